Background: an optimization exercise with open tools, aiming at small area, a short achievable clock period and few clock cycles per item. Do not read the settings as production practice. At most, simulation tests tie the RTL to the original design; equivalence was not proved. Runs are listed by start time; runs that overlapped did not see each other's results, and the first one shown may already differ from the original design. Not every run is shown, and edits may drop behaviour that the tests do not exercise. The RTL of runs 2 to 4 and 18 was laid out without a check of its function. Power and IR drop assume default switching activity.

===== config.mk =====
export PLATFORM = sky130hd
export DESIGN_NAME = pratica3
export DESIGN_NICKNAME = pratica3
export VERILOG_FILES = /design/flow/design.v
export SDC_FILE = /design/flow/constraint.sdc
export NUM_CORES = 4
export LEC_CHECK = 0
export CAP_MARGIN = 20
export CORE_MARGIN = 2
export CORE_UTILIZATION = 40
export SLEW_MARGIN = 20

===== constraint.sdc =====
create_clock -name core_clock -period 33.0 [get_ports {clock}]
set_input_delay 6.6000 -clock core_clock [delete_from_list [all_inputs] [get_ports {clock}]]
set_output_delay 6.6000 -clock core_clock [all_outputs]
set_load 0.01 [all_outputs]

===== design.v =====
module mux(R1, R2, R3, R4, R5, R6, R7, RegAddr, RegOut);
	input [15:0]R1, R2, R3, R4, R5, R6, R7;
	input [2:0]RegAddr;
	output reg [15:0]RegOut;
  always@(*)
  begin
    case(RegAddr)
      3'b001: RegOut = R1;
      3'b010: RegOut = R2;
      3'b011: RegOut = R3;
      3'b100: RegOut = R4;
      3'b101: RegOut = R5;
      3'b110: RegOut = R6;
      3'b111: RegOut = R7;
      default: RegOut = 16'd0;    
    endcase
  end
endmodule
module BancoRegistradores(clock, reset, data, address, write, R1, R2, R3, R4, R5, R6, R7);
	input clock, reset;
	input [15:0]data;
	input write;
	input [2:0]address;
	output reg[15:0]R1,R2,R3,R4,R5,R6,R7;
	always@(posedge clock)
	begin
		if(reset)
		begin
		  R1 <= 1; R2 <= 1; R3 <= 1; R4 <= 2; R5 <= 0; R6 <= 1; R7 <= 0;
		end
		else if(write==1'b1)
		begin
		  if(address == 3'b001)
			 R1 <= data;
		  if(address == 3'b010)
			 R2 <= data;
		  if(address == 3'b011)
			 R3 <= data;
		  if(address == 3'b100)
			 R4 <= data;
		  if(address == 3'b101)
			 R5 <= data;
		  if(address == 3'b110)
			 R6 <= data;
		  if(address == 3'b111)
			 R7 <= data;
		end
	end
endmodule
module FilaInstrucao(clock, reset, inValid, inInstr, inReady, outLiberado, instructionOut, disponibilidade);
  input clock, reset, inValid, disponibilidade;
  input [15:0] inInstr;
  output inReady;
  output reg outLiberado;
  output reg[15:0]instructionOut;
  assign inReady = ~outLiberado | disponibilidade;
	always @ (posedge clock)
	begin
	  if(reset)
	    outLiberado <= 1'b0;
	  else if(inReady)
	  begin
	    outLiberado <= inValid;
	    if(inValid)
	      instructionOut <= inInstr;
	  end
	end
endmodule
module UnidadeFuncional(clock, reset, iIn, opIn, Vj, Vk, instructionIn, instructionOut, done, out, disponivelUnidadeFuncional);
	input clock, reset, iIn;
	input [3:0] opIn;
	input [15:0] Vj, Vk;
	input [2:0] instructionIn;
	output done;
	output reg [15:0] out;
	output reg [2:0] instructionOut;
	output disponivelUnidadeFuncional;
	reg busy, Latencia;
	reg [15:0] result;
	always @(*)
	begin
		case(opIn)
			4'b0000: result = Vj + Vk;
			4'b0001: result = Vj - Vk;
			4'b0100: result = Vj * Vk;
			4'b0101: result = (Vk == 16'd0) ? 16'hFFFF : Vj / Vk;
			default: result = 16'd0;
		endcase
	end
	assign disponivelUnidadeFuncional = ~busy;
	assign done = busy & ~Latencia;
	always @(posedge clock)
	begin
		if(reset)
			busy <= 1'b0;
		else if(iIn && !busy)
		begin
			busy <= 1'b1;
			Latencia <= (opIn == 4'b0100 || opIn == 4'b0101);
			instructionOut <= instructionIn;
			out <= result;
		end
		else if(busy)
		begin
			if(Latencia)
				Latencia <= 1'b0;
			else
				busy <= 1'b0;
		end
	end
endmodule
module estacaoReserva(instruction, Clock, reset, enableInstr, R1, R2, R3, R4, R5, R6, R7,
                      disponivel, write, address, data, busyAny);
   input[15:0] R1, R2, R3, R4, R5, R6, R7;
   input Clock, reset, enableInstr;
   input [15:0] instruction;
   output disponivel;
   output write;
   output [2:0] address;
   output [15:0] data;
   output busyAny;
   reg [7:1] Busy;
   reg [7:1] Disp;
   reg [3:0] OP [7:1];
   reg [2:0] Dst [7:1];
   reg [15:0] Vj [7:1];
   reg [15:0] Vk [7:1];
   reg [2:0] Qj [7:1];
   reg [2:0] Qk [7:1];
   reg [2:0] regList [7:1];
   wire [15:0] regY, regX;
   wire [2:0] ry = instruction[9:7];
   wire [2:0] rx = instruction[6:4];
   wire [2:0] rz = instruction[12:10];
   wire [3:0] opc = instruction[3:0];
   wire isArith = (opc == 4'b0000 || opc == 4'b0001 || opc == 4'b0100 || opc == 4'b0101) && (rz != 3'b000);
   wire cdbValid;
   wire [2:0] cdbTag;
   wire [15:0] cdbVal;
   wire disponivelUF;
   assign disponivel = ~&Busy;
   assign busyAny = |Busy;
   wire issue = enableInstr & disponivel;
   wire alloc = issue & isArith;
   reg [2:0] freeTag;
   integer j;
   always @(*)
   begin
      freeTag = 3'd0;
      for(j=7; j>=1; j=j-1)
         if(!Busy[j]) freeTag = j;
   end
   mux SelecRy(R1, R2, R3, R4, R5, R6, R7, ry, regY);
   mux SelecRx(R1, R2, R3, R4, R5, R6, R7, rx, regX);
   wire [2:0] tagY = (ry == 3'b000) ? 3'd0 : regList[ry];
   wire [2:0] tagX = (rx == 3'b000) ? 3'd0 : regList[rx];
   wire fwdY = cdbValid && tagY != 3'd0 && tagY == cdbTag;
   wire fwdX = cdbValid && tagX != 3'd0 && tagX == cdbTag;
   wire [2:0] newQj = fwdY ? 3'd0 : tagY;
   wire [2:0] newQk = fwdX ? 3'd0 : tagX;
   wire [15:0] newVj = fwdY ? cdbVal : regY;
   wire [15:0] newVk = fwdX ? cdbVal : regX;
   reg [2:0] selTag;
   integer i;
   always @(*)
   begin
      selTag = 3'd0;
      for(i=1; i<=7; i=i+1)
         if(Busy[i] && !Disp[i] && Qj[i] == 3'd0 && Qk[i] == 3'd0) selTag = i;
   end
   wire dispatch = disponivelUF && selTag != 3'd0;
   wire [3:0] selOp = (selTag == 3'd0) ? 4'd0 : OP[selTag];
   wire [15:0] selVj = (selTag == 3'd0) ? 16'd0 : Vj[selTag];
   wire [15:0] selVk = (selTag == 3'd0) ? 16'd0 : Vk[selTag];
   UnidadeFuncional UnFuncional(Clock, reset, dispatch, selOp, selVj, selVk, selTag,
                                cdbTag, cdbValid, cdbVal, disponivelUF);
   wire [2:0] wbDst = (cdbTag == 3'd0) ? 3'd0 : Dst[cdbTag];
   assign address = wbDst;
   assign data = cdbVal;
   assign write = cdbValid && wbDst != 3'd0 && regList[wbDst] == cdbTag;
   integer k;
   always @(posedge Clock)
   begin
      if(reset)
      begin
         Busy <= 7'd0;
         Disp <= 7'd0;
         for(k=1; k<=7; k=k+1)
            regList[k] <= 3'd0;
      end
      else
      begin
         for(k=1; k<=7; k=k+1)
         begin
            if(alloc && rz == k)
               regList[k] <= freeTag;
            else if(cdbValid && regList[k] == cdbTag)
               regList[k] <= 3'd0;
            if(alloc && freeTag == k)
            begin
               Busy[k] <= 1'b1;
               Disp[k] <= 1'b0;
               OP[k] <= opc;
               Dst[k] <= rz;
               Qj[k] <= newQj;
               Qk[k] <= newQk;
               Vj[k] <= newVj;
               Vk[k] <= newVk;
            end
            else if(Busy[k])
            begin
               if(cdbValid && cdbTag == k)
                  Busy[k] <= 1'b0;
               if(dispatch && selTag == k)
                  Disp[k] <= 1'b1;
               if(cdbValid && Qj[k] != 3'd0 && Qj[k] == cdbTag)
               begin
                  Qj[k] <= 3'd0;
                  Vj[k] <= cdbVal;
               end
               if(cdbValid && Qk[k] != 3'd0 && Qk[k] == cdbTag)
               begin
                  Qk[k] <= 3'd0;
                  Vk[k] <= cdbVal;
               end
            end
         end
      end
   end
endmodule
module CDB(clock, reset, instr_valid, instr, instr_ready, idle,
           R1, R2, R3, R4, R5, R6, R7);
  input clock, reset, instr_valid;
  input [15:0] instr;
  output instr_ready, idle;
  output [15:0] R1, R2, R3, R4, R5, R6, R7;
  wire [15:0] instructionNext, CDBIn;
  wire instructionNextUsando, disponibilidade, busyAny;
  wire [2:0] address;
  wire wEnable;
  FilaInstrucao fila(clock, reset, instr_valid, instr, instr_ready,
                     instructionNextUsando, instructionNext, disponibilidade);
  estacaoReserva controleFuncional(instructionNext, clock, reset, instructionNextUsando,
                                   R1, R2, R3, R4, R5, R6, R7,
                                   disponibilidade, wEnable, address, CDBIn, busyAny);
  BancoRegistradores bancoRegistradores(clock, reset, CDBIn, address, wEnable,
                                        R1, R2, R3, R4, R5, R6, R7);
  assign idle = ~instructionNextUsando & ~busyAny;
endmodule
module pratica3(clock, reset, instr_valid, instr, instr_ready, idle,
                R1, R2, R3, R4, R5, R6, R7);
	input clock, reset;
	input instr_valid;
	input [15:0] instr;
	output instr_ready, idle;
	output [15:0] R1, R2, R3, R4, R5, R6, R7;
	CDB cdb(clock, reset, instr_valid, instr, instr_ready, idle,
	        R1, R2, R3, R4, R5, R6, R7);
endmodule

===== run.sh =====
#!/bin/bash
# synth_recipe.tcl (not shown) runs the flow's synth.tcl, then flattens the netlist and writes it again
# the make line also repeats each setting of config.mk as NAME=value (left out here)
make -C /OpenROAD-flow-scripts/flow DESIGN_CONFIG=/design/flow/config.mk WORK_HOME=/design/flow/orfs CLKGATE_MAP_FILE= SYNTH_SCRIPT=/design/flow/synth_recipe.tcl finish

==> metrics.cfg, run 1 <==
[cts]
clkTransAtPathRegs_ps=60
postCtsHoldBufs=0
cts_buffers=50
cts_tree=built
clock_latency_ps=610
clock-sinks=497
cts_max_path_buffers=3
htree_levels=2
cts-root-buf=clkbuf_16

[setup_path]
worstPathMaxFanout=8
worst_path_largest_cell_delay_ps=640
path_buf_inv=12
start_kind=flip-flop
cp-end-kind=flip-flop
cpMostUsedCell=o21a_1
cp_top_family=compound AO/OA/AOI/OAI gates
arrival_ps=31670
crit_slowest_cell=or4_4
required_ps=33330
crit_type=reg -> reg

[synthesis]
synth_area_um2=36440
syn-num-nets=4376
ys_ff_latch=497
yosys_warnings=54
synth_edf_count=348
synth_compound_area_frac=0.1626
synth_xor_area_frac=0.04141
synth_fa_ha_area_frac=0.1149
synth_top_area_cell=edfxtp_1
seq_area_frac_synth=0.3686
syn_inst=4071
yosysTopAreaCellShare=0.2868
synthFlopType=edfxtp_1
synthArstFlopShare=0
syn_area_per_cell_um2=8.951
yosys.area_share.simple=0.1921
synth.area.top_cells=edfxtp_1, dfxtp_1, nor2_1
synthMuxAreaShare=0.07636
synth_cell_type_count=103
synth_top_family_by_area=simple AND/OR/NAND/NOR gates

[floorplan]
core_area_um2=90150
ios=133
die_w_um=305.8
rows=110
initial_core_util=0.4042
die_area_um2=93530
die_height_um=305.8

[global_route]
grt_pass1_vias=32400
overflow=0
antenna_found_initial=2
grt_max_degree=98
grt_pass1_wl_mm=199.7
track_usage=0.2760

[placed_design]
place_ws_ps=-205.4
place_congestion=0.9664
placed_cell_area_um2=41930
io_buffers=129
hpwl_mm=95.26

[timing]
slew_viol_final=0
final-setup-viol-count=0
skew_ps=21.93
hold_viol=0
fmax_ghz=0.03191
whs_ps=509.4
worst_pin_slew_ps=1185
max_slew_margin=0.2032
fin_crit_ps=31340
finalCritPeriodShare=0.9497
setup_ws_ps=1659

[cells_and_area]
finish.instance_area_um2=44460
diodes=0
post-route-util=0.4931
final_cell_mix=nor2_1, buf_4, nand2_1, edfxtp_1, ha_1
nNetsFinal=4822
final_common_cell=nor2_1
areaGrowthSynthToFinish_pct=22.00
drive_gt1_frac=0.1843

[routing]
antenna_left=0
drtIter0Drc=3068
first_pass_iters=7
routed-via-count=33420
vias_per_cell=5.828
wl_mm=131.8
routedWlPerCell_um=22.98
drc_errors=0

[outcome]
status=finished clean

[hold_path]
hp-class=reg -> reg

[job]
drv_cap=0

## worst paths after layout
check | startpoint | endpoint | slack, ps | cells after the start
max | cdb.controleFuncional.Qk[5][0] | cdb.controleFuncional.UnFuncional.out[0] | 1660 | 162
min | cdb.controleFuncional.Disp[2] | cdb.controleFuncional.Disp[2] | 510 | 2
max reg2reg | cdb.controleFuncional.Qk[5][0] | cdb.controleFuncional.UnFuncional.out[0] | 1660 | 162
min reg2reg | cdb.controleFuncional.Disp[2] | cdb.controleFuncional.Disp[2] | 510 | 2
## routing by layer
metal	track usage	routed length [um]	vias to the layer above
met4	0.1046	5559	2
met5	0	13	-
met1	0.3655	54310	16192
li1	-	-	15480
met2	0.4586	61630	1450
met3	0.03760	10270	296
## through the flow
step	std cells	TNS [ps]
2_1_floorplan	4071	0
3_3_place_gp	5598	0
3_5_place_dp	5598	-205.4
4_1_cts	5696	0
5_1_grt	5734	-181.8
6_report	5734	0
## cells in the mapped netlist, types with 10 or more instances
master	n
mux2_2	62
edfxtp_1	348
fa_1	81
nor2_1	743
dfxtp_1	149
inv_1	177
and2_1	32
a221oi_1	32
nor2b_1	43
o211ai_1	31
mux2i_1	143
a21o_1	32
a41oi_1	10
o21ai_0	194
a211oi_1	13
o31ai_1	32
mux4_2	29
xor2_1	47
o21a_1	55
nand4_1	34
nand2_1	403
a21oi_1	193
buf_1	35
clkbuf_1	194
a21boi_0	12
ha_1	205
and3_1	14
a22oi_1	50
a221o_1	32
a211o_1	11
or2_2	15
xnor2_1	120
nor3_1	98
o22ai_1	18
a31oi_1	43
nand2b_1	31
nand3_1	81
or3_1	18
nor3b_1	21
nor4_1	14
## tightest hold or removal path: stages (launching register included)
cell and delay, ps:
dfxtp_1 340, a32oi_1 60, nor2_1 70
## repair_timing
item / 4_1_cts / 5_1_grt
setup endpoints to repair: 1 / 2
setup buffers: 5 / 38
pin swaps: 3 / 73
hold endpoints to repair: 0 / 0
gates resized for setup: 5 / 121
## cell families after synthesis
| group | Yosys count |
|---|---|
| AOI/OAI and AO/OA | 874 |
| and+or+nand+nor | 1590 |
| buffers and inverters | 421 |
| adders and majority gates | 286 |
| muxes | 234 |
| xor gates and xnor gates | 169 |
| DFF | 497 |
## flip-flops by register name, indices dropped and copies added, names as in the netlist, 21 cells and up
register / count
cdb.controleFuncional.Vj: 112
cdb.controleFuncional.Vk: 112
cdb.controleFuncional.Dst: 21
cdb.controleFuncional.regList: 21
cdb.controleFuncional.Qk: 21
cdb.controleFuncional.Qj: 21
cdb.controleFuncional.OP: 28
## layout make-up
cell class,count,area [um2]
fill,8569,45690
multi-input combinational,3153,22110
sequential,497,13430
timing repair buffer,634,5099
tap,1176,1471
clock buffer,69,1394
inverter,181,684.4
clock inverter,24,264.0
Testbench counts, summed over its fixed seeds: cycles 28,783, items 12,000.
Power of run 1 is not shown: default switching activity piles up to over one toggle a cycle in this logic, so the estimate is an artifact.
==> inputs of run 2 (changes only) <==
==> design.v (replaced) <==
module mux(R1, R2, R3, R4, R5, R6, R7, RegAddr, RegOut);
	input [15:0]R1, R2, R3, R4, R5, R6, R7;
	input [2:0]RegAddr;
	output reg [15:0]RegOut;
  always@(*)
  begin
    case(RegAddr)
      3'b001: RegOut = R1;
      3'b010: RegOut = R2;
      3'b011: RegOut = R3;
      3'b100: RegOut = R4;
      3'b101: RegOut = R5;
      3'b110: RegOut = R6;
      3'b111: RegOut = R7;
      default: RegOut = 16'd0;    
    endcase
  end
endmodule
module BancoRegistradores(clock, reset, data, address, write, R1, R2, R3, R4, R5, R6, R7);
	input clock, reset;
	input [15:0]data;
	input write;
	input [2:0]address;
	output reg[15:0]R1,R2,R3,R4,R5,R6,R7;
	always@(posedge clock)
	begin
		if(reset)
		begin
		  R1 <= 1; R2 <= 1; R3 <= 1; R4 <= 2; R5 <= 0; R6 <= 1; R7 <= 0;
		end
		else if(write==1'b1)
		begin
		  if(address == 3'b001)
			 R1 <= data;
		  if(address == 3'b010)
			 R2 <= data;
		  if(address == 3'b011)
			 R3 <= data;
		  if(address == 3'b100)
			 R4 <= data;
		  if(address == 3'b101)
			 R5 <= data;
		  if(address == 3'b110)
			 R6 <= data;
		  if(address == 3'b111)
			 R7 <= data;
		end
	end
endmodule
module FilaInstrucao(clock, reset, inValid, inInstr, inReady, valid, instrOut, done);
  input clock, reset, inValid, done;
  input [15:0] inInstr;
  output inReady;
  output reg valid;
  output reg [12:0] instrOut;
  assign inReady = ~valid | done;
  always @(posedge clock)
  begin
    if(reset)
      valid <= 1'b0;
    else if(inReady)
      valid <= inValid;
    if(inReady)
      instrOut <= inInstr[12:0];
  end
endmodule
module UnidadeFuncional(clock, reset, valid, op, rz, Y, X, done, we, result);
	input clock, reset, valid;
	input [3:0] op;
	input [2:0] rz;
	input [15:0] Y, X;
	output done, we;
	output reg [15:0] result;
	wire isAdd = (op == 4'b0000);
	wire isSub = (op == 4'b0001);
	wire isMul = (op == 4'b0100);
	wire isDiv = (op == 4'b0101);
	reg [1:0] cnt;
	reg [15:0] rem;
	reg [11:0] quo;
	wire last = (cnt == 2'd3);
	assign done = ~isDiv | last;
	assign we = valid & (rz != 3'd0) & (isAdd | isSub | isMul | (isDiv & last));
	wire [16:0] sumW = {Y, 1'b1} + {X ^ {16{isSub}}, isSub};
	wire [15:0] prod = Y * X;
	reg [3:0] ybits;
	always @(*)
	begin
		case(cnt)
			2'd0: ybits = Y[15:12];
			2'd1: ybits = Y[11:8];
			2'd2: ybits = Y[7:4];
			default: ybits = Y[3:0];
		endcase
	end
	reg [15:0] r;
	reg [16:0] t, d;
	reg [3:0] qb;
	integer b;
	always @(*)
	begin
		r = (cnt == 2'd0) ? 16'd0 : rem;
		for(b=3; b>=0; b=b-1)
		begin
			t = {r, ybits[b]};
			d = t - {1'b0, X};
			qb[b] = ~d[16];
			r = d[16] ? t[15:0] : d[15:0];
		end
	end
	always @(*)
	begin
		if(isMul)
			result = prod;
		else if(isDiv)
			result = {quo, qb};
		else
			result = sumW[16:1];
	end
	always @(posedge clock)
	begin
		if(reset)
			cnt <= 2'd0;
		else if(valid & isDiv)
			cnt <= cnt + 2'd1;
		rem <= r;
		quo <= {quo[7:0], qb};
	end
endmodule
module pratica3(clock, reset, instr_valid, instr, instr_ready, idle,
                R1, R2, R3, R4, R5, R6, R7);
	input clock, reset;
	input instr_valid;
	input [15:0] instr;
	output instr_ready, idle;
	output [15:0] R1, R2, R3, R4, R5, R6, R7;
	wire        v;
	wire [12:0] ir;
	wire        done;
	wire        we;
	wire [15:0] result;
	wire [15:0] regY, regX;
	FilaInstrucao fila(clock, reset, instr_valid, instr, instr_ready, v, ir, done);
	mux SelecRy(R1, R2, R3, R4, R5, R6, R7, ir[9:7], regY);
	mux SelecRx(R1, R2, R3, R4, R5, R6, R7, ir[6:4], regX);
	UnidadeFuncional uf(clock, reset, v, ir[3:0], ir[12:10], regY, regX, done, we, result);
	BancoRegistradores banco(clock, reset, result, ir[12:10], we,
	                         R1, R2, R3, R4, R5, R6, R7);
	assign idle = ~v;
endmodule
==> metrics.cfg, run 2 <==
[timing]
fin_tns_setup_ps=0
hold_viol=0
final-setup-viol-count=0
slew_viol_final=0
worst_pin_slew_ps=979.0
skew_ps=16.23
rsz0062_at_grt=false
fmax_ghz=0.06299
whs_ps=351.1
finalCritPeriodShare=0.4811
max_slew_margin=0.3473
fin_crit_ps=15880

[routing]
wl_mm=53.87
first_pass_iters=5
drtIter0Drc=1066
drc_errors=0
vias_per_cell=5.756
antenna_left=0
routed-via-count=14804
routedWlPerCell_um=20.95

[setup_path]
cpMostUsedCell=ha_1
crit_type=reg -> reg
worst_path_largest_cell_delay_ps=680
worstPathMaxFanout=35
start_kind=flip-flop
required_ps=33340
arrival_ps=16210
crit_slowest_cell=o41ai_1
cp-end-kind=flip-flop

[global_route]
antenna_found_initial=1
track_usage=0.2617
grt_max_degree=89
grt_pass1_vias=14387
overflow=0
grt_pass1_wl_mm=83.95

[outcome]
status=finished clean

[cells_and_area]
drive_gt1_frac=0.08842
final_common_cell=nor2_1
finish.instance_area_um2=18500
diodes=0
areaGrowthSynthToFinish_pct=15.85
nNetsFinal=2270
fillers=3846
final_cell_mix=nor2_1, nand2_1, inv_1, dfxtp_1, ha_1
post-route-util=0.4677

[floorplan]
rows=73
die_area_um2=41530
core_area_um2=39550
die_height_um=203.8
ios=133
initial_core_util=0.4037
die_w_um=203.8

[cts]
clock_latency_ps=440
postCtsHoldBufs=0
cts_buffers=17
clkTransAtPathRegs_ps=70
cts_tree=built
ctsResizeCount=0
post_cts_buffers=0
cts_max_path_buffers=2
htree_levels=4
clock-sinks=156
cts-root-buf=clkbuf_16

[synthesis]
syn-num-nets=2173
synth_cell_type_count=86
yosys_warnings=4
synth_edf_count=13
synth_top_cells_by_count=nor2_1, nand2_1, inv_1, dfxtp_1, ha_1
synth.area.top_cells=dfxtp_1, fa_1, ha_1
synth_top_area_cell=dfxtp_1
ys_ff_latch=156
synth_most_common_cell=nor2_1
yosysTopAreaCellShare=0.1793
synth_area_um2=15970
seq_area_frac_synth=0.2038
synthFlopType=dfxtp_1
syn_area_per_cell_um2=8.242
synthArstFlopShare=0
syn_inst=1937

[placed_design]
io_buffers=129
placed_cell_area_um2=17860
hpwl_mm=39.92
place_congestion=0.9015

[hold_path]
hp-class=reg -> reg

[job]
drv_cap=0

[power]
powerDensity_nw_per_um2=84.55
vdd_drop_max_uv=163.8
p_leak_nw=7.611

==> run 2: worst max-delay path, delay by kind of cell (launching register included) <==
kind / cells / cell delay, ps
simple gates: 14 / 3360
xor+xnor: 2 / 300
fa+ha+maj: 5 / 1760
mux: 4 / 1650
buf+inv: 7 / 2270
compound gates: 21 / 6040
flops: 1 / 330
==> run 2: final cells by class <==
cell class / count / area [um2] / area share
clock inverter: 13 / 167.7 / 0.009065
tap: 525 / 656.9 / 0.03552
clock buffer: 19 / 464.2 / 0.02510
inverter: 168 / 630.6 / 0.03410
multi-input combinational: 1516 / 11690 / 0.6320
sequential: 156 / 3253 / 0.1759
timing repair buffer: 175 / 1634 / 0.08835
==> run 2: cell families after synthesis <==
group / Yosys count / synth area share
mux: 108 / 0.08997
flops: 156 / 0.2038
buf+inv: 265 / 0.06481
simple gates: 644 / 0.1808
fa+ha+maj: 217 / 0.2096
compound gates: 434 / 0.1864
xor+xnor: 113 / 0.06473
==> run 2: worst paths after layout <==
kind                          from           to  slack (ps)  cells past startpoint
setup reg to reg  fila.instrOut[9]  banco.R7[0]       17120                     53
hold reg to reg          uf.quo[6]   uf.quo[10]         350                      0
setup / recovery  fila.instrOut[9]  banco.R7[0]       17120                     53
hold / removal           uf.quo[6]   uf.quo[10]         350                      0
==> run 2: power breakdown <==
part	total [mW]	switching (mW)	internal, mW
logic	1.11	0.577	0.535
registers	0.233	0.00950	0.224
clock network	0.218	0.0963	0.122
==> run 2: metal layers <==
metal / GRT usage / wire length (um) / vias up
li1: - / - / 6954
met5: 0 / 0 / -
met3: 0.04650 / 4091 / 101
met2: 0.4185 / 24510 / 583
met1: 0.3538 / 23470 / 7166
met4: 0.09359 / 1800 / 0
==> run 2: through the flow <==
step / setup slack, ps / power (mW) / instances
4_1_cts: 17370 / 1.554 / 2572
6_report: 17120 / 1.564 / 2572
3_3_place_gp: 17660 / 1.304 / 2540
5_1_grt: 16170 / 1.678 / 2572
3_5_place_dp: 17470 / 1.328 / 2540
2_1_floorplan: 20430 / 1.136 / 1937
==> inputs of run 3 (changes only) <==
==> design.v (replaced) <==
module mux(R1, R2, R3, R4, R5, R6, R7, RegAddr, RegOut);
	input [15:0]R1, R2, R3, R4, R5, R6, R7;
	input [2:0]RegAddr;
	output reg [15:0]RegOut;
  always@(*)
  begin
    case(RegAddr)
      3'b001: RegOut = R1;
      3'b010: RegOut = R2;
      3'b011: RegOut = R3;
      3'b100: RegOut = R4;
      3'b101: RegOut = R5;
      3'b110: RegOut = R6;
      3'b111: RegOut = R7;
      default: RegOut = 16'd0;    
    endcase
  end
endmodule
module BancoRegistradores(clock, reset, data, address, write, R1, R2, R3, R4, R5, R6, R7);
	input clock, reset;
	input [15:0] data;
	input write;
	input [2:0] address;
	output reg [15:0] R1, R2, R3, R4, R5, R6, R7;
	always @(posedge clock)
	begin
		if(reset)
		begin
		  R1 <= 1; R2 <= 1; R3 <= 1; R4 <= 2; R5 <= 0; R6 <= 1; R7 <= 0;
		end
		else if(write)
		begin
		  if(address == 3'b001) R1 <= data;
		  if(address == 3'b010) R2 <= data;
		  if(address == 3'b011) R3 <= data;
		  if(address == 3'b100) R4 <= data;
		  if(address == 3'b101) R5 <= data;
		  if(address == 3'b110) R6 <= data;
		  if(address == 3'b111) R7 <= data;
		end
	end
endmodule
module FilaInstrucao(clock, reset, inValid, inInstr, inReady, idle,
                     valid, instrOut, stallNext, evNext);
  input clock, reset, inValid;
  input [15:0] inInstr;
  input stallNext;    
  input evNext;       
  output reg inReady;
  output reg idle;
  output reg valid;
  output reg [12:0] instrOut;
  wire validNext = ~inReady | inValid;
  always @(posedge clock)
  begin
    if(reset)
    begin
      valid <= 1'b0;
      inReady <= 1'b1;
      idle <= 1'b1;
    end
    else
    begin
      valid <= validNext;
      inReady <= ~validNext | ~stallNext;
      idle <= ~validNext & ~evNext;
    end
    if(inReady)
      instrOut <= inInstr[12:0];
  end
endmodule
module UnidadeFuncional(clock, reset, load, loadValid, loadOp, loadDst, Yin, Xin,
                        stall, stallNext, evNext, we, dst, result);
	input clock, reset;
	input load, loadValid;
	input [1:0] loadOp;
	input [2:0] loadDst;
	input [15:0] Yin, Xin;
	output stall, stallNext, evNext, we;
	output reg [2:0] dst;
	output reg [15:0] result;
	reg ev;
	reg [1:0] op;
	reg [1:0] cnt;
	reg [15:0] A, B, rem;
	reg [17:0] B3;
	wire isDiv = (op == 2'b11);
	wire last = (cnt == 2'd3);
	wire done = ev & (~isDiv | last);
	assign stall = ev & isDiv & ~last;
	assign we = done;
	assign evNext = load ? loadValid : (ev & ~done);
	assign stallNext = load ? (loadValid & (loadOp == 2'b11))
	                        : (ev & isDiv & ~cnt[1]);
	wire sub = op[0];
	wire [16:0] sumW = {A, 1'b1} + {B ^ {16{sub}}, sub};
	wire [15:0] prod = A * B;
	wire [3:0] a = A[15:12];
	wire ge0 = (B[15:1] == 15'd0) & ({1'b0, a[3]} >= B[0]);
	wire [0:0] r0 = ge0 ? (a[3] - B[0]) : a[3];
	wire ge1 = (B[15:2] == 14'd0) & ({r0, a[2]} >= B[1:0]);
	wire [1:0] r1 = ge1 ? ({r0, a[2]} - B[1:0]) : {r0, a[2]};
	wire ge2 = (B[15:3] == 13'd0) & ({r1, a[1]} >= B[2:0]);
	wire [2:0] r2 = ge2 ? ({r1, a[1]} - B[2:0]) : {r1, a[1]};
	wire ge3 = (B[15:4] == 12'd0) & ({r2, a[0]} >= B[3:0]);
	wire [3:0] r3 = ge3 ? ({r2, a[0]} - B[3:0]) : {r2, a[0]};
	wire [3:0] qNarrow = {ge0, ge1, ge2, ge3};
	function [17:0] r4step;      
		input [15:0] r;
		input [1:0] y;
		input [15:0] d;
		input [17:0] d3;
		reg [17:0] x;
		reg [18:0] s1, s2, s3;
		begin
			x = {r, y};
			s1 = {1'b0, x} - {3'b000, d};
			s2 = {1'b0, x} - {2'b00, d, 1'b0};
			s3 = {1'b0, x} - {1'b0, d3};
			if(~s3[18])      r4step = {2'd3, s3[15:0]};
			else if(~s2[18]) r4step = {2'd2, s2[15:0]};
			else if(~s1[18]) r4step = {2'd1, s1[15:0]};
			else             r4step = {2'd0, x[15:0]};
		end
	endfunction
	wire [17:0] st1 = r4step(rem, A[15:14], B, B3);
	wire [17:0] st2 = r4step(st1[15:0], A[13:12], B, B3);
	wire [3:0] qWide = {st1[17:16], st2[17:16]};
	wire first = (cnt == 2'd0);
	wire [3:0] qBits = first ? qNarrow : qWide;
	wire [15:0] remNext = first ? {12'd0, r3} : st2[15:0];
	wire [15:0] quotient = {A[11:0], qBits};
	always @(*)
	begin
		case(op)
			2'b10: result = prod;
			2'b11: result = quotient;
			default: result = sumW[16:1];
		endcase
	end
	always @(posedge clock)
	begin
		if(reset)
			ev <= 1'b0;
		else
			ev <= evNext;
		if(load)
		begin
			op <= loadOp;
			dst <= loadDst;
			B <= Xin;
			cnt <= 2'd0;
		end
		else
			cnt <= cnt + 2'd1;
		A <= load ? Yin : quotient;
		rem <= remNext;
		B3 <= {2'b00, B} + {1'b0, B, 1'b0};
	end
endmodule
module estacaoReserva(ir, irValid, stall, R1, R2, R3, R4, R5, R6, R7,
                      we, dst, result, adv, newValid, newOp, newY, newX);
   input [12:0] ir;
   input irValid, stall;
   input [15:0] R1, R2, R3, R4, R5, R6, R7;
   input we;
   input [2:0] dst;
   input [15:0] result;
   output adv, newValid;
   output [1:0] newOp;
   output [15:0] newY, newX;
   wire [2:0] rz = ir[12:10];
   wire [2:0] ry = ir[9:7];
   wire [2:0] rx = ir[6:4];
   wire [3:0] opc = ir[3:0];
   wire isArith = (opc == 4'b0000 || opc == 4'b0001 || opc == 4'b0100 || opc == 4'b0101);
   assign adv = irValid & ~stall;
   assign newValid = isArith & (rz != 3'd0);
   assign newOp = {opc[2], opc[0]};    
   wire [15:0] regY, regX;
   mux SelecRy(R1, R2, R3, R4, R5, R6, R7, ry, regY);
   mux SelecRx(R1, R2, R3, R4, R5, R6, R7, rx, regX);
   wire fwdY = we & (dst == ry);
   wire fwdX = we & (dst == rx);
   assign newY = fwdY ? result : regY;
   assign newX = fwdX ? result : regX;
endmodule
module CDB(clock, reset, instr_valid, instr, instr_ready, idle,
           R1, R2, R3, R4, R5, R6, R7);
  input clock, reset, instr_valid;
  input [15:0] instr;
  output instr_ready, idle;
  output [15:0] R1, R2, R3, R4, R5, R6, R7;
  wire        irValid;
  wire [12:0] ir;
  wire        stall, stallNext, evNext;
  wire        adv;           
  wire        newValid;      
  wire [1:0]  newOp;
  wire [15:0] newY, newX;
  wire        we;
  wire [2:0]  dst;
  wire [15:0] result;
  FilaInstrucao fila(clock, reset, instr_valid, instr, instr_ready, idle,
                     irValid, ir, stallNext, evNext);
  estacaoReserva operandos(ir, irValid, stall, R1, R2, R3, R4, R5, R6, R7,
                           we, dst, result, adv, newValid, newOp, newY, newX);
  UnidadeFuncional uf(clock, reset, adv, newValid, newOp, ir[12:10], newY, newX,
                      stall, stallNext, evNext, we, dst, result);
  BancoRegistradores banco(clock, reset, result, dst, we,
                           R1, R2, R3, R4, R5, R6, R7);
endmodule
module pratica3(clock, reset, instr_valid, instr, instr_ready, idle,
                R1, R2, R3, R4, R5, R6, R7);
	input clock, reset;
	input instr_valid;
	input [15:0] instr;
	output instr_ready, idle;
	output [15:0] R1, R2, R3, R4, R5, R6, R7;
	CDB cdb(clock, reset, instr_valid, instr, instr_ready, idle,
	        R1, R2, R3, R4, R5, R6, R7);
endmodule
==> metrics.cfg, run 3 <==
[floorplan]
die_w_um=228.4
die_height_um=228.4
ios=133
initial_core_util=0.4032
die_area_um2=52180
core_area_um2=49970
rows=82

[synthesis]
synth_top_area_cell=dfxtp_1
ys_ff_latch=202
synth_edf_count=34
synth_most_common_cell=ha_1
seq_area_frac_synth=0.2176
yosys.area_share.simple=0.1515
syn_inst=2403
synth_compound_area_frac=0.2218
synth.area.top_cells=dfxtp_1, ha_1, fa_1
synth_fa_ha_area_frac=0.2186
synthArstFlopShare=0
synth_area_um2=20150
synth_cell_type_count=80
synth_xor_area_frac=0.06130
syn_area_per_cell_um2=8.384
synthFlopType=dfxtp_1
syn-num-nets=2720
yosys_warnings=4
synthMuxAreaShare=0.06819
synth_top_family_by_area=compound AO/OA/AOI/OAI gates
yosysTopAreaCellShare=0.1669
synth_top_cells_by_count=ha_1, inv_1, nor2_1, nand2_1, a21oi_1

[hold_path]
hp-class=reg -> reg

[setup_path]
required_ps=26400
crit_type=reg -> out
r2r-start=cdb.uf.B[3]
cp_num_cells=1
arrival_ps=1930
crit_chain=clkdlybuf4s50_1
crit_path_end=instr_ready
crit_slowest_cell=dfxtp_1
crit_start=cdb.fila.inReady
reg2reg_slack_ps=25190
r2r-end=cdb.uf.rem[10]
path_buf_inv=1
worstPathMaxFanout=15
reg2regPathDepth=19
worst_path_largest_cell_delay_ps=710
cp_top_family=flip-flops
start_kind=flip-flop
cp-end-kind=output pin

[routing]
routedWlPerCell_um=20.78
drtIter0Drc=1573
first_pass_iters=6
antenna_left=0
vias_per_cell=5.819
drc_errors=0
routed-via-count=18399
wl_mm=65.71

[cts]
ctsResizeCount=0
cts_tree=built
clock-sinks=202
cts-root-buf=clkbuf_16
clkTransAtPathRegs_ps=60
cts_max_path_buffers=3
post_cts_buffers=0
postCtsHoldBufs=0
htree_levels=1
clock_latency_ps=560
cts_buffers=24

[timing]
final-setup-viol-count=0
max_slew_margin=0.2310
finalCritPeriodShare=0.2585
fin_crit_ps=8529
worst_pin_slew_ps=1151
skew_ps=14.03
hold_viol=0
slew_viol_final=0
fmax_ghz=0.1172
fin_tns_setup_ps=0
rsz0062_at_grt=false

[placed_design]
io_buffers=129
place_congestion=0.9579
hpwl_mm=48.17

[global_route]
grt_max_degree=79
track_usage=0.2466
antenna_found_initial=0
grt_pass1_wl_mm=103.4
grt_pass1_vias=18058
overflow=0

[cells_and_area]
areaGrowthSynthToFinish_pct=13.98
final_common_cell=ha_1
largest_register_ffs=18
final_cell_mix=ha_1, inv_1, nor2_1, nand2_1, a21oi_1
top_register=cdb.uf.B3
drive_gt1_frac=0.06225
nNetsFinal=2789
fillers=4905
diodes=0

[outcome]
status=finished clean

[job]
drv_cap=0

[run 3: cell types whose count changed after synthesis, sizes merged, moves of 33 or more]
cell / change
inv: +37
nor2: -49
and2: +48
ha: +75
clkbuf: +33
a21oi: +77
o21ai: +80
[run 3: cell type report]
class,instances,area (um2),share of cell area
clock buffers,34,688.2,0.02997
inverters,202,758.2,0.03302
flip-flops and latches,202,4384,0.1909
well taps,672,840.8,0.03662
repair buffers,165,1556,0.06778
multi-input cells,1877,14580,0.6349
clock inverters,10,156.4,0.006811
[run 3: routing by layer]
metal | part of all wire | vias up | global-route usage
met5 | 0 | - | 0
met4 | 0.023 | 0 | 0.06291
met2 | 0.45 | 649 | 0.3986
met3 | 0.073 | 99 | 0.04204
met1 | 0.45 | 8956 | 0.3410
li1 | - | 8695 | -
[run 3: worst register-to-register path, stage by stage, from the launching register on]
cell and delay (ps):
edfxtp_1 870, inv_1 430, ha_1 460, o21a_1 120, o31a_1 130, o41a_1 440, a21oi_1 250, o21a_1 590
a21oi_1 140, o21ai_0 560, ha_1 380, o21a_1 130, o21ai_0 350, a21oi_1 240, o2111a_1 320, o31a_1 280
a2111oi_4 630, and2_1 700, mux2_4 350, a221o_1 340
[run 3: logic make-up (layout without fill, tap and decap cells)]
| logic type | after synthesis | count (layout) |
|---|---|---|
| AO/OA/AOI/OAI | 681 | 681 |
| AND/OR/NAND/NOR | 648 | 648 |
| buffers and inverters | 324 | 411 |
| adder cells (fa/ha/maj) | 298 | 298 |
| flip-flops | 202 | 202 |
| XOR/XNOR | 141 | 141 |
| multiplexers | 109 | 109 |
[run 3: worst min path at each step]
stage / startpoint / end / slack (ps) / depth (start not counted)
after detailed placement: cdb.fila.instrOut[2] / cdb.uf.op[1] / 440 / 0
after global routing: cdb.fila.instrOut[2] / cdb.uf.op[1] / 470 / 0
final: cdb.fila.instrOut[2] / cdb.uf.op[1] / 450 / 0
after floorplan: cdb.uf.cnt[0] / cdb.uf.cnt[0] / 420 / 1
after CTS: cdb.fila.instrOut[2] / cdb.uf.op[1] / 450 / 0
after global placement: cdb.uf.cnt[0] / cdb.uf.cnt[0] / 430 / 1
[run 3: per-stage QoR]
stage,util,area [um2],worst slack (ps),hold slack [ps],instances
floorplan,-,20150,25540,417.3,2403
global placement,0.4426,22110,25060,428.9,3118
detailed placement,0.4426,22110,25030,438.2,3118
CTS,0.4595,22960,24410,452.4,3162
global route,0.4596,22960,24370,469.9,3162
finish,0.4596,22960,24470,448.5,3162
Power of run 3 is not shown: the default activity estimate is doubtful for this run.
==> inputs of run 4 (changes only) <==
==> design.v (replaced) <==
module mux(R1, R2, R3, R4, R5, R6, R7, RegAddr, RegOut);
	input [15:0]R1, R2, R3, R4, R5, R6, R7;
	input [2:0]RegAddr;
	output reg [15:0]RegOut;
  always@(*)
  begin
    case(RegAddr)
      3'b001: RegOut = R1;
      3'b010: RegOut = R2;
      3'b011: RegOut = R3;
      3'b100: RegOut = R4;
      3'b101: RegOut = R5;
      3'b110: RegOut = R6;
      3'b111: RegOut = R7;
      default: RegOut = 16'd0;    
    endcase
  end
endmodule
module BancoRegistradores(clock, reset, data, address, write, R1, R2, R3, R4, R5, R6, R7);
	input clock, reset;
	input [15:0] data;
	input write;
	input [2:0] address;
	output reg [15:0] R1, R2, R3, R4, R5, R6, R7;
	wire [15:0] d0 = data & {16{~reset}};                   
	wire [15:0] d1 = {d0[15:1], data[0] | reset};           
	wire [15:0] d2 = {d0[15:2], data[1] | reset, d0[0]};    
	wire [7:0] sel = {7'd0, write} << address;
	always @(posedge clock)
	begin
		if(reset | sel[1]) R1 <= d1;
		if(reset | sel[2]) R2 <= d1;
		if(reset | sel[3]) R3 <= d1;
		if(reset | sel[4]) R4 <= d2;
		if(reset | sel[5]) R5 <= d0;
		if(reset | sel[6]) R6 <= d1;
		if(reset | sel[7]) R7 <= d0;
	end
endmodule
module FilaInstrucao(clock, reset, inValid, inInstr, inReady, idle,
                     valid, instrOut, stall, stallNext, evNext);
  input clock, reset, inValid;
  input [15:0] inInstr;
  input stall;        
  input stallNext;    
  input evNext;       
  output reg inReady;
  output reg idle;
  output reg valid;
  output reg [12:0] instrOut;
  wire take = ~valid | ~stall;
  wire validNext = ~take | inValid;
  always @(posedge clock)
  begin
    if(reset)
    begin
      valid <= 1'b0;
      inReady <= 1'b1;
      idle <= 1'b1;
    end
    else
    begin
      valid <= validNext;
      inReady <= ~validNext | ~stallNext;
      idle <= ~validNext & ~evNext;
    end
    if(take)
      instrOut <= inInstr[12:0];
  end
endmodule
module UnidadeFuncional(clock, reset, adv, loadValid, loadDiv, fwdAny, loadOp, loadDst,
                        Yin, Xin, trivial, prepA, prepRem, prepCnt,
                        stall, pend, stallNext, evNext, A, B, we, dst, result);
	input clock, reset;
	input adv, loadValid, loadDiv, fwdAny;
	input [1:0] loadOp;
	input [2:0] loadDst;
	input [15:0] Yin, Xin;
	input trivial;
	input [15:0] prepA, prepRem;
	input [3:0] prepCnt;
	output stall, pend, stallNext, evNext, we;
	output reg [15:0] A, B;
	output reg [2:0] dst;
	output reg [15:0] result;
	localparam ADD = 3'd0, SUB = 3'd1, MUL = 3'd2, MOV = 3'd3, ITER = 3'd4, PEND = 3'd5;
	reg ev;
	reg [2:0] op;
	reg [3:0] cnt;
	reg [15:0] rem;
	wire isIter = (op == ITER);
	assign pend = ev & (op == PEND);
	wire last = (cnt == 4'd1);
	wire done = ev & ~pend & (~isIter | last);
	assign stall = ev & (pend | (isIter & ~last));
	assign we = done;
	wire loadPrep = adv & loadDiv & ~fwdAny;    
	wire prep = loadPrep | pend;
	wire [2:0] divOp = trivial ? MOV : ITER;
	wire [2:0] loadOpE = loadDiv ? (fwdAny ? PEND : divOp) : {1'b0, loadOp};
	assign evNext = adv ? loadValid : (ev & ~done);
	assign stallNext = adv ? (loadValid & loadDiv & (fwdAny | ~trivial))
	                       : (pend ? ~trivial : (ev & isIter & (cnt > 4'd2)));
	wire sub = op[0];
	wire [16:0] sumW = {A, 1'b1} + {B ^ {16{sub}}, sub};
	wire [15:0] prod = A * B;
	wire [16:0] t1 = {rem, A[15]};
	wire [16:0] d1 = t1 - {1'b0, B};
	wire q1 = ~d1[16];
	wire [15:0] r1 = q1 ? d1[15:0] : t1[15:0];
	wire [16:0] t2 = {r1, A[14]};
	wire [16:0] d2 = t2 - {1'b0, B};
	wire q2 = ~d2[16];
	wire [15:0] r2 = q2 ? d2[15:0] : t2[15:0];
	wire [15:0] shifted = {A[13:0], q1, q2};
	always @(*)
	begin
		case(op)
			ADD, SUB: result = sumW[16:1];
			MUL: result = prod;
			MOV: result = A;
			default: result = shifted;
		endcase
	end
	always @(posedge clock)
	begin
		if(reset)
			ev <= 1'b0;
		else
			ev <= evNext;
		if(adv)
		begin
			op <= loadOpE;
			dst <= loadDst;
			B <= Xin;
		end
		else if(pend)
			op <= divOp;
		A <= prep ? prepA : (adv ? Yin : shifted);
		rem <= prep ? prepRem : r2;
		cnt <= prep ? prepCnt : cnt - 4'd1;
	end
endmodule
module estacaoReserva(ir, irValid, stall, pend, A, B, R1, R2, R3, R4, R5, R6, R7,
                      we, dst, result, adv, newValid, newDiv, fwdAny, newOp, newY, newX,
                      trivial, prepA, prepRem, prepCnt);
   input [12:0] ir;
   input irValid, stall, pend;
   input [15:0] A, B;
   input [15:0] R1, R2, R3, R4, R5, R6, R7;
   input we;
   input [2:0] dst;
   input [15:0] result;
   output adv, newValid, newDiv, fwdAny;
   output [1:0] newOp;
   output [15:0] newY, newX;
   output trivial;
   output reg [15:0] prepA, prepRem;
   output reg [3:0] prepCnt;
   wire [2:0] rz = ir[12:10];
   wire [2:0] ry = ir[9:7];
   wire [2:0] rx = ir[6:4];
   wire [3:0] opc = ir[3:0];
   wire isArith = (opc == 4'b0000 || opc == 4'b0001 || opc == 4'b0100 || opc == 4'b0101);
   assign adv = irValid & ~stall;
   assign newValid = isArith & (rz != 3'd0);
   assign newDiv = (opc == 4'b0101);
   assign newOp = {opc[2], opc[0]};    
   wire [15:0] regY, regX;
   mux SelecRy(R1, R2, R3, R4, R5, R6, R7, ry, regY);
   mux SelecRx(R1, R2, R3, R4, R5, R6, R7, rx, regX);
   wire fwdY = we & (dst == ry);
   wire fwdX = we & (dst == rx);
   assign fwdAny = fwdY | fwdX;
   assign newY = fwdY ? result : regY;
   assign newX = fwdX ? result : regX;
   wire [15:0] y = pend ? A : regY;
   wire [15:0] x = pend ? B : regX;
   wire xz = (x == 16'd0);
   wire x1 = (x == 16'd1);
   wire lt0 = (y < x);
   wire lt4 = (y[15:4] < x);
   wire lt8 = (y[15:8] < x);
   wire lt12 = (y[15:12] < x);
   assign trivial = xz | x1 | lt0;
   always @(*)
   begin
      if(trivial)
      begin
         prepA = xz ? 16'hFFFF : (x1 ? y : 16'd0);
         prepRem = 16'd0;
         prepCnt = 4'd0;
      end
      else if(lt4)
      begin
         prepA = {y[3:0], 12'd0};
         prepRem = {4'd0, y[15:4]};
         prepCnt = 4'd2;
      end
      else if(lt8)
      begin
         prepA = {y[7:0], 8'd0};
         prepRem = {8'd0, y[15:8]};
         prepCnt = 4'd4;
      end
      else if(lt12)
      begin
         prepA = {y[11:0], 4'd0};
         prepRem = {12'd0, y[15:12]};
         prepCnt = 4'd6;
      end
      else
      begin
         prepA = y;
         prepRem = 16'd0;
         prepCnt = 4'd8;
      end
   end
endmodule
module CDB(clock, reset, instr_valid, instr, instr_ready, idle,
           R1, R2, R3, R4, R5, R6, R7);
  input clock, reset, instr_valid;
  input [15:0] instr;
  output instr_ready, idle;
  output [15:0] R1, R2, R3, R4, R5, R6, R7;
  wire        irValid;
  wire [12:0] ir;
  wire        stall, pend, stallNext, evNext;
  wire        adv, newValid, newDiv, fwdAny;
  wire [1:0]  newOp;
  wire [15:0] newY, newX;
  wire        trivial;
  wire [15:0] prepA, prepRem;
  wire [3:0]  prepCnt;
  wire [15:0] A, B;
  wire        we;
  wire [2:0]  dst;
  wire [15:0] result;
  FilaInstrucao fila(clock, reset, instr_valid, instr, instr_ready, idle,
                     irValid, ir, stall, stallNext, evNext);
  estacaoReserva operandos(ir, irValid, stall, pend, A, B, R1, R2, R3, R4, R5, R6, R7,
                           we, dst, result, adv, newValid, newDiv, fwdAny, newOp, newY, newX,
                           trivial, prepA, prepRem, prepCnt);
  UnidadeFuncional uf(clock, reset, adv, newValid, newDiv, fwdAny, newOp, ir[12:10],
                      newY, newX, trivial, prepA, prepRem, prepCnt,
                      stall, pend, stallNext, evNext, A, B, we, dst, result);
  BancoRegistradores banco(clock, reset, result, dst, we,
                           R1, R2, R3, R4, R5, R6, R7);
endmodule
module pratica3(clock, reset, instr_valid, instr, instr_ready, idle,
                R1, R2, R3, R4, R5, R6, R7);
	input clock, reset;
	input instr_valid;
	input [15:0] instr;
	output instr_ready, idle;
	output [15:0] R1, R2, R3, R4, R5, R6, R7;
	CDB cdb(clock, reset, instr_valid, instr, instr_ready, idle,
	        R1, R2, R3, R4, R5, R6, R7);
endmodule
==> metrics.cfg, run 4 <==
[floorplan]
rows=76
die_height_um=213.3
die_w_um=213.3
initial_core_util=0.4060
core_area_um2=43170
ios=133
die_area_um2=45510

[setup_path]
start_kind=flip-flop
crit_type=reg -> out
r2r-start=cdb.uf.B[3]
path_buf_inv=1
worst_path_largest_cell_delay_ps=580
required_ps=26400
worstPathMaxFanout=3
crit_chain=clkdlybuf4s50_1
r2r-end=cdb.uf.A[12]
arrival_ps=1490
crit_slowest_cell=clkdlybuf4s50_1
cp-end-kind=output pin
reg2regPathDepth=19
cp_top_family=buffers and inverters
reg2reg_slack_ps=25650

[cells_and_area]
instances_no_fill=2530
nNetsFinal=2171
drive_gt1_frac=0.08278
finish.instance_area_um2=20030
final_cell_mix=inv_1, nand2_1, edfxtp_1, ha_1, nor2_1
areaGrowthSynthToFinish_pct=14.29
multi_input_area_um2=11240
final_common_cell=inv_1
seq_area_um2=5215
diodes=0
fillers=4134

[timing]
fin_crit_ps=8086
hold_viol=0
rsz0062_at_grt=false
final-setup-viol-count=0
max_slew_margin=0.2268
whs_ps=452.6
finalCritPeriodShare=0.2450
worst_pin_slew_ps=1150
fmax_ghz=0.1237
skew_ps=19.14
slew_viol_final=0
fin_tns_setup_ps=0

[hold_path]
min_to=cdb.uf.dst[2]
hold_path_depth=0
holdCritStartpoint=cdb.fila.instrOut[12]
hp-class=reg -> reg

[global_route]
grt_pass1_vias=14912
overflow=0
track_usage=0.2609
grt_max_degree=49
grt_pass1_wl_mm=89.43
antenna_found_initial=1

[synthesis]
synth.area.top_cells=edfxtp_1, ha_1, fa_1
ys_ff_latch=187
yosysTopAreaCellShare=0.2518
synthFlopType=edfxtp_1
synth_cell_type_count=88
synth_area_um2=17530
seq_area_frac_synth=0.2975
syn_area_per_cell_um2=9.522
yosys_warnings=5
syn_inst=1841
syn-num-nets=2080
synth_top_cells_by_count=inv_1, nand2_1, edfxtp_1, ha_1, nor2_1
synth_most_common_cell=inv_1
synth_edf_count=147
synth_top_area_cell=edfxtp_1
synthArstFlopShare=0

[placed_design]
placed_cell_area_um2=19450
place_congestion=0.9831
hpwl_mm=43.24
dp_cells=2498
io_buffers=129

[routing]
wl_met1_mm=24.78
vias_per_cell=5.891
wl_mm=58.13
drtIter0Drc=1307
first_pass_iters=5
wl_met2_mm=26.69
routed-via-count=14905
drc_errors=0
antenna_left=0
dr_wl_met3_mm=4.720
routedWlPerCell_um=22.98
top_layer_used=met4

[cts]
htree_levels=4
cts-root-buf=clkbuf_16
postCtsHoldBufs=0
cts_buffers=17
clock_latency_ps=470
post_cts_buffers=0
cts_tree=built
cts_max_path_buffers=2
ctsResizeCount=0
clkTransAtPathRegs_ps=80
clock-sinks=187

[outcome]
status=finished clean

[job]
drv_cap=0

run 4: cell types whose count changed after synthesis, moves of 25 or more:
cell	change
a221oi_1	+25
ha_1	-70
xnor2_1	-30
o21ai_0	-44
inv_1	-30
nor3_1	-35
nor2_1	-55
clkbuf_1	-31
a211oi_1	-53
dfxtp_1	-128
a21oi_1	-96
nand2_1	-25
edfxtp_1	+113
run 4: how the worst max path moves through the flow:
stage	startpoint	endpoint	slack, ps	depth (start not counted)
final	cdb.banco.R4[13]	R4[13]	24910	1
after global routing	cdb.banco.R1[1]	R1[1]	24880	1
after CTS	cdb.banco.R4[1]	R4[1]	24930	1
after detailed placement	reset	cdb.banco.R4[11]	24490	5
after global placement	reset	cdb.banco.R4[11]	24480	5
after floorplan	reset	cdb.banco.R2[0]	24950	4
run 4: per-layer routing:
layer	up-vias	track usage
li1	6789	-
met1	7360	0.3413
met2	630	0.4238
met3	126	0.05931
met4	0	0.09459
met5	-	0
run 4: cell families after synthesis:
logic type,Yosys count,synth area share
AND/OR/NAND/NOR,491,0.1342
AO/OA/AOI/OAI,433,0.1712
buffers and inverters,275,0.06253
adder cells (fa/ha/maj),220,0.1921
flip-flops,187,0.2975
multiplexers,139,0.09179
XOR/XNOR,96,0.05061
run 4: metrics by stage:
step | utilization | worst slack [ps]
after floorplan | - | 24950
after global placement | 0.4506 | 24480
after detailed placement | 0.4506 | 24490
after CTS | 0.4641 | 24930
after global routing | 0.4641 | 24880
final | 0.4641 | 24910
run 4: area by class of cell:
type	instances	area share
clock inverters	15	0.007682
repair buffers	170	0.07982
multi-input cells	1379	0.5613
well taps	585	0.03654
clock buffers	17	0.02123
inverters	177	0.03316
flip-flops and latches	187	0.2603
Power of run 4 is not shown: the default activity estimate is doubtful for this run.
==> inputs of run 5 (changes only) <==
--- a/design.v
+++ b/design.v
@@ -17,7 +17,7 @@
   end
 endmodule
 module BancoRegistradores(clock, reset, data, address, write, R1, R2, R3, R4, R5, R6, R7);
-	input clock, reset;
+	input clock, reset;    
 	input [15:0] data;
 	input write;
 	input [2:0] address;
@@ -56,7 +56,7 @@
     begin
       valid <= 1'b0;
       inReady <= 1'b1;
-      idle <= 1'b1;
+      idle <= 1'b0;       
     end
     else
     begin
@@ -103,7 +103,8 @@
 	                       : (pend ? ~trivial : (ev & isIter & (cnt > 4'd2)));
 	wire sub = op[0];
 	wire [16:0] sumW = {A, 1'b1} + {B ^ {16{sub}}, sub};
-	wire [15:0] prod = A * B;
+	wire [15:0] prod;
+	multiplicador mul(A, B, prod);
 	wire [16:0] t1 = {rem, A[15]};
 	wire [16:0] d1 = t1 - {1'b0, B};
 	wire q1 = ~d1[16];
@@ -140,6 +141,51 @@
 		rem <= prep ? prepRem : r2;
 		cnt <= prep ? prepCnt : cnt - 4'd1;
 	end
+endmodule
+module multiplicador(a, b, p);
+	input [15:0] a, b;
+	output [15:0] p;
+	wire [16:0] bx = {b, 1'b0};
+	reg [15:0] row [0:8];
+	reg [15:0] m;
+	reg neg;
+	reg [7:0] negs;
+	integer k;
+	always @(*)
+	begin
+		for(k = 0; k < 8; k = k + 1)
+		begin
+			case(bx[2*k +: 3])
+				3'b000, 3'b111: begin m = 16'd0; neg = 1'b0; end
+				3'b001, 3'b010: begin m = a; neg = 1'b0; end
+				3'b011:         begin m = {a[14:0], 1'b0}; neg = 1'b0; end
+				3'b100:         begin m = ~{a[14:0], 1'b0}; neg = 1'b1; end
+				default:        begin m = ~a; neg = 1'b1; end
+			endcase
+			row[k] = m << (2*k);
+			negs[k] = neg;
+		end
+		for(k = 1; k < 8; k = k + 1)
+			row[k][2*k-2] = negs[k-1];
+		row[8] = {1'b0, negs[7], 14'd0};
+	end
+	function [31:0] csa;    
+		input [15:0] x, y, z;
+		reg [15:0] s, c;
+		begin
+			s = x ^ y ^ z;
+			c = (x & y) | (x & z) | (y & z);
+			csa = {c[14:0], 1'b0, s};
+		end
+	endfunction
+	wire [31:0] l1a = csa(row[0], row[1], row[2]);
+	wire [31:0] l1b = csa(row[3], row[4], row[5]);
+	wire [31:0] l1c = csa(row[6], row[7], row[8]);
+	wire [31:0] l2a = csa(l1a[15:0], l1a[31:16], l1b[15:0]);
+	wire [31:0] l2b = csa(l1b[31:16], l1c[15:0], l1c[31:16]);
+	wire [31:0] l3 = csa(l2a[15:0], l2a[31:16], l2b[15:0]);
+	wire [31:0] l4 = csa(l3[15:0], l3[31:16], l2b[31:16]);
+	assign p = l4[15:0] + l4[31:16];
 endmodule
 module estacaoReserva(ir, irValid, stall, pend, A, B, R1, R2, R3, R4, R5, R6, R7,
                       we, dst, result, adv, newValid, newDiv, fwdAny, newOp, newY, newX,
@@ -179,9 +225,9 @@
    wire xz = (x == 16'd0);
    wire x1 = (x == 16'd1);
    wire lt0 = (y < x);
-   wire lt4 = (y[15:4] < x);
-   wire lt8 = (y[15:8] < x);
-   wire lt12 = (y[15:12] < x);
+   wire lt4 = (x[15:12] != 4'd0) | (y[15:4] < x[11:0]);
+   wire lt8 = (x[15:8] != 8'd0) | (y[15:8] < x[7:0]);
+   wire lt12 = (x[15:4] != 12'd0) | (y[15:12] < x[3:0]);
    assign trivial = xz | x1 | lt0;
    always @(*)
    begin
@@ -244,7 +290,10 @@
   UnidadeFuncional uf(clock, reset, adv, newValid, newDiv, fwdAny, newOp, ir[12:10],
                       newY, newX, trivial, prepA, prepRem, prepCnt,
                       stall, pend, stallNext, evNext, A, B, we, dst, result);
-  BancoRegistradores banco(clock, reset, result, dst, we,
+  reg resetRF;
+  always @(posedge clock)
+    resetRF <= reset;
+  BancoRegistradores banco(clock, resetRF, result, dst, we,
                            R1, R2, R3, R4, R5, R6, R7);
 endmodule
 module pratica3(clock, reset, instr_valid, instr, instr_ready, idle,
==> metrics.cfg, run 5 <==
[synthesis]
synth_top_area_cell=edfxtp_1
syn_inst=1850
yosysTopAreaCellShare=0.2557
syn_area_per_cell_um2=9.330
synth_top_cells_by_count=edfxtp_1, nor2_1, nand2_1, ha_1, a21oi_1
synth_cell_type_count=91
synth_edf_count=147
seq_area_frac_synth=0.3033
synth_area_um2=17260
ys_ff_latch=188
syn-num-nets=2032
synthArstFlopShare=0
synth_most_common_cell=edfxtp_1
yosys_warnings=8
synth.area.top_cells=edfxtp_1, ha_1, fa_1
synthFlopType=edfxtp_1

[global_route]
grt_pass1_vias=14774
antenna_found_initial=0
track_usage=0.2680
overflow=0
grt_pass1_wl_mm=91.67
grt_max_degree=47

[cells_and_area]
fillers=4102
finish.instance_area_um2=19640
drive_gt1_frac=0.09030
areaGrowthSynthToFinish_pct=13.79
final_cell_mix=edfxtp_1, nor2_1, clkdlybuf4s50_1, nand2_1, ha_1
multi_input_area_um2=11120
seq_area_um2=5235
final_common_cell=edfxtp_1
nNetsFinal=2096
diodes=0

[setup_path]
crit_slowest_cell=clkdlybuf4s50_1
worst_path_largest_cell_delay_ps=620
cp_num_cells=1
reg2regPathDepth=17
path_buf_inv=1
crit_chain=clkdlybuf4s50_1
r2r-end=cdb.banco.R2[15]
start_kind=flip-flop
required_ps=26400
r2r-start=cdb.uf.B[9]
crit_type=reg -> out
cp_top_family=buffers and inverters
arrival_ps=1500
worstPathMaxFanout=3
reg2reg_slack_ps=26070
crit_path_end=R1[0]
cp-end-kind=output pin
crit_start=cdb.banco.R1[0]

[job]
drv_cap=0

[timing]
max_slew_margin=0.2709
finalCritPeriodShare=0.2454
fmax_ghz=0.1235
hold_viol=0
fin_tns_setup_ps=0
worst_pin_slew_ps=1084
whs_ps=454.3
slew_viol_final=0
setup_ws_ps=24900
fin_crit_ps=8099
skew_ps=9.507
final-setup-viol-count=0
rsz0062_at_grt=false

[placed_design]
place_ws_ps=25380
io_buffers=129
placed_cell_area_um2=19040
hpwl_mm=44.67
place_congestion=0.9954

[hold_path]
hp-class=reg -> reg
hold_path_depth=0

[cts]
postCtsHoldBufs=0
cts_buffers=17
post_cts_buffers=0
cts_tree=built
htree_levels=4
ctsResizeCount=0
clock-sinks=188
cts-root-buf=clkbuf_16
clkTransAtPathRegs_ps=80
cts_max_path_buffers=2
clock_latency_ps=450

[floorplan]
core_area_um2=42790
die_w_um=211.7
die_area_um2=44830
ios=133
die_height_um=211.7
rows=76
initial_core_util=0.4034

[outcome]
status=finished clean

[routing]
drc_errors=0
first_pass_iters=6
drtIter0Drc=1474
routed-via-count=15497
vias_per_cell=6.266
antenna_left=0
routedWlPerCell_um=24.36
wl_mm=60.24

## run 5: cell count changes after synthesis, sizes merged, moves of 14 or more
cell	delta
and2	-68
buf	+28
fa	-40
a21oi	+35
nand2	-31
xor2	+35
a22oi	+14
a21o	+14
inv	-78
ha	-17
## run 5: worst min path at each step
| stage | startpoint | endpoint |
|---|---|---|
| global placement | cdb.fila.instrOut[11] | cdb.uf.dst[1] |
| floorplan | cdb.fila.instrOut[11] | cdb.uf.dst[1] |
| global route | cdb.fila.instrOut[11] | cdb.uf.dst[1] |
| finish | cdb.fila.instrOut[11] | cdb.uf.dst[1] |
| CTS | cdb.fila.instrOut[11] | cdb.uf.dst[1] |
| detailed placement | cdb.fila.instrOut[11] | cdb.uf.dst[1] |
## run 5: layer usage
metal,vias up,wire [um],track usage
met5,-,0,0
met4,0,1742,0.08694
met3,117,4781,0.04614
met2,753,27830,0.4364
met1,7572,25880,0.3616
li1,7055,-,-
## run 5: cell type report
type | instances | share of cell area
Multi-Input combinational cell | 1433 | 0.5662
Tap cell | 546 | 0.03478
Clock inverter | 14 | 0.007454
Sequential cell | 188 | 0.2665
Inverter | 96 | 0.01835
Clock buffer | 18 | 0.02185
Timing Repair Buffer | 178 | 0.08486
## run 5: stage by stage
| stage | util | std cells |
|---|---|---|
| 4_1_cts | 0.4585 | 2472 |
| 3_3_place_gp | 0.4450 | 2440 |
| 5_1_grt | 0.4590 | 2473 |
| 3_5_place_dp | 0.4450 | 2440 |
| 6_report | 0.4590 | 2473 |
| 2_1_floorplan | - | 1850 |
## run 5: logic make-up after synthesis
kind of cell,Yosys count,share of synthesized area
AND/OR/NAND/NOR,460,0.1280
adder cells (fa/ha/maj),163,0.1364
flip-flops,188,0.3033
buffers and inverters,229,0.05502
AO/OA/AOI/OAI,548,0.2237
XOR/XNOR,131,0.06807
multiplexers,131,0.08547
Testbench counts for the RTL of run 5, summed over its fixed seeds: cycles 13,239, items 12,000.
Power of run 5 is not shown: the default activity estimate is doubtful for this run.
==> inputs of run 6 (changes only) <==
==> flow/run.sh (new file) <==
#!/bin/bash
# The standard layout, except that the port buffers are sky130_fd_sc_hd__buf_2
# cells rather than the delay buffers buffer_ports picks by default.
set -euo pipefail
bash standard.sh BUFFER_PORTS_ARGS="-buffer_cell sky130_fd_sc_hd__buf_2" finish > standard.log 2>&1
==> standard.sh (new file) <==
#!/bin/bash
# synth_recipe.tcl (not shown) runs the flow's synth.tcl, then flattens the netlist and writes it again
# the make line also repeats each setting of config.mk as NAME=value (left out here)
make -C /OpenROAD-flow-scripts/flow DESIGN_CONFIG=/design/flow/config.mk WORK_HOME=/design/flow/orfs CLKGATE_MAP_FILE= SYNTH_SCRIPT=/design/flow/synth_recipe.tcl "${@:-finish}"
removed: run.sh
==> metrics.cfg, run 6 <==
[synthesis]
ys_ff_latch=188
synth_cell_type_count=91
synthArstFlopShare=0
syn-num-nets=2032
synth.area.top_cells=edfxtp_1, ha_1, fa_1
synth_area_um2=17260
syn_area_per_cell_um2=9.330
syn_inst=1850
synth_edf_count=147
synth_top_cells_by_count=edfxtp_1, nor2_1, nand2_1, ha_1, a21oi_1
synth_most_common_cell=edfxtp_1
yosys_warnings=8
seq_area_frac_synth=0.3033
synth_top_area_cell=edfxtp_1
synthFlopType=edfxtp_1
yosysTopAreaCellShare=0.2557

[cts]
clkTransAtPathRegs_ps=80
postCtsHoldBufs=0
cts_tree=built
cts-root-buf=clkbuf_16
htree_levels=4
cts_buffers=17
clock_latency_ps=470
ctsResizeCount=0
clock-sinks=188
cts_max_path_buffers=2
post_cts_buffers=0

[job]
drv_cap=0

[floorplan]
core_area_um2=42790
die_area_um2=44830
die_w_um=211.7
ios=133
rows=76
initial_core_util=0.4034
die_height_um=211.7

[cells_and_area]
final_common_cell=edfxtp_1
diodes=0
final_cell_mix=edfxtp_1, nor2_1, buf_2, nand2_1, ha_1
finish.instance_area_um2=18990
nNetsFinal=2092
areaGrowthSynthToFinish_pct=10.02
instances_no_fill=2469
drive_gt1_frac=0.1550

[placed_design]
placed_cell_area_um2=18370
dp_cells=2437
io_buffers=129
hpwl_mm=44.25
place_congestion=1.023

[timing]
slew_viol_final=0
max_slew_margin=0.1896
skew_ps=16.61
hold_viol=0
final-setup-viol-count=0
fin_tns_setup_ps=0
finalCritPeriodShare=0.2341
rsz0062_at_grt=false
fin_crit_ps=7726
whs_ps=463.1
fmax_ghz=0.1294
worst_pin_slew_ps=1203

[setup_path]
crit_type=reg -> out
cp-end-kind=output pin
crit_chain=buf_2
worstPathMaxFanout=3
cp_top_family=flip-flops
crit_slowest_cell=edfxtp_1
reg2reg_slack_ps=26100
reg2regPathDepth=17
start_kind=flip-flop
worst_path_largest_cell_delay_ps=470
r2r-end=cdb.banco.R1[14]
path_buf_inv=1
arrival_ps=1130
required_ps=26400
r2r-start=cdb.uf.B[2]

[routing]
drtIter0Drc=1300
routed-via-count=15375
routedWlPerCell_um=24.10
wl_mm=59.51
first_pass_iters=6
vias_per_cell=6.227
drc_errors=0
antenna_left=0

[hold_path]
hp-class=reg -> reg
hold_path_depth=0
holdCritStartpoint=cdb.fila.instrOut[11]
min_to=cdb.uf.dst[1]

[global_route]
grt_pass1_wl_mm=89.99
antenna_found_initial=0
track_usage=0.2643
overflow=0
grt_pass1_vias=14781
grt_max_degree=50

[outcome]
status=finished clean

==> run 6: metrics by stage <==
| step | setup WS, ps | utilization |
|---|---|---|
| after global placement | 25770 | 0.4293 |
| after CTS | 25260 | 0.4438 |
| after detailed placement | 25760 | 0.4293 |
| after floorplan | 25970 | - |
| final | 25270 | 0.4438 |
| after global routing | 25250 | 0.4438 |
==> run 6: worst max path at each step <==
stage / cells after the start / to / slack [ps] / start
3_3_place_gp: 1 / R1[0] / 25770 / cdb.banco.R1[0]
3_5_place_dp: 1 / R1[0] / 25760 / cdb.banco.R1[0]
5_1_grt: 1 / R1[0] / 25250 / cdb.banco.R1[0]
6_report: 1 / R1[0] / 25270 / cdb.banco.R1[0]
4_1_cts: 1 / R1[0] / 25260 / cdb.banco.R1[0]
2_1_floorplan: 0 / R1[4] / 25970 / cdb.banco.R1[4]
==> run 6: area by class of cell <==
type	count	area, um2
multi-input combinational	1433	11110
fill	4097	23800
clock inverter	15	195.2
clock buffer	17	425.4
inverter	96	360.3
timing repair buffer	174	983.4
sequential	188	5235
tap	546	683.2
==> run 6: logic make-up after synthesis <==
family	share of synthesized area
AO/OA/AOI/OAI	0.2237
XOR/XNOR	0.06807
adder cells (fa/ha/maj)	0.1364
buffers and inverters	0.05502
flip-flops	0.3033
multiplexers	0.08547
AND/OR/NAND/NOR	0.1280
==> run 6: metal layers <==
metal  vias up  part of all wire  global-route usage
met4         0             0.038              0.1105
met3       129             0.082             0.05459
met2       737              0.46              0.4318
met1      7464              0.42              0.3400
li1       7045                 -                   -
met5         -                 0                   0
Power of run 6 is not shown: the default activity estimate is doubtful for this run.
==> inputs of run 7 (changes only) <==
--- a/config.mk
+++ b/config.mk
@@ -8,4 +8,6 @@
 export CAP_MARGIN = 20
 export CORE_MARGIN = 2
 export CORE_UTILIZATION = 40
+export CTS_BUF_LIST = sky130_fd_sc_hd__clkbuf_8
+export CTS_CLUSTER_SIZE = 40
 export SLEW_MARGIN = 20
==> metrics.cfg, run 7 <==
[outcome]
status=finished clean

[synthesis]
yosysTopAreaCellShare=0.2557
syn_area_per_cell_um2=9.330
synth_most_common_cell=edfxtp_1
ys_ff_latch=188
synth.area.top_cells=edfxtp_1, ha_1, fa_1
synth_top_area_cell=edfxtp_1
synth_top_cells_by_count=edfxtp_1, nor2_1, nand2_1, ha_1, a21oi_1
yosys_warnings=8
synth_edf_count=147
synthFlopType=edfxtp_1
synth_area_um2=17260
seq_area_frac_synth=0.3033
synth_cell_type_count=91
syn-num-nets=2032
syn_inst=1850
synthArstFlopShare=0

[global_route]
grt_pass1_vias=14724
overflow=0
grt_max_degree=50
grt_pass1_wl_mm=89.94
antenna_found_initial=0
track_usage=0.2646

[cts]
postCtsHoldBufs=0
ctsResizeCount=0
cts_buffers=17
clock-sinks=188
clock_latency_ps=530
clkTransAtPathRegs_ps=110
cts-root-buf=clkbuf_8
cts_tree=built
post_cts_buffers=0
htree_levels=4
cts_max_path_buffers=2

[floorplan]
initial_core_util=0.4034
rows=76
die_area_um2=44830
die_w_um=211.7
die_height_um=211.7
ios=133
core_area_um2=42790

[setup_path]
required_ps=26400
crit_chain=buf_2
start_kind=flip-flop
cp-end-kind=output pin
path_buf_inv=1
arrival_ps=1200
worstPathMaxFanout=3
cp_top_family=flip-flops
worst_path_largest_cell_delay_ps=480
crit_slowest_cell=edfxtp_1
crit_type=reg -> out

[timing]
whs_ps=468.0
final-setup-viol-count=0
worst_pin_slew_ps=1177
fmax_ghz=0.1282
rsz0062_at_grt=false
fin_tns_setup_ps=0
max_slew_margin=0.2071
slew_viol_final=0
hold_viol=0
setup_ws_ps=25200
skew_ps=22.34
finalCritPeriodShare=0.2364
fin_crit_ps=7802

[routing]
wl_mm=59.51
routed-via-count=15297
drtIter0Drc=1388
antenna_left=0
first_pass_iters=5
routedWlPerCell_um=24.10
vias_per_cell=6.196
drc_errors=0

[placed_design]
place_ws_ps=25760
place_congestion=1.023
io_buffers=129
hpwl_mm=44.25

[cells_and_area]
drive_gt1_frac=0.1550
fillers=4129
final_cell_mix=edfxtp_1, nor2_1, buf_2, nand2_1, ha_1
areaGrowthSynthToFinish_pct=8.909
nNetsFinal=2092
final_common_cell=edfxtp_1
diodes=0

[hold_path]
hp-class=reg -> reg

[job]
drv_cap=0

run 7: cell count changes in the layout (fill, tap and decap cells not counted):
cell / before / now
clkbuf_16: 17 / 0
clkbuf_8: 0 / 17
run 7: logic make-up after synthesis:
family / synth area share
AOI/OAI and AO/OA: 0.2237
xor gates and xnor gates: 0.06807
adders and majority gates: 0.1364
buffers and inverters: 0.05502
DFF: 0.3033
muxes: 0.08547
and+or+nand+nor: 0.1280
run 7: per-stage QoR:
stage / cells / cell area [um2] / util
final: 2469 / 18800 / 0.4393
after global routing: 2469 / 18800 / 0.4393
after CTS: 2469 / 18800 / 0.4393
after detailed placement: 2437 / 18370 / 0.4293
after global placement: 2437 / 18370 / 0.4293
after floorplan: 1850 / 17260 / -
run 7: cell type report:
cell class	instances	area (um2)	share of cell area
sequential	188	5235	0.2785
clock inverter	15	195.2	0.01038
inverter	96	360.3	0.01917
tap	546	683.2	0.03634
timing repair buffer	174	983.4	0.05232
clock buffer	17	234.0	0.01245
multi-input combinational	1433	11110	0.5909
run 7: worst paths after layout:
path	depth (start not counted)	endpoint	from	slack [ps]
max	1	R1[0]	cdb.banco.R1[0]	25200
min	0	cdb.uf.dst[1]	cdb.fila.instrOut[11]	470
max reg2reg	17	cdb.banco.R4[15]	cdb.uf.B[9]	26110
min reg2reg	0	cdb.uf.dst[1]	cdb.fila.instrOut[11]	470
run 7: per-layer routing:
layer,wire [um],GRT usage,vias up
li1,-,-,7040
met3,5072,0.05667,125
met2,27320,0.4273,698
met5,0,0,-
met1,24740,0.3408,7434
met4,2380,0.1170,0
Power of run 7 is not shown: the default activity estimate is doubtful for this run.
==> inputs of run 8 (changes only) <==
==> flow/run.sh (replaced) <==
#!/bin/bash
# The standard layout with two changes:
#  - ABC maps the logic with delay-targeted area recovery (map -D, then
#    buffering and gate sizing to the same target) instead of the default
#    speed script, which sizes every path for minimum delay;
#  - the port buffers are sky130_fd_sc_hd__buf_2 cells rather than the delay
#    buffers buffer_ports picks by default.
# Synthesis is otherwise ORFS's (synth_recipe.tcl, unchanged), so the
# registers and their names are the standard synthesis's.
set -euo pipefail
work=$PWD
rm -rf "$work/scripts"
cp -r "$FLOW_HOME/scripts" "$work/scripts"
cp "$work/flow/abc_area.script" "$work/scripts/abc_area.script"
bash standard.sh SCRIPTS_DIR="$work/scripts" ABC_AREA=1 \
  BUFFER_PORTS_ARGS="-buffer_cell sky130_fd_sc_hd__buf_2" finish > standard.log 2>&1
==> flow/abc_area.script (new file) <==
strash
dch
map -D 5000 -B 0.9
topo
stime -c
buffer -c
upsize -c -D 5000
dnsize -c -D 5000
--- a/config.mk
+++ b/config.mk
@@ -8,6 +8,4 @@
 export CAP_MARGIN = 20
 export CORE_MARGIN = 2
 export CORE_UTILIZATION = 40
-export CTS_BUF_LIST = sky130_fd_sc_hd__clkbuf_8
-export CTS_CLUSTER_SIZE = 40
 export SLEW_MARGIN = 20
==> metrics.cfg, run 8 <==
[cts]
post_cts_buffers=0
ctsResizeCount=0
clock_latency_ps=470
cts_tree=built
cts_buffers=17
htree_levels=4
cts_max_path_buffers=2
cts-root-buf=clkbuf_16
clock-sinks=188
clkTransAtPathRegs_ps=80
postCtsHoldBufs=0

[global_route]
overflow=0
antenna_found_initial=0
grt_max_degree=55
grt_pass1_wl_mm=89.53
grt_pass1_vias=15067
track_usage=0.2885

[setup_path]
r2r-end=cdb.uf.A[0]
path_buf_inv=1
crit_slowest_cell=edfxtp_1
crit_type=reg -> out
cp_top_family=flip-flops
arrival_ps=1120
worst_path_largest_cell_delay_ps=470
reg2reg_slack_ps=25310
worstPathMaxFanout=3
reg2regPathDepth=42
crit_chain=buf_2
required_ps=26400
cp-end-kind=output pin
r2r-start=cdb.uf.B[1]
start_kind=flip-flop

[synthesis]
synth_top_family_by_area=compound AO/OA/AOI/OAI gates
synth_edf_count=147
synth_area_um2=15710
yosysTopAreaCellShare=0.2810
syn_area_per_cell_um2=7.906
yosys.area_share.simple=0.1407
seq_area_frac_synth=0.3333
synth_top_cells_by_count=nand2_1, inv_1, o21ai_0, a21oi_1, edfxtp_1
synth_fa_ha_area_frac=0.1499
synth_top_area_cell=edfxtp_1
synthArstFlopShare=0
synthMuxAreaShare=0
synthFlopType=edfxtp_1
yosys_warnings=8
syn_inst=1987
synth_compound_area_frac=0.2495
synth_most_common_cell=nand2_1
synth_xor_area_frac=0.03680
syn-num-nets=2169
synth_cell_type_count=40
ys_ff_latch=188
synth.area.top_cells=edfxtp_1, ha_1, nand2_1

[hold_path]
hold_path_depth=0
min_to=cdb.uf.dst[1]
hp-class=reg -> reg
holdCritStartpoint=cdb.fila.instrOut[11]

[timing]
skew_ps=19.61
slew_viol_final=0
fin_tns_setup_ps=0
rsz0062_at_grt=false
hold_viol=0
max_slew_margin=0.2512
fin_crit_ps=7718
whs_ps=450.7
final-setup-viol-count=0
setup_ws_ps=25280
fmax_ghz=0.1296
worst_pin_slew_ps=1123
finalCritPeriodShare=0.2339

[floorplan]
initial_core_util=0.4055
core_area_um2=38740
die_w_um=202.2
ios=133
die_height_um=202.2
die_area_um2=40870
rows=72

[cells_and_area]
areaGrowthSynthToFinish_pct=11.47
final_cell_mix=nand2_1, inv_1, o21ai_0, a21oi_1, edfxtp_1
diodes=0
final_common_cell=nand2_1
drive_gt1_frac=0.09134
fillers=3915
nNetsFinal=2261

[placed_design]
place_congestion=0.9734
place_ws_ps=25530
io_buffers=129
hpwl_mm=44.91

[routing]
first_pass_iters=6
drtIter0Drc=1629
antenna_left=0
wl_mm=59.35
vias_per_cell=5.982
drc_errors=0
routed-via-count=15608
routedWlPerCell_um=22.75

[outcome]
status=finished clean

[job]
drv_cap=0

-- run 8: changes by cell type in the layout (fill, tap and decap cells not counted), sizes merged, moves of 20 or more --
cell	change
nand2	+192
a21oi	+46
o21ai	+119
a21o	-21
nor2b	-27
buf	-20
mux2i	-78
o221ai	+44
inv	+196
xor2	-25
o22ai	+57
nand2b	-23
xnor2	-38
mux2	-45
-- run 8: layout make-up --
class / instances / area (um2) / area share
Tap cell: 518 / 648.1 / 0.03701
Clock inverter: 14 / 183.9 / 0.01050
Timing Repair Buffer: 154 / 833.3 / 0.04759
Multi-Input combinational cell: 1423 / 9077 / 0.5184
Sequential cell: 188 / 5235 / 0.2990
Inverter: 295 / 1107 / 0.06324
Clock buffer: 17 / 425.4 / 0.02429
-- run 8: kinds of logic (layout without fill, tap and decap cells) --
logic type,count (synthesis),after routing
AO/OA/AOI/OAI,643,643
AND/OR/NAND/NOR,551,551
buffers and inverters,376,480
flip-flops,188,188
adder cells (fa/ha/maj),163,163
XOR/XNOR,66,66
-- run 8: worst max path at each step --
stage | start | endpoint | slack, ps | depth (start not counted)
after global routing | cdb.uf.B[1] | cdb.uf.A[0] | 24770 | 42
after global placement | cdb.uf.B[1] | cdb.banco.R1[0] | 25510 | 38
final | cdb.banco.R1[10] | R1[10] | 25280 | 1
after detailed placement | cdb.uf.B[1] | cdb.banco.R1[0] | 25530 | 38
after floorplan | cdb.banco.R5[15] | R5[15] | 25980 | 0
after CTS | cdb.banco.R1[10] | R1[10] | 25290 | 1
-- run 8: routing by layer --
metal / track usage / wire [um] / up-vias
li1: - / - / 7177
met1: 0.3769 / 24540 / 7381
met2: 0.4512 / 26070 / 879
met3: 0.06014 / 5562 / 171
met4: 0.1502 / 3180 / 0
met5: 0 / 0 / -
-- run 8: stage by stage --
step	std cells	area [um2]	util
2_1_floorplan	1987	15710	-
3_3_place_gp	2578	16900	0.4363
3_5_place_dp	2578	16900	0.4363
4_1_cts	2609	17510	0.4520
5_1_grt	2609	17510	0.4520
6_report	2609	17510	0.4520
Power of run 8 is not shown: the default activity estimate is doubtful for this run.
==> inputs of run 9 (changes only) <==
==> flow/abc_area.script (replaced) <==
strash
dch
map -D 4500 -B 0.9
topo
stime -c
buffer -c
upsize -c -D 4500
dnsize -c -D 4500
==> metrics.cfg, run 9 <==
[timing]
skew_ps=23.31
worst_pin_slew_ps=1208
final-setup-viol-count=0
fmax_ghz=0.1295
finalCritPeriodShare=0.2339
rsz0062_at_grt=false
fin_crit_ps=7720
slew_viol_final=0
setup_ws_ps=25280
fin_tns_setup_ps=0
max_slew_margin=0.1737
hold_viol=0

[synthesis]
synth_xor_area_frac=0.03520
syn-num-nets=2232
synth_top_cells_by_count=nand2_1, inv_1, o21ai_0, a21oi_1, edfxtp_1
synth_compound_area_frac=0.2459
synth_top_area_cell=edfxtp_1
yosys_warnings=8
synth.area.top_cells=edfxtp_1, ha_1, nand2_1
ys_ff_latch=188
seq_area_frac_synth=0.3287
yosysTopAreaCellShare=0.2772
synth_cell_type_count=44
synth_top_family_by_area=compound AO/OA/AOI/OAI gates
yosys.area_share.simple=0.1509
synth_area_um2=15920
synth_fa_ha_area_frac=0.1479
syn_area_per_cell_um2=7.768
synthArstFlopShare=0
synth_most_common_cell=nand2_1
synthFlopType=edfxtp_1
syn_inst=2050
synthMuxAreaShare=0
synth_edf_count=147

[setup_path]
start_kind=flip-flop
crit_type=reg -> out
worst_path_largest_cell_delay_ps=470
worstPathMaxFanout=3
cp-end-kind=output pin
r2r-start=cdb.uf.B[7]
path_buf_inv=1
arrival_ps=1120
cp_top_family=flip-flops
crit_slowest_cell=edfxtp_1
crit_chain=buf_2
crit_start=cdb.banco.R3[10]
required_ps=26400

[routing]
drtIter0Drc=1773
wl_mm=59.23
drc_errors=0
vias_per_cell=5.910
routedWlPerCell_um=22.07
antenna_left=0
first_pass_iters=6
routed-via-count=15862

[floorplan]
core_area_um2=39550
die_height_um=203.5
rows=73
initial_core_util=0.4026
die_area_um2=41420
ios=133
die_w_um=203.5

[global_route]
overflow=0
grt_pass1_wl_mm=88.95
antenna_found_initial=0
grt_max_degree=54
track_usage=0.2835
grt_pass1_vias=15193

[hold_path]
hp-class=reg -> reg
holdCritStartpoint=cdb.fila.instrOut[11]

[cells_and_area]
final_common_cell=nand2_1
diodes=0
areaGrowthSynthToFinish_pct=11.42
nNetsFinal=2328
final_cell_mix=nand2_1, inv_1, o21ai_0, a21oi_1, edfxtp_1
drive_gt1_frac=0.09588

[cts]
postCtsHoldBufs=0
cts_buffers=17
clock-sinks=188
cts_tree=built
cts_max_path_buffers=2
cts-root-buf=clkbuf_16
htree_levels=4
post_cts_buffers=0
ctsResizeCount=0
clock_latency_ps=480
clkTransAtPathRegs_ps=70

[job]
drv_cap=0

[placed_design]
place_congestion=1.011
io_buffers=129
place_ws_ps=25580
hpwl_mm=44.70

[outcome]
status=finished clean

run 9: cell count changes after synthesis, moves of 5 or more:
cell / previous run / this run
a21oi_1: 157 / 169
a221oi_1: 30 / 23
nand2_1: 317 / 353
nor2_1: 146 / 140
o2111ai_1: 7 / 12
o21ai_0: 218 / 237
o221ai_1: 51 / 42
run 9: cells by family after synthesis:
group / count (synthesis)
compound gates: 653
simple gates: 594
buf+inv: 388
flops: 188
fa+ha+maj: 163
xor+xnor: 64
run 9: area by class of cell:
type / instances / area [um2]
inverters: 302 / 1134
clock buffers: 17 / 425.4
flip-flops and latches: 188 / 5235
multi-input cells: 1474 / 9251
fillers: 4004 / 21810
repair buffers: 163 / 898.4
well taps: 525 / 656.9
clock inverters: 15 / 142.6
run 9: layer usage:
metal,track usage,vias to the layer above,wire length (um)
met2,0.4533,891,26430
met4,0.1429,0,2799
met3,0.05849,142,5992
met1,0.3641,7443,24000
met5,0,-,0
li1,-,7386,-
run 9: path summary, 6_finish.rpt:
check                                  endpoint  slack (ps)  cells after the start
worst min register to register    cdb.uf.dst[1]         440                      0
worst max-delay path                     R3[10]       25280                      1
worst max register to register  cdb.banco.R1[0]       25400                     29
worst min-delay path              cdb.uf.dst[1]         440                      0
run 9: stage by stage:
stage / hold WS (ps) / instance area, um2 / std cells / utilization
finish: 444.4 / 17740 / 2684 / 0.4486
global route: 460.3 / 17740 / 2684 / 0.4486
CTS: 447.7 / 17740 / 2683 / 0.4484
detailed placement: 435.3 / 17170 / 2651 / 0.4341
global placement: 441.3 / 17170 / 2651 / 0.4341
floorplan: 426.5 / 15920 / 2050 / -
Power of run 9 is not shown: the default activity estimate is doubtful for this run.
==> inputs of run 10 (changes only) <==
==> flow/abc_area.script (replaced) <==
strash
dch
map -D 4000 -B 0.9
topo
stime -c
buffer -c
upsize -c -D 4000
dnsize -c -D 4000
==> metrics.cfg, run 10 <==
[routing]
top_layer_used=met4
routedWlPerCell_um=22.47
dr_wl_met3_mm=6.252
antenna_left=0
first_pass_iters=6
wl_mm=62.25
routed-via-count=16471
drc_errors=0
drtIter0Drc=2146
vias_per_cell=5.946
wl_met1_mm=25.47
wl_met2_mm=27.84

[timing]
fin_tns_setup_ps=0
skew_ps=18.67
final-setup-viol-count=0
rsz0062_at_grt=false
fin_crit_ps=7743
max_slew_margin=0.2996
fmax_ghz=0.1291
hold_viol=0
worst_pin_slew_ps=1043
slew_viol_final=0
finalCritPeriodShare=0.2346

[synthesis]
ys_ff_latch=188
syn_inst=2141
synth_edf_count=147
synth_cell_type_count=42
seq_area_frac_synth=0.3230
synthFlopType=edfxtp_1
synth_top_area_cell=edfxtp_1
synth_most_common_cell=nand2_1
yosys_warnings=8
syn-num-nets=2323
synthArstFlopShare=0
synth_area_um2=16210
synth.area.top_cells=edfxtp_1, nand2_1, ha_1
yosysTopAreaCellShare=0.2723
syn_area_per_cell_um2=7.570
synth_top_cells_by_count=nand2_1, inv_1, o21ai_0, a21oi_1

[setup_path]
cp_top_family=flip-flops
worstPathMaxFanout=3
cp-end-kind=output pin
crit_type=reg -> out
crit_chain=buf_2
start_kind=flip-flop
required_ps=26400
arrival_ps=1140
worst_path_largest_cell_delay_ps=470
crit_slowest_cell=edfxtp_1
path_buf_inv=1

[floorplan]
core_area_um2=39820
ios=133
initial_core_util=0.4070
rows=73
die_height_um=205.3
die_w_um=205.3
die_area_um2=42150

[global_route]
antenna_found_initial=0
grt_pass1_wl_mm=94.10
grt_max_degree=56
overflow=0
track_usage=0.2987
grt_pass1_vias=15658

[cts]
postCtsHoldBufs=0
clock_latency_ps=490
ctsResizeCount=0
cts-root-buf=clkbuf_16
clkTransAtPathRegs_ps=80
cts_max_path_buffers=2
clock-sinks=188
cts_tree=built
post_cts_buffers=0
htree_levels=4
cts_buffers=17

[hold_path]
hp-class=reg -> reg

[outcome]
status=finished clean

[placed_design]
place_congestion=0.9669
hpwl_mm=47.33
io_buffers=129

[cells_and_area]
final_common_cell=nand2_1
diodes=0
nNetsFinal=2414
areaGrowthSynthToFinish_pct=11.11
drive_gt1_frac=0.08775
final_cell_mix=nand2_1, inv_1, o21ai_0, a21oi_1

[job]
drv_cap=0

## run 10: changes by cell type in the layout (fill, tap and decap cells not counted), sizes merged, moves of 6 or more
cell and delta:
a31oi +7, buf -6, inv +13, nand2 +52, nand3 +26, nand4 -6, nor2 +7, o21ai +25
o21bai -6, o221ai -6
## run 10: per-layer routing
layer	track usage	vias up
met5	0	-
met4	0.1341	0
met3	0.06446	147
met2	0.4745	937
met1	0.3901	7761
li1	-	7626
## run 10: area by class of cell
class | instances | area, um2
timing repair buffer | 156 | 848.3
clock inverter | 14 | 163.9
fill | 4080 | 21810
tap | 525 | 656.9
multi-input combinational | 1553 | 9489
clock buffer | 18 | 429.2
sequential | 188 | 5235
inverter | 316 | 1186
## run 10: worst paths after layout
check	slack, ps	startpoint	cells after the start	endpoint
max	25260	cdb.banco.R5[3]	1	R5[3]
min	460	cdb.fila.instrOut[12]	0	cdb.uf.dst[2]
max reg2reg	25740	cdb.uf.B[3]	27	cdb.uf.A[12]
min reg2reg	460	cdb.fila.instrOut[12]	0	cdb.uf.dst[2]
## run 10: logic make-up (layout without fill, tap and decap cells)
| family | Yosys count | count (layout) | synth area share |
|---|---|---|---|
| simple gates | 670 | 670 | 0.1667 |
| flops | 188 | 188 | 0.3230 |
| fa+ha+maj | 163 | 163 | 0.1453 |
| buf+inv | 400 | 504 | 0.09271 |
| xor+xnor | 58 | 58 | 0.03134 |
| compound gates | 660 | 660 | 0.2397 |
| mux | 2 | 2 | 0.001235 |
## run 10: through the flow
step | instances | hold WS (ps) | util | worst slack, ps | instance area (um2)
after floorplan | 2141 | 420.7 | - | 25980 | 16210
after global placement | 2738 | 447.0 | 0.4373 | 25790 | 17410
after detailed placement | 2738 | 443.1 | 0.4373 | 25770 | 17410
after CTS | 2770 | 451.5 | 0.4522 | 25260 | 18010
after global routing | 2770 | 459.2 | 0.4522 | 25230 | 18010
final | 2770 | 456.0 | 0.4522 | 25260 | 18010
Power of run 10 is not shown: the default activity estimate is doubtful for this run.
==> inputs of run 11 (changes only) <==
--- a/design.v
+++ b/design.v
@@ -38,18 +38,24 @@
 	end
 endmodule
 module FilaInstrucao(clock, reset, inValid, inInstr, inReady, idle,
-                     valid, instrOut, stall, stallNext, evNext);
+                     valid, instrOut, stall, busyNext, weNext, dstNext, evNext);
   input clock, reset, inValid;
   input [15:0] inInstr;
-  input stall;        
-  input stallNext;    
-  input evNext;       
+  input stall;          
+  input busyNext;       
+  input weNext;         
+  input [2:0] dstNext;  
+  input evNext;         
   output reg inReady;
   output reg idle;
   output reg valid;
   output reg [12:0] instrOut;
   wire take = ~valid | ~stall;
   wire validNext = ~take | inValid;
+  wire [12:0] irNext = take ? inInstr[12:0] : instrOut;
+  wire hazNext = (irNext[3:0] == 4'b0101) & weNext &
+                 ((irNext[9:7] == dstNext) | (irNext[6:4] == dstNext));
+  wire stallNext = busyNext | hazNext;
   always @(posedge clock)
   begin
     if(reset)
@@ -68,39 +74,38 @@
       instrOut <= inInstr[12:0];
   end
 endmodule
-module UnidadeFuncional(clock, reset, adv, loadValid, loadDiv, fwdAny, loadOp, loadDst,
+module UnidadeFuncional(clock, reset, adv, loadValid, loadDiv, loadOp, loadDst,
                         Yin, Xin, trivial, prepA, prepRem, prepCnt,
-                        stall, pend, stallNext, evNext, A, B, we, dst, result);
+                        busy, busyNext, weNext, dstNext, evNext, we, dst, result);
 	input clock, reset;
-	input adv, loadValid, loadDiv, fwdAny;
+	input adv, loadValid, loadDiv;
 	input [1:0] loadOp;
 	input [2:0] loadDst;
 	input [15:0] Yin, Xin;
 	input trivial;
 	input [15:0] prepA, prepRem;
 	input [3:0] prepCnt;
-	output stall, pend, stallNext, evNext, we;
-	output reg [15:0] A, B;
+	output busy, busyNext, weNext, evNext, we;
+	output [2:0] dstNext;
 	output reg [2:0] dst;
 	output reg [15:0] result;
-	localparam ADD = 3'd0, SUB = 3'd1, MUL = 3'd2, MOV = 3'd3, ITER = 3'd4, PEND = 3'd5;
+	localparam ADD = 3'd0, SUB = 3'd1, MUL = 3'd2, MOV = 3'd3, ITER = 3'd4;
 	reg ev;
 	reg [2:0] op;
 	reg [3:0] cnt;
-	reg [15:0] rem;
+	reg [15:0] A, B, rem;
 	wire isIter = (op == ITER);
-	assign pend = ev & (op == PEND);
 	wire last = (cnt == 4'd1);
-	wire done = ev & ~pend & (~isIter | last);
-	assign stall = ev & (pend | (isIter & ~last));
+	wire done = ev & (~isIter | last);
+	assign busy = ev & isIter & ~last;
 	assign we = done;
-	wire loadPrep = adv & loadDiv & ~fwdAny;    
-	wire prep = loadPrep | pend;
-	wire [2:0] divOp = trivial ? MOV : ITER;
-	wire [2:0] loadOpE = loadDiv ? (fwdAny ? PEND : divOp) : {1'b0, loadOp};
+	wire prep = adv & loadDiv;
+	wire longDiv = loadDiv & ~trivial;
+	wire [2:0] loadOpE = loadDiv ? (trivial ? MOV : ITER) : {1'b0, loadOp};
 	assign evNext = adv ? loadValid : (ev & ~done);
-	assign stallNext = adv ? (loadValid & loadDiv & (fwdAny | ~trivial))
-	                       : (pend ? ~trivial : (ev & isIter & (cnt > 4'd2)));
+	assign busyNext = adv ? (loadValid & longDiv) : (ev & isIter & (cnt > 4'd2));
+	assign weNext = adv ? (loadValid & ~longDiv) : (ev & isIter & (cnt == 4'd2));
+	assign dstNext = adv ? loadDst : dst;
 	wire sub = op[0];
 	wire [16:0] sumW = {A, 1'b1} + {B ^ {16{sub}}, sub};
 	wire [15:0] prod;
@@ -135,8 +140,6 @@
 			dst <= loadDst;
 			B <= Xin;
 		end
-		else if(pend)
-			op <= divOp;
 		A <= prep ? prepA : (adv ? Yin : shifted);
 		rem <= prep ? prepRem : r2;
 		cnt <= prep ? prepCnt : cnt - 4'd1;
@@ -187,17 +190,16 @@
 	wire [31:0] l4 = csa(l3[15:0], l3[31:16], l2b[31:16]);
 	assign p = l4[15:0] + l4[31:16];
 endmodule
-module estacaoReserva(ir, irValid, stall, pend, A, B, R1, R2, R3, R4, R5, R6, R7,
-                      we, dst, result, adv, newValid, newDiv, fwdAny, newOp, newY, newX,
+module estacaoReserva(ir, irValid, busy, R1, R2, R3, R4, R5, R6, R7,
+                      we, dst, result, stall, adv, newValid, newDiv, newOp, newY, newX,
                       trivial, prepA, prepRem, prepCnt);
    input [12:0] ir;
-   input irValid, stall, pend;
-   input [15:0] A, B;
+   input irValid, busy;
    input [15:0] R1, R2, R3, R4, R5, R6, R7;
    input we;
    input [2:0] dst;
    input [15:0] result;
-   output adv, newValid, newDiv, fwdAny;
+   output stall, adv, newValid, newDiv;
    output [1:0] newOp;
    output [15:0] newY, newX;
    output trivial;
@@ -208,20 +210,20 @@
    wire [2:0] rx = ir[6:4];
    wire [3:0] opc = ir[3:0];
    wire isArith = (opc == 4'b0000 || opc == 4'b0001 || opc == 4'b0100 || opc == 4'b0101);
-   assign adv = irValid & ~stall;
-   assign newValid = isArith & (rz != 3'd0);
-   assign newDiv = (opc == 4'b0101);
-   assign newOp = {opc[2], opc[0]};    
    wire [15:0] regY, regX;
    mux SelecRy(R1, R2, R3, R4, R5, R6, R7, ry, regY);
    mux SelecRx(R1, R2, R3, R4, R5, R6, R7, rx, regX);
    wire fwdY = we & (dst == ry);
    wire fwdX = we & (dst == rx);
-   assign fwdAny = fwdY | fwdX;
    assign newY = fwdY ? result : regY;
    assign newX = fwdX ? result : regX;
-   wire [15:0] y = pend ? A : regY;
-   wire [15:0] x = pend ? B : regX;
+   assign newValid = isArith & (rz != 3'd0);
+   assign newDiv = (opc == 4'b0101);
+   assign newOp = {opc[2], opc[0]};    
+   assign stall = busy | (newDiv & (fwdY | fwdX));
+   assign adv = irValid & ~stall;
+   wire [15:0] y = regY;
+   wire [15:0] x = regX;
    wire xz = (x == 16'd0);
    wire x1 = (x == 16'd1);
    wire lt0 = (y < x);
@@ -271,25 +273,25 @@
   output [15:0] R1, R2, R3, R4, R5, R6, R7;
   wire        irValid;
   wire [12:0] ir;
-  wire        stall, pend, stallNext, evNext;
-  wire        adv, newValid, newDiv, fwdAny;
+  wire        busy, busyNext, weNext, evNext;
+  wire [2:0]  dstNext;
+  wire        stall, adv, newValid, newDiv;
   wire [1:0]  newOp;
   wire [15:0] newY, newX;
   wire        trivial;
   wire [15:0] prepA, prepRem;
   wire [3:0]  prepCnt;
-  wire [15:0] A, B;
   wire        we;
   wire [2:0]  dst;
   wire [15:0] result;
   FilaInstrucao fila(clock, reset, instr_valid, instr, instr_ready, idle,
-                     irValid, ir, stall, stallNext, evNext);
-  estacaoReserva operandos(ir, irValid, stall, pend, A, B, R1, R2, R3, R4, R5, R6, R7,
-                           we, dst, result, adv, newValid, newDiv, fwdAny, newOp, newY, newX,
+                     irValid, ir, stall, busyNext, weNext, dstNext, evNext);
+  estacaoReserva operandos(ir, irValid, busy, R1, R2, R3, R4, R5, R6, R7,
+                           we, dst, result, stall, adv, newValid, newDiv, newOp, newY, newX,
                            trivial, prepA, prepRem, prepCnt);
-  UnidadeFuncional uf(clock, reset, adv, newValid, newDiv, fwdAny, newOp, ir[12:10],
+  UnidadeFuncional uf(clock, reset, adv, newValid, newDiv, newOp, ir[12:10],
                       newY, newX, trivial, prepA, prepRem, prepCnt,
-                      stall, pend, stallNext, evNext, A, B, we, dst, result);
+                      busy, busyNext, weNext, dstNext, evNext, we, dst, result);
   reg resetRF;
   always @(posedge clock)
     resetRF <= reset;
==> flow/abc_area.script (replaced) <==
strash
dch
map -D 5000 -B 0.9
topo
stime -c
buffer -c
upsize -c -D 5000
dnsize -c -D 5000
==> metrics.cfg, run 11 <==
[synthesis]
synthArstFlopShare=0
synth_area_um2=15650
syn-num-nets=2179
yosysTopAreaCellShare=0.2571
synth_cell_type_count=43
synth_top_cells_by_count=inv_1, nand2_1, o21ai_0, nor2_1, a21oi_1
synthFlopType=edfxtp_1
ys_ff_latch=188
syn_inst=1997
synth_top_area_cell=edfxtp_1
synth_edf_count=134
syn_area_per_cell_um2=7.837
yosys_warnings=8
seq_area_frac_synth=0.3262
synth.area.top_cells=edfxtp_1, ha_1, inv_1
synth_most_common_cell=inv_1

[timing]
slew_viol_final=0
fmax_ghz=0.1301
fin_tns_setup_ps=0
hold_viol=0
max_slew_margin=0.1980
finalCritPeriodShare=0.2328
skew_ps=15.00
rsz0062_at_grt=false
fin_crit_ps=7684
worst_pin_slew_ps=1192
setup_ws_ps=25320
final-setup-viol-count=0

[setup_path]
cp-end-kind=output pin
r2r-start=cdb.uf.B[1]
crit_slowest_cell=edfxtp_1
crit_chain=buf_2
required_ps=26400
start_kind=flip-flop
reg2regPathDepth=33
arrival_ps=1080
reg2reg_slack_ps=25430
path_buf_inv=1
crit_type=reg -> out
worstPathMaxFanout=3
r2r-end=cdb.banco.R2[15]
cp_top_family=flip-flops
worst_path_largest_cell_delay_ps=450

[cts]
cts_max_path_buffers=2
post_cts_buffers=0
cts_buffers=17
cts_tree=built
clkTransAtPathRegs_ps=80
htree_levels=4
cts-root-buf=clkbuf_16
ctsResizeCount=0
postCtsHoldBufs=0
clock_latency_ps=450
clock-sinks=188

[global_route]
track_usage=0.2848
overflow=0
grt_pass1_vias=15184
grt_pass1_wl_mm=89.59
grt_max_degree=41
antenna_found_initial=0

[floorplan]
die_height_um=201.8
die_area_um2=40720
ios=133
die_w_um=201.8
rows=72
core_area_um2=38650
initial_core_util=0.4049

[cells_and_area]
diodes=0
areaGrowthSynthToFinish_pct=12.92
final_cell_mix=inv_1, nand2_1, o21ai_0, nor2_1, a21oi_1
nNetsFinal=2295
drive_gt1_frac=0.1058
final_common_cell=inv_1
post-route-util=0.4573

[routing]
vias_per_cell=5.893
antenna_left=0
drtIter0Drc=1669
routed-via-count=15581
first_pass_iters=6
routedWlPerCell_um=22.05
wl_mm=58.31
drc_errors=0

[placed_design]
hpwl_mm=43.58
place_ws_ps=25100
place_congestion=0.9769
io_buffers=129

[hold_path]
min_to=cdb.fila.instrOut[1]
hp-class=reg -> reg
hold_path_depth=2
holdCritStartpoint=cdb.fila.instrOut[1]

[outcome]
status=finished clean

[job]
drv_cap=0

[run 11: cell count changes after synthesis, sizes merged, moves of 10 or more]
cell / before / now
edfxtp: 147 / 134
a21oi: 165 / 145
o211ai: 14 / 24
nand2: 405 / 303
dfxtp: 41 / 54
o21ai: 262 / 202
nor4: 5 / 20
nand3: 76 / 51
clkbuf: 81 / 70
inv: 307 / 322
xnor2: 17 / 28
[run 11: through the flow]
| step | cells | hold slack, ps | cell area [um2] |
|---|---|---|---|
| 2_1_floorplan | 1997 | 439.9 | 15650 |
| 3_3_place_gp | 2612 | 462.9 | 17020 |
| 3_5_place_dp | 2612 | 468.7 | 17020 |
| 4_1_cts | 2644 | 484.0 | 17670 |
| 5_1_grt | 2644 | 512.4 | 17670 |
| 6_report | 2644 | 483.1 | 17670 |
[run 11: layout make-up]
type / instances / area, um2
Clock buffer: 17 / 425.4
Tap cell: 518 / 648.1
Multi-Input combinational cell: 1404 / 9056
Timing Repair Buffer: 174 / 983.4
Sequential cell: 188 / 5105
Clock inverter: 15 / 222.7
Fill cell: 3830 / 20980
Inverter: 328 / 1231
[run 11: worst max-delay path by stage]
stage	start	end	cells past startpoint
2_1_floorplan	instr[4]	cdb.fila.inReady	7
3_3_place_gp	instr[4]	cdb.fila.inReady	8
3_5_place_dp	instr[4]	cdb.fila.inReady	8
4_1_cts	cdb.banco.R1[1]	R1[1]	1
5_1_grt	cdb.uf.B[1]	cdb.banco.R5[15]	33
6_report	cdb.banco.R1[1]	R1[1]	1
[run 11: cell families (layout without fill, tap and decap cells)]
logic type / Yosys count / count (layout) / synth area share
AOI/OAI and AO/OA: 607 / 607 / 0.2382
and+or+nand+nor: 561 / 561 / 0.1469
buffers and inverters: 405 / 534 / 0.09714
DFF: 188 / 188 / 0.3262
adders and majority gates: 163 / 163 / 0.1505
xor gates and xnor gates: 69 / 69 / 0.03862
muxes: 4 / 4 / 0.002558
[run 11: routing by layer]
layer	global-route usage	share of wire
met5	0	0
met3	0.05031	0.087
met4	0.1074	0.038
met2	0.4729	0.46
met1	0.3704	0.41
Testbench counts for the RTL of run 11, summed over its fixed seeds: cycles 13,239, items 12,000.
Power of run 11 is not shown: the default activity estimate is doubtful for this run.
==> inputs of run 12 (changes only) <==
==> flow/run.sh (replaced) <==
#!/bin/bash
# The standard layout with three changes:
#  - ABC maps the logic with delay-targeted area recovery (map -D, then
#    buffering and gate sizing to the same target) instead of the default
#    speed script, which sizes every path for minimum delay;
#  - the port buffers are sky130_fd_sc_hd__buf_2 cells rather than the delay
#    buffers buffer_ports picks by default;
#  - the flow's own timing repair (after floorplan, CTS and global routing)
#    aims for 25.4 ns of setup slack, so it sizes the few long paths of the
#    area-mapped netlist up instead of leaving them as mapped.
# Synthesis is otherwise ORFS's (synth_recipe.tcl, unchanged), so the
# registers and their names are the standard synthesis's. The clock, the
# input and output delays and every other constraint are the standard flow's.
set -euo pipefail
work=$PWD
rm -rf "$work/scripts"
cp -r "$FLOW_HOME/scripts" "$work/scripts"
cp "$work/flow/abc_area.script" "$work/scripts/abc_area.script"
bash standard.sh SCRIPTS_DIR="$work/scripts" ABC_AREA=1 SETUP_SLACK_MARGIN=25.4 \
  BUFFER_PORTS_ARGS="-buffer_cell sky130_fd_sc_hd__buf_2" finish > standard.log 2>&1
==> metrics.cfg, run 12 <==
[routing]
drc_errors=0
wl_mm=59.35
routedWlPerCell_um=21.60
drtIter0Drc=1730
first_pass_iters=6
antenna_left=0
routed-via-count=16018
vias_per_cell=5.829

[timing]
final-setup-viol-count=0
setup_ws_ps=25300
skew_ps=12.90
fin_tns_setup_ps=0
hold_viol=0
rsz0062_at_grt=true
finalCritPeriodShare=0.2333
slew_viol_final=0
fmax_ghz=0.1299
worst_pin_slew_ps=1130
fin_crit_ps=7698
max_slew_margin=0.2399

[synthesis]
synth_cell_type_count=43
yosys_warnings=8
syn_area_per_cell_um2=7.837
synthFlopType=edfxtp_1
synth_fa_ha_area_frac=0.1505
synth.area.top_cells=edfxtp_1, ha_1, inv_1
yosysTopAreaCellShare=0.2571
syn_inst=1997
synth_top_cells_by_count=inv_1, nand2_1, o21ai_0, nor2_1, a21oi_1
seq_area_frac_synth=0.3262
synth_compound_area_frac=0.2382
synthArstFlopShare=0
yosys.area_share.simple=0.1469
synth_area_um2=15650
synth_most_common_cell=inv_1
synth_top_area_cell=edfxtp_1
synth_edf_count=134
syn-num-nets=2179
synth_xor_area_frac=0.03862
synth_top_family_by_area=compound AO/OA/AOI/OAI gates
ys_ff_latch=188
synthMuxAreaShare=0.002558

[cts]
clock_latency_ps=450
postCtsHoldBufs=0
htree_levels=4
cts-root-buf=clkbuf_16
clock-sinks=188
cts_max_path_buffers=2
cts_tree=built
clkTransAtPathRegs_ps=80
cts_buffers=17

[outcome]
status=finished clean

[setup_path]
arrival_ps=1100
start_kind=flip-flop
required_ps=26400
crit_slowest_cell=edfxtp_1
r2r-start=cdb.uf.B[4]
reg2regPathDepth=34
cp-end-kind=output pin
cp_top_family=flip-flops
reg2reg_slack_ps=25890
path_buf_inv=1
crit_chain=buf_2
worstPathMaxFanout=2
r2r-end=cdb.banco.R2[15]
worst_path_largest_cell_delay_ps=470
crit_type=reg -> out

[floorplan]
die_height_um=201.8
ios=133
core_area_um2=38650
die_area_um2=40720
initial_core_util=0.4049
die_w_um=201.8
rows=72

[cells_and_area]
diodes=0
fillers=3719
nNetsFinal=2399
final_common_cell=inv_1
instances_no_fill=2748
final_cell_mix=inv_1, nand2_1, o21ai_0, buf_4, a21oi_1
drive_gt1_frac=0.1502
areaGrowthSynthToFinish_pct=19.12

[placed_design]
place_ws_ps=25100
dp_cells=2612
io_buffers=129
place_congestion=0.9769
hpwl_mm=43.58

[hold_path]
hp-class=reg -> reg
min_to=cdb.fila.instrOut[1]
hold_path_depth=2
holdCritStartpoint=cdb.fila.instrOut[1]

[global_route]
grt_pass1_wl_mm=90.60
track_usage=0.2879
antenna_found_initial=0
overflow=0
grt_max_degree=41
grt_pass1_vias=15495

[job]
drv_cap=0

## run 12: cell types whose count changed in the layout (fill, tap and decap cells not counted)
| cell | previous run | this run |
|---|---|---|
| buf_2 | 129 | 102 |
| buf_4 | 45 | 149 |
| buf_6 | 0 | 27 |
| nor2_1 | 146 | 142 |
| nor2_2 | 0 | 4 |
| nor3_1 | 18 | 17 |
| nor3_2 | 1 | 2 |
| o31ai_1 | 1 | 0 |
| o31ai_2 | 0 | 1 |
## run 12: how the worst max path moves through the flow
stage,from,end,slack (ps),cells past startpoint
2_1_floorplan,instr[4],cdb.fila.inReady,25430,7
3_3_place_gp,instr[4],cdb.fila.inReady,25100,8
3_5_place_dp,instr[4],cdb.fila.inReady,25100,8
4_1_cts,cdb.banco.R3[1],R3[1],25320,1
5_1_grt,cdb.banco.R2[11],R2[11],25300,1
6_report,cdb.banco.R2[11],R2[11],25300,1
## run 12: layer usage
layer | vias up | wire length, um | share of wire | track usage
li1 | 7413 | - | - | -
met2 | 773 | 27540 | 0.46 | 0.4818
met4 | 0 | 2277 | 0.038 | 0.1077
met5 | - | 0 | 0 | 0
met1 | 7680 | 24480 | 0.41 | 0.3709
met3 | 152 | 5053 | 0.085 | 0.05208
## run 12: area by class of cell
type / instances / area [um2] / share of cell area
Timing Repair Buffer: 278 / 1933 / 0.1037
Inverter: 328 / 1231 / 0.06604
Clock buffer: 17 / 425.4 / 0.02282
Sequential cell: 188 / 5105 / 0.2738
Multi-Input combinational cell: 1404 / 9076 / 0.4869
Tap cell: 518 / 648.1 / 0.03477
Clock inverter: 15 / 222.7 / 0.01195
## run 12: timing repair
item	CTS	global route
endpoints found under the setup margin	107	150
cloned	0	0
setup buffers	71	33
gates resized for setup	6	41
## run 12: kinds of logic after synthesis
| logic type | after synthesis |
|---|---|
| AO/OA/AOI/OAI | 607 |
| flip-flops | 188 |
| adder cells (fa/ha/maj) | 163 |
| buffers and inverters | 405 |
| XOR/XNOR | 69 |
| multiplexers | 4 |
| AND/OR/NAND/NOR | 561 |
## run 12: metrics by stage
stage	utilization	area, um2	hold slack [ps]
after floorplan	-	15650	439.9
after global placement	0.4403	17020	462.9
after detailed placement	0.4405	17020	468.7
after CTS	0.4720	18240	484.0
after global routing	0.4824	18640	512.4
final	0.4824	18640	483.6
Power of run 12 is not shown: the default activity estimate is doubtful for this run.
==> inputs of run 13 (changes only) <==
==> flow/run.sh (replaced) <==
#!/bin/bash
# The standard layout with three changes:
#  - Yosys leaves adders to ABC instead of mapping them onto full- and
#    half-adder cells first (ADDER_MAP_FILE empty: no extract_fa), so ABC
#    can optimise through them;
#  - ABC maps for area and then buffers and sizes gates against a delay
#    target (flow/abc_area.script) instead of the default speed script,
#    which sizes every path for minimum delay;
#  - the port buffers are sky130_fd_sc_hd__buf_2 cells rather than the delay
#    buffers buffer_ports picks by default.
# Synthesis is otherwise ORFS's (synth_recipe.tcl, unchanged), so the
# registers and their names are the standard synthesis's. The clock, the
# input and output delays and every other constraint are the standard flow's.
set -euo pipefail
work=$PWD
rm -rf "$work/scripts"
cp -r "$FLOW_HOME/scripts" "$work/scripts"
cp "$work/flow/abc_area.script" "$work/scripts/abc_area.script"
bash standard.sh SCRIPTS_DIR="$work/scripts" ABC_AREA=1 ADDER_MAP_FILE= \
  BUFFER_PORTS_ARGS="-buffer_cell sky130_fd_sc_hd__buf_2" finish > standard.log 2>&1
==> flow/abc_area.script (replaced) <==
strash
dch
map -a
topo
stime -c
buffer -c
upsize -c -D 5500
dnsize -c -D 5500
==> metrics.cfg, run 13 <==
[synthesis]
syn_area_per_cell_um2=6.738
syn_inst=2297
yosys_warnings=8
seq_area_frac_synth=0.3298
synth_cell_type_count=40
yosysTopAreaCellShare=0.2600
synth_edf_count=134
synth_top_cells_by_count=nor2_1, inv_1, nand2_1, o21ai_0, a21oi_1
synth_most_common_cell=nor2_1
ys_ff_latch=188
synth_area_um2=15480
synthArstFlopShare=0
synthFlopType=edfxtp_1
synth.area.top_cells=edfxtp_1, nor2_1, inv_1
synth_top_area_cell=edfxtp_1
syn-num-nets=2316

[routing]
routedWlPerCell_um=19.87
vias_per_cell=5.741
drc_errors=0
routed-via-count=16770
drtIter0Drc=1538
first_pass_iters=6
antenna_left=0
wl_mm=58.03

[cts]
ctsResizeCount=0
cts_max_path_buffers=2
cts-root-buf=clkbuf_16
clock_latency_ps=480
htree_levels=4
postCtsHoldBufs=0
clock-sinks=188
post_cts_buffers=0
cts_tree=built
cts_buffers=17
clkTransAtPathRegs_ps=80

[cells_and_area]
diodes=0
final_cell_mix=nor2_1, inv_1, nand2_1, o21ai_0, a21oi_1
drive_gt1_frac=0.08906
nNetsFinal=2409
areaGrowthSynthToFinish_pct=12.07
final_common_cell=nor2_1

[floorplan]
die_area_um2=40280
die_w_um=200.7
rows=72
initial_core_util=0.4033
die_height_um=200.7
ios=133
core_area_um2=38380

[placed_design]
place_congestion=1.026
io_buffers=129
place_ws_ps=25260
hpwl_mm=44.58

[timing]
rsz0062_at_grt=false
final-setup-viol-count=0
finalCritPeriodShare=0.2399
skew_ps=28.12
fin_tns_setup_ps=0
slew_viol_final=0
whs_ps=473.9
setup_ws_ps=25080
worst_pin_slew_ps=1071
fin_crit_ps=7916
hold_viol=0
fmax_ghz=0.1263
max_slew_margin=0.2858

[setup_path]
cp-end-kind=flip-flop
path_buf_inv=7
reg2reg_slack_ps=25080
worstPathMaxFanout=13
crit_slowest_cell=edfxtp_1
required_ps=33150
crit_type=reg -> reg
arrival_ps=8060
cpMostUsedCell=nor2_1
start_kind=flip-flop
cp_top_family=simple AND/OR/NAND/NOR gates
worst_path_largest_cell_delay_ps=610

[global_route]
overflow=0
antenna_found_initial=0
grt_max_degree=40
grt_pass1_wl_mm=88.47
grt_pass1_vias=15782
track_usage=0.2824

[job]
drv_cap=0

[hold_path]
hp-class=reg -> reg

[outcome]
status=finished clean

-- run 13: changes by cell type in the layout (fill, tap and decap cells not counted), moves of 24 or more --
cell | previous run | this run
a21oi_1 | 145 | 199
a22oi_1 | 12 | 76
buf_2 | 102 | 129
buf_4 | 149 | 30
buf_6 | 27 | 0
fa_1 | 42 | 0
ha_1 | 121 | 0
nor2_1 | 142 | 418
o221ai_1 | 42 | 71
o22ai_1 | 85 | 42
xnor2_1 | 28 | 52
xor2_1 | 41 | 69
-- run 13: per-layer routing --
metal  up-vias  wire (um)  part of all wire  track usage
li1       8058          -                 -            -
met1      7739      23750              0.41       0.3529
met2       825      26830              0.46       0.4706
met3       148       4888             0.084      0.05211
met4         0       2561             0.044       0.1365
met5         -          0                 0            0
-- run 13: path summary, 6_finish.rpt --
kind                            cells after the start          endpoint           from
worst max-delay path                               34  cdb.banco.R7[15]    cdb.uf.B[1]
worst min-delay path                                1     cdb.uf.cnt[0]  cdb.uf.cnt[0]
worst max register to register                     34  cdb.banco.R7[15]    cdb.uf.B[1]
worst min register to register                      1     cdb.uf.cnt[0]  cdb.uf.cnt[0]
-- run 13: kinds of logic (layout without fill, tap and decap cells) --
family | count (synthesis) | in the layout | synth area share
XOR/XNOR | 121 | 121 | 0.06847
AND/OR/NAND/NOR | 857 | 857 | 0.2213
buffers and inverters | 435 | 541 | 0.1055
adder cells (fa/ha/maj) | 4 | 4 | 0.002587
AO/OA/AOI/OAI | 692 | 692 | 0.2723
flip-flops | 188 | 188 | 0.3298
-- run 13: through the flow --
stage                     std cells  instance area (um2)    util
after floorplan                2297                15480       -
after global placement         2889                16730  0.4358
after detailed placement       2889                16730  0.4358
after CTS                      2921                17340  0.4518
after global routing           2921                17350  0.4520
final                          2921                17350  0.4520
-- run 13: final cells by class --
| class | count | area, um2 |
|---|---|---|
| Inverter | 350 | 1314 |
| Clock buffer | 17 | 425.4 |
| Fill cell | 3967 | 21030 |
| Sequential cell | 188 | 5105 |
| Clock inverter | 15 | 188.9 |
| Multi-Input combinational cell | 1674 | 8793 |
| Timing Repair Buffer | 159 | 870.8 |
| Tap cell | 518 | 648.1 |
-- run 13: worst register-to-register path: cells and delay by family, from the launching register on --
kind | cells | cell delay, ps
XOR/XNOR | 4 | 810
adder cells (fa/ha/maj) | 1 | 420
flip-flops | 1 | 610
AND/OR/NAND/NOR | 14 | 2340
AO/OA/AOI/OAI | 8 | 2230
buffers and inverters | 7 | 1200
Power of run 13 is not shown: the default activity estimate is doubtful for this run.
==> inputs of run 14 (changes only) <==
--- a/design.v
+++ b/design.v
@@ -227,15 +227,16 @@
    wire xz = (x == 16'd0);
    wire x1 = (x == 16'd1);
    wire lt0 = (y < x);
+   wire lt1 = x[15] | (y[15:1] < x[14:0]);    
    wire lt4 = (x[15:12] != 4'd0) | (y[15:4] < x[11:0]);
    wire lt8 = (x[15:8] != 8'd0) | (y[15:8] < x[7:0]);
    wire lt12 = (x[15:4] != 12'd0) | (y[15:12] < x[3:0]);
-   assign trivial = xz | x1 | lt0;
+   assign trivial = xz | x1 | lt1;
    always @(*)
    begin
       if(trivial)
       begin
-         prepA = xz ? 16'hFFFF : (x1 ? y : 16'd0);
+         prepA = xz ? 16'hFFFF : (x1 ? y : {15'd0, ~lt0});
          prepRem = 16'd0;
          prepCnt = 4'd0;
       end
==> flow/run.sh (replaced) <==
#!/bin/bash
# The standard layout with two changes:
#  - ABC maps the logic with delay-targeted area recovery (map -D, then
#    buffering and gate sizing to the same target) instead of the default
#    speed script, which sizes every path for minimum delay;
#  - the port buffers are sky130_fd_sc_hd__buf_2 cells rather than the delay
#    buffers buffer_ports picks by default.
# Synthesis is otherwise ORFS's (synth_recipe.tcl, unchanged), so the
# registers and their names are the standard synthesis's.
set -euo pipefail
work=$PWD
rm -rf "$work/scripts"
cp -r "$FLOW_HOME/scripts" "$work/scripts"
cp "$work/flow/abc_area.script" "$work/scripts/abc_area.script"
bash standard.sh SCRIPTS_DIR="$work/scripts" ABC_AREA=1 \
  BUFFER_PORTS_ARGS="-buffer_cell sky130_fd_sc_hd__buf_2" finish > standard.log 2>&1
==> flow/abc_area.script (replaced) <==
strash
dch
map -D 5000 -B 0.9
topo
stime -c
buffer -c
upsize -c -D 5000
dnsize -c -D 5000
--- a/config.mk
+++ b/config.mk
@@ -7,5 +7,5 @@
 export LEC_CHECK = 0
 export CAP_MARGIN = 20
 export CORE_MARGIN = 2
-export CORE_UTILIZATION = 40
+export CORE_UTILIZATION = 65
 export SLEW_MARGIN = 20
==> metrics.cfg, run 14 <==
[outcome]
status=finished clean

[routing]
drc_errors=0
routedWlPerCell_um=22.88
routed-via-count=16583
wl_mm=57.27
drtIter0Drc=1807
first_pass_iters=10
vias_per_cell=6.625
antenna_left=0

[cells_and_area]
multi_input_area_um2=9403
final_common_cell=nand2_1
seq_area_um2=5105
drive_gt1_frac=0.09500
areaGrowthSynthToFinish_pct=10.31
diodes=0
nNetsFinal=2362
final_cell_mix=nand2_1, inv_1, o21ai_0, a21oi_1, nor2_1
fillers=1926

[synthesis]
yosys_warnings=8
yosysTopAreaCellShare=0.2520
ys_ff_latch=188
syn_inst=2061
synth_area_um2=15970
synthFlopType=edfxtp_1
seq_area_frac_synth=0.3197
synth_most_common_cell=nand2_1
syn-num-nets=2257
syn_area_per_cell_um2=7.746
synth.area.top_cells=edfxtp_1, ha_1, nand2_1
synth_edf_count=134
synth_top_area_cell=edfxtp_1
synth_top_cells_by_count=nand2_1, inv_1, o21ai_0, a21oi_1, nor2_1
synth_cell_type_count=43
synthArstFlopShare=0

[cts]
ctsResizeCount=0
htree_levels=4
cts-root-buf=clkbuf_16
clock_latency_ps=450
clock-sinks=188
cts_max_path_buffers=2
clkTransAtPathRegs_ps=80
post_cts_buffers=0
postCtsHoldBufs=0
cts_buffers=17
cts_tree=built

[floorplan]
die_area_um2=25830
ios=133
core_area_um2=24250
die_w_um=160.7
die_height_um=160.7
rows=57
initial_core_util=0.6584

[timing]
skew_ps=16.29
rsz0062_at_grt=false
fin_crit_ps=7723
final-setup-viol-count=0
finalCritPeriodShare=0.2340
fmax_ghz=0.1295
slew_viol_final=0
worst_pin_slew_ps=1102
hold_viol=0
fin_tns_setup_ps=0
max_slew_margin=0.2593

[setup_path]
path_buf_inv=1
start_kind=flip-flop
crit_chain=buf_2
cp_top_family=flip-flops
arrival_ps=1120
crit_slowest_cell=edfxtp_1
crit_type=reg -> out
worst_path_largest_cell_delay_ps=480
worstPathMaxFanout=3
required_ps=26400
cp-end-kind=output pin

[job]
drv_cap=0

[global_route]
grt_pass1_wl_mm=87.72
track_usage=0.4380
antenna_found_initial=0
grt_max_degree=44
grt_pass1_vias=15979
overflow=0

[placed_design]
hpwl_mm=42.98
place_congestion=1.054
io_buffers=129

[hold_path]
hp-class=reg -> reg

==> run 14: logic make-up (layout without fill, tap and decap cells) <==
logic type,after synthesis,count (layout),share of synthesized area
AO/OA/AOI/OAI,613,613,0.2306
AND/OR/NAND/NOR,606,606,0.1543
buffers and inverters,400,518,0.09428
flip-flops,188,188,0.3197
adder cells (fa/ha/maj),177,177,0.1585
XOR/XNOR,73,73,0.04005
multiplexers,4,4,0.002508
==> run 14: area by class of cell <==
class                      instances  area share
sequential                       188      0.2899
clock buffer                      19     0.02515
timing repair buffer             166     0.05243
tap                              324     0.02302
clock inverter                    13    0.007389
inverter                         320     0.06821
multi-input combinational       1473      0.5339
==> run 14: metal layers <==
metal	track usage	wire length, um	part of all wire
met4	0.2841	4377	0.076
met1	0.5357	20270	0.35
met2	0.7098	25750	0.45
met5	0	0	0
met3	0.08678	6872	0.12
==> run 14: final timing paths <==
check                             from                    to  slack [ps]  cells past startpoint
setup reg to reg           cdb.uf.B[1]       cdb.banco.R3[0]       25280                     38
hold reg to reg   cdb.fila.instrOut[1]  cdb.fila.instrOut[1]         480                      2
setup / recovery       cdb.banco.R4[1]                 R4[1]       25280                      1
hold / removal    cdb.fila.instrOut[1]  cdb.fila.instrOut[1]         480                      2
==> run 14: metrics by stage <==
step                utilization  hold slack (ps)  setup slack [ps]  area [um2]  cells
finish                   0.7263            479.1             25280       17610   2503
global route             0.7263            510.2             24680       17610   2503
CTS                      0.7259            480.9             25300       17600   2503
detailed placement       0.7023            466.2             25140       17030   2471
global placement         0.7023            462.6             25160       17030   2471
floorplan                     -            439.9             25510       15970   2061
Testbench counts for the RTL of run 14, summed over its fixed seeds: cycles 12,917, items 12,000.
Power of run 14 is not shown: the default activity estimate is doubtful for this run.
==> inputs of run 15 (changes only) <==
--- a/flow/run.sh
+++ b/flow/run.sh
@@ -12,5 +12,5 @@
 rm -rf "$work/scripts"
 cp -r "$FLOW_HOME/scripts" "$work/scripts"
 cp "$work/flow/abc_area.script" "$work/scripts/abc_area.script"
-bash standard.sh SCRIPTS_DIR="$work/scripts" ABC_AREA=1 \
+bash standard.sh SCRIPTS_DIR="$work/scripts" ABC_AREA=1 SYNTH_OPERATIONS_ARGS=-nofsm \
   BUFFER_PORTS_ARGS="-buffer_cell sky130_fd_sc_hd__buf_2" finish > standard.log 2>&1
==> metrics.cfg, run 15 <==
[placed_design]
place_congestion=1.044
dp_cells=2335
hpwl_mm=39.99
place_ws_ps=25150
placed_cell_area_um2=16830
io_buffers=129

[cts]
cts_buffers=17
post_cts_buffers=0
ctsResizeCount=0
clock-sinks=188
clkTransAtPathRegs_ps=80
clock_latency_ps=450
cts-root-buf=clkbuf_16
cts_tree=built
postCtsHoldBufs=0
htree_levels=4
cts_max_path_buffers=2

[global_route]
overflow=0
grt_pass1_vias=15337
grt_pass1_wl_mm=83.71
grt_max_degree=27
track_usage=0.4212
antenna_found_initial=0

[floorplan]
die_height_um=159.8
die_w_um=159.8
core_area_um2=23610
die_area_um2=25520
rows=56
ios=133
initial_core_util=0.6678

[routing]
drc_errors=0
vias_per_cell=6.591
first_pass_iters=8
routedWlPerCell_um=22.66
drtIter0Drc=2075
routed-via-count=15607
wl_mm=53.66
antenna_left=0

[timing]
skew_ps=20.44
slew_viol_final=0
setup_ws_ps=24920
fmax_ghz=0.1238
rsz0062_at_grt=false
worst_pin_slew_ps=1252
max_slew_margin=0.1575
fin_tns_setup_ps=0
final-setup-viol-count=0
hold_viol=0
finalCritPeriodShare=0.2449
fin_crit_ps=8080

[setup_path]
worst_path_largest_cell_delay_ps=650
crit_slowest_cell=edfxtp_1
arrival_ps=8340
worstPathMaxFanout=11
cp-end-kind=flip-flop
crit_type=reg -> reg
start_kind=flip-flop
required_ps=33260
cpMostUsedCell=nand2_1

[synthesis]
synth_area_um2=15770
synth_cell_type_count=40
synth.area.top_cells=edfxtp_1, ha_1, fa_1
synth_edf_count=134
synth_most_common_cell=nand2_1
synthFlopType=edfxtp_1
yosys_warnings=8
ys_ff_latch=188
seq_area_frac_synth=0.3238
syn-num-nets=2146
syn_area_per_cell_um2=8.182
yosysTopAreaCellShare=0.2552
synth_top_area_cell=edfxtp_1
synth_top_cells_by_count=nand2_1, inv_1, o21ai_0, edfxtp_1, ha_1
synthArstFlopShare=0
syn_inst=1927

[job]
drv_cap=0

[cells_and_area]
areaGrowthSynthToFinish_pct=10.92
final_common_cell=nand2_1
nNetsFinal=2255
finish.instance_area_um2=17490
diodes=0
instances_no_fill=2368
drive_gt1_frac=0.1020
final_cell_mix=nand2_1, inv_1, o21ai_0, edfxtp_1, ha_1

[outcome]
status=finished clean

[hold_path]
hp-class=reg -> reg

[run 15: changes by cell type after synthesis, moves of 11 or more]
cell	delta
a21oi_1	-57
a22oi_1	+15
fa_1	+26
nand2_1	-22
nor2_1	-26
nor3_1	-12
o211ai_1	-11
o21ai_0	-44
xor2_1	-15
[run 15: cells by family after synthesis]
family                   share of synthesized area
AO/OA/AOI/OAI                               0.2159
buffers and inverters                      0.09403
flip-flops                                  0.3238
AND/OR/NAND/NOR                             0.1374
XOR/XNOR                                   0.03722
multiplexers                             0.0006348
adder cells (fa/ha/maj)                     0.1911
[run 15: cell type report]
| class | instances | area [um2] |
|---|---|---|
| fillers | 1831 | 6123 |
| well taps | 319 | 399.1 |
| multi-input cells | 1344 | 9210 |
| inverters | 318 | 1194 |
| repair buffers | 167 | 928.4 |
| flip-flops and latches | 188 | 5105 |
| clock buffers | 17 | 425.4 |
| clock inverters | 15 | 227.7 |
[run 15: path summary, 6_finish.rpt]
kind	start	endpoint	slack, ps	cells after the start
min	cdb.fila.instrOut[0]	cdb.fila.instrOut[0]	550	2
min reg2reg	cdb.fila.instrOut[0]	cdb.fila.instrOut[0]	550	2
max reg2reg	cdb.uf.B[1]	cdb.banco.R2[15]	24920	30
max	cdb.uf.B[1]	cdb.banco.R2[15]	24920	30
[run 15: metal layers]
metal	track usage	wire (um)	vias to the layer above
li1	-	-	6928
met5	0	0	-
met2	0.6633	24150	1239
met1	0.5323	18910	7141
met3	0.09688	6992	299
met4	0.2512	3612	0
[run 15: per-stage QoR]
| stage | hold WS [ps] | utilization |
|---|---|---|
| floorplan | 469.8 | - |
| global placement | 504.1 | 0.7128 |
| detailed placement | 520.2 | 0.7128 |
| CTS | 541.1 | 0.7405 |
| global route | 568.1 | 0.7407 |
| finish | 546.0 | 0.7407 |
[run 15: worst max-delay path, delay by kind of cell, from the launching register on]
kind / cells / cell delay [ps]
simple gates: 8 / 1310
flops: 1 / 650
buf+inv: 5 / 710
xor+xnor: 2 / 440
fa+ha+maj: 6 / 2420
compound gates: 9 / 2350
Power of run 15 is not shown: the default activity estimate is doubtful for this run.
==> inputs of run 16 (changes only) <==
--- a/flow/run.sh
+++ b/flow/run.sh
@@ -12,5 +12,5 @@
 rm -rf "$work/scripts"
 cp -r "$FLOW_HOME/scripts" "$work/scripts"
 cp "$work/flow/abc_area.script" "$work/scripts/abc_area.script"
-bash standard.sh SCRIPTS_DIR="$work/scripts" ABC_AREA=1 SYNTH_OPERATIONS_ARGS=-nofsm \
+bash standard.sh SCRIPTS_DIR="$work/scripts" ABC_AREA=1 \
   BUFFER_PORTS_ARGS="-buffer_cell sky130_fd_sc_hd__buf_2" finish > standard.log 2>&1
--- a/config.mk
+++ b/config.mk
@@ -8,4 +8,6 @@
 export CAP_MARGIN = 20
 export CORE_MARGIN = 2
 export CORE_UTILIZATION = 65
+export CTS_CLUSTER_DIAMETER = 300
+export CTS_CLUSTER_SIZE = 100
 export SLEW_MARGIN = 20
==> metrics.cfg, run 16 <==
[floorplan]
die_height_um=160.7
core_area_um2=24250
rows=57
die_area_um2=25830
initial_core_util=0.6584
die_w_um=160.7
ios=133

[timing]
final-setup-viol-count=0
fin_crit_ps=7723
fmax_ghz=0.1295
rsz0062_at_grt=false
whs_ps=479.1
worst_pin_slew_ps=1102
hold_viol=0
max_slew_margin=0.2593
skew_ps=16.29
fin_tns_setup_ps=0
finalCritPeriodShare=0.2340
setup_ws_ps=25280
slew_viol_final=0

[routing]
vias_per_cell=6.625
routedWlPerCell_um=22.88
drtIter0Drc=1807
first_pass_iters=10
wl_mm=57.27
drc_errors=0
routed-via-count=16583
antenna_left=0

[cts]
cts_tree=built
cts_max_path_buffers=2
cts_buffers=17
clock_latency_ps=450
clock-sinks=188
ctsResizeCount=0
post_cts_buffers=0
clkTransAtPathRegs_ps=80
htree_levels=4
postCtsHoldBufs=0
cts-root-buf=clkbuf_16

[global_route]
track_usage=0.4380
overflow=0
grt_pass1_vias=15979
grt_max_degree=44
busiest_layer=met2
grt_pass1_wl_mm=87.72
grtUsageMet1=0.5357
use_met2=0.7098
met3_usage=0.08678
antenna_found_initial=0

[synthesis]
synth_top_cells_by_count=nand2_1, inv_1, o21ai_0, a21oi_1, nor2_1
synth_top_area_cell=edfxtp_1
synth.area.top_cells=edfxtp_1, ha_1, nand2_1
synth_edf_count=134
synth_cell_type_count=43
yosys_warnings=8
yosysTopAreaCellShare=0.2520
synthFlopType=edfxtp_1
synth_most_common_cell=nand2_1
syn-num-nets=2257
syn_area_per_cell_um2=7.746
synthArstFlopShare=0
ys_ff_latch=188
synth_area_um2=15970
seq_area_frac_synth=0.3197
syn_inst=2061

[placed_design]
place_ws_ps=25140
io_buffers=129
hpwl_mm=42.98
place_congestion=1.054
placed_cell_area_um2=17030

[setup_path]
reg2reg_slack_ps=25280
crit_type=reg -> out
arrival_ps=1120
reg2regPathDepth=38
r2r-end=cdb.banco.R3[0]
worst_path_largest_cell_delay_ps=480
path_buf_inv=1
r2r-start=cdb.uf.B[1]
crit_chain=buf_2
worstPathMaxFanout=3
cp-end-kind=output pin
crit_slowest_cell=edfxtp_1
start_kind=flip-flop
cp_top_family=flip-flops
required_ps=26400

[hold_path]
hold_path_depth=2
hp-class=reg -> reg
min_to=cdb.fila.instrOut[1]
holdCritStartpoint=cdb.fila.instrOut[1]

[cells_and_area]
finish.instance_area_um2=17610
drive_gt1_frac=0.09500
seq_area_um2=5105
areaGrowthSynthToFinish_pct=10.31
final_common_cell=nand2_1
fillers=1926
diodes=0
multi_input_area_um2=9403
nNetsFinal=2362
final_cell_mix=nand2_1, inv_1, o21ai_0, a21oi_1, nor2_1

[job]
drv_cap=0

[outcome]
status=finished clean

run 16: cell count changes in the layout (fill, tap and decap cells not counted), sizes merged, moves of 12 or more:
| cell | previous run | this run |
|---|---|---|
| xor2 | 26 | 41 |
| nor2 | 121 | 147 |
| o21ai | 179 | 224 |
| a21oi | 93 | 150 |
| a22oi | 23 | 8 |
| nand2 | 327 | 349 |
| fa | 68 | 42 |
| nor3 | 14 | 26 |
run 16: worst max path at each step:
stage,cells after the start,from,to
global route,38,cdb.uf.B[1],cdb.banco.R2[0]
floorplan,7,instr[9],cdb.fila.inReady
detailed placement,8,instr[8],cdb.fila.inReady
CTS,1,cdb.banco.R4[1],R4[1]
finish,1,cdb.banco.R4[1],R4[1]
global placement,8,instr[8],cdb.fila.inReady
run 16: kinds of logic (layout without fill, tap and decap cells):
| kind of cell | Yosys count | in the layout | share of synthesized area |
|---|---|---|---|
| simple gates | 606 | 606 | 0.1543 |
| compound gates | 613 | 613 | 0.2306 |
| fa+ha+maj | 177 | 177 | 0.1585 |
| mux | 4 | 4 | 0.002508 |
| buf+inv | 400 | 518 | 0.09428 |
| xor+xnor | 73 | 73 | 0.04005 |
| flops | 188 | 188 | 0.3197 |
run 16: area by class of cell:
class	count	area share
tap	324	0.02302
inverter	320	0.06821
timing repair buffer	166	0.05243
clock buffer	19	0.02515
clock inverter	13	0.007389
sequential	188	0.2899
multi-input combinational	1473	0.5339
run 16: tightest hold or removal path: stages (launching register included):
cell and delay (ps):
dfxtp_1 320, nand2_1 60, nand2_1 60
run 16: stage by stage:
step	util	std cells
after floorplan	-	2061
after global placement	0.7023	2471
after detailed placement	0.7023	2471
after CTS	0.7259	2503
after global routing	0.7263	2503
final	0.7263	2503
run 16: routing by layer:
layer  part of all wire  up-vias
li1                   -     7384
met1               0.35     7596
met2               0.45     1260
met3               0.12      343
met4              0.076        0
met5                  0        -
Power of run 16 is not shown: the default activity estimate is doubtful for this run.
==> inputs of run 17 (changes only) <==
--- a/design.v
+++ b/design.v
@@ -227,16 +227,15 @@
    wire xz = (x == 16'd0);
    wire x1 = (x == 16'd1);
    wire lt0 = (y < x);
-   wire lt1 = x[15] | (y[15:1] < x[14:0]);    
    wire lt4 = (x[15:12] != 4'd0) | (y[15:4] < x[11:0]);
    wire lt8 = (x[15:8] != 8'd0) | (y[15:8] < x[7:0]);
    wire lt12 = (x[15:4] != 12'd0) | (y[15:12] < x[3:0]);
-   assign trivial = xz | x1 | lt1;
+   assign trivial = xz | x1 | lt0;
    always @(*)
    begin
       if(trivial)
       begin
-         prepA = xz ? 16'hFFFF : (x1 ? y : {15'd0, ~lt0});
+         prepA = xz ? 16'hFFFF : (x1 ? y : 16'd0);
          prepRem = 16'd0;
          prepCnt = 4'd0;
       end
--- a/config.mk
+++ b/config.mk
@@ -8,6 +8,4 @@
 export CAP_MARGIN = 20
 export CORE_MARGIN = 2
 export CORE_UTILIZATION = 65
-export CTS_CLUSTER_DIAMETER = 300
-export CTS_CLUSTER_SIZE = 100
 export SLEW_MARGIN = 20
==> metrics.cfg, run 17 <==
[outcome]
status=finished clean

[setup_path]
start_kind=flip-flop
crit_chain=buf_2
arrival_ps=1100
worst_path_largest_cell_delay_ps=470
required_ps=26400
worstPathMaxFanout=3
path_buf_inv=1
cp_top_family=flip-flops
crit_type=reg -> out
cp-end-kind=output pin
crit_slowest_cell=edfxtp_1

[synthesis]
syn-num-nets=2179
syn_area_per_cell_um2=7.837
synth_top_area_cell=edfxtp_1
synth_edf_count=134
synth_most_common_cell=inv_1
synth_area_um2=15650
synth.area.top_cells=edfxtp_1, ha_1, inv_1
yosys_warnings=8
synthFlopType=edfxtp_1
syn_inst=1997
ys_ff_latch=188
synth_cell_type_count=43
seq_area_frac_synth=0.3262
synth_top_cells_by_count=inv_1, nand2_1, o21ai_0, nor2_1, a21oi_1
yosysTopAreaCellShare=0.2571
synthArstFlopShare=0

[routing]
first_pass_iters=9
routedWlPerCell_um=22.09
routed-via-count=16084
wl_mm=53.77
drtIter0Drc=1946
vias_per_cell=6.608
drc_errors=0
antenna_left=0

[cts]
htree_levels=4
cts_buffers=17
clock_latency_ps=460
ctsResizeCount=0
post_cts_buffers=0
cts-root-buf=clkbuf_16
clock-sinks=188
cts_tree=built
cts_max_path_buffers=2
postCtsHoldBufs=0
clkTransAtPathRegs_ps=80

[placed_design]
place_congestion=1.002
io_buffers=129
hpwl_mm=39.36

[cells_and_area]
drive_gt1_frac=0.1031
final_cell_mix=inv_1, nand2_1, o21ai_0, nor2_1, a21oi_1
areaGrowthSynthToFinish_pct=11.02
diodes=0
final_common_cell=inv_1
nNetsFinal=2284

[floorplan]
die_w_um=159.2
core_area_um2=23540
ios=133
die_height_um=159.2
die_area_um2=25330
initial_core_util=0.6648
rows=56

[job]
drv_cap=0

[timing]
slew_viol_final=0
hold_viol=0
skew_ps=20.44
max_slew_margin=0.1825
worst_pin_slew_ps=1225
fin_crit_ps=7701
finalCritPeriodShare=0.2334
fin_tns_setup_ps=0
rsz0062_at_grt=false
final-setup-viol-count=0
fmax_ghz=0.1298

[global_route]
grt_max_degree=41
grt_pass1_vias=15535
antenna_found_initial=0
track_usage=0.4186
overflow=0
grt_pass1_wl_mm=83.26

[hold_path]
hp-class=reg -> reg

[run 17: changes by cell type after synthesis, sizes merged, moves of 6 or more]
cell    before  now
nand2      349  303
o21ai      224  202
ha         135  121
o22ai       76   85
inv        314  322
o221ai      50   42
nor3        26   19
or2          4   11
a22o         4   10
a32o         0    6
nand3       45   51
o211ai      30   24
o21a         3    9
[run 17: per-stage QoR]
step	instances	cell area, um2	hold WS (ps)	util	worst slack (ps)
floorplan	1997	15650	439.9	-	25430
global placement	2401	16700	456.9	0.7093	25090
detailed placement	2402	16730	467.6	0.7105	24990
CTS	2434	17370	481.3	0.7378	25330
global route	2434	17380	509.2	0.7380	24860
finish	2434	17380	482.0	0.7380	25300
[run 17: tightest hold or removal path: cells and delay by family (launching register included)]
kind	cells	cell delay, ps
DFF	1	320
and+or+nand+nor	2	120
[run 17: final cells by class]
cell class / instances / area [um2]
repair buffers: 163 / 904.6
clock buffers: 17 / 425.4
multi-input cells: 1404 / 9092
fillers: 1885 / 6167
inverters: 328 / 1231
well taps: 319 / 399.1
flip-flops and latches: 188 / 5105
clock inverters: 15 / 217.7
[run 17: metal layers]
metal	track usage	share of wire	vias to the layer above
li1	-	-	7204
met1	0.5237	0.36	7386
met2	0.6723	0.45	1180
met3	0.08935	0.12	314
met4	0.2463	0.068	0
met5	0	0	-
[run 17: cell families after synthesis]
logic type | Yosys count | synth area share
compound gates | 607 | 0.2382
simple gates | 561 | 0.1469
buf+inv | 405 | 0.09714
flops | 188 | 0.3262
fa+ha+maj | 163 | 0.1505
xor+xnor | 69 | 0.03862
mux | 4 | 0.002558
[run 17: final timing paths]
| check | start | endpoint | slack (ps) | cells past startpoint |
|---|---|---|---|---|
| worst min-delay path | cdb.fila.instrOut[1] | cdb.fila.instrOut[1] | 480 | 2 |
| worst max-delay path | cdb.banco.R3[10] | R3[10] | 25300 | 1 |
| worst min register to register | cdb.fila.instrOut[1] | cdb.fila.instrOut[1] | 480 | 2 |
| worst max register to register | cdb.uf.B[1] | cdb.uf.B[15] | 25440 | 33 |
Testbench counts for the RTL of run 17, summed over its fixed seeds: cycles 13,239, items 12,000.
Power of run 17 is not shown: the default activity estimate is doubtful for this run.
==> inputs of run 18 (changes only) <==
--- a/design.v
+++ b/design.v
@@ -93,7 +93,8 @@
 	reg ev;
 	reg [2:0] op;
 	reg [3:0] cnt;
-	reg [15:0] A, B, rem;
+	reg [15:0] A, Bn, rem;    
+	wire [15:0] B = ~Bn;
 	wire isIter = (op == ITER);
 	wire last = (cnt == 4'd1);
 	wire done = ev & (~isIter | last);
@@ -138,7 +139,7 @@
 		begin
 			op <= loadOpE;
 			dst <= loadDst;
-			B <= Xin;
+			Bn <= ~Xin;
 		end
 		A <= prep ? prepA : (adv ? Yin : shifted);
 		rem <= prep ? prepRem : r2;
@@ -227,15 +228,16 @@
    wire xz = (x == 16'd0);
    wire x1 = (x == 16'd1);
    wire lt0 = (y < x);
+   wire lt1 = x[15] | (y[15:1] < x[14:0]);    
    wire lt4 = (x[15:12] != 4'd0) | (y[15:4] < x[11:0]);
    wire lt8 = (x[15:8] != 8'd0) | (y[15:8] < x[7:0]);
    wire lt12 = (x[15:4] != 12'd0) | (y[15:12] < x[3:0]);
-   assign trivial = xz | x1 | lt0;
+   assign trivial = xz | x1 | lt1;
    always @(*)
    begin
       if(trivial)
       begin
-         prepA = xz ? 16'hFFFF : (x1 ? y : 16'd0);
+         prepA = xz ? 16'hFFFF : (x1 ? y : {15'd0, ~lt0});
          prepRem = 16'd0;
          prepCnt = 4'd0;
       end
==> metrics.cfg, run 18 <==
[outcome]
status=finished clean

[floorplan]
initial_core_util=0.6568
core_area_um2=24180
die_w_um=160.3
ios=133
die_area_um2=25700
die_height_um=160.3
rows=57

[global_route]
grt_pass1_wl_mm=85.48
antenna_found_initial=0
grt_pass1_vias=15689
track_usage=0.4297
overflow=0
grt_max_degree=29

[synthesis]
syn_area_per_cell_um2=7.800
synth.area.top_cells=edfxtp_1, ha_1, nand2_1
synth_area_um2=15880
seq_area_frac_synth=0.3215
yosysTopAreaCellShare=0.2534
synth_cell_type_count=44
synth_top_area_cell=edfxtp_1
yosys_warnings=8
syn-num-nets=2231
synth_most_common_cell=nand2_1
syn_inst=2036
synth_top_cells_by_count=nand2_1, inv_1, o21ai_0, nor2_1
synthFlopType=edfxtp_1
synthArstFlopShare=0
ys_ff_latch=188
synth_edf_count=134

[setup_path]
cpMostUsedCell=nand2_1
start_kind=flip-flop
worst_path_largest_cell_delay_ps=670
crit_slowest_cell=edfxtp_1
worstPathMaxFanout=27
arrival_ps=8780
cp-end-kind=flip-flop
crit_type=reg -> reg
required_ps=33310

[placed_design]
place_congestion=1.060
io_buffers=129
hpwl_mm=41.03

[cts]
clock-sinks=188
postCtsHoldBufs=0
htree_levels=4
clkTransAtPathRegs_ps=80
clock_latency_ps=460
cts_max_path_buffers=2
cts-root-buf=clkbuf_16
ctsResizeCount=0
post_cts_buffers=0
cts_buffers=17
cts_tree=built

[cells_and_area]
final_cell_mix=nand2_1, inv_1, o21ai_0, nor2_1
nNetsFinal=2338
drive_gt1_frac=0.09694
fillers=1943
areaGrowthSynthToFinish_pct=10.66
final_common_cell=nand2_1

[timing]
rsz0062_at_grt=false
finalCritPeriodShare=0.2566
whs_ps=500.0
max_slew_margin=0.1691
fin_crit_ps=8469
fmax_ghz=0.1181
final-setup-viol-count=0
slew_viol_final=0
fin_tns_setup_ps=0
worst_pin_slew_ps=1239
skew_ps=22.06
hold_viol=0

[routing]
first_pass_iters=6
drc_errors=0
wl_mm=55.52
antenna_left=0
drtIter0Drc=2039
routed-via-count=16392
routedWlPerCell_um=22.38
vias_per_cell=6.607

[job]
drv_cap=0

[hold_path]
hp-class=reg -> reg

-- run 18: logic make-up (layout without fill, tap and decap cells) --
kind of cell / after synthesis / after routing / share of synthesized area
flops: 188 / 188 / 0.3215
simple gates: 612 / 612 / 0.1577
compound gates: 605 / 605 / 0.2320
fa+ha+maj: 176 / 176 / 0.1585
xor+xnor: 71 / 71 / 0.03916
buf+inv: 383 / 503 / 0.09061
other cells: 0 / 1 / 0
mux: 1 / 1 / 0.0006303
-- run 18: area by class of cell --
| class | count | area [um2] | share of cell area |
|---|---|---|---|
| timing repair buffer | 166 | 930.9 | 0.05297 |
| clock inverter | 15 | 176.4 | 0.01004 |
| clock buffer | 17 | 425.4 | 0.02421 |
| tap | 324 | 405.4 | 0.02307 |
| antenna | 1 | 2.502 | 0.0001424 |
| inverter | 305 | 1145 | 0.06515 |
| sequential | 188 | 5105 | 0.2905 |
| multi-input combinational | 1465 | 9383 | 0.5339 |
-- run 18: stage by stage --
step	utilization	std cells	setup WS [ps]	instance area, um2
6_report	0.7269	2481	24530	17570
5_1_grt	0.7268	2480	23850	17570
4_1_cts	0.7261	2479	24720	17560
3_5_place_dp	0.7012	2447	24750	16950
3_3_place_gp	0.7010	2447	24880	16950
2_1_floorplan	-	2036	25440	15880
-- run 18: final timing paths --
path | start | depth (start not counted) | to | slack [ps]
hold reg to reg | cdb.fila.instrOut[1] | 2 | cdb.fila.instrOut[1] | 500
setup reg to reg | cdb.uf.Bn[1] | 33 | cdb.uf.rem[3] | 24530
setup / recovery | cdb.uf.Bn[1] | 33 | cdb.uf.rem[3] | 24530
hold / removal | cdb.fila.instrOut[1] | 2 | cdb.fila.instrOut[1] | 500
-- run 18: critical path, delay by kind of cell, from the launching register on --
family,cells,cell delay (ps)
DFF,1,670
adders and majority gates,2,850
AOI/OAI and AO/OA,15,3520
and+or+nand+nor,12,1900
buffers and inverters,4,1390
-- run 18: layer usage --
| metal | GRT usage | up-vias | wire, um |
|---|---|---|---|
| li1 | - | 7365 | - |
| met1 | 0.5319 | 7501 | 19780 |
| met2 | 0.6917 | 1217 | 24750 |
| met3 | 0.09762 | 309 | 7212 |
| met4 | 0.2568 | 0 | 3781 |
| met5 | 0 | - | 0 |
Power of run 18 is not shown: the default activity estimate is doubtful for this run.
==> inputs of run 19 (changes only) <==
--- a/design.v
+++ b/design.v
@@ -93,8 +93,7 @@
 	reg ev;
 	reg [2:0] op;
 	reg [3:0] cnt;
-	reg [15:0] A, Bn, rem;    
-	wire [15:0] B = ~Bn;
+	reg [15:0] A, B, rem;
 	wire isIter = (op == ITER);
 	wire last = (cnt == 4'd1);
 	wire done = ev & (~isIter | last);
@@ -139,7 +138,7 @@
 		begin
 			op <= loadOpE;
 			dst <= loadDst;
-			Bn <= ~Xin;
+			B <= Xin;
 		end
 		A <= prep ? prepA : (adv ? Yin : shifted);
 		rem <= prep ? prepRem : r2;
==> flow/run.sh (replaced) <==
#!/bin/bash
# The standard layout with three changes:
#  - ABC maps the logic with delay-targeted area recovery (map -D, then
#    buffering and gate sizing to the same target) instead of the default
#    speed script, which sizes every path for minimum delay;
#  - the port buffers are sky130_fd_sc_hd__buf_2 cells rather than the delay
#    buffers buffer_ports picks by default;
#  - the flow's own timing repair (after floorplan, CTS and global routing)
#    aims for 25.3 ns of setup slack on the worst path only
#    (TNS_END_PERCENT 0 in config.mk), so it sizes up the few cells of the
#    area-mapped netlist's longest path instead of leaving them as mapped.
# Synthesis is otherwise ORFS's (synth_recipe.tcl, unchanged), so the
# registers and their names are the standard synthesis's. The clock, the
# input and output delays and every other constraint are the standard flow's.
set -euo pipefail
work=$PWD
rm -rf "$work/scripts"
cp -r "$FLOW_HOME/scripts" "$work/scripts"
cp "$work/flow/abc_area.script" "$work/scripts/abc_area.script"
bash standard.sh SCRIPTS_DIR="$work/scripts" ABC_AREA=1 SETUP_SLACK_MARGIN=25.3 \
  BUFFER_PORTS_ARGS="-buffer_cell sky130_fd_sc_hd__buf_2" finish > standard.log 2>&1
--- a/config.mk
+++ b/config.mk
@@ -9,3 +9,4 @@
 export CORE_MARGIN = 2
 export CORE_UTILIZATION = 65
 export SLEW_MARGIN = 20
+export TNS_END_PERCENT = 0
==> metrics.cfg, run 19 <==
[outcome]
status=finished clean

[synthesis]
synth.area.top_cells=edfxtp_1, ha_1, nand2_1
synthArstFlopShare=0
synth_top_cells_by_count=nand2_1, inv_1, o21ai_0, a21oi_1, nor2_1
synthFlopType=edfxtp_1
synth_area_um2=15970
ys_ff_latch=188
synth_top_area_cell=edfxtp_1
syn_area_per_cell_um2=7.746
synth_most_common_cell=nand2_1
yosys_warnings=8
syn_inst=2061
synth_cell_type_count=43
syn-num-nets=2257
synth_edf_count=134
yosysTopAreaCellShare=0.2520
seq_area_frac_synth=0.3197

[floorplan]
die_area_um2=25830
rows=57
die_w_um=160.7
die_height_um=160.7
core_area_um2=24250
ios=133
initial_core_util=0.6584

[timing]
fin_tns_setup_ps=0
final-setup-viol-count=0
fmax_ghz=0.1294
fin_crit_ps=7726
slew_viol_final=0
rsz0062_at_grt=true
finalCritPeriodShare=0.2341
skew_ps=18.10
hold_viol=0
worst_pin_slew_ps=1148
max_slew_margin=0.2283

[setup_path]
path_buf_inv=1
cp_top_family=flip-flops
crit_type=reg -> out
crit_slowest_cell=edfxtp_1
arrival_ps=1130
cp-end-kind=output pin
crit_chain=buf_2
required_ps=26400
start_kind=flip-flop
worstPathMaxFanout=3
worst_path_largest_cell_delay_ps=480

[placed_design]
dp_cells=2471
place_congestion=1.054
io_buffers=129
hpwl_mm=42.98

[job]
drv_cap=0

[cells_and_area]
fillers=1920
instances_no_fill=2506
nNetsFinal=2365
post-route-util=0.7276
diodes=0
final_common_cell=nand2_1
final_cell_mix=nand2_1, inv_1, o21ai_0, a21oi_1, nor2_1
areaGrowthSynthToFinish_pct=10.51
drive_gt1_frac=0.09762

[hold_path]
hp-class=reg -> reg

[routing]
drtIter0Drc=1841
first_pass_iters=6
wl_mm=57.18
routed-via-count=16553
drc_errors=0
routedWlPerCell_um=22.82
antenna_left=0
vias_per_cell=6.605

[global_route]
grt_max_degree=44
antenna_found_initial=0
grt_pass1_vias=15969
track_usage=0.4380
overflow=0
grt_pass1_wl_mm=87.73

[cts]
clkTransAtPathRegs_ps=80
cts_tree=built
clock-sinks=188
cts_buffers=17
clock_latency_ps=450
htree_levels=4
cts-root-buf=clkbuf_16
cts_max_path_buffers=2

run 19: changes by cell type after synthesis, moves of 5 or more:
cell	before	now
nor2_1	140	147
o21bai_1	4	9
nor4_1	13	19
inv_1	300	314
a221oi_1	22	17
a32oi_1	2	8
o22ai_1	82	76
xor2_1	29	41
xnor2_1	42	32
a21oi_1	132	150
a2111oi_0	11	3
nand3_1	57	45
run 19: final timing paths:
kind	slack, ps	cells after the start	to	startpoint
setup reg to reg	25610	29	cdb.banco.R6[14]	cdb.uf.B[4]
setup / recovery	25270	1	R1[1]	cdb.banco.R1[1]
hold reg to reg	480	2	cdb.fila.instrOut[1]	cdb.fila.instrOut[1]
hold / removal	480	2	cdb.fila.instrOut[1]	cdb.fila.instrOut[1]
run 19: cell type report:
cell class / instances / area, um2 / share of cell area
Clock buffer: 19 / 442.9 / 0.02510
Timing Repair inverter: 1 / 5.005 / 0.0002837
Multi-Input combinational cell: 1473 / 9408 / 0.5332
Timing Repair Buffer: 168 / 938.4 / 0.05319
Inverter: 320 / 1209 / 0.06851
Sequential cell: 188 / 5105 / 0.2893
Tap cell: 324 / 405.4 / 0.02298
Clock inverter: 13 / 130.1 / 0.007375
run 19: cells by family (layout without fill, tap and decap cells):
| logic type | count (synthesis) | after routing | share of synthesized area |
|---|---|---|---|
| compound gates | 613 | 613 | 0.2306 |
| xor+xnor | 73 | 73 | 0.04005 |
| fa+ha+maj | 177 | 177 | 0.1585 |
| buf+inv | 400 | 521 | 0.09428 |
| flops | 188 | 188 | 0.3197 |
| mux | 4 | 4 | 0.002508 |
| simple gates | 606 | 606 | 0.1543 |
run 19: timing repair:
| item | CTS | global route |
|---|---|---|
| resized for setup | 0 | 4 |
| gates cloned | 0 | 1 |
| hold buffers | 0 | 0 |
| setup endpoints to repair | 1 | 42 |
| buffers inserted | 1 | 1 |
run 19: stage by stage:
| stage | instance area (um2) | setup slack, ps | hold slack (ps) |
|---|---|---|---|
| after floorplan | 15970 | 25510 | 439.9 |
| after global placement | 17030 | 25160 | 462.6 |
| after detailed placement | 17030 | 25140 | 466.2 |
| after CTS | 17610 | 25300 | 480.9 |
| after global routing | 17640 | 25230 | 510.2 |
| final | 17640 | 25270 | 478.8 |
run 19: routing by layer:
layer / GRT usage / up-vias / wire (um) / share of wire
li1: - / 7395 / - / -
met5: 0 / - / 0 / 0
met2: 0.7098 / 1220 / 25740 / 0.45
met4: 0.2829 / 0 / 4331 / 0.076
met1: 0.5366 / 7615 / 20430 / 0.36
met3: 0.08652 / 323 / 6669 / 0.12
run 19: tightest hold or removal path: stages (launching register included):
cell     delay (ps)
dfxtp_1         320
nand2_1          60
nand2_1          60
Testbench counts for the RTL of run 19, summed over its fixed seeds: cycles 12,917, items 12,000.
Power of run 19 is not shown: the default activity estimate is doubtful for this run.
==> inputs of run 20 (changes only) <==
--- a/design.v
+++ b/design.v
@@ -38,12 +38,13 @@
 	end
 endmodule
 module FilaInstrucao(clock, reset, inValid, inInstr, inReady, idle,
-                     valid, instrOut, stall, busyNext, weNext, dstNext, evNext);
+                     valid, instrOut, stall, busyNext, weNext, fastNext, dstNext, evNext);
   input clock, reset, inValid;
   input [15:0] inInstr;
   input stall;          
   input busyNext;       
   input weNext;         
+  input fastNext;       
   input [2:0] dstNext;  
   input evNext;         
   output reg inReady;
@@ -53,7 +54,7 @@
   wire take = ~valid | ~stall;
   wire validNext = ~take | inValid;
   wire [12:0] irNext = take ? inInstr[12:0] : instrOut;
-  wire hazNext = (irNext[3:0] == 4'b0101) & weNext &
+  wire hazNext = (irNext[3:0] == 4'b0101) & weNext & ~fastNext &
                  ((irNext[9:7] == dstNext) | (irNext[6:4] == dstNext));
   wire stallNext = busyNext | hazNext;
   always @(posedge clock)
@@ -76,7 +77,8 @@
 endmodule
 module UnidadeFuncional(clock, reset, adv, loadValid, loadDiv, loadOp, loadDst,
                         Yin, Xin, trivial, prepA, prepRem, prepCnt,
-                        busy, busyNext, weNext, dstNext, evNext, we, dst, result);
+                        busy, busyNext, weNext, fastNext, dstNext, evNext, we, fast, sum,
+                        dst, result);
 	input clock, reset;
 	input adv, loadValid, loadDiv;
 	input [1:0] loadOp;
@@ -85,7 +87,8 @@
 	input trivial;
 	input [15:0] prepA, prepRem;
 	input [3:0] prepCnt;
-	output busy, busyNext, weNext, evNext, we;
+	output busy, busyNext, weNext, fastNext, evNext, we, fast;
+	output [15:0] sum;
 	output [2:0] dstNext;
 	output reg [2:0] dst;
 	output reg [15:0] result;
@@ -106,8 +109,11 @@
 	assign busyNext = adv ? (loadValid & longDiv) : (ev & isIter & (cnt > 4'd2));
 	assign weNext = adv ? (loadValid & ~longDiv) : (ev & isIter & (cnt == 4'd2));
 	assign dstNext = adv ? loadDst : dst;
+	assign fast = (op[2:1] == 2'b00);
+	assign fastNext = adv & ~loadDiv & ~loadOp[1];
 	wire sub = op[0];
 	wire [16:0] sumW = {A, 1'b1} + {B ^ {16{sub}}, sub};
+	assign sum = sumW[16:1];
 	wire [15:0] prod;
 	multiplicador mul(A, B, prod);
 	wire [16:0] t1 = {rem, A[15]};
@@ -191,7 +197,7 @@
 	assign p = l4[15:0] + l4[31:16];
 endmodule
 module estacaoReserva(ir, irValid, busy, R1, R2, R3, R4, R5, R6, R7,
-                      we, dst, result, stall, adv, newValid, newDiv, newOp, newY, newX,
+                      we, dst, result, fast, sum, stall, adv, newValid, newDiv, newOp, newY, newX,
                       trivial, prepA, prepRem, prepCnt);
    input [12:0] ir;
    input irValid, busy;
@@ -199,6 +205,8 @@
    input we;
    input [2:0] dst;
    input [15:0] result;
+   input fast;           
+   input [15:0] sum;     
    output stall, adv, newValid, newDiv;
    output [1:0] newOp;
    output [15:0] newY, newX;
@@ -220,10 +228,10 @@
    assign newValid = isArith & (rz != 3'd0);
    assign newDiv = (opc == 4'b0101);
    assign newOp = {opc[2], opc[0]};    
-   assign stall = busy | (newDiv & (fwdY | fwdX));
+   assign stall = busy | (newDiv & (fwdY | fwdX) & ~fast);
    assign adv = irValid & ~stall;
-   wire [15:0] y = regY;
-   wire [15:0] x = regX;
+   wire [15:0] y = fwdY ? sum : regY;
+   wire [15:0] x = fwdX ? sum : regX;
    wire xz = (x == 16'd0);
    wire x1 = (x == 16'd1);
    wire lt0 = (y < x);
@@ -274,7 +282,8 @@
   output [15:0] R1, R2, R3, R4, R5, R6, R7;
   wire        irValid;
   wire [12:0] ir;
-  wire        busy, busyNext, weNext, evNext;
+  wire        busy, busyNext, weNext, fastNext, evNext, fast;
+  wire [15:0] sum;
   wire [2:0]  dstNext;
   wire        stall, adv, newValid, newDiv;
   wire [1:0]  newOp;
@@ -286,13 +295,14 @@
   wire [2:0]  dst;
   wire [15:0] result;
   FilaInstrucao fila(clock, reset, instr_valid, instr, instr_ready, idle,
-                     irValid, ir, stall, busyNext, weNext, dstNext, evNext);
+                     irValid, ir, stall, busyNext, weNext, fastNext, dstNext, evNext);
   estacaoReserva operandos(ir, irValid, busy, R1, R2, R3, R4, R5, R6, R7,
-                           we, dst, result, stall, adv, newValid, newDiv, newOp, newY, newX,
+                           we, dst, result, fast, sum, stall, adv, newValid, newDiv, newOp, newY, newX,
                            trivial, prepA, prepRem, prepCnt);
   UnidadeFuncional uf(clock, reset, adv, newValid, newDiv, newOp, ir[12:10],
                       newY, newX, trivial, prepA, prepRem, prepCnt,
-                      busy, busyNext, weNext, dstNext, evNext, we, dst, result);
+                      busy, busyNext, weNext, fastNext, dstNext, evNext, we, fast, sum,
+                      dst, result);
   reg resetRF;
   always @(posedge clock)
     resetRF <= reset;
==> metrics.cfg, run 20 <==
[setup_path]
reg2reg_slack_ps=25880
worstPathMaxFanout=2
worst_path_largest_cell_delay_ps=470
start_kind=flip-flop
reg2regPathDepth=30
cp_num_cells=1
crit_type=reg -> out
path_buf_inv=1
crit_chain=buf_2
cp_top_family=flip-flops
arrival_ps=1110
crit_slowest_cell=edfxtp_1
crit_start=cdb.banco.R4[1]
r2r-start=cdb.uf.B[1]
required_ps=26400
r2r-end=cdb.banco.R2[14]
cp-end-kind=output pin

[cells_and_area]
areaGrowthSynthToFinish_pct=10.22
post-route-util=0.7293
instances_no_fill=2531
nNetsFinal=2390
final_common_cell=nand2_1
fillers=1981
final_cell_mix=nand2_1, inv_1, o21ai_0, a21oi_1, ha_1
drive_gt1_frac=0.09515
diodes=0

[cts]
cts_tree=built
clkTransAtPathRegs_ps=100
cts-root-buf=clkbuf_16
clock_latency_ps=460
postCtsHoldBufs=0
clock-sinks=188
htree_levels=4
cts_buffers=17
cts_max_path_buffers=2

[floorplan]
die_height_um=161.3
initial_core_util=0.6617
core_area_um2=24320
rows=57
ios=133
die_area_um2=26030
die_w_um=161.3

[placed_design]
dp_cells=2494
hpwl_mm=41.44
place_congestion=1.001
place_ws_ps=25120
io_buffers=129

[synthesis]
synthFlopType=edfxtp_1
seq_area_frac_synth=0.3172
synth_most_common_cell=nand2_1
synth_top_family_by_area=compound AO/OA/AOI/OAI gates
syn_inst=2087
syn-num-nets=2283
synth_xor_area_frac=0.04463
synth_edf_count=134
yosysTopAreaCellShare=0.2501
synth.area.top_cells=edfxtp_1, ha_1, nand2_1
synth_top_area_cell=edfxtp_1
syn_area_per_cell_um2=7.710
synthMuxAreaShare=0.0006998
synth_area_um2=16090
yosys.area_share.simple=0.1718
synth_cell_type_count=42
synth_top_cells_by_count=nand2_1, inv_1, o21ai_0, a21oi_1, ha_1
synth_compound_area_frac=0.2253
yosys_warnings=8
ys_ff_latch=188
synth_fa_ha_area_frac=0.1572
synthArstFlopShare=0

[timing]
setup_ws_ps=25290
max_slew_margin=0.3982
fin_crit_ps=7711
rsz0062_at_grt=true
worst_pin_slew_ps=901.5
skew_ps=22.41
fin_tns_setup_ps=0
final-setup-viol-count=0
slew_viol_final=0
finalCritPeriodShare=0.2337
hold_viol=0
fmax_ghz=0.1297

[job]
drv_cap=0

[hold_path]
hp-class=reg -> reg
holdCritStartpoint=cdb.uf.cnt[0]
min_to=cdb.uf.cnt[0]
hold_path_depth=3

[routing]
antenna_left=0
routedWlPerCell_um=21.91
wl_mm=55.45
first_pass_iters=8
vias_per_cell=6.540
drtIter0Drc=1872
drc_errors=0
routed-via-count=16552

[global_route]
overflow=0
track_usage=0.4261
grt_pass1_vias=15765
antenna_found_initial=0
grt_max_degree=42
grt_pass1_wl_mm=85.70

[outcome]
status=finished clean

==> run 20: through the flow <==
step,hold WS [ps],instance area (um2)
2_1_floorplan,499.3,16090
3_3_place_gp,525.0,17100
3_5_place_dp,551.7,17100
4_1_cts,571.5,17700
5_1_grt,606.9,17740
6_report,570.8,17740
==> run 20: final cells by class <==
cell class	instances	area [um2]	share of cell area
Timing Repair Buffer	165	915.9	0.05164
Tap cell	324	405.4	0.02286
Clock buffer	18	429.2	0.02420
Inverter	278	1047	0.05904
Multi-Input combinational cell	1543	9657	0.5444
Timing Repair inverter	1	7.507	0.0004233
Clock inverter	14	170.2	0.009594
Sequential cell	188	5105	0.2878
==> run 20: cells by family (layout without fill, tap and decap cells) <==
| family | count (synthesis) | count (layout) |
|---|---|---|
| mux | 1 | 1 |
| buf+inv | 356 | 476 |
| xor+xnor | 82 | 82 |
| fa+ha+maj | 177 | 177 |
| simple gates | 681 | 681 |
| flops | 188 | 188 |
| compound gates | 602 | 602 |
==> run 20: timing repair <==
item / CTS / global route
resized for setup: 0 / 2
hold endpoints to repair: 0 / 0
endpoints found under the setup margin: 0 / 36
buffers inserted: 0 / 4
==> run 20: how the worst max path moves through the flow <==
stage               slack (ps)               end
finish                   25290             R4[1]
floorplan                25450  cdb.fila.inReady
global route             25280             R4[1]
detailed placement       25120  cdb.fila.inReady
global placement         25140  cdb.fila.inReady
CTS                      25310             R4[1]
==> run 20: layer usage <==
metal  routed length (um)  share of wire  vias to the layer above  track usage
li1                     -              -                     7508            -
met1                20380           0.37                     7541       0.5464
met2                24050           0.43                     1228       0.6521
met3                 6857           0.12                      275      0.09373
met4                 4164          0.075                        0       0.2796
met5                    0              0                        -            0
==> run 20: worst reg2reg max path: cells and delay by family, from the launching register on <==
kind            cells  cell delay, ps
compound gates      8            1200
fa+ha+maj           5            2060
buf+inv             5             870
flops               1             420
simple gates       12            2280
Testbench counts for the RTL of run 20, summed over its fixed seeds: cycles 12,652, items 12,000.
Power of run 20 is not shown: the default activity estimate is doubtful for this run.

re-timing with driven ports:
The results above use ideal ports. As a check the final layouts listed here were re-extracted and re-timed, cells and wires unchanged.
Step 1 assumes that a clkbuf_16 drives the clock port and a buf_2 every other input.
Step 2 also shifts input and output timing later by t, the mid clock arrival at the registers, as if the neighbouring blocks saw the same clock.
Three values: no drivers, after step 1, after step 2; two values: the first two.
| run | shift t [ns] | setup slack, ns | latest minus earliest clock arrival (ns) | worst slew at a driven data input, ns |
|---|---|---|---|---|
| run 1 | 0.655 | 1.659 / 1.659 / 1.659 | 0.022 / 0.023 | 0.04 |
| run 2 | 0.487 | 17.125 / 17.125 / 17.125 | 0.017 / 0.017 | 0.04 |
| run 3 | 0.611 | 24.471 / 24.417 / 24.996 | 0.017 / 0.017 | 0.04 |
| run 4 | 0.506 | 24.914 / 24.866 / 24.451 | 0.019 / 0.019 | 0.06 |
| run 5 | 0.500 | 24.901 / 24.850 / 25.350 | 0.010 / 0.010 | 0.04 |
| run 6 | 0.514 | 25.274 / 25.221 / 25.735 | 0.017 / 0.017 | 0.03 |
| run 7 | 0.572 | 25.198 / 25.150 / 25.722 | 0.023 / 0.022 | 0.03 |
| run 8 | 0.514 | 25.283 / 25.228 / 25.315 | 0.019 / 0.020 | 0.05 |
| run 9 | 0.520 | 25.280 / 25.227 / 25.401 | 0.023 / 0.023 | 0.04 |
| run 10 | 0.540 | 25.257 / 25.200 / 25.737 | 0.018 / 0.019 | 0.04 |
| run 11 | 0.499 | 25.316 / 25.263 / 25.087 | 0.015 / 0.015 | 0.05 |
| run 12 | 0.496 | 25.302 / 25.247 / 25.133 | 0.012 / 0.013 | 0.06 |
| run 13 | 0.517 | 25.084 / 25.084 / 25.084 | 0.029 / 0.028 | 0.04 |
| run 14 | 0.497 | 25.277 / 25.226 / 25.105 | 0.019 / 0.019 | 0.03 |
| run 15 | 0.495 | 24.920 / 24.920 / 24.920 | 0.022 / 0.022 | 0.03 |
| run 16 | 0.497 | 25.277 / 25.226 / 25.105 | 0.019 / 0.019 | 0.03 |
| run 17 | 0.500 | 25.298 / 25.250 / 24.997 | 0.021 / 0.021 | 0.03 |
| run 18 | 0.500 | 24.531 / 24.531 / 24.531 | 0.022 / 0.022 | 0.04 |
| run 19 | 0.497 | 25.274 / 25.221 / 25.100 | 0.018 / 0.018 | 0.03 |
| run 20 | 0.498 | 25.289 / 25.240 / 25.045 | 0.022 / 0.023 | 0.03 |
After both steps every run listed still meets setup and hold. The setup slack of run 4, which loses most, moves by -0.048 ns with the drivers and by -0.463 ns with both steps.
